This is an optimization exercise on Yosys and OpenROAD, whose aim is small area, not a production implementation.
The RTL was checked by simulation tests, not by an equivalence proof against the original design.
Order is by start time. A run may have started before the one above it ended, and the first run may already hold edits.
The series may have gaps, and a smaller design here may also do less where the tests do not look.
The clock port is modelled as an ideal driver; clocking choices that lean on that would not hold on a real chip.

==> design/flow/design.v <==
module baud_tick_gen(
	input clk, reset, enable,
	output tick);
parameter clk_freq = 12000000;
parameter baud = 115200;
parameter oversampling = 1;
function integer log2(input integer v); begin log2=0; while(v >> log2) log2 = log2 + 1; end endfunction
localparam acc_width = log2(clk_freq / baud) + 8;  
reg [acc_width:0] acc;
localparam shiftlimiter = log2((baud * oversampling) >> (31 - acc_width));  
localparam inc = ((baud * oversampling << (acc_width - shiftlimiter)) + (clk_freq >> (shiftlimiter + 1))) / (clk_freq >> shiftlimiter);  
always @(posedge clk) if (reset) acc <= 0; else if (enable) acc <= acc[acc_width-1:0] + inc[acc_width:0]; else acc <= inc[acc_width:0];
assign tick = acc[acc_width];
endmodule
module uart_rx(
	input clk,
	input reset,
	input rx,
	output reg rx_ready,
	output reg [7:0] rx_data,  
	output rx_idle,  
	output reg rx_eop  
);
parameter clk_freq = 12000000;
parameter baud = 115200;
parameter oversampling = 8;  
localparam
	IDLE      = 4'b0000,
	BIT_START = 4'b0001,
	BIT0      = 4'b1000,
	BIT1      = 4'b1001,
	BIT2      = 4'b1010,
	BIT3      = 4'b1011,
	BIT4      = 4'b1100,
	BIT5      = 4'b1101,
	BIT6      = 4'b1110,
	BIT7      = 4'b1111,
	BIT_STOP  = 4'b0010;
reg [3:0] rx_state;
wire os_tick;
baud_tick_gen #(clk_freq, baud, oversampling) tickgen(.clk(clk), .reset(reset), .enable(1'b1), .tick(os_tick));
reg [1:0] rx_sync;
always @(posedge clk) if (reset) rx_sync <= 2'b11; else if(os_tick) rx_sync <= {rx_sync[0], rx};
reg [1:0] filter_cnt;
reg rx_bit;
always @(posedge clk)
	if (reset) begin
		filter_cnt <= 2'b11;
		rx_bit <= 1'b1;
	end else if(os_tick) begin
		if((rx_sync[1] == 1'b1) && (filter_cnt != 2'b11)) filter_cnt <= filter_cnt + 1'd1;
		if((rx_sync[1] == 1'b0) && (filter_cnt != 2'b00)) filter_cnt <= filter_cnt - 1'd1;
		if(filter_cnt == 2'b11) rx_bit <= 1'b1;
		else 
		if(filter_cnt == 2'b00) rx_bit <= 1'b0;
	end
function integer log2(input integer v); begin log2 = 0; while(v >> log2) log2 = log2 + 1; end endfunction
localparam l2o = log2(oversampling);
reg [l2o-2:0] os_cnt;
always @(posedge clk) if (reset) os_cnt <= 0; else if(os_tick) os_cnt <= (rx_state == IDLE) ? 1'd0 : os_cnt + 1'd1;
wire sample_now = os_tick && (os_cnt == ((oversampling / 2) - 1));
always @(posedge clk)
	if (reset) rx_state <= IDLE; else
	case(rx_state)
		IDLE:      if(~rx_bit) rx_state <= BIT_START;
		BIT_START: if(sample_now) rx_state <= BIT0;
		BIT0:      if(sample_now) rx_state <= BIT1;
		BIT1:      if(sample_now) rx_state <= BIT2;
		BIT2:      if(sample_now) rx_state <= BIT3;
		BIT3:      if(sample_now) rx_state <= BIT4;
		BIT4:      if(sample_now) rx_state <= BIT5;
		BIT5:      if(sample_now) rx_state <= BIT6;
		BIT6:      if(sample_now) rx_state <= BIT7;
		BIT7:      if(sample_now) rx_state <= BIT_STOP;
		BIT_STOP:  if(sample_now) rx_state <= IDLE;
		default:   rx_state <= IDLE;
	endcase
always @(posedge clk) begin
	if(sample_now && rx_state[3]) begin
		rx_data <= {rx_bit, rx_data[7:1]};
	end
end
always @(posedge clk)
begin
	if (reset) rx_ready <= 1'b0; else
	rx_ready <= (sample_now && (rx_state == BIT_STOP) && rx_bit);  
end
reg [l2o+1:0] gap_cnt;
always @(posedge clk)
	if (reset || rx_state != IDLE) 
		gap_cnt <= 0;
	else
		if(os_tick & ~gap_cnt[l2o+1]) gap_cnt <= gap_cnt + 1'd1;
assign rx_idle = gap_cnt[l2o+1];
always @(posedge clk) if (reset) rx_eop <= 1'b0; else rx_eop <= os_tick & ~gap_cnt[l2o+1] & &gap_cnt[l2o:0];
endmodule
module uart_tx(
	input clk,
	input reset,
	input tx_start,
	input [7:0] tx_data,
	output tx,
	output tx_busy);
parameter clk_freq = 12000000;
parameter baud = 115200;
wire bit_tick;
baud_tick_gen #(clk_freq, baud) tickgen(.clk(clk), .reset(reset), .enable(tx_busy), .tick(bit_tick));
localparam
	IDLE      = 4'b0000,  
	BIT_START = 4'b0100,  
	BIT0      = 4'b1000,  
	BIT1      = 4'b1001,  
	BIT2      = 4'b1010,  
	BIT3      = 4'b1011,  
	BIT4      = 4'b1100,  
	BIT5      = 4'b1101,  
	BIT6      = 4'b1110,  
	BIT7      = 4'b1111,  
	BIT_STOP1 = 4'b0010,  
	BIT_STOP2 = 4'b0011;  
reg [3:0] tx_state;
wire tx_ready = (tx_state == 0);
assign tx_busy = ~tx_ready;
reg [7:0] tx_shift;
always @(posedge clk)
if (reset) begin
	tx_shift <= 0;
	tx_state <= IDLE;
end else begin
	if (tx_ready & tx_start)
		tx_shift <= tx_data;
	else
	if (tx_state[3] & bit_tick)
		tx_shift <= (tx_shift >> 1);
	case (tx_state)
		IDLE:      if(tx_start) tx_state <= BIT_START;
		BIT_START: if(bit_tick) tx_state <= BIT0;
		BIT0:      if(bit_tick) tx_state <= BIT1;
		BIT1:      if(bit_tick) tx_state <= BIT2;
		BIT2:      if(bit_tick) tx_state <= BIT3;
		BIT3:      if(bit_tick) tx_state <= BIT4;
		BIT4:      if(bit_tick) tx_state <= BIT5;
		BIT5:      if(bit_tick) tx_state <= BIT6;
		BIT6:      if(bit_tick) tx_state <= BIT7;
		BIT7:      if(bit_tick) tx_state <= BIT_STOP1;
		BIT_STOP1: if(bit_tick) tx_state <= BIT_STOP2;
		BIT_STOP2: if(bit_tick) tx_state <= IDLE;
		default:   if(bit_tick) tx_state <= IDLE;
	endcase
end
assign tx = (tx_state < 4) | (tx_state[3] & tx_shift[0]);
endmodule
`default_nettype none
module control #(
	parameter FREQ = 28125000,
	parameter BAUD = 115200,
	parameter DOUT_WIDTH = 64,
	parameter DIN_WIDTH = 64
) (
	input clk, reset,
	input uart_rx,
	output uart_tx,
	output reg strobe,
	output reg [DOUT_WIDTH-1:0] dout,
	input [DIN_WIDTH-1:0] din
);
	localparam DOUT_NIBBLES = (DOUT_WIDTH + 3) / 4;
	localparam DIN_NIBBLES = (DIN_WIDTH + 3) / 4;
	reg [DOUT_NIBBLES*4 - 1 : 0] dout_sr;
	wire [DIN_NIBBLES*4 - 1 : 0] din_pad = {{(DIN_NIBBLES*4 - DIN_WIDTH){1'b0}}, din};
	wire uart_rx_ready;
	wire [7:0] uart_rx_data;
	reg [1:0] shift_out_state;
	reg [15:0] shift_out_ctr;
	reg [7:0] uart_tx_data;
	reg uart_tx_valid;
	wire uart_tx_busy;
	always @(posedge clk) begin
		strobe <= 1'b0;
		if (uart_rx_ready) begin
			if (uart_rx_data[7:4] == 4'h4)  
				dout_sr <= {dout_sr[DOUT_NIBBLES*4 - 5 : 0], uart_rx_data[3:0]};
			else if (uart_rx_data == 8'h6F) begin  
				shift_out_ctr <= 16'hFFFF;
				shift_out_state <= 1;
				strobe <= 1'b1;
			end
		end
		if (shift_out_state == 1) begin
			uart_tx_valid <= 1'b1;
			shift_out_state <= 2;
		end else if (shift_out_state == 2) begin
			uart_tx_valid <= 1'b0;
			shift_out_state <= 3;
		end else if (shift_out_state == 3) begin
			if (!uart_tx_busy) begin
				shift_out_ctr <= shift_out_ctr + 1'b1;
				if (shift_out_ctr < DIN_NIBBLES || &shift_out_ctr)
					shift_out_state <= 1;
				else
					shift_out_state <= 0;
			end
		end
		dout <= dout_sr;
		uart_tx_data <= &shift_out_ctr ? 8'h07 : {4'h4, (shift_out_ctr < DIN_NIBBLES) ? din_pad[shift_out_ctr * 4 +: 4] : 4'h0};
		if (reset) begin
			dout <= 0;
			dout_sr <= 0;
			shift_out_ctr <= 0;
			shift_out_state <= 1'b0;
			uart_tx_data <= 0;
			uart_tx_valid <= 0;
			strobe <= 1'b0;
		end
	end
    uart_rx #(
        .clk_freq(FREQ),
        .baud(BAUD)
    ) uart_rx_i (
        .clk(clk),
        .reset(reset),
        .rx(uart_rx),
        .rx_ready(uart_rx_ready),
        .rx_data(uart_rx_data)
    );
    uart_tx #(
        .clk_freq(FREQ),
        .baud(BAUD)
    ) uart_tx_i (
        .clk(clk),
        .reset(reset),
        .tx_start(uart_tx_valid),
        .tx_data(uart_tx_data),
        .tx_busy(uart_tx_busy),
        .tx(uart_tx)
    );
endmodule
module dut(
	input a_signed, b_signed,
	input [34:0] a,
	input [29:0] b,
	output [64:0] z
);
	assign z = a * b;
endmodule
module top(input clk, input gsrn, uart_rx, output uart_tx, output [3:0] led);
	wire strobe;
	reg reset;
	always @(posedge clk)
		reset <= !gsrn;
	localparam DOUT_WIDTH = 67;
	localparam DIN_WIDTH = 65;
	wire [66:0] dut_din;
	wire [64:0] dut_dout;
	dut dut_i (.a(dut_din[0 +: 35]),
	    .a_signed(dut_din[35 +: 1]),
	    .b(dut_din[36 +: 30]),
	    .b_signed(dut_din[66 +: 1]),
	    .z(dut_dout[0 +: 65]));
	control #(
		.FREQ(28125000),
		.BAUD(921600),
		.DOUT_WIDTH(DOUT_WIDTH),
		.DIN_WIDTH(DIN_WIDTH)
	) ctrl_i (
		.clk(clk),
		.reset(reset),
		.uart_rx(uart_rx),
		.uart_tx(uart_tx),
		.strobe(strobe),
		.dout(dut_din),
		.din(dut_dout)
	);
	reg [15:0] led_ctr;
	always @(posedge clk)
		if (reset) led_ctr <= 0;
		else led_ctr <= led_ctr + 1'b1;
	assign led = ~{reset, ~uart_tx, ~uart_rx, led_ctr[15]};
endmodule
==> design/flow/run.sh <==
#!/bin/bash
# synth_recipe.tcl (not shown) runs the flow's synth.tcl, then flattens the netlist and writes it again
# the make line also repeats each setting of config.mk as NAME=value (left out here)
make -C /OpenROAD-flow-scripts/flow DESIGN_CONFIG=/design/flow/config.mk WORK_HOME=/design/flow/orfs CLKGATE_MAP_FILE= SYNTH_SCRIPT=/design/flow/synth_recipe.tcl finish
==> design/flow/config.mk <==
export PLATFORM = sky130hd
export DESIGN_NAME = top
export DESIGN_NICKNAME = top
export VERILOG_FILES = /design/flow/design.v
export SDC_FILE = /design/flow/constraint.sdc
export NUM_CORES = 4
export LEC_CHECK = 0
export CAP_MARGIN = 20
export CORE_MARGIN = 2
export CORE_UTILIZATION = 40
export PLACE_DENSITY = 0.6
export SLEW_MARGIN = 20
==> design/flow/constraint.sdc <==
create_clock -name core_clock -period 12.0 [get_ports {clk}]
set_input_delay 2.4000 -clock core_clock [delete_from_list [all_inputs] [get_ports {clk}]]
set_output_delay 2.4000 -clock core_clock [all_outputs]
set_load 0.01 [all_outputs]
==> flow_summary.yaml, run 1 <==
clocking:
  path_clk_slew_ps: 70
  cts_setup_buffers: 0
  cts_root_buffer: "clkbuf_16"
  cts_resized: 0
  cts_buffer_depth: 3
  cts_buffers: 24
  worstSkewPairLatency_ps: 530
  cts-hold-fix-buffers: 0
  clkSinkCount: 230
  cts_tree: "built"
  htreeDepth: 1
layout:
  drive_gt1_share_pct: 3.16
  multi_input_area_mm2: 0.0335
  fin_nets: 5945
  area_growth_pct: 5.07
  ff_latch_area_mm2: 0.00469
  fillers: 10600
detailed_routing:
  drt_iter0_drc: 1827
  ant_nets: 0
  via_per_inst: 5.09
  firstDrtPassIters: 5
  routedWlPerCell_um: 17.9
  drc: 0
  routed_wl_mm: 111
  vias: 31500
grt:
  grt_max_degree: 76
  grt.total_usage_pct: 20.9
  grt_pass1_wl_mm: 186
  grt_pass1_vias: 34200
  antenna_found_initial: 2
  use_met2_pct: 35.7
  grt_busiest_layer: "met2"
  gr-total-overflow: 0
  met3_usage_pct: 2.19
  grt_use_met1_pct: 28.0
logic_synthesis:
  synth.net_count: 6123
  yosysTopAreaCellShare_pct: 42.7
  synth_edf_count: 8
  synth_common_cells: "inv_1, fa_1, nand2_1"
  synth_top_area_cell: "fa_1"
  syn_inst: 4935
  yosysMostFrequentCell: "inv_1"
  netlist_area_mm2: 0.0431
  seq_area_frac_synth_pct: 10.9
  synthArstFlopShare_pct: 0
  ys_top_cells_by_area: "fa_1, dfxtp_1, inv_1"
  yosysUniqueCellTypes: 90
  syn_area_per_cell_um2: 8.74
  ys_warn_count: 6
  synthFlopType: "dfxtp_1"
  ys_ff_latch: 230
sta:
  finalClockSkew_ps: 20.6
  worst_slew_pin_slew_ps: 1140
  setup_viol: 0
  post-route-period-util_pct: 71.3
  rsz0062_at_grt: "false"
  hold_violations: 0
  maxSlewViolCount: 0
  min_period_ps: 8550
  slew_headroom_pct: 24.1
  tns_ps: 0
  max_freq_mhz: 117
floorplanning:
  die_h_um: 332
  core_area_mm2: 0.107
  start_util_pct: 40.3
  io-pin-count: 8
  fp.dieArea_mm2: 0.110
  die_w_um: 332
  row_count: 120
hold_path:
  hold_path.class: "reg2reg"
setup_path:
  crit_required_ps: 12380
  end_kind: "flip-flop"
  critPathLaunchType: "flip-flop"
  crit_type: "reg2reg"
  slowest_stage: "dfxtp_1"
  crit_chain: "buf_4 > nand2_1 > fa_1 > fa_1 > fa_1 > fa_1 > fa_1 > fa_1 > fa_1 > fa_1 > inv_1 > ha_1 > a211oi_1 > o21ai_1 > a41oi_2 > nor2_1 > nor3_2 > o211ai_1 > a221oi_2 > o31ai_1 > xor2_1 > a221oi_2 > o32ai_2"
  critPathMaxFanout: 29
  crit_arrival_ps: 8930
  cp_common_cell: "fa_1"
  worst_path_largest_cell_delay_ps: 730
  cp.buffers_inverters: 2
  crit_family: "adder cells"
placed_design:
  hpwl_mm: 85.8
  place_congestion: 0.946
  portBuffers: 7
flow_run:
  cap_violations: 0
run_status:
  status: "timing/DRC/antenna clean"
-- metrics by stage --
step                      setup WS, ps  cells  cell area, µm²  util (%)  hold WS (ps)
after global placement            3620   6134           44400      41.5           431
final                             3450   6179           45300      42.3           450
after global routing              2960   6177           45300      42.3           463
after detailed placement          3510   6134           44400      41.5           430
after floorplan                   4540   4935           43100         -           417
after CTS                         3480   6177           45300      42.3           453
-- registers in the layout (all words and copies together) (netlist names), 2 cells and up --
signal / count
ctrl_i.dout_sr: 66
ctrl_i.dout: 65
ctrl_i.shift_out_ctr: 16
led_ctr: 16
ctrl_i.uart_rx_i.tickgen.acc: 14
ctrl_i.uart_tx_i.tickgen.acc: 12
ctrl_i.uart_rx_i.rx_data: 8
ctrl_i.uart_tx_i.tx_shift: 7
ctrl_i.uart_tx_data: 5
ctrl_i.uart_rx_i.rx_state: 4
ctrl_i.uart_tx_i.tx_state: 4
ctrl_i.uart_rx_i.os_cnt: 3
ctrl_i.shift_out_state: 2
ctrl_i.uart_rx_i.filter_cnt: 2
ctrl_i.uart_rx_i.rx_sync: 2
-- cell usage in the layout (no fill, tap or decap), types with 6 or more instances in the layout --
cell,instances
a211oi_1,10
and2_1,478
o31ai_1,8
o21bai_1,7
edfxtp_1,8
a41oi_1,6
clkdlybuf4s50_1,7
ha_1,265
fa_1,920
and3_1,24
clkbuf_16,25
a311oi_1,11
mux2i_1,12
nor2_1,150
nor2b_1,69
a211o_1,7
o211ai_1,9
nand2b_1,9
or3_1,7
nand2_1,809
nor3b_1,6
o21ai_1,7
xor2_1,31
o2111ai_1,7
a21oi_1,186
a21o_1,30
o21ai_0,67
nor4_1,10
o21a_1,8
buf_4,75
dfxtp_1,219
xnor2_1,49
nand3_1,50
inv_1,1019
nand4_1,27
nor3_1,27
-- area by class of cell --
type	count	area share [%]
antenna	2	0.0110
clock buffer	31	1.50
clock inverter	12	0.445
inverter	1020	8.45
multi-input combinational	3399	74.0
sequential	230	10.4
tap	1403	3.87
timing repair buffer	82	1.40
-- cell families after synthesis --
group | Yosys count | share of synthesized area, %
XOR/XNOR | 80 | 1.62
multiplexers | 15 | 0.357
flip-flops | 230 | 10.9
AO/OA/AOI/OAI | 426 | 6.33
AND/OR/NAND/NOR | 1693 | 19.0
buffers and inverters | 1306 | 11.4
adder cells (fa/ha/maj) | 1185 | 50.4
-- worst paths after layout --
path | slack (ps) | cells after the start | endpoint | startpoint
setup reg to reg | 3450 | 23 | ctrl_i.uart_tx_data[2]$_SDFF_PP0_ | ctrl_i.dout[54]$_SDFF_PP0_
hold / removal | 450 | 1 | led_ctr[0]$_SDFF_PP0_ | led_ctr[0]$_SDFF_PP0_
hold reg to reg | 450 | 1 | led_ctr[0]$_SDFF_PP0_ | led_ctr[0]$_SDFF_PP0_
setup / recovery | 3450 | 23 | ctrl_i.uart_tx_data[2]$_SDFF_PP0_ | ctrl_i.dout[54]$_SDFF_PP0_
-- metal layers --
metal / share of wire, % / routed length (µm)
met5: 0 / 0
met4: 3.1 / 3450
met3: 5.2 / 5770
met2: 48 / 53100
met1: 44 / 48300
Power of run 1 is not shown: the default activity estimate is doubtful for this run.
==> inputs of run 2 (changes only) <==
==> design/flow/design.v (replaced) <==
module baud_tick_gen(
	input clk, reset,
	output reg tick,
	output wrap);
reg [12:0] acc;
always @(posedge clk)
	if (reset) {tick, acc} <= 14'd0;
	else {tick, acc} <= {1'b0, acc} + 14'd2147;
assign wrap = (acc == 13'd6045);
endmodule
module uart_rx(
	input clk,
	input reset,
	input rx,
	input tick,               
	input shift,              
	output reg rx_ready,
	output reg [7:0] rx_data
);
localparam
	IDLE      = 4'b0000,
	BIT_START = 4'b0001,
	BIT7      = 4'b1111,
	BIT_STOP  = 4'b0010;
reg [3:0] rx_state;
reg [1:0] rx_sync;
always @(posedge clk) if (reset) rx_sync <= 2'b11; else if (tick) rx_sync <= {rx_sync[0], rx};
reg [1:0] filter_cnt;
reg rx_bit;
always @(posedge clk)
	if (reset) begin
		filter_cnt <= 2'b11;
		rx_bit <= 1'b1;
	end else if (tick) begin
		if ((rx_sync[1] == 1'b1) && (filter_cnt != 2'b11)) filter_cnt <= filter_cnt + 1'd1;
		if ((rx_sync[1] == 1'b0) && (filter_cnt != 2'b00)) filter_cnt <= filter_cnt - 1'd1;
		if (filter_cnt == 2'b11) rx_bit <= 1'b1;
		else if (filter_cnt == 2'b00) rx_bit <= 1'b0;
	end
reg [2:0] os_cnt;
always @(posedge clk) if (reset) os_cnt <= 0; else if (tick) os_cnt <= (rx_state == IDLE) ? 3'd0 : os_cnt + 1'd1;
wire sample_now = tick && (os_cnt == 3'd3);
always @(posedge clk)
	if (reset) rx_state <= IDLE; else
	case (rx_state)
		IDLE:      if (~rx_bit) rx_state <= BIT_START;
		BIT_START: if (sample_now) rx_state <= 4'b1000;
		BIT_STOP:  if (sample_now) rx_state <= IDLE;
		4'b1000, 4'b1001, 4'b1010, 4'b1011,
		4'b1100, 4'b1101, 4'b1110:
		           if (sample_now) rx_state <= rx_state + 1'b1;
		BIT7:      if (sample_now) rx_state <= BIT_STOP;
		default:   rx_state <= IDLE;
	endcase
always @(posedge clk)
	if ((sample_now && rx_state[3]) || shift)
		rx_data <= {rx_bit, rx_data[7:1]};
always @(posedge clk)
	if (reset) rx_ready <= 1'b0;
	else rx_ready <= sample_now && (rx_state == BIT_STOP) && rx_bit;
endmodule
module uart_tx(
	input clk,
	input reset,
	input start,              
	input cont,               
	input [3:0] nib,          
	input full,               
	output load,              
	output active,
	output tx);
localparam
	IDLE  = 4'd0,
	STOP1 = 4'd2,
	STOP2 = 4'd3,
	G1    = 4'd4,
	G2    = 4'd5,
	G3    = 4'd6,
	START = 4'd7;    
reg [3:0] s;
reg [4:0] cnt;
reg [3:0] nb;
reg d6;
wire bitstate = s[3] | (s == START) | (s == STOP1) | (s == STOP2);
wire short = (s == 4'd9) | (s == 4'd11) | (s == 4'd13) | (s == STOP1);
wire tick = (cnt == (short ? 5'd29 : 5'd30));
assign load = (s == G3);
assign active = (s != IDLE);
always @(posedge clk) begin
	if (reset) begin
		s <= IDLE;
		cnt <= 0;
	end else begin
		cnt <= (bitstate && !tick) ? cnt + 1'b1 : 5'd0;
		case (s)
			IDLE:    if (start) s <= G2;
			G1:      s <= cont ? G2 : IDLE;
			G2:      s <= G3;
			G3:      s <= START;
			4'd15:   if (tick) s <= STOP1;
			STOP2:   if (tick) s <= G1;
			4'd1:    s <= IDLE;
			default: if (tick) s <= s + 1'b1;
		endcase
	end
	if (load) begin
		nb <= full ? nib : 4'b0111;
		d6 <= full;
	end
end
wire dbit = s[2] ? (s[1:0] == 2'd2 ? d6 : 1'b0) : nb[s[1:0]];
assign tx = s[3] ? dbit : (s != START);
endmodule
module control(
	input wire clk, reset,
	input wire uart_rx,
	output wire uart_tx,
	output wire wrap        
);
	wire rx_tick, rx_ready;
	wire [7:0] rx_data;
	wire ins_now;
	baud_tick_gen tickgen(.clk(clk), .reset(reset), .tick(rx_tick), .wrap(wrap));
	uart_rx uart_rx_i(
		.clk(clk), .reset(reset), .rx(uart_rx), .tick(rx_tick),
		.shift(ins_now), .rx_ready(rx_ready), .rx_data(rx_data));
	reg [65:0] ring;
	reg [6:0] ph;
	reg clr, insp, insa;
	wire nib_rx = rx_ready && rx_data[7:4] == 4'h4;
	wire ins_start = (insp || nib_rx) && (ph == 7'd62 || ph == 7'd29);
	assign ins_now = insa || ins_start;
	wire ins_hi = ins_now && ph > 7'd40;     
	wire ins_lo = ins_now && ph < 7'd40;     
	wire ins_end = insa && (ph == 7'd65 || ph == 7'd32);
	always @(posedge clk)
		ring <= {ins_hi ? rx_data[0] : (ring[0] && !clr), ring[65:34],
		         ins_lo ? rx_data[0] : ring[33], ring[32:1]};
	always @(posedge clk)
		if (reset) begin
			ph <= 0;
			clr <= 1;
			insp <= 0;
			insa <= 0;
		end else begin
			if (ph == 7'd65) begin
				ph <= ins_end ? 7'd4 : 7'd0;
				clr <= 0;
			end else if (ins_end)
				ph <= 7'd37;
			else
				ph <= ph + 1'b1;
			insa <= ins_now && !ins_end;
			insp <= (insp || nib_rx) && !ins_start;
		end
	wire start = rx_ready && rx_data == 8'h6F;
	wire load, active, full;
	wire [3:0] nib;
	wire [6:0] col;
	dut mul(
		.clk(clk), .start(start), .run(active), .consume(load),
		.ph(ph), .ring(ring), .nib(nib), .full(full), .i(col));
	uart_tx uart_tx_i(
		.clk(clk), .reset(reset), .start(start),
		.cont(col != 7'd76), .nib(nib), .full(full),
		.load(load), .active(active), .tx(uart_tx));
endmodule
module dut(
	input clk,
	input start,               
	input run,                 
	input consume,             
	input [6:0] ph,
	input [65:0] ring,
	output reg [3:0] nib,      
	output reg full,           
	output reg [6:0] i         
);
	reg [5:0] acc;
	reg act;
	wire [7:0] k = {1'b0, i} - {1'b0, ph};
	wire valid = act && (ph <= 7'd34) && !k[7] && (k[6:0] <= 7'd29);
	wire [6:0] p = 7'd36 + i - {ph[5:0], 1'b0};
	wire pp = valid && ring[0] && ring[p];
	wire col_end = act && (ph == 7'd35);
	always @(posedge clk) begin
		if (start) begin
			i <= 0;
			acc <= 0;
			full <= 0;
			act <= 0;
		end else begin
			if (col_end) begin
				acc <= {1'b0, acc[5:1]};
				nib <= {acc[0], nib[3:1]};
				i <= i + 1'b1;
				full <= (i[1:0] == 2'd3);
				act <= 0;
			end else begin
				if (pp) acc <= acc + 1'b1;
				if (ph == 7'd65 && run && !full) act <= 1;
				if (consume) full <= 0;
			end
		end
	end
endmodule
module top(input clk, input gsrn, uart_rx, output uart_tx, output [3:0] led);
	wire wrap;
	reg reset;
	always @(posedge clk)
		reset <= !gsrn;
	control ctrl_i (
		.clk(clk),
		.reset(reset),
		.uart_rx(uart_rx),
		.uart_tx(uart_tx),
		.wrap(wrap)
	);
	reg [2:0] led_hi;
	always @(posedge clk)
		if (reset) led_hi <= 0;
		else if (wrap) led_hi <= led_hi + 1'b1;
	assign led = ~{reset, ~uart_tx, ~uart_rx, led_hi[2]};
endmodule
==> run 2 against run 1 <==
Effect of this change:
- clock-buffer cell count is 7 lower
- cell count is 86% lower
- worst hold slack worse by 110 ps
==> flow_summary.yaml, run 2 <==
clocking:
  cts_root_buffer: "clkbuf_16"
  worstSkewPairLatency_ps: 420
  path_clk_slew_ps: 50
  cts_buffer_depth: 2
  cts_buffers: 17
  cts_resized: 0
  htreeDepth: 4
  cts_setup_buffers: 0
  cts_tree: "built"
  clkSinkCount: 148
  cts-hold-fix-buffers: 0
setup_path:
  slowest_stage: "clkdlybuf4s50_1"
  critPathLaunchType: "primary input"
  r2r_end: "ctrl_i.mul.acc[4]$_SDFFE_PP0P_"
  crit_type: "in2out"
  cp.buffers_inverters: 2
  ff2ff_setup_slack_ps: 7230
  crit_chain: "clkdlybuf4s50_1 > clkdlybuf4s50_1"
  rr_worst_depth: 12
  end_kind: "output port"
  worst_path_largest_cell_delay_ps: 530
  crit_arrival_ps: 3400
  crit_family: "buffers and inverters"
  cp_common_cell: "clkdlybuf4s50_1"
  r2r_start: "ctrl_i.ph[0]$_SDFF_PP0_"
  crit_required_ps: 9600
  critPathMaxFanout: 2
detailed_routing:
  drc: 0
  via_per_inst: 5.11
  ant_nets: 0
  routed_wl_mm: 11.9
  drt_iter0_drc: 183
  vias: 4328
  routedWlPerCell_um: 14.0
  firstDrtPassIters: 4
flow_run:
  cap_violations: 0
logic_synthesis:
  netlist_area_mm2: 0.00648
  synthArstFlopShare_pct: 0
  yosysTopAreaCellShare_pct: 40.5
  ys_warn_count: 6
  ys_top_cells_by_area: "dfxtp_1, edfxtp_1, ha_1"
  syn_inst: 606
  yosysMostFrequentCell: "dfxtp_1"
  synth_top_area_cell: "dfxtp_1"
  synth_edf_count: 17
  yosysUniqueCellTypes: 62
  synth_common_cells: "dfxtp_1, nor2_1, ha_1"
  syn_area_per_cell_um2: 10.7
  seq_area_frac_synth_pct: 48.4
  synthFlopType: "dfxtp_1"
  ys_ff_latch: 148
  synth.net_count: 650
sta:
  post-route-period-util_pct: 48.3
  tns_ps: 0
  maxSlewViolCount: 0
  rsz0062_at_grt: "false"
  worst_slew_pin_slew_ps: 983
  min_period_ps: 5800
  setup_viol: 0
  finalClockSkew_ps: 13.1
  max_freq_mhz: 172
  hold_violations: 0
  slew_headroom_pct: 34.5
floorplanning:
  die_w_um: 131
  die_h_um: 131
  row_count: 46
  io-pin-count: 8
  start_util_pct: 40.8
  core_area_mm2: 0.0159
  fp.dieArea_mm2: 0.0172
layout:
  multi_input_area_mm2: 0.00308
  drive_gt1_share_pct: 10.1
  final_common_cell: "dfxtp_1"
  fin_nets: 662
  postLayoutCellArea_mm2: 0.00724
  area_growth_pct: 11.7
  top_register: "ctrl_i.ring"
  top_regs: "ctrl_i.ring (66), ctrl_i.tickgen.acc (13), ctrl_i.uart_rx_i.rx_data (8)"
  ff_latch_area_mm2: 0.00313
  fillers: 1497
  largest_register_ffs: 66
  layout_common_cells: "dfxtp_1, nor2_1, ha_1"
  antennaDiodeCount: 0
grt:
  grt.total_usage_pct: 14.8
  grt_pass1_wl_mm: 20.6
  grt_max_degree: 33
  antenna_found_initial: 0
  gr-total-overflow: 0
  grt_pass1_vias: 4322
placed_design:
  portBuffers: 7
  placed_area_mm2: 0.00671
  hpwl_mm: 8.37
  place_congestion: 0.864
hold_path:
  hold_path.startpoint: "ctrl_i.ring[56]$_DFF_P_"
  hold_end: "ctrl_i.ring[55]$_DFF_P_"
  hold_path.class: "reg2reg"
  hold_depth: 0
run_status:
  status: "timing/DRC/antenna clean"
[run 2: through the flow]
step                hold slack [ps]  cells  setup WS (ps)  util, %
global placement                331    815           6190     42.3
detailed placement              333    815           6190     42.3
CTS                             345    847           6190     45.6
floorplan                       326    606           7080        -
global route                    351    847           6180     45.6
finish                          344    847           6200     45.6
[run 2: how the worst max path moves through the flow]
stage	depth (start not counted)	endpoint	from
floorplan	1	led[1]	uart_rx
global placement	2	led[1]	uart_rx
detailed placement	2	led[1]	uart_rx
CTS	2	led[1]	uart_rx
global route	2	led[1]	uart_rx
finish	2	led[1]	uart_rx
[run 2: area by class of cell]
type | instances | area share [%]
clock inverter | 8 | 0.743
multi-input combinational | 403 | 42.5
inverter | 38 | 1.97
timing repair buffer | 10 | 1.28
tap | 216 | 3.73
sequential | 148 | 43.3
clock buffer | 24 | 6.52
[run 2: cell families after synthesis]
logic type | synth area share (%)
AND/OR/NAND/NOR | 15.5
buffers and inverters | 4.17
AO/OA/AOI/OAI | 9.35
XOR/XNOR | 5.29
adder cells (fa/ha/maj) | 8.15
flip-flops | 48.4
multiplexers | 9.21
[run 2: per-layer routing]
| metal | up-vias | track usage [%] | part of all wire [%] |
|---|---|---|---|
| li1 | 2166 | - | - |
| met4 | 0 | 6.28 | 2.0 |
| met3 | 21 | 4.36 | 3.6 |
| met2 | 74 | 24.4 | 48 |
| met5 | - | 0 | 0 |
| met1 | 2067 | 18.0 | 46 |
Power of run 2 is not shown: the default activity estimate is doubtful for this run.
==> inputs of run 3 (changes only) <==
--- a/design/flow/config.mk
+++ b/design/flow/config.mk
@@ -8,5 +8,8 @@
 export CAP_MARGIN = 20
 export CORE_MARGIN = 2
 export CORE_UTILIZATION = 40
+export CTS_BUF_LIST = sky130_fd_sc_hd__clkbuf_8
+export CTS_CLUSTER_DIAMETER = 150
+export CTS_CLUSTER_SIZE = 50
 export PLACE_DENSITY = 0.6
 export SLEW_MARGIN = 20
==> run 3 against run 2 <==
Effect of this change:
- setup slack did not move
- fmax did not move
- critical path type unchanged
- critical path depth did not move
==> flow_summary.yaml, run 3 <==
run_status:
  status: "timing/DRC/antenna clean"
sta:
  post-route-period-util_pct: 48.3
  maxSlewViolCount: 0
  worst_slew_pin_slew_ps: 971
  setup_viol: 0
  tns_ps: 0
  max_freq_mhz: 172
  rsz0062_at_grt: "false"
  slew_headroom_pct: 35.3
  min_period_ps: 5800
  hold_violations: 0
  finalClockSkew_ps: 13.3
detailed_routing:
  drt_iter0_drc: 211
  ant_nets: 0
  routed_wl_mm: 11.8
  routedWlPerCell_um: 13.9
  vias: 4309
  via_per_inst: 5.09
  drc: 0
  firstDrtPassIters: 4
setup_path:
  critPathLaunchType: "primary input"
  cp.buffers_inverters: 2
  crit_family: "buffers and inverters"
  cp_common_cell: "clkdlybuf4s50_1"
  crit_required_ps: 9600
  crit_type: "in2out"
  critPathMaxFanout: 2
  crit_chain: "clkdlybuf4s50_1 > clkdlybuf4s50_1"
  crit_arrival_ps: 3400
  end_kind: "output port"
  slowest_stage: "clkdlybuf4s50_1"
  worst_path_largest_cell_delay_ps: 530
clocking:
  path_clk_slew_ps: 70
  cts_resized: 0
  worstSkewPairLatency_ps: 450
  cts_setup_buffers: 0
  cts_root_buffer: "clkbuf_8"
  cts_tree: "built"
  cts-hold-fix-buffers: 0
  htreeDepth: 4
  clkSinkCount: 148
  cts_buffer_depth: 2
  cts_buffers: 17
layout:
  final_core_util_pct: 44.4
  largest_register_ffs: 66
  top_register: "ctrl_i.ring"
  top_regs: "ctrl_i.ring (66), ctrl_i.tickgen.acc (13), ctrl_i.uart_rx_i.rx_data (8)"
  final_common_cell: "dfxtp_1"
  antennaDiodeCount: 0
  fin_nets: 662
  layout_common_cells: "dfxtp_1, nor2_1, inv_1"
  drive_gt1_share_pct: 10.1
  area_growth_pct: 8.79
logic_synthesis:
  synth_top_area_cell: "dfxtp_1"
  yosysMostFrequentCell: "dfxtp_1"
  syn_inst: 606
  ys_warn_count: 6
  yosysTopAreaCellShare_pct: 40.5
  ys_ff_latch: 148
  seq_area_frac_synth_pct: 48.4
  synth.net_count: 650
  syn_area_per_cell_um2: 10.7
  ys_top_cells_by_area: "dfxtp_1, edfxtp_1, ha_1"
  yosysUniqueCellTypes: 62
  synthArstFlopShare_pct: 0
  synth_common_cells: "dfxtp_1, nor2_1, ha_1"
  netlist_area_mm2: 0.00648
  synthFlopType: "dfxtp_1"
  synth_edf_count: 17
grt:
  grt_pass1_wl_mm: 20.5
  grt_pass1_vias: 4313
  gr-total-overflow: 0
  antenna_found_initial: 0
  grt.total_usage_pct: 14.6
  grt_max_degree: 33
placed_design:
  place_congestion: 0.864
  hpwl_mm: 8.37
  portBuffers: 7
floorplanning:
  die_h_um: 131
  fp.dieArea_mm2: 0.0172
  start_util_pct: 40.8
  core_area_mm2: 0.0159
  die_w_um: 131
  io-pin-count: 8
  row_count: 46
flow_run:
  cap_violations: 0
hold_path:
  hold_path.class: "reg2reg"
[run 3: changes by cell type in the layout (fill, tap and decap cells not counted)]
cell       delta
clkbuf_1      -5
clkbuf_16    -17
inv_1         +5
clkbuf_8     +17
[run 3: metrics by stage]
step	hold WS (ps)	instances	worst slack [ps]	cell area, µm²
6_report	346	847	6200	7050
5_1_grt	349	847	6180	7050
4_1_cts	345	847	6190	7050
3_5_place_dp	333	815	6190	6710
3_3_place_gp	331	815	6190	6710
2_1_floorplan	326	606	7080	6480
[run 3: worst paths after layout]
| check | startpoint | to | slack [ps] | cells after the start |
|---|---|---|---|---|
| setup / recovery | uart_rx | led[1] | 6200 | 2 |
| hold / removal | ctrl_i.ring[48]$_DFF_P_ | ctrl_i.ring[47]$_DFF_P_ | 350 | 0 |
| setup reg to reg | ctrl_i.ph[0]$_SDFF_PP0_ | ctrl_i.mul.acc[4]$_SDFFE_PP0P_ | 7250 | 12 |
| hold reg to reg | ctrl_i.ring[48]$_DFF_P_ | ctrl_i.ring[47]$_DFF_P_ | 350 | 0 |
[run 3: layout make-up]
type                            count  area [µm²]
Inverter                           38         143
Fill cell                        1527        8840
Multi-Input combinational cell    403        3080
Clock inverter                     13        72.6
Clock buffer                       19         262
Timing Repair Buffer               10        92.6
Tap cell                          216         270
Sequential cell                   148        3130
[run 3: layer usage]
metal  up-vias  GRT usage (%)  wire, µm  share of wire [%]
met5         -              0         0                  0
met4         0           6.34       212                1.8
met3        20           4.32       373                3.2
met2        66           24.0      5710                 48
met1      2057           17.8      5500                 47
li1       2166              -         -                  -
[run 3: cell families after synthesis]
| logic type | Yosys count | share of synthesized area [%] |
|---|---|---|
| and+or+nand+nor | 196 | 15.5 |
| DFF | 148 | 48.4 |
| AOI/OAI and AO/OA | 94 | 9.35 |
| buffers and inverters | 55 | 4.17 |
| adders and majority gates | 41 | 8.15 |
| xor gates and xnor gates | 37 | 5.29 |
| muxes | 35 | 9.21 |
Power of run 3 is not shown: the default activity estimate is doubtful for this run.
==> inputs of run 4 (changes only) <==
--- a/design/flow/design.v
+++ b/design/flow/design.v
@@ -65,7 +65,6 @@
 	input start,              
 	input cont,               
 	input [3:0] nib,          
-	input full,               
 	output load,              
 	output active,
 	output tx);
@@ -79,8 +78,7 @@
 	START = 4'd7;    
 reg [3:0] s;
 reg [4:0] cnt;
-reg [3:0] nb;
-reg d6;
+reg first;                
 wire bitstate = s[3] | (s == START) | (s == STOP1) | (s == STOP2);
 wire short = (s == 4'd9) | (s == 4'd11) | (s == 4'd13) | (s == STOP1);
 wire tick = (cnt == (short ? 5'd29 : 5'd30));
@@ -103,12 +101,10 @@
 			default: if (tick) s <= s + 1'b1;
 		endcase
 	end
-	if (load) begin
-		nb <= full ? nib : 4'b0111;
-		d6 <= full;
-	end
+	if (start) first <= 1;
+	else if (s == G1) first <= 0;
 end
-wire dbit = s[2] ? (s[1:0] == 2'd2 ? d6 : 1'b0) : nb[s[1:0]];
+wire dbit = s[2] ? (s[1:0] == 2'd2 && !first) : (first ? s[1:0] != 2'd3 : nib[s[1:0]]);
 assign tx = s[3] ? dbit : (s != START);
 endmodule
 module control(
@@ -124,18 +120,18 @@
 	uart_rx uart_rx_i(
 		.clk(clk), .reset(reset), .rx(uart_rx), .tick(rx_tick),
 		.shift(ins_now), .rx_ready(rx_ready), .rx_data(rx_data));
-	reg [65:0] ring;
+	reg [67:0] ring;
 	reg [6:0] ph;
 	reg clr, insp, insa;
 	wire nib_rx = rx_ready && rx_data[7:4] == 4'h4;
-	wire ins_start = (insp || nib_rx) && (ph == 7'd62 || ph == 7'd29);
+	wire ins_start = (insp || nib_rx) && (ph == 7'd64 || ph == 7'd30);
 	assign ins_now = insa || ins_start;
 	wire ins_hi = ins_now && ph > 7'd40;     
 	wire ins_lo = ins_now && ph < 7'd40;     
-	wire ins_end = insa && (ph == 7'd65 || ph == 7'd32);
-	always @(posedge clk)
-		ring <= {ins_hi ? rx_data[0] : (ring[0] && !clr), ring[65:34],
-		         ins_lo ? rx_data[0] : ring[33], ring[32:1]};
+	wire ins_end = insa && (ph == 7'd67 || ph == 7'd33);
+	always @(posedge clk)
+		ring <= {ins_hi ? rx_data[0] : (ring[0] && !clr), ring[67:35],
+		         ins_lo ? rx_data[0] : ring[34], ring[33:1]};
 	always @(posedge clk)
 		if (reset) begin
 			ph <= 0;
@@ -143,65 +139,62 @@
 			insp <= 0;
 			insa <= 0;
 		end else begin
-			if (ph == 7'd65) begin
+			if (ph == 7'd67) begin
 				ph <= ins_end ? 7'd4 : 7'd0;
 				clr <= 0;
 			end else if (ins_end)
-				ph <= 7'd37;
+				ph <= 7'd38;
 			else
 				ph <= ph + 1'b1;
 			insa <= ins_now && !ins_end;
 			insp <= (insp || nib_rx) && !ins_start;
 		end
 	wire start = rx_ready && rx_data == 8'h6F;
-	wire load, active, full;
+	wire load, active;
 	wire [3:0] nib;
 	wire [6:0] col;
 	dut mul(
-		.clk(clk), .start(start), .run(active), .consume(load),
-		.ph(ph), .ring(ring), .nib(nib), .full(full), .i(col));
+		.clk(clk), .start(start), .run(active), .load(load),
+		.ph(ph), .ring(ring), .nib(nib), .i(col));
 	uart_tx uart_tx_i(
 		.clk(clk), .reset(reset), .start(start),
-		.cont(col != 7'd76), .nib(nib), .full(full),
+		.cont(col < 7'd75), .nib(nib),
 		.load(load), .active(active), .tx(uart_tx));
 endmodule
 module dut(
 	input clk,
 	input start,               
 	input run,                 
-	input consume,             
+	input load,                
 	input [6:0] ph,
-	input [65:0] ring,
-	output reg [3:0] nib,      
-	output reg full,           
+	input [67:0] ring,
+	output reg [3:0] nib,
 	output reg [6:0] i         
 );
 	reg [5:0] acc;
-	reg act;
+	reg act, skip;
 	wire [7:0] k = {1'b0, i} - {1'b0, ph};
 	wire valid = act && (ph <= 7'd34) && !k[7] && (k[6:0] <= 7'd29);
 	wire [6:0] p = 7'd36 + i - {ph[5:0], 1'b0};
 	wire pp = valid && ring[0] && ring[p];
 	wire col_end = act && (ph == 7'd35);
+	wire sweep = ph == 7'd67;
 	always @(posedge clk) begin
 		if (start) begin
 			i <= 0;
 			acc <= 0;
-			full <= 0;
+			act <= 0;
+		end else if (col_end) begin
+			acc <= {1'b0, acc[5:1]};
+			nib[i[1:0]] <= acc[0];
+			i <= i + 1'b1;
 			act <= 0;
 		end else begin
-			if (col_end) begin
-				acc <= {1'b0, acc[5:1]};
-				nib <= {acc[0], nib[3:1]};
-				i <= i + 1'b1;
-				full <= (i[1:0] == 2'd3);
-				act <= 0;
-			end else begin
-				if (pp) acc <= acc + 1'b1;
-				if (ph == 7'd65 && run && !full) act <= 1;
-				if (consume) full <= 0;
-			end
+			if (pp) acc <= acc + 1'b1;
+			if (sweep) act <= run && !skip && !load;
 		end
+		if (sweep) skip <= 0;
+		else if (load || start) skip <= 1;
 	end
 endmodule
 module top(input clk, input gsrn, uart_rx, output uart_tx, output [3:0] led);
==> run 4 against run 3 <==
Effect of this change:
- setup slack got worse by 16 ps
- synthesized area rose by 0.12%
- worst hold slack got worse by 1.0 ps
- global-route usage rose by 0.096 points
- first-iteration DRC count rose by 44%
- register-to-register slack improved by 410 ps
- non-clock buffer count did not move
- synthesized cell count rose by 6.1%
==> flow_summary.yaml, run 4 <==
floorplanning:
  row_count: 46
  core_area_mm2: 0.0159
  fp.dieArea_mm2: 0.0173
  die_h_um: 131
  io-pin-count: 8
  die_w_um: 131
  start_util_pct: 40.8
logic_synthesis:
  synthFlopType: "dfxtp_1"
  yosysTopAreaCellShare_pct: 41.4
  syn_inst: 643
  ys_ff_latch: 146
  ys_warn_count: 6
  seq_area_frac_synth_pct: 46.9
  synthArstFlopShare_pct: 0
  ys_top_cells_by_area: "dfxtp_1, ha_1, edfxtp_1"
  syn_area_per_cell_um2: 10.1
  yosysMostFrequentCell: "dfxtp_1"
  netlist_area_mm2: 0.00649
  synth_top_area_cell: "dfxtp_1"
  yosysUniqueCellTypes: 67
  synth.net_count: 689
  synth_edf_count: 12
  synth_common_cells: "dfxtp_1, nor2_1, ha_1"
clocking:
  cts_buffer_depth: 2
  cts_buffers: 17
  cts_tree: "built"
  worstSkewPairLatency_ps: 450
  cts_root_buffer: "clkbuf_8"
  cts_resized: 0
  cts-hold-fix-buffers: 0
  htreeDepth: 4
  path_clk_slew_ps: 90
  clkSinkCount: 146
  cts_setup_buffers: 0
setup_path:
  cp.buffers_inverters: 2
  end_kind: "output port"
  crit_chain: "clkdlybuf4s50_1 > clkdlybuf4s50_1"
  critPathMaxFanout: 2
  rr_worst_depth: 12
  slowest_stage: "clkdlybuf4s50_1"
  critPathLaunchType: "primary input"
  worst_path_largest_cell_delay_ps: 540
  crit_arrival_ps: 3420
  crit_required_ps: 9600
  crit_type: "in2out"
  worst-path-stages: 2
  cp_common_cell: "clkdlybuf4s50_1"
  crit_family: "buffers and inverters"
grt:
  antenna_found_initial: 0
  grt_max_degree: 33
  grt.total_usage_pct: 14.7
  grt_pass1_vias: 4397
  grt_pass1_wl_mm: 20.7
  gr-total-overflow: 0
detailed_routing:
  routed_wl_mm: 12.2
  firstDrtPassIters: 5
  via_per_inst: 5.20
  drt_iter0_drc: 303
  drc: 0
  routedWlPerCell_um: 13.9
  ant_nets: 0
  vias: 4563
layout:
  antennaDiodeCount: 0
  final_common_cell: "dfxtp_1"
  fin_nets: 694
  area_growth_pct: 9.78
  largest_register_ffs: 68
  drive_gt1_share_pct: 9.98
  top_regs: "ctrl_i.ring (68), ctrl_i.tickgen.acc (13), ctrl_i.uart_rx_i.rx_data (8)"
  layout_common_cells: "dfxtp_1, nor2_1, ha_1"
  top_register: "ctrl_i.ring"
sta:
  finalClockSkew_ps: 11.6
  setup_viol: 0
  maxSlewViolCount: 0
  hold_violations: 0
  tns_ps: 0
  worst_slew_pin_slew_ps: 827
  rsz0062_at_grt: "false"
  slew_headroom_pct: 44.7
  post-route-period-util_pct: 48.5
  min_period_ps: 5820
  max_freq_mhz: 172
placed_design:
  hpwl_mm: 8.53
  portBuffers: 7
  place_congestion: 0.843
flow_run:
  cap_violations: 0
hold_path:
  hold_depth: 0
  hold_path.class: "reg2reg"
run_status:
  status: "timing/DRC/antenna clean"
-- run 4: changes by cell type after synthesis, moves of 7 or more --
| cell | change |
|---|---|
| clkbuf_1 | +9 |
| inv_2 | +7 |
| mux2i_1 | +9 |
| nand2_1 | +7 |
| nand2b_1 | -8 |
| nand3_1 | +9 |
| o21ai_1 | +11 |
-- run 4: area by class of cell --
type	count	area, µm²
timing repair buffer	10	92.6
sequential	146	3040
inverter	41	154
fill	1540	8760
clock buffer	18	248
multi-input combinational	432	3190
clock inverter	14	123
tap	216	270
-- run 4: final timing paths --
path	startpoint	to	slack [ps]
setup / recovery	uart_rx	led[1]	6180
setup reg to reg	ctrl_i.ph[0]$_SDFF_PP0_	ctrl_i.mul.acc[2]$_SDFFE_PP0P_	7660
hold / removal	ctrl_i.ring[3]$_DFF_P_	ctrl_i.ring[2]$_DFF_P_	350
hold reg to reg	ctrl_i.ring[3]$_DFF_P_	ctrl_i.ring[2]$_DFF_P_	350
-- run 4: cell families after synthesis --
group | share of synthesized area, %
AND/OR/NAND/NOR | 15.7
adder cells (fa/ha/maj) | 8.53
XOR/XNOR | 4.57
AO/OA/AOI/OAI | 11.6
flip-flops | 46.9
multiplexers | 8.80
buffers and inverters | 3.93
-- run 4: per-stage QoR --
step                area [µm²]  hold slack [ps]  worst slack (ps)  utilization (%)  instances
floorplan                 6490              324              7080                -        643
global placement          6750              329              6180             42.5        845
detailed placement        6750              329              6180             42.5        845
CTS                       7120              344              6170             44.8        877
global route              7120              356              6140             44.8        877
finish                    7120              345              6180             44.8        877
-- run 4: per-layer routing --
layer,part of all wire [%],track usage (%)
met3,3.0,3.74
met1,49,18.9
met4,1.6,6.22
met2,47,23.6
met5,0,0
Power of run 4 is not shown: the default activity estimate is doubtful for this run.
==> inputs of run 5 (changes only) <==
==> design/flow/config.mk (replaced) <==
export PLATFORM = sky130hd
export DESIGN_NAME = top
export DESIGN_NICKNAME = top
export VERILOG_FILES = /design/flow/design.v
export SDC_FILE = /design/flow/constraint.sdc
export NUM_CORES = 4
export LEC_CHECK = 0
export CAP_MARGIN = 20
export CORE_MARGIN = 2
export CORE_UTILIZATION = 60
export CTS_BUF_LIST = sky130_fd_sc_hd__clkbuf_8
export CTS_CLUSTER_DIAMETER = 300
export CTS_CLUSTER_SIZE = 100
export PLACE_DENSITY = 0.75
export SLEW_MARGIN = 20
==> run 5 against run 4 <==
Effect of this change:
- sequential share of layout area increased by 0.62 points
- global-route usage is 7.7 points higher
- highest routed layer unchanged
- flip-flop and latch count unchanged
- die area down 32%
==> flow_summary.yaml, run 5 <==
setup_path:
  crit_chain: "clkdlybuf4s50_1 > clkdlybuf4s50_1"
  critPathMaxFanout: 2
  crit_required_ps: 9600
  end_kind: "output port"
  slowest_stage: "clkdlybuf4s50_1"
  cp-endpoint: "led[1]"
  cp.buffers_inverters: 2
  crit_family: "buffers and inverters"
  critPathLaunchType: "primary input"
  ff2ff_setup_slack_ps: 7710
  crit_arrival_ps: 3410
  r2r_start: "ctrl_i.ph[0]$_SDFF_PP0_"
  worst_path_largest_cell_delay_ps: 530
  crit_start: "uart_rx"
  r2r_end: "ctrl_i.mul.acc[2]$_SDFFE_PP0P_"
  worst-path-stages: 2
  cp_common_cell: "clkdlybuf4s50_1"
  rr_worst_depth: 12
  crit_type: "in2out"
clocking:
  cts_resized: 0
  clkSinkCount: 146
  cts_root_buffer: "clkbuf_8"
  cts-hold-fix-buffers: 0
  worstSkewPairLatency_ps: 460
  cts_buffers: 17
  cts_tree: "built"
  htreeDepth: 4
  path_clk_slew_ps: 90
  cts_buffer_depth: 2
  cts_setup_buffers: 0
layout:
  fin_nets: 694
  drive_gt1_share_pct: 9.98
  layout_common_cells: "dfxtp_1, nor2_1, ha_1"
  top_register: "ctrl_i.ring"
  area_growth_pct: 8.22
  top_regs: "ctrl_i.ring (68), ctrl_i.tickgen.acc (13), ctrl_i.uart_rx_i.rx_data (8)"
  fillers: 811
  final_common_cell: "dfxtp_1"
  antennaDiodeCount: 0
  stdcell_count: 797
  largest_register_ffs: 68
detailed_routing:
  via_per_inst: 5.73
  vias: 4563
  routed_wl_mm: 11.9
  firstDrtPassIters: 5
  drc: 0
  drt_iter0_drc: 251
  routedWlPerCell_um: 14.9
  ant_nets: 0
logic_synthesis:
  synthArstFlopShare_pct: 0
  synthFlopType: "dfxtp_1"
  synth.net_count: 689
  ys_ff_latch: 146
  synth_common_cells: "dfxtp_1, nor2_1, ha_1"
  yosysTopAreaCellShare_pct: 41.4
  synth_top_area_cell: "dfxtp_1"
  ys_top_cells_by_area: "dfxtp_1, ha_1, edfxtp_1"
  seq_area_frac_synth_pct: 46.9
  synth_edf_count: 12
  yosysUniqueCellTypes: 67
  ys_warn_count: 6
  syn_area_per_cell_um2: 10.1
  syn_inst: 643
  yosysMostFrequentCell: "dfxtp_1"
  netlist_area_mm2: 0.00649
sta:
  max_freq_mhz: 172
  post-route-period-util_pct: 48.4
  setup_viol: 0
  worst_slew_pin_slew_ps: 842
  tns_ps: 0
  rsz0062_at_grt: "false"
  finalClockSkew_ps: 12.7
  maxSlewViolCount: 0
  min_period_ps: 5810
  hold_violations: 0
  slew_headroom_pct: 43.7
  setup_slack_ps: 6190
placed_design:
  placed_cells: 765
  portBuffers: 7
  hpwl_mm: 8.34
  place_congestion: 0.906
  dp_slack_ps: 6190
floorplanning:
  core_area_mm2: 0.0104
  fp.dieArea_mm2: 0.0117
  row_count: 37
  die_w_um: 108
  io-pin-count: 8
  die_h_um: 108
  start_util_pct: 62.3
grt:
  grt_pass1_vias: 4435
  gr-total-overflow: 0
  grt_max_degree: 33
  grt.total_usage_pct: 22.4
  antenna_found_initial: 0
  grt_pass1_wl_mm: 20.4
hold_path:
  hold_path.class: "reg2reg"
  hold_depth: 0
run_status:
  status: "timing/DRC/antenna clean"
flow_run:
  cap_violations: 0
run 5: how the worst min path moves through the flow:
stage	from	to	slack [ps]
6_report	ctrl_i.ring[29]$_DFF_P_	ctrl_i.ring[28]$_DFF_P_	350
2_1_floorplan	ctrl_i.ring[29]$_DFF_P_	ctrl_i.ring[28]$_DFF_P_	320
4_1_cts	ctrl_i.ring[49]$_DFF_P_	ctrl_i.ring[48]$_DFF_P_	350
3_3_place_gp	ctrl_i.ring[29]$_DFF_P_	ctrl_i.ring[28]$_DFF_P_	330
3_5_place_dp	ctrl_i.ring[49]$_DFF_P_	ctrl_i.ring[48]$_DFF_P_	330
5_1_grt	ctrl_i.ring[51]$_DFF_P_	ctrl_i.ring[50]$_DFF_P_	360
run 5: logic make-up (layout without fill, tap and decap cells):
kind of cell	count (synthesis)	count (layout)	synth area share [%]
and+or+nand+nor	202	202	15.7
muxes	39	39	8.80
AOI/OAI and AO/OA	115	115	11.6
xor gates and xnor gates	33	33	4.57
buffers and inverters	65	83	3.93
adders and majority gates	43	43	8.53
DFF	146	146	46.9
run 5: layout make-up:
type                       count  area, µm²  area share [%]
clock buffer                  18        248            3.53
clock inverter                14        121            1.73
inverter                      41        154            2.19
multi-input combinational    432       3190            45.5
sequential                   146       3040            43.4
tap                          136        170            2.42
timing repair buffer          10       92.6            1.32
run 5: per-layer routing:
layer  part of all wire (%)  vias to the layer above  wire, µm  GRT usage (%)
li1                       -                     2294         -              -
met1                     47                     2202      5550           28.4
met2                     50                       58      5910           36.5
met3                    2.8                        9       334           6.45
met4                   0.97                        0       115           8.52
met5                      0                        -         0              0
run 5: per-stage QoR:
step                      util (%)  area, µm²  hold slack [ps]
after floorplan                  -       6490              324
after global placement        63.8       6650              328
after detailed placement      63.8       6650              334
after CTS                     67.4       7020              354
after global routing          67.4       7020              360
final                         67.4       7020              352
Power of run 5 is not shown: the default activity estimate is doubtful for this run.
==> inputs of run 6 (changes only) <==
==> design/flow/config.mk (replaced) <==
export PLATFORM = sky130hd
export DESIGN_NAME = top
export DESIGN_NICKNAME = top
export VERILOG_FILES = /design/flow/design.v
export SDC_FILE = /design/flow/constraint.sdc
export NUM_CORES = 4
export LEC_CHECK = 0
export ABC_AREA = 1
export CAP_MARGIN = 20
export CORE_MARGIN = 2
export CORE_UTILIZATION = 40
export CTS_BUF_LIST = sky130_fd_sc_hd__clkbuf_8
export CTS_CLUSTER_DIAMETER = 150
export CTS_CLUSTER_SIZE = 50
export PLACE_DENSITY = 0.6
export SLEW_MARGIN = 20
==> run 6 against run 5 <==
Effect of this change:
- clock skew is 1.6 ps lower
- highest routed layer unchanged
- synthesized cell count is 30% higher
- clock-buffer cell count is 1 higher
- fmax hardly changed
- wire length is 6.9% higher
- cell count is 35% higher
- largest cell class unchanged
- setup slack worse by 2.5 ps
- still clean
==> flow_summary.yaml, run 6 <==
logic_synthesis:
  synth.net_count: 885
  synthFlopType: "dfxtp_1"
  synthArstFlopShare_pct: 0
  seq_area_frac_synth_pct: 46.0
  synth_common_cells: "nand2_1, dfxtp_1, nand3_1"
  syn_area_per_cell_um2: 7.89
  yosysTopAreaCellShare_pct: 40.5
  netlist_area_mm2: 0.00662
  synth_edf_count: 12
  yosysUniqueCellTypes: 42
  yosysMostFrequentCell: "nand2_1"
  ys_ff_latch: 146
  syn_inst: 839
  synth_top_area_cell: "dfxtp_1"
  ys_warn_count: 6
  ys_top_cells_by_area: "dfxtp_1, nand2_1, ha_1"
grt:
  grt_pass1_vias: 4710
  grt.total_usage_pct: 15.2
  grt_pass1_wl_mm: 21.9
  gr-total-overflow: 0
  antenna_found_initial: 0
  grt_max_degree: 42
setup_path:
  slowest_stage: "clkdlybuf4s50_1"
  crit_chain: "clkdlybuf4s50_1 > clkdlybuf4s50_1"
  critPathMaxFanout: 2
  crit_required_ps: 9600
  crit_family: "buffers and inverters"
  cp.buffers_inverters: 2
  end_kind: "output port"
  crit_type: "in2out"
  crit_arrival_ps: 3410
  worst_path_largest_cell_delay_ps: 530
  critPathLaunchType: "primary input"
  cp_common_cell: "clkdlybuf4s50_1"
clocking:
  cts_buffers: 17
  cts-hold-fix-buffers: 0
  cts_buffer_depth: 2
  cts_setup_buffers: 0
  clkSinkCount: 146
  htreeDepth: 4
  path_clk_slew_ps: 90
  cts_resized: 0
  worstSkewPairLatency_ps: 440
  cts_root_buffer: "clkbuf_8"
  cts_tree: "built"
detailed_routing:
  ant_nets: 0
  drt_iter0_drc: 345
  firstDrtPassIters: 5
  vias: 5201
  via_per_inst: 4.82
  routed_wl_mm: 12.7
  routedWlPerCell_um: 11.8
  drc: 0
layout:
  area_growth_pct: 9.26
  top_regs: "ctrl_i.ring (68), ctrl_i.tickgen.acc (13), ctrl_i.uart_rx_i.rx_data (8)"
  fillers: 1686
  multi_input_area_mm2: 0.00307
  drive_gt1_share_pct: 5.59
  top_register: "ctrl_i.ring"
  largest_register_ffs: 68
  layout_common_cells: "nand2_1, dfxtp_1, nand3_1"
  ff_latch_area_mm2: 0.00304
  antennaDiodeCount: 0
  fin_nets: 891
  final_common_cell: "nand2_1"
placed_design:
  portBuffers: 7
  hpwl_mm: 8.84
  place_congestion: 0.889
sta:
  rsz0062_at_grt: "false"
  max_freq_mhz: 172
  min_period_ps: 5810
  worst_slew_pin_slew_ps: 801
  slew_headroom_pct: 46.5
  setup_viol: 0
  finalClockSkew_ps: 11.1
  post-route-period-util_pct: 48.4
  hold_violations: 0
  maxSlewViolCount: 0
  tns_ps: 0
floorplanning:
  fp.dieArea_mm2: 0.0176
  die_w_um: 133
  io-pin-count: 8
  core_area_mm2: 0.0163
  start_util_pct: 40.5
  die_h_um: 133
  row_count: 47
hold_path:
  hold_path.class: "reg2reg"
flow_run:
  cap_violations: 0
run_status:
  status: "timing/DRC/antenna clean"
run 6: layer usage:
layer	global-route usage [%]	share of wire, %	up-vias
met1	20.4	51	2349
met2	24.2	45	59
met5	0	0	-
met3	3.68	2.9	6
li1	-	-	2787
met4	4.96	0.72	0
run 6: per-stage QoR:
step | utilization (%) | hold slack, ps | instance area, µm² | worst slack [ps] | std cells
after floorplan | - | 326 | 6620 | 7080 | 839
after global placement | 41.9 | 330 | 6850 | 6190 | 1046
after detailed placement | 41.9 | 335 | 6850 | 6190 | 1046
after CTS | 44.2 | 351 | 7230 | 6190 | 1078
after global routing | 44.2 | 353 | 7230 | 6170 | 1078
final | 44.2 | 346 | 7230 | 6190 | 1078
run 6: cell families (layout without fill, tap and decap cells):
group                      Yosys count  in the layout  share of synthesized area [%]
adders and majority gates           43             43                           8.36
buffers and inverters              121            140                           7.56
xor gates and xnor gates            14             14                           1.97
AOI/OAI and AO/OA                  121            121                           9.98
DFF                                146            146                           46.0
and+or+nand+nor                    394            394                           26.1
run 6: path summary, 6_finish.rpt:
kind         depth (start not counted)  slack, ps                     from                              to
min                                  0        350  ctrl_i.ring[18]$_DFF_P_         ctrl_i.ring[17]$_DFF_P_
min reg2reg                          0        350  ctrl_i.ring[18]$_DFF_P_         ctrl_i.ring[17]$_DFF_P_
max reg2reg                         17       7900  ctrl_i.ph[0]$_SDFF_PP0_  ctrl_i.mul.acc[3]$_SDFFE_PP0P_
max                                  2       6190                  uart_rx                          led[1]
run 6: layout make-up:
type | instances | share of cell area, %
multi-input combinational | 572 | 42.5
timing repair buffer | 8 | 1.07
inverter | 100 | 5.19
clock buffer | 19 | 3.62
sequential | 146 | 42.1
tap | 220 | 3.81
clock inverter | 13 | 1.71
Power of run 6 is not shown: the default activity estimate is doubtful for this run.
==> inputs of run 7 (changes only) <==
==> design/flow/flow/run.sh (new file) <==
#!/bin/bash
# Layout flow: the standard ORFS flow, except that the combinational logic
# of the standard synthesis is re-mapped by ABC for area (the registers, their
# names and cell types are kept), which is then proven equivalent to the
# standard netlist before it is used.
set -euo pipefail
W=$PWD
F=$W/flow
R=$W/orfs/results/$FLOW_PLATFORM/top/base
PD=$FLOW_HOME/platforms/$FLOW_PLATFORM
LIB=$(ls $PD/lib/sky130_fd_sc_hd__tt_025C_1v80.lib)

# 1. standard synthesis
bash standard.sh $R/1_2_yosys.v > synth_standard.log 2>&1
cp $R/1_2_yosys.v netlist_standard.v

# 2. re-map the combinational logic (sequential cells are black boxes)
DU=$(sed -n '/DONT_USE_CELLS/,/^$/p' $PD/config.mk | grep -o 'sky130_fd_sc_hd__[a-z0-9_]*' | sed 's/^/-dont_use /' | tr '\n' ' ')
BB=$(sed 's/^/setattr -mod -set blackbox 1 /' $F/seq_cells.txt)
cat > resyn.ys <<EOF
read_liberty -ignore_miss_func $LIB
$BB
read_verilog netlist_standard.v
hierarchy -top $FLOW_TOP
flatten
opt -full
abc -liberty $LIB $DU
opt_clean -purge
stat -liberty $LIB
write_verilog -noattr -noexpr -nohex -nodec netlist_resyn.v
EOF
yosys -s resyn.ys > resyn.log 2>&1

# 3. prove the new netlist equivalent to the standard one
cat > equiv.ys <<EOF
read_liberty -ignore_miss_func $LIB
read_verilog netlist_standard.v
hierarchy -top $FLOW_TOP
rename $FLOW_TOP gold
flatten gold
design -stash goldd
read_liberty -ignore_miss_func $LIB
read_verilog netlist_resyn.v
hierarchy -top $FLOW_TOP
rename $FLOW_TOP gate
flatten gate
design -stash gated
design -copy-from goldd -as gold gold
design -copy-from gated -as gate gate
equiv_make gold gate equiv
hierarchy -top equiv
opt_clean
equiv_simple -seq 2
equiv_induct
equiv_status -assert
EOF
if yosys -s equiv.ys > equiv.log 2>&1; then
  cp netlist_resyn.v $R/1_2_yosys.v
  echo "re-mapped netlist proven equivalent; using it" > resyn_status.txt
else
  echo "equivalence not proven; keeping the standard netlist" > resyn_status.txt
fi

# 4. the rest of the standard flow
bash standard.sh finish > flow_standard.log 2>&1
==> design/flow/flow/seq_cells.txt (new file) <==
sky130_fd_sc_hd__dfbbn_1
sky130_fd_sc_hd__dfbbn_2
sky130_fd_sc_hd__dfbbp_1
sky130_fd_sc_hd__dfrbp_1
sky130_fd_sc_hd__dfrbp_2
sky130_fd_sc_hd__dfrtn_1
sky130_fd_sc_hd__dfrtp_1
sky130_fd_sc_hd__dfrtp_2
sky130_fd_sc_hd__dfrtp_4
sky130_fd_sc_hd__dfsbp_1
sky130_fd_sc_hd__dfsbp_2
sky130_fd_sc_hd__dfstp_1
sky130_fd_sc_hd__dfstp_2
sky130_fd_sc_hd__dfstp_4
sky130_fd_sc_hd__dfxbp_1
sky130_fd_sc_hd__dfxbp_2
sky130_fd_sc_hd__dfxtp_1
sky130_fd_sc_hd__dfxtp_2
sky130_fd_sc_hd__dfxtp_4
sky130_fd_sc_hd__dlclkp_1
sky130_fd_sc_hd__dlclkp_2
sky130_fd_sc_hd__dlclkp_4
sky130_fd_sc_hd__dlrbn_1
sky130_fd_sc_hd__dlrbn_2
sky130_fd_sc_hd__dlrbp_1
sky130_fd_sc_hd__dlrbp_2
sky130_fd_sc_hd__dlrtn_1
sky130_fd_sc_hd__dlrtn_2
sky130_fd_sc_hd__dlrtn_4
sky130_fd_sc_hd__dlrtp_1
sky130_fd_sc_hd__dlrtp_2
sky130_fd_sc_hd__dlrtp_4
sky130_fd_sc_hd__dlxbn_1
sky130_fd_sc_hd__dlxbn_2
sky130_fd_sc_hd__dlxbp_1
sky130_fd_sc_hd__dlxtn_1
sky130_fd_sc_hd__dlxtn_2
sky130_fd_sc_hd__dlxtn_4
sky130_fd_sc_hd__dlxtp_1
sky130_fd_sc_hd__edfxbp_1
sky130_fd_sc_hd__edfxtp_1
sky130_fd_sc_hd__lpflow_inputisolatch_1
sky130_fd_sc_hd__sdfbbn_1
sky130_fd_sc_hd__sdfbbn_2
sky130_fd_sc_hd__sdfbbp_1
sky130_fd_sc_hd__sdfrbp_1
sky130_fd_sc_hd__sdfrbp_2
sky130_fd_sc_hd__sdfrtn_1
sky130_fd_sc_hd__sdfrtp_1
sky130_fd_sc_hd__sdfrtp_2
sky130_fd_sc_hd__sdfrtp_4
sky130_fd_sc_hd__sdfsbp_1
sky130_fd_sc_hd__sdfsbp_2
sky130_fd_sc_hd__sdfstp_1
sky130_fd_sc_hd__sdfstp_2
sky130_fd_sc_hd__sdfstp_4
sky130_fd_sc_hd__sdfxbp_1
sky130_fd_sc_hd__sdfxbp_2
sky130_fd_sc_hd__sdfxtp_1
sky130_fd_sc_hd__sdfxtp_2
sky130_fd_sc_hd__sdfxtp_4
sky130_fd_sc_hd__sdlclkp_1
sky130_fd_sc_hd__sdlclkp_2
sky130_fd_sc_hd__sdlclkp_4
sky130_fd_sc_hd__sedfxbp_1
sky130_fd_sc_hd__sedfxbp_2
sky130_fd_sc_hd__sedfxtp_1
sky130_fd_sc_hd__sedfxtp_2
sky130_fd_sc_hd__sedfxtp_4
==> design/flow/standard.sh (new file) <==
#!/bin/bash
# synth_recipe.tcl (not shown) runs the flow's synth.tcl, then flattens the netlist and writes it again
# the make line also repeats each setting of config.mk as NAME=value (left out here)
make -C /OpenROAD-flow-scripts/flow DESIGN_CONFIG=/design/flow/config.mk WORK_HOME=/design/flow/orfs CLKGATE_MAP_FILE= SYNTH_SCRIPT=/design/flow/synth_recipe.tcl "${@:-finish}"
--- a/design/flow/config.mk
+++ b/design/flow/config.mk
@@ -5,7 +5,6 @@
 export SDC_FILE = /design/flow/constraint.sdc
 export NUM_CORES = 4
 export LEC_CHECK = 0
-export ABC_AREA = 1
 export CAP_MARGIN = 20
 export CORE_MARGIN = 2
 export CORE_UTILIZATION = 40
removed: design/flow/run.sh
==> run 7 against run 6 <==
Effect of this change:
- register-to-register slack improved by 110 ps
- still clean on timing, DRC and antenna
- global-route usage rose by 0.41 points
- flip-flop and latch count did not move
- clock-buffer cell count fell by 2
- core utilization rose by 1.5 points
- non-clock buffer count rose by 4
- fmax barely moved
- setup slack got worse by 5.3 ps
- first-iteration DRC count fell by 23%
- critical endpoint unchanged
- sequential share of layout area rose by 6.2 points
- wire length fell by 15%
==> flow_summary.yaml, run 7 <==
clocking:
  path_clk_slew_ps: 80
  cts_setup_buffers: 0
  cts_buffers: 17
  worstSkewPairLatency_ps: 450
  htreeDepth: 4
  cts_tree: "built"
  cts-hold-fix-buffers: 0
  cts_resized: 0
  cts_root_buffer: "clkbuf_8"
  cts_buffer_depth: 2
  clkSinkCount: 146
floorplanning:
  die_h_um: 123
  io-pin-count: 8
  core_area_mm2: 0.0138
  row_count: 43
  die_w_um: 123
  start_util_pct: 40.8
  fp.dieArea_mm2: 0.0150
detailed_routing:
  routedWlPerCell_um: 13.7
  vias: 4223
  ant_nets: 0
  drc: 0
  via_per_inst: 5.33
  firstDrtPassIters: 4
  routed_wl_mm: 10.9
  drt_iter0_drc: 266
sta:
  slew_headroom_pct: 35.9
  rsz0062_at_grt: "false"
  fin_hold_ws_ps: 346
  min_period_ps: 5820
  finalClockSkew_ps: 12.5
  worst_slew_pin_slew_ps: 958
  hold_violations: 0
  tns_ps: 0
  maxSlewViolCount: 0
  max_freq_mhz: 172
  setup_viol: 0
  post-route-period-util_pct: 48.5
layout:
  top_regs: "ctrl_i.ring (68), ctrl_i.tickgen.acc (13), ctrl_i.uart_rx_i.rx_data (8)"
  final_common_cell: "dfxtp_1"
  area_growth_pct: 12.2
  antennaDiodeCount: 0
  fin_nets: 603
  stdcell_count: 792
  largest_register_ffs: 68
  layout_common_cells: "dfxtp_1, nor2_1, nand2_1"
  drive_gt1_share_pct: 7.19
  postLayoutCellArea_mm2: 0.00630
  top_register: "ctrl_i.ring"
setup_path:
  critPathMaxFanout: 2
  crit_family: "buffers and inverters"
  cp_common_cell: "clkdlybuf4s50_1"
  critPathLaunchType: "primary input"
  crit_arrival_ps: 3420
  end_kind: "output port"
  crit_chain: "clkdlybuf4s50_1 > clkdlybuf4s50_1"
  slowest_stage: "clkdlybuf4s50_1"
  worst_path_largest_cell_delay_ps: 540
  crit_type: "in2out"
  cp.buffers_inverters: 2
  crit_required_ps: 9600
grt:
  gr-total-overflow: 0
  grt_max_degree: 30
  antenna_found_initial: 0
  grt.total_usage_pct: 15.6
  grt_pass1_vias: 4089
  grt_pass1_wl_mm: 18.4
logic_synthesis:
  netlist_area_mm2: 0.00562
  synth.net_count: 572
  syn_inst: 569
  syn_area_per_cell_um2: 9.87
  ys_warn_count: 6
run_status:
  status: "timing/DRC/antenna clean"
placed_design:
  hpwl_mm: 7.39
  placed_cells: 761
  portBuffers: 7
  placed_area_mm2: 0.00595
  place_congestion: 0.808
hold_path:
  hold_path.class: "reg2reg"
flow_run:
  cap_violations: 0
run 7: cell types whose count changed in the layout (fill, tap and decap cells not counted), sizes merged, moves of 12 or more:
cell,previous run,this run
clkinv,5,24
ha,41,0
inv,104,5
nand2,185,54
nand2b,1,16
nand3,102,17
nand4,15,3
nor2b,0,13
nor3,14,30
o21ai,46,28
run 7: final cells by class:
class                           count  area, µm²
Fill cell                        1353       7470
Sequential cell                   146       3040
Multi-Input combinational cell    405       2510
Clock buffer                       17        234
Tap cell                          180        225
Clock inverter                     14        118
Timing Repair Buffer               12        108
Inverter                           18       67.6
run 7: metal layers:
layer / global-route usage [%] / vias to the layer above / routed length (µm)
li1: - / 2136 / -
met2: 25.4 / 79 / 5170
met5: 0 / - / 0
met4: 6.68 / 0 / 266
met3: 5.76 / 29 / 394
met1: 18.5 / 1979 / 5030
run 7: path summary, 6_finish.rpt:
check | from | endpoint | slack (ps) | cells after the start
hold / removal | ctrl_i.ring[38]$_DFF_P_ | ctrl_i.ring[37]$_DFF_P_ | 350 | 0
hold reg to reg | ctrl_i.ring[38]$_DFF_P_ | ctrl_i.ring[37]$_DFF_P_ | 350 | 0
setup reg to reg | ctrl_i.ph[1]$_SDFF_PP0_ | ctrl_i.mul.acc[3]$_SDFFE_PP0P_ | 8010 | 11
setup / recovery | uart_rx | led[1] | 6180 | 2
run 7: through the flow:
stage / utilization, % / setup WS (ps)
after global placement: 43.2 / 6180
after CTS: 45.8 / 6170
after detailed placement: 43.2 / 6180
final: 45.8 / 6180
after floorplan: - / 7200
after global routing: 45.8 / 6150
Power of run 7 is not shown: the default activity estimate is doubtful for this run.
==> inputs of run 8 (changes only) <==
--- a/design/flow/flow/run.sh
+++ b/design/flow/flow/run.sh
@@ -62,4 +62,4 @@
 fi
 
 # 4. the rest of the standard flow
-bash standard.sh finish > flow_standard.log 2>&1
+bash standard.sh "CTS_ARGS=-sink_clustering_enable -repair_clock_nets -sink_clustering_size 50 -sink_clustering_max_diameter 150 -buf_list sky130_fd_sc_hd__clkbuf_8 -dont_use_dummy_load" finish > flow_standard.log 2>&1
==> run 8 against run 7 <==
Effect of this change:
- still clean
- die area is the same
- global-route usage shrank 0.25 points
- sequential share of layout area grew 0.92 points
- flip-flop and latch count is the same
- clock skew grew 13 ps
- highest routed layer unchanged
==> flow_summary.yaml, run 8 <==
run_status:
  status: "timing/DRC/antenna clean"
setup_path:
  worst_path_largest_cell_delay_ps: 540
  crit_start: "uart_rx"
  crit_type: "in2out"
  worst-path-stages: 2
  crit_chain: "clkdlybuf4s50_1 > clkdlybuf4s50_1"
  r2r_start: "ctrl_i.ph[1]$_SDFF_PP0_"
  cp.buffers_inverters: 2
  critPathLaunchType: "primary input"
  cp_common_cell: "clkdlybuf4s50_1"
  r2r_end: "ctrl_i.mul.acc[2]$_SDFFE_PP0P_"
  crit_family: "buffers and inverters"
  end_kind: "output port"
  slowest_stage: "clkdlybuf4s50_1"
  critPathMaxFanout: 2
  cp-endpoint: "led[1]"
  crit_arrival_ps: 3420
  rr_worst_depth: 11
  ff2ff_setup_slack_ps: 8020
  crit_required_ps: 9600
floorplanning:
  fp.dieArea_mm2: 0.0150
  start_util_pct: 40.8
  core_area_mm2: 0.0138
  row_count: 43
  io-pin-count: 8
  die_w_um: 123
  die_h_um: 123
placed_design:
  place_congestion: 0.808
  portBuffers: 7
  placed_area_mm2: 0.00595
  hpwl_mm: 7.39
grt:
  grt_max_degree: 30
  grt_pass1_wl_mm: 18.1
  antenna_found_initial: 0
  grt.total_usage_pct: 15.4
  grt_pass1_vias: 4028
  gr-total-overflow: 0
sta:
  finalClockSkew_ps: 25.1
  setup_viol: 0
  slew_headroom_pct: 37.6
  rsz0062_at_grt: "false"
  post-route-period-util_pct: 48.5
  hold_violations: 0
  worst_slew_pin_slew_ps: 932
  tns_ps: 0
  max_freq_mhz: 172
  maxSlewViolCount: 0
  min_period_ps: 5820
detailed_routing:
  drc: 0
  via_per_inst: 5.38
  routedWlPerCell_um: 13.8
  ant_nets: 0
  firstDrtPassIters: 4
  drt_iter0_drc: 268
  vias: 4185
  routed_wl_mm: 10.7
clocking:
  worstSkewPairLatency_ps: 440
  path_clk_slew_ps: 80
  cts_setup_buffers: 0
  cts_root_buffer: "clkbuf_8"
  htreeDepth: 4
  cts_resized: 0
  clkSinkCount: 146
  cts_tree: "built"
  cts_buffer_depth: 2
  cts_buffers: 17
  cts-hold-fix-buffers: 0
logic_synthesis:
  ys_warn_count: 6
  synth.net_count: 572
  netlist_area_mm2: 0.00562
  syn_inst: 569
  syn_area_per_cell_um2: 9.87
flow_run:
  cap_violations: 0
layout:
  largest_register_ffs: 68
  antennaDiodeCount: 0
  drive_gt1_share_pct: 5.35
  top_register: "ctrl_i.ring"
  top_regs: "ctrl_i.ring (68), ctrl_i.tickgen.acc (13), ctrl_i.uart_rx_i.rx_data (8)"
  area_growth_pct: 10.1
  final_common_cell: "dfxtp_1"
  postLayoutCellArea_mm2: 0.00618
  fin_nets: 603
  layout_common_cells: "dfxtp_1, nor2_1, nand2_1"
hold_path:
  hold_path.class: "reg2reg"
-- run 8: cell types whose count changed in the layout (fill, tap and decap cells not counted) --
cell | before | now
inv_1 | 2 | 0
inv_4 | 1 | 0
clkinv_4 | 3 | 0
bufinv_16 | 1 | 0
inv_6 | 2 | 0
clkinvlp_4 | 2 | 0
clkinv_2 | 3 | 0
-- run 8: worst min path at each step --
| stage | startpoint | endpoint | cells past startpoint |
|---|---|---|---|
| after floorplan | ctrl_i.ring[18]$_DFF_P_ | ctrl_i.ring[17]$_DFF_P_ | 0 |
| after global placement | ctrl_i.ring[61]$_DFF_P_ | ctrl_i.ring[60]$_DFF_P_ | 0 |
| after detailed placement | ctrl_i.ring[38]$_DFF_P_ | ctrl_i.ring[37]$_DFF_P_ | 0 |
| after CTS | ctrl_i.ring[38]$_DFF_P_ | ctrl_i.ring[37]$_DFF_P_ | 0 |
| after global routing | ctrl_i.ring[29]$_DFF_P_ | ctrl_i.ring[28]$_DFF_P_ | 0 |
| final | ctrl_i.ring[29]$_DFF_P_ | ctrl_i.ring[28]$_DFF_P_ | 0 |
-- run 8: metrics by stage --
| stage | utilization, % | setup slack, ps | std cells | hold slack, ps |
|---|---|---|---|---|
| global placement | 43.2 | 6180 | 761 | 328 |
| floorplan | - | 7200 | 569 | 324 |
| CTS | 44.9 | 6170 | 778 | 342 |
| global route | 44.9 | 6150 | 778 | 335 |
| detailed placement | 43.2 | 6180 | 761 | 331 |
| finish | 44.9 | 6180 | 778 | 336 |
-- run 8: routing by layer --
metal	vias up	global-route usage [%]	part of all wire, %
li1	2119	-	-
met1	1973	18.4	47
met2	73	24.5	47
met3	20	5.76	3.6
met4	0	6.90	2.3
met5	-	0	0
-- run 8: layout make-up --
cell class / count / area [µm²]
tap: 180 / 225
clock buffer: 17 / 234
inverter: 18 / 67.6
sequential: 146 / 3040
timing repair buffer: 12 / 108
multi-input combinational: 405 / 2510
fill: 1363 / 7590
Power of run 8 is not shown: the default activity estimate is doubtful for this run.
==> inputs of run 9 (changes only) <==
--- a/design/flow/flow/run.sh
+++ b/design/flow/flow/run.sh
@@ -62,4 +62,4 @@
 fi
 
 # 4. the rest of the standard flow
-bash standard.sh "CTS_ARGS=-sink_clustering_enable -repair_clock_nets -sink_clustering_size 50 -sink_clustering_max_diameter 150 -buf_list sky130_fd_sc_hd__clkbuf_8 -dont_use_dummy_load" finish > flow_standard.log 2>&1
+bash standard.sh "CTS_ARGS=-sink_clustering_enable -repair_clock_nets -sink_clustering_size 80 -sink_clustering_max_diameter 300 -buf_list sky130_fd_sc_hd__clkbuf_8 -dont_use_dummy_load -sink_buffer_max_cap_derate 1.0 -sink_clustering_levels 1" finish > flow_standard.log 2>&1
==> run 9 against run 8 <==
Effect of this change:
- wire length unchanged
- clock-buffer cell count unchanged
- via count is the same
- first-iteration DRC count stayed put
- flip-flop and latch count is the same
- sequential share of layout area unchanged
- setup slack is the same
- non-clock buffer count unchanged
- global-route usage unchanged
- highest routed layer unchanged
- core utilization is the same
- fmax unchanged
==> flow_summary.yaml, run 9 <==
setup_path:
  end_kind: "output port"
  worst_path_largest_cell_delay_ps: 540
  ff2ff_setup_slack_ps: 8020
  crit_type: "in2out"
  crit_required_ps: 9600
  critPathLaunchType: "primary input"
  cp.buffers_inverters: 2
  slowest_stage: "clkdlybuf4s50_1"
  crit_chain: "clkdlybuf4s50_1 > clkdlybuf4s50_1"
  crit_family: "buffers and inverters"
  crit_arrival_ps: 3420
  cp_common_cell: "clkdlybuf4s50_1"
  critPathMaxFanout: 2
layout:
  top_regs: "ctrl_i.ring (68), ctrl_i.tickgen.acc (13), ctrl_i.uart_rx_i.rx_data (8)"
  ff_latch_area_mm2: 0.00304
  multi_input_area_mm2: 0.00251
  top_register: "ctrl_i.ring"
  antennaDiodeCount: 0
  drive_gt1_share_pct: 5.35
  final_common_cell: "dfxtp_1"
  fin_nets: 603
  area_growth_pct: 10.1
  postLayoutCellArea_mm2: 0.00618
  largest_register_ffs: 68
  fillers: 1363
  layout_common_cells: "dfxtp_1, nor2_1, nand2_1"
grt:
  grt_pass1_wl_mm: 18.1
  grt_pass1_vias: 4028
  grt.total_usage_pct: 15.4
  grt_max_degree: 30
  gr-total-overflow: 0
  antenna_found_initial: 0
clocking:
  cts_buffer_depth: 2
  cts-hold-fix-buffers: 0
  clkSinkCount: 146
  htreeDepth: 4
  cts_buffers: 17
  cts_resized: 0
  cts_root_buffer: "clkbuf_8"
  cts_tree: "built"
  cts_setup_buffers: 0
  path_clk_slew_ps: 80
  worstSkewPairLatency_ps: 440
detailed_routing:
  routed_wl_mm: 10.7
  drt_iter0_drc: 268
  ant_nets: 0
  drc: 0
  routedWlPerCell_um: 13.8
  firstDrtPassIters: 4
  vias: 4185
  via_per_inst: 5.38
logic_synthesis:
  ys_warn_count: 6
  syn_area_per_cell_um2: 9.87
  synth.net_count: 572
  syn_inst: 569
  netlist_area_mm2: 0.00562
sta:
  max_freq_mhz: 172
  slew_headroom_pct: 37.6
  setup_viol: 0
  rsz0062_at_grt: "false"
  worst_slew_pin_slew_ps: 932
  finalClockSkew_ps: 25.1
  tns_ps: 0
  hold_violations: 0
  min_period_ps: 5820
  post-route-period-util_pct: 48.5
  maxSlewViolCount: 0
flow_run:
  cap_violations: 0
floorplanning:
  core_area_mm2: 0.0138
  fp.dieArea_mm2: 0.0150
  io-pin-count: 8
  die_w_um: 123
  start_util_pct: 40.8
  die_h_um: 123
  row_count: 43
hold_path:
  hold_path.class: "reg2reg"
placed_design:
  hpwl_mm: 7.39
  place_congestion: 0.808
  portBuffers: 7
  placed_area_mm2: 0.00595
run_status:
  status: "timing/DRC/antenna clean"
run 9: layer usage:
| layer | up-vias | track usage (%) | wire (µm) |
|---|---|---|---|
| met4 | 0 | 6.90 | 243 |
| met2 | 73 | 24.5 | 5070 |
| met3 | 20 | 5.76 | 383 |
| li1 | 2119 | - | - |
| met5 | - | 0 | 0 |
| met1 | 1973 | 18.4 | 5000 |
run 9: worst paths after layout:
check | depth (start not counted) | from | to
worst max-delay path | 2 | uart_rx | led[1]
worst min-delay path | 0 | ctrl_i.ring[29]$_DFF_P_ | ctrl_i.ring[28]$_DFF_P_
worst max register to register | 11 | ctrl_i.ph[1]$_SDFF_PP0_ | ctrl_i.mul.acc[2]$_SDFFE_PP0P_
worst min register to register | 0 | ctrl_i.ring[29]$_DFF_P_ | ctrl_i.ring[28]$_DFF_P_
run 9: layout make-up:
cell class	instances	share of cell area, %
multi-input combinational	405	40.5
clock buffer	17	3.78
sequential	146	49.2
tap	180	3.64
inverter	18	1.09
timing repair buffer	12	1.74
run 9: metrics by stage:
step	worst slack [ps]	utilization, %	hold WS (ps)	instances
3_5_place_dp	6180	43.2	331	761
4_1_cts	6170	44.9	342	778
5_1_grt	6150	44.9	335	778
3_3_place_gp	6180	43.2	328	761
6_report	6180	44.9	336	778
2_1_floorplan	7200	-	324	569
Power of run 9 is not shown: the default activity estimate is doubtful for this run.
==> inputs of run 10 (changes only) <==
--- a/design/flow/flow/run.sh
+++ b/design/flow/flow/run.sh
@@ -62,4 +62,4 @@
 fi
 
 # 4. the rest of the standard flow
-bash standard.sh "CTS_ARGS=-sink_clustering_enable -repair_clock_nets -sink_clustering_size 80 -sink_clustering_max_diameter 300 -buf_list sky130_fd_sc_hd__clkbuf_8 -dont_use_dummy_load -sink_buffer_max_cap_derate 1.0 -sink_clustering_levels 1" finish > flow_standard.log 2>&1
+bash standard.sh "CTS_ARGS=-sink_clustering_enable -repair_clock_nets -sink_clustering_size 80 -sink_clustering_max_diameter 300 -buf_list sky130_fd_sc_hd__clkbuf_16 -dont_use_dummy_load -sink_buffer_max_cap_derate 1.0" finish > flow_standard.log 2>&1
==> run 10 against run 9 <==
Effect of this change:
- still clean
- wire length increased by 0.79%
- via count decreased by 0.67%
- global-route usage increased by 0.18 points
- register-to-register slack about the same
- flip-flop and latch count unchanged
- core utilization increased by 1.4 points
- synthesized cell count unchanged
- fmax unchanged
- highest routed layer unchanged
==> flow_summary.yaml, run 10 <==
run_status:
  status: "timing/DRC/antenna clean"
setup_path:
  crit_arrival_ps: 3420
  end_kind: "output port"
  critPathMaxFanout: 2
  cp_common_cell: "clkdlybuf4s50_1"
  ff2ff_setup_slack_ps: 8020
  cp.buffers_inverters: 2
  critPathLaunchType: "primary input"
  crit_family: "buffers and inverters"
  crit_type: "in2out"
  rr_worst_depth: 11
  slowest_stage: "clkdlybuf4s50_1"
  crit_chain: "clkdlybuf4s50_1 > clkdlybuf4s50_1"
  r2r_start: "ctrl_i.ph[1]$_SDFF_PP0_"
  crit_required_ps: 9600
  r2r_end: "ctrl_i.mul.acc[2]$_SDFFE_PP0P_"
  worst_path_largest_cell_delay_ps: 540
hold_path:
  hold_path.class: "reg2reg"
  hold_depth: 0
  hold_path.startpoint: "ctrl_i.ring[38]$_DFF_P_"
  hold_end: "ctrl_i.ring[37]$_DFF_P_"
detailed_routing:
  dr_wl_met2_mm: 5.22
  m1WireLength_mm: 5.03
  drt_iter0_drc: 220
  routed_wl_mm: 10.8
  drc: 0
  dr.max_layer_used: "met4"
  ant_nets: 0
  firstDrtPassIters: 4
  wl_met3_um: 378
  vias: 4157
  routedWlPerCell_um: 13.9
  via_per_inst: 5.34
sta:
  hold_violations: 0
  min_period_ps: 5820
  maxSlewViolCount: 0
  worst_slew_pin_slew_ps: 951
  max_freq_mhz: 172
  setup_slack_ps: 6180
  slew_headroom_pct: 36.4
  setup_viol: 0
  fin_hold_ws_ps: 342
  rsz0062_at_grt: "false"
  post-route-period-util_pct: 48.5
  finalClockSkew_ps: 7.48
  tns_ps: 0
layout:
  area_growth_pct: 13.5
  antennaDiodeCount: 0
  fin_nets: 603
  final_common_cell: "dfxtp_1"
  top_regs: "ctrl_i.ring (68), ctrl_i.tickgen.acc (13), ctrl_i.uart_rx_i.rx_data (8)"
  top_register: "ctrl_i.ring"
  stdcell_count: 778
  drive_gt1_share_pct: 5.35
  layout_common_cells: "dfxtp_1, nor2_1, nand2_1"
  fillers: 1338
  largest_register_ffs: 68
placed_design:
  placed_cells: 761
  hpwl_mm: 7.39
  place_congestion: 0.808
  portBuffers: 7
  dp_slack_ps: 6180
clocking:
  cts_root_buffer: "clkbuf_16"
  cts_tree: "built"
  path_clk_slew_ps: 60
  clkSinkCount: 146
  cts_buffers: 17
  cts_buffer_depth: 2
  worstSkewPairLatency_ps: 410
  cts_setup_buffers: 0
  htreeDepth: 4
  cts-hold-fix-buffers: 0
  cts_resized: 0
grt:
  grt_max_degree: 30
  grt_pass1_vias: 4074
  grt_pass1_wl_mm: 18.3
  grt.total_usage_pct: 15.5
  gr-total-overflow: 0
  antenna_found_initial: 0
floorplanning:
  row_count: 43
  start_util_pct: 40.8
  core_area_mm2: 0.0138
  io-pin-count: 8
  fp.dieArea_mm2: 0.0150
  die_h_um: 123
  die_w_um: 123
logic_synthesis:
  syn_inst: 569
  syn_area_per_cell_um2: 9.87
  synth.net_count: 572
  netlist_area_mm2: 0.00562
  ys_warn_count: 6
flow_run:
  cap_violations: 0
[run 10: final cells by class]
cell class                 instances  area, µm²  area share (%)
sequential                       146       3040            47.7
tap                              180        225            3.53
timing repair buffer              12        108            1.69
multi-input combinational        405       2510            39.3
clock buffer                      17        425            6.67
inverter                          18       67.6            1.06
[run 10: layer usage]
| metal | GRT usage, % | vias up |
|---|---|---|
| met2 | 25.1 | 61 |
| met3 | 5.07 | 11 |
| met5 | 0 | - |
| met1 | 18.4 | 1956 |
| met4 | 8.26 | 0 |
| li1 | - | 2129 |
[run 10: how the worst max path moves through the flow]
stage | startpoint | slack [ps] | endpoint | cells past startpoint
floorplan | uart_rx | 7200 | led[1] | 0
finish | uart_rx | 6180 | led[1] | 2
detailed placement | uart_rx | 6180 | led[1] | 2
global route | uart_rx | 6150 | led[1] | 2
global placement | uart_rx | 6180 | led[1] | 2
CTS | uart_rx | 6170 | led[1] | 2
[run 10: metrics by stage]
stage,instance area [µm²],utilization [%]
5_1_grt,6380,46.3
6_report,6380,46.3
4_1_cts,6380,46.3
3_5_place_dp,5950,43.2
2_1_floorplan,5620,-
3_3_place_gp,5950,43.2
[run 10: worst reg2reg max path, cell delays in order (launching register included)]
cell,delay (ps)
dfxtp_1,550
xor2_1,320
nand2_1,180
xor2_1,770
mux4_2,380
nor2b_1,150
a211oi_1,60
or3b_1,380
a31oi_1,310
nor2_1,220
o31a_1,360
a22o_1,190
Power of run 10 is not shown: the default activity estimate is doubtful for this run.
==> inputs of run 11 (changes only) <==
--- a/design/flow/design.v
+++ b/design/flow/design.v
@@ -15,7 +15,9 @@
 	input tick,               
 	input shift,              
 	output reg rx_ready,
-	output reg [7:0] rx_data
+	output reg [3:0] nib,     
+	output is_nib,            
+	output is_read            
 );
 localparam
 	IDLE      = 4'b0000,
@@ -38,7 +40,7 @@
 		else if (filter_cnt == 2'b00) rx_bit <= 1'b0;
 	end
 reg [2:0] os_cnt;
-always @(posedge clk) if (reset) os_cnt <= 0; else if (tick) os_cnt <= (rx_state == IDLE) ? 3'd0 : os_cnt + 1'd1;
+always @(posedge clk) if (tick) os_cnt <= (rx_state == IDLE) ? 3'd0 : os_cnt + 1'd1;
 wire sample_now = tick && (os_cnt == 3'd3);
 always @(posedge clk)
 	if (reset) rx_state <= IDLE; else
@@ -52,9 +54,20 @@
 		BIT7:      if (sample_now) rx_state <= BIT_STOP;
 		default:   rx_state <= IDLE;
 	endcase
-always @(posedge clk)
-	if ((sample_now && rx_state[3]) || shift)
-		rx_data <= {rx_bit, rx_data[7:1]};
+reg hi_ok, d5;
+always @(posedge clk) begin
+	if ((sample_now && rx_state[3] && !rx_state[2]) || shift)
+		nib <= {rx_bit, nib[3:1]};
+	if (sample_now && rx_state[3] && rx_state[2])
+		case (rx_state[1:0])
+			2'd0: hi_ok <= !rx_bit;
+			2'd1: d5 <= rx_bit;
+			2'd2: hi_ok <= hi_ok && rx_bit;
+			2'd3: hi_ok <= hi_ok && !rx_bit;
+		endcase
+end
+assign is_nib = hi_ok && !d5;
+assign is_read = hi_ok && d5 && nib == 4'hF;
 always @(posedge clk)
 	if (reset) rx_ready <= 1'b0;
 	else rx_ready <= sample_now && (rx_state == BIT_STOP) && rx_bit;
@@ -85,11 +98,10 @@
 assign load = (s == G3);
 assign active = (s != IDLE);
 always @(posedge clk) begin
+	cnt <= (bitstate && !tick) ? cnt + 1'b1 : 5'd0;    
 	if (reset) begin
 		s <= IDLE;
-		cnt <= 0;
 	end else begin
-		cnt <= (bitstate && !tick) ? cnt + 1'b1 : 5'd0;
 		case (s)
 			IDLE:    if (start) s <= G2;
 			G1:      s <= cont ? G2 : IDLE;
@@ -114,24 +126,26 @@
 	output wire wrap        
 );
 	wire rx_tick, rx_ready;
-	wire [7:0] rx_data;
+	wire [3:0] rx_nib;
+	wire is_nib, is_read;
 	wire ins_now;
 	baud_tick_gen tickgen(.clk(clk), .reset(reset), .tick(rx_tick), .wrap(wrap));
 	uart_rx uart_rx_i(
 		.clk(clk), .reset(reset), .rx(uart_rx), .tick(rx_tick),
-		.shift(ins_now), .rx_ready(rx_ready), .rx_data(rx_data));
+		.shift(ins_now), .rx_ready(rx_ready), .nib(rx_nib),
+		.is_nib(is_nib), .is_read(is_read));
 	reg [67:0] ring;
 	reg [6:0] ph;
 	reg clr, insp, insa;
-	wire nib_rx = rx_ready && rx_data[7:4] == 4'h4;
+	wire nib_rx = rx_ready && is_nib;
 	wire ins_start = (insp || nib_rx) && (ph == 7'd64 || ph == 7'd30);
 	assign ins_now = insa || ins_start;
 	wire ins_hi = ins_now && ph > 7'd40;     
 	wire ins_lo = ins_now && ph < 7'd40;     
 	wire ins_end = insa && (ph == 7'd67 || ph == 7'd33);
 	always @(posedge clk)
-		ring <= {ins_hi ? rx_data[0] : (ring[0] && !clr), ring[67:35],
-		         ins_lo ? rx_data[0] : ring[34], ring[33:1]};
+		ring <= {ins_hi ? rx_nib[0] : (ring[0] && !clr), ring[67:35],
+		         ins_lo ? rx_nib[0] : ring[34], ring[33:1]};
 	always @(posedge clk)
 		if (reset) begin
 			ph <= 0;
@@ -149,7 +163,7 @@
 			insa <= ins_now && !ins_end;
 			insp <= (insp || nib_rx) && !ins_start;
 		end
-	wire start = rx_ready && rx_data == 8'h6F;
+	wire start = rx_ready && is_read;
 	wire load, active;
 	wire [3:0] nib;
 	wire [6:0] col;
@@ -173,10 +187,11 @@
 );
 	reg [5:0] acc;
 	reg act, skip;
-	wire [7:0] k = {1'b0, i} - {1'b0, ph};
-	wire valid = act && (ph <= 7'd34) && !k[7] && (k[6:0] <= 7'd29);
-	wire [6:0] p = 7'd36 + i - {ph[5:0], 1'b0};
-	wire pp = valid && ring[0] && ring[p];
+	wire [6:0] k = {1'b0, i[5:0]} - {1'b0, ph[5:0]};    
+	wire valid = act && !i[6] && !k[6] && (k[5:0] <= 6'd29);
+	wire [4:0] q = 5'd17 + i[5:1] - ph[4:0];         
+	wire [63:0] rb = ring[65:2];
+	wire pp = valid && ring[0] && rb[{q, i[0]}];
 	wire col_end = act && (ph == 7'd35);
 	wire sweep = ph == 7'd67;
 	always @(posedge clk) begin
--- a/design/flow/flow/run.sh
+++ b/design/flow/flow/run.sh
@@ -1,8 +1,10 @@
 #!/bin/bash
-# Layout flow: the standard ORFS flow, except that the combinational logic
-# of the standard synthesis is re-mapped by ABC for area (the registers, their
-# names and cell types are kept), which is then proven equivalent to the
-# standard netlist before it is used.
+# Layout flow: the standard ORFS flow, except that
+# - the combinational logic of the standard synthesis is re-mapped by ABC for
+#   area (the registers, their names and cell types are kept), and proven
+#   equivalent to the standard netlist before it is used;
+# - the clock tree is four buffers, one per quarter of the registers
+#   (manual_cts.tcl), fed from the clock port through clock_tree_synthesis.
 set -euo pipefail
 W=$PWD
 F=$W/flow
@@ -24,7 +26,7 @@
 hierarchy -top $FLOW_TOP
 flatten
 opt -full
-abc -liberty $LIB $DU
+abc -liberty $LIB $DU -script +strash;dch,-f;amap,-F,20,-A,40;strash;dch,-f;amap,-F,20,-A,40;strash;dch,-f;amap,-F,20,-A,40;topo
 opt_clean -purge
 stat -liberty $LIB
 write_verilog -noattr -noexpr -nohex -nodec netlist_resyn.v
@@ -62,4 +64,4 @@
 fi
 
 # 4. the rest of the standard flow
-bash standard.sh "CTS_ARGS=-sink_clustering_enable -repair_clock_nets -sink_clustering_size 80 -sink_clustering_max_diameter 300 -buf_list sky130_fd_sc_hd__clkbuf_16 -dont_use_dummy_load -sink_buffer_max_cap_derate 1.0" finish > flow_standard.log 2>&1
+bash standard.sh "PRE_CTS_TCL=$F/manual_cts.tcl" "MANUAL_CTS_NET=clk" "MANUAL_CTS_LEAVES=4" "MANUAL_CTS_BUF=sky130_fd_sc_hd__clkbuf_16" "MANUAL_CTS_ROOT=sky130_fd_sc_hd__clkbuf_4" "CTS_ARGS=-clk_nets clk -buf_list sky130_fd_sc_hd__clkbuf_8 -dont_use_dummy_load" finish > flow_standard.log 2>&1
==> design/flow/flow/manual_cts.tcl (new file) <==
# Sourced by ORFS's CTS step (PRE_CTS_TCL) before clock_tree_synthesis.
# Builds the clock tree by hand: the register clock pins are split into
# MANUAL_CTS_LEAVES groups by position (recursive halving, alternately by x
# and by y), each group is driven by one MANUAL_CTS_BUF buffer at the group's
# centre, and those buffers by one MANUAL_CTS_ROOT buffer at their centre,
# which is the clock port's only load. clock_tree_synthesis then finds the
# port's net already buffered and leaves it alone.
set block [ord::get_db_block]
set db [ord::get_db]
set clk_net [$block findNet $::env(MANUAL_CTS_NET)]
set leaf_master [$db findMaster $::env(MANUAL_CTS_BUF)]
set root_master [$db findMaster $::env(MANUAL_CTS_ROOT)]
set nleaves $::env(MANUAL_CTS_LEAVES)

set sinks {}
foreach it [$clk_net getITerms] {
  set loc [[$it getInst] getLocation]
  lappend sinks [list $it [lindex $loc 0] [lindex $loc 1]]
}
puts "manual_cts: [llength $sinks] sinks on [$clk_net getName]"

proc split_groups {groups idx} {
  set out {}
  foreach g $groups {
    set s [lsort -integer -index $idx $g]
    set h [expr {[llength $s] / 2}]
    lappend out [lrange $s 0 [expr {$h - 1}]] [lrange $s $h end]
  }
  return $out
}

set groups [list $sinks]
set idx 1
while {[llength $groups] < $nleaves} {
  set groups [split_groups $groups $idx]
  set idx [expr {3 - $idx}]
}

proc centre {items} {
  set sx 0
  set sy 0
  foreach s $items {
    set sx [expr {$sx + [lindex $s 1]}]
    set sy [expr {$sy + [lindex $s 2]}]
  }
  set n [llength $items]
  return [list [expr {$sx / $n}] [expr {$sy / $n}]]
}

set root_net [odb::dbNet_create $block "clknet_manual_root"]
$root_net setSigType CLOCK
set leaves {}
set k 0
foreach g $groups {
  lassign [centre $g] cx cy
  set buf [odb::dbInst_create $block $leaf_master "clkbuf_manual_$k"]
  set net [odb::dbNet_create $block "clknet_manual_$k"]
  $net setSigType CLOCK
  foreach s $g {
    set it [lindex $s 0]
    $it disconnect
    $it connect $net
  }
  [$buf findITerm A] connect $root_net
  [$buf findITerm X] connect $net
  $buf setLocation $cx $cy
  $buf setPlacementStatus PLACED
  lappend leaves [list $buf $cx $cy]
  puts "manual_cts: clkbuf_manual_$k drives [llength $g] sinks at ($cx, $cy)"
  incr k
}

lassign [centre $leaves] rx ry
set root [odb::dbInst_create $block $root_master "clkbuf_manual_root"]
[$root findITerm A] connect $clk_net
[$root findITerm X] connect $root_net
$root setLocation $rx $ry
$root setPlacementStatus PLACED
puts "manual_cts: clkbuf_manual_root drives $k buffers at ($rx, $ry)"
==> run 11 against run 10 <==
Effect of this change:
- critical endpoint unchanged
- setup slack better by 2.2 ps
- synthesized area decreased by 5.9%
- core utilization is 2.6 points lower
- highest routed layer unchanged
- flip-flop and latch count is 2 lower
- still clean
==> flow_summary.yaml, run 11 <==
run_status:
  status: "timing/DRC/antenna clean"
detailed_routing:
  routedWlPerCell_um: 12.9
  ant_nets: 0
  via_per_inst: 5.29
  drc: 0
  vias: 4118
  drt_iter0_drc: 325
  firstDrtPassIters: 4
  routed_wl_mm: 10.1
setup_path:
  rr_worst_depth: 23
  r2r_end: "ctrl_i.mul.acc[5]$_SDFFE_PP0P_"
  critPathLaunchType: "primary input"
  slowest_stage: "clkdlybuf4s50_1"
  cp.buffers_inverters: 2
  crit_type: "in2out"
  crit_chain: "clkdlybuf4s50_1 > clkdlybuf4s50_1"
  cp_common_cell: "clkdlybuf4s50_1"
  crit_family: "buffers and inverters"
  ff2ff_setup_slack_ps: 7970
  end_kind: "output port"
  crit_arrival_ps: 3410
  worst_path_largest_cell_delay_ps: 540
  critPathMaxFanout: 2
  crit_required_ps: 9600
  r2r_start: "ctrl_i.ph[1]$_SDFF_PP0_"
sta:
  max_freq_mhz: 172
  worst_slew_pin_slew_ps: 1020
  fin_hold_ws_ps: 343
  tns_ps: 0
  slew_headroom_pct: 31.7
  rsz0062_at_grt: "false"
  min_period_ps: 5810
  finalClockSkew_ps: 8.26
  post-route-period-util_pct: 48.4
  hold_violations: 0
  maxSlewViolCount: 0
  setup_viol: 0
layout:
  final_core_util_pct: 43.7
  top_regs: "ctrl_i.ring (68), ctrl_i.tickgen.acc (13)"
  area_growth_pct: 8.14
  postLayoutCellArea_mm2: 0.00572
  largest_register_ffs: 68
  fillers: 1285
  fin_nets: 607
  top_register: "ctrl_i.ring"
  drive_gt1_share_pct: 1.50
  layout_common_cells: "dfxtp_1, nor2_1, clkinv_1"
  final_common_cell: "dfxtp_1"
floorplanning:
  die_h_um: 119
  io-pin-count: 8
  fp.dieArea_mm2: 0.0142
  start_util_pct: 40.4
  core_area_mm2: 0.0131
  die_w_um: 119
  row_count: 42
placed_design:
  placed_area_mm2: 0.00561
  hpwl_mm: 7.08
  place_congestion: 0.857
  portBuffers: 7
hold_path:
  hold_path.class: "reg2reg"
  hold_end: "ctrl_i.ring[66]$_DFF_P_"
  hold_path.startpoint: "ctrl_i.ring[67]$_DFF_P_"
  hold_depth: 0
logic_synthesis:
  netlist_area_mm2: 0.00529
  synth.net_count: 589
  syn_area_per_cell_um2: 9.02
  syn_inst: 586
  ys_warn_count: 6
clocking:
  cts_setup_buffers: 0
  worstSkewPairLatency_ps: 460
  path_clk_slew_ps: 120
  cts-hold-fix-buffers: 0
  cts_resized: 0
grt:
  grt_pass1_vias: 3903
  grt_max_degree: 40
  antenna_found_initial: 1
  grt_pass1_wl_mm: 17.7
  gr-total-overflow: 0
  grt.total_usage_pct: 14.3
flow_run:
  cap_violations: 0
run 11: cell count changes in the layout (fill, tap and decap cells not counted), sizes merged, moves of 12 or more:
| cell | before | now |
|---|---|---|
| o21ai | 28 | 48 |
| o22a | 1 | 14 |
| nand2b | 16 | 0 |
| nor2b | 13 | 1 |
| o22ai | 4 | 39 |
| nand2 | 54 | 35 |
| nor2 | 54 | 82 |
| clkbuf | 17 | 5 |
| clkinv | 18 | 81 |
| xnor2 | 13 | 1 |
run 11: worst max-delay path by stage:
stage                        from  slack (ps)  endpoint  cells after the start
after detailed placement  uart_rx        6180    led[1]                      2
after CTS                 uart_rx        6180    led[1]                      2
final                     uart_rx        6190    led[1]                      2
after global placement    uart_rx        6180    led[1]                      2
after global routing      uart_rx        6140    led[1]                      2
after floorplan           uart_rx        7200    led[1]                      0
run 11: final cells by class:
class                      instances  area, µm²  area share [%]
antenna                            1       2.50          0.0438
buffer                             5        108            1.88
inverter                          81        304            5.32
multi-input combinational        361       1970            34.4
sequential                       144       3010            52.7
tap                              176        220            3.85
timing repair buffer              11        100            1.75
run 11: per-stage QoR:
step           worst slack [ps]  cells
2_1_floorplan              7200    586
3_3_place_gp               6180    773
3_5_place_dp               6180    773
4_1_cts                    6180    778
5_1_grt                    6140    778
6_report                   6190    779
run 11: routing by layer:
layer,track usage (%),vias to the layer above,share of wire (%),wire [µm]
met5,0,-,0,0
met4,1.86,0,1.4,141
met3,1.20,8,2.5,251
met2,25.1,38,46,4670
met1,19.7,1918,50,5020
li1,-,2154,-,-
Power of run 11 is not shown: the default activity estimate is doubtful for this run.
==> inputs of run 12 (changes only) <==
--- a/design/flow/flow/run.sh
+++ b/design/flow/flow/run.sh
@@ -64,4 +64,4 @@
 fi
 
 # 4. the rest of the standard flow
-bash standard.sh "PRE_CTS_TCL=$F/manual_cts.tcl" "MANUAL_CTS_NET=clk" "MANUAL_CTS_LEAVES=4" "MANUAL_CTS_BUF=sky130_fd_sc_hd__clkbuf_16" "MANUAL_CTS_ROOT=sky130_fd_sc_hd__clkbuf_4" "CTS_ARGS=-clk_nets clk -buf_list sky130_fd_sc_hd__clkbuf_8 -dont_use_dummy_load" finish > flow_standard.log 2>&1
+bash standard.sh "PRE_CTS_TCL=$F/manual_cts.tcl" "MANUAL_CTS_NET=clk" "MANUAL_CTS_LEAVES=8" "MANUAL_CTS_BUF=sky130_fd_sc_hd__clkbuf_8" "MANUAL_CTS_ROOT=sky130_fd_sc_hd__clkbuf_4" "CTS_ARGS=-clk_nets clk -buf_list sky130_fd_sc_hd__clkbuf_8 -dont_use_dummy_load" finish > flow_standard.log 2>&1
==> run 12 against run 11 <==
Effect of this change:
- still clean on timing, DRC and antenna
- core utilization increased by 0.077 points
- design area increased by 0.18%
- synthesized area unchanged
- cell count increased by 0.51%
- critical path type unchanged
- register-to-register slack about the same
- critical path depth unchanged
- highest routed layer unchanged
==> flow_summary.yaml, run 12 <==
setup_path:
  ff2ff_setup_slack_ps: 7970
  slowest_stage: "clkdlybuf4s50_1"
  worst-path-stages: 2
  r2r_start: "ctrl_i.ph[1]$_SDFF_PP0_"
  crit_chain: "clkdlybuf4s50_1 > clkdlybuf4s50_1"
  crit_required_ps: 9600
  crit_arrival_ps: 3410
  crit_type: "in2out"
  crit_family: "buffers and inverters"
  r2r_end: "ctrl_i.mul.acc[5]$_SDFFE_PP0P_"
  worst_path_largest_cell_delay_ps: 540
  critPathMaxFanout: 2
  rr_worst_depth: 23
  cp.buffers_inverters: 2
  critPathLaunchType: "primary input"
  cp-endpoint: "led[1]"
  cp_common_cell: "clkdlybuf4s50_1"
  crit_start: "uart_rx"
  end_kind: "output port"
placed_design:
  place_congestion: 0.857
  placed_area_mm2: 0.00561
  portBuffers: 7
  dp_slack_ps: 6180
  hpwl_mm: 7.08
clocking:
  cts_resized: 0
  path_clk_slew_ps: 110
  cts-hold-fix-buffers: 0
  cts_setup_buffers: 0
  worstSkewPairLatency_ps: 500
floorplanning:
  die_h_um: 119
  die_w_um: 119
  row_count: 42
  start_util_pct: 40.4
  core_area_mm2: 0.0131
  fp.dieArea_mm2: 0.0142
  io-pin-count: 8
detailed_routing:
  firstDrtPassIters: 7
  drc: 0
  drt_iter0_drc: 365
  routed_wl_mm: 10.2
  routedWlPerCell_um: 13.0
  ant_nets: 0
  via_per_inst: 5.27
  vias: 4129
sta:
  worst_slew_pin_slew_ps: 1020
  post-route-period-util_pct: 48.4
  finalClockSkew_ps: 8.29
  setup_viol: 0
  max_freq_mhz: 172
  min_period_ps: 5810
  hold_violations: 0
  maxSlewViolCount: 0
  slew_headroom_pct: 31.4
  tns_ps: 0
  setup_slack_ps: 6190
  rsz0062_at_grt: "false"
layout:
  largest_register_ffs: 68
  final_common_cell: "dfxtp_1"
  final_core_util_pct: 43.8
  layout_common_cells: "dfxtp_1, nor2_1, clkinv_1"
  top_register: "ctrl_i.ring"
  fillers: 1284
  drive_gt1_share_pct: 2.15
  area_growth_pct: 8.33
  postLayoutCellArea_mm2: 0.00573
  top_regs: "ctrl_i.ring (68), ctrl_i.tickgen.acc (13)"
  fin_nets: 611
grt:
  grt_pass1_vias: 3930
  grt_pass1_wl_mm: 18.0
  antenna_found_initial: 1
  grt.total_usage_pct: 14.6
  gr-total-overflow: 0
  grt_max_degree: 40
flow_run:
  cap_violations: 0
logic_synthesis:
  syn_inst: 586
  netlist_area_mm2: 0.00529
  ys_warn_count: 6
  synth.net_count: 589
  syn_area_per_cell_um2: 9.02
hold_path:
  hold_path.class: "reg2reg"
run_status:
  status: "timing/DRC/antenna clean"
==> run 12: worst min-delay path by stage <==
stage / slack [ps] / cells after the start / start / to
finish: 340 / 0 / ctrl_i.ring[67]$_DFF_P_ / ctrl_i.ring[66]$_DFF_P_
global route: 350 / 0 / ctrl_i.ring[66]$_DFF_P_ / ctrl_i.ring[65]$_DFF_P_
CTS: 320 / 0 / ctrl_i.ring[67]$_DFF_P_ / ctrl_i.ring[66]$_DFF_P_
detailed placement: 320 / 0 / ctrl_i.ring[67]$_DFF_P_ / ctrl_i.ring[66]$_DFF_P_
global placement: 320 / 0 / ctrl_i.ring[66]$_DFF_P_ / ctrl_i.ring[65]$_DFF_P_
floorplan: 310 / 0 / ctrl_i.ring[1]$_DFF_P_ / ctrl_i.ring[0]$_DFF_P_
==> run 12: area by class of cell <==
| type | instances | area [µm²] | area share [%] |
|---|---|---|---|
| Sequential cell | 144 | 3010 | 52.6 |
| Buffer | 9 | 118 | 2.05 |
| Inverter | 81 | 304 | 5.31 |
| Timing Repair Buffer | 11 | 100 | 1.75 |
| Tap cell | 176 | 220 | 3.85 |
| Multi-Input combinational cell | 361 | 1970 | 34.4 |
| Antenna cell | 1 | 2.50 | 0.0437 |
==> run 12: through the flow <==
step / cells / hold slack [ps]
finish: 783 / 340
global route: 782 / 350
CTS: 782 / 319
detailed placement: 773 / 319
global placement: 773 / 317
floorplan: 586 / 310
==> run 12: metal layers <==
layer / up-vias / global-route usage (%) / routed length, µm
li1: 2156 / - / -
met1: 1920 / 20.0 / 5050
met2: 40 / 25.3 / 4660
met3: 13 / 1.48 / 295
met4: 0 / 2.23 / 183
met5: - / 0 / 0
Power of run 12 is not shown: the default activity estimate is doubtful for this run.
==> inputs of run 13 (changes only) <==
--- a/design/flow/flow/run.sh
+++ b/design/flow/flow/run.sh
@@ -64,4 +64,4 @@
 fi
 
 # 4. the rest of the standard flow
-bash standard.sh "PRE_CTS_TCL=$F/manual_cts.tcl" "MANUAL_CTS_NET=clk" "MANUAL_CTS_LEAVES=8" "MANUAL_CTS_BUF=sky130_fd_sc_hd__clkbuf_8" "MANUAL_CTS_ROOT=sky130_fd_sc_hd__clkbuf_4" "CTS_ARGS=-clk_nets clk -buf_list sky130_fd_sc_hd__clkbuf_8 -dont_use_dummy_load" finish > flow_standard.log 2>&1
+bash standard.sh "PRE_CTS_TCL=$F/manual_cts.tcl" "MANUAL_CTS_NET=clk" "BUFFER_PORTS_ARGS=-buffer_cell sky130_fd_sc_hd__buf_1" "MANUAL_CTS_LEAVES=8" "MANUAL_CTS_BUF=sky130_fd_sc_hd__clkbuf_8" "MANUAL_CTS_ROOT=sky130_fd_sc_hd__clkbuf_4" "CTS_ARGS=-clk_nets clk -buf_list sky130_fd_sc_hd__clkbuf_8 -dont_use_dummy_load" finish > flow_standard.log 2>&1
==> design/flow/config.mk (replaced) <==
export PLATFORM = sky130hd
export DESIGN_NAME = top
export DESIGN_NICKNAME = top
export VERILOG_FILES = /design/flow/design.v
export SDC_FILE = /design/flow/constraint.sdc
export NUM_CORES = 4
export LEC_CHECK = 0
export CAP_MARGIN = 0
export CORE_MARGIN = 2
export CORE_UTILIZATION = 40
export GPL_TIMING_DRIVEN = 0
export PLACE_DENSITY = 0.6
export SLEW_MARGIN = 0
==> run 13 against run 12 <==
Effect of this change:
- wire length decreased by 0.93%
- first-iteration DRC count decreased by 29%
- synthesized area unchanged
- global-route usage decreased by 0.13 points
- worst hold slack got worse by 12 ps
- sequential share of layout area increased by 0.62 points
- fmax increased by 6.7%
- synthesized cell count unchanged
- flip-flop and latch count unchanged
- critical path type is now reg2reg
- largest cell class unchanged
==> flow_summary.yaml, run 13 <==
clocking:
  path_clk_slew_ps: 110
  cts_resized: 0
  cts_setup_buffers: 0
  cts-hold-fix-buffers: 0
  worstSkewPairLatency_ps: 500
layout:
  layout_common_cells: "dfxtp_1, nor2_1, clkinv_1"
  fin_nets: 608
  ff_latch_area_mm2: 0.00301
  final_common_cell: "dfxtp_1"
  multi_input_area_mm2: 0.00197
  drive_gt1_share_pct: 1.66
  largest_register_ffs: 68
  fillers: 1284
  top_register: "ctrl_i.ring"
  top_regs: "ctrl_i.ring (68), ctrl_i.tickgen.acc (13)"
  area_growth_pct: 7.08
setup_path:
  crit_type: "reg2reg"
  cp.buffers_inverters: 3
  crit_chain: "clkinv_1 > a21oi_1 > o21bai_1 > nand2_1 > o21ai_0 > o22ai_1 > o22ai_1 > nand2_1 > nand2_1 > o21ai_0 > nor4_1 > nand2_1 > nor2_1 > clkinv_1 > nor2_1 > nand2_1 > clkinv_1 > nand2_1 > a21oi_1 > nor2_1"
  critPathMaxFanout: 40
  cp_common_cell: "nand2_1"
  end_kind: "flip-flop"
  ff2ff_setup_slack_ps: 6550
  critPathLaunchType: "flip-flop"
  crit_arrival_ps: 5830
  crit_required_ps: 12380
  worst_path_largest_cell_delay_ps: 1340
  crit_family: "buffers and inverters"
  slowest_stage: "clkinv_1"
detailed_routing:
  ant_nets: 0
  firstDrtPassIters: 7
  routedWlPerCell_um: 12.9
  vias: 4155
  routed_wl_mm: 10.1
  via_per_inst: 5.33
  drt_iter0_drc: 258
  drc: 0
grt:
  gr-total-overflow: 0
  antenna_found_initial: 1
  grt_pass1_wl_mm: 17.8
  grt_max_degree: 41
  grt_pass1_vias: 3944
  grt.total_usage_pct: 14.4
sta:
  rsz0062_at_grt: "false"
  hold_violations: 0
  setup_viol: 0
  max_freq_mhz: 184
  maxSlewViolCount: 0
  finalClockSkew_ps: 9.42
  tns_ps: 0
  min_period_ps: 5450
  post-route-period-util_pct: 45.4
  worst_slew_pin_slew_ps: 1250
  slew_headroom_pct: 16.7
floorplanning:
  core_area_mm2: 0.0131
  io-pin-count: 8
  die_w_um: 119
  start_util_pct: 40.4
  die_h_um: 119
  fp.dieArea_mm2: 0.0142
  row_count: 42
logic_synthesis:
  ys_warn_count: 6
  syn_inst: 586
  synth.net_count: 589
  netlist_area_mm2: 0.00529
  syn_area_per_cell_um2: 9.02
placed_design:
  place_congestion: 0.876
  portBuffers: 7
  hpwl_mm: 6.96
hold_path:
  hold_path.class: "reg2reg"
run_status:
  status: "timing/DRC/antenna clean"
flow_run:
  cap_violations: 0
[run 13: cell count changes in the layout (fill, tap and decap cells not counted)]
| cell | before | now |
|---|---|---|
| clkdlybuf4s50_1 | 7 | 0 |
| o21ai_1 | 0 | 1 |
| buf_4 | 4 | 1 |
| buf_1 | 0 | 7 |
| o21ai_0 | 48 | 47 |
[run 13: final cells by class]
class / instances / area share [%]
repair buffers: 8 / 0.597
well taps: 176 / 3.89
diodes: 1 / 0.0442
flip-flops and latches: 144 / 53.2
inverters: 81 / 5.37
multi-input cells: 361 / 34.8
plain buffers: 9 / 2.08
[run 13: path summary, 6_finish.rpt]
path                           startpoint                              to  depth (start not counted)
min reg2reg       ctrl_i.ring[66]$_DFF_P_         ctrl_i.ring[65]$_DFF_P_                          0
max reg2reg  ctrl_i.mul.i[0]$_SDFFE_PP0P_  ctrl_i.mul.acc[5]$_SDFFE_PP0P_                         20
max          ctrl_i.mul.i[0]$_SDFFE_PP0P_  ctrl_i.mul.acc[5]$_SDFFE_PP0P_                         20
min               ctrl_i.ring[66]$_DFF_P_         ctrl_i.ring[65]$_DFF_P_                          0
[run 13: per-layer routing]
metal	track usage [%]	up-vias	share of wire [%]
li1	-	2156	-
met1	19.7	1914	49
met2	24.7	64	45
met3	1.58	21	3.6
met4	2.98	0	2.4
met5	0	-	0
[run 13: through the flow]
stage | hold WS [ps] | std cells | setup WS (ps) | utilization [%] | instance area [µm²]
6_report | 328 | 780 | 6550 | 43.3 | 5660
5_1_grt | 337 | 779 | 5650 | 43.2 | 5660
4_1_cts | 315 | 779 | 6490 | 43.2 | 5660
3_5_place_dp | 312 | 770 | 6490 | 42.3 | 5540
3_3_place_gp | 316 | 769 | 6610 | 42.3 | 5530
2_1_floorplan | 310 | 586 | 7200 | - | 5290
Power of run 13 is not shown: the default activity estimate is doubtful for this run.
==> inputs of run 14 (changes only) <==
==> design/flow/config.mk (replaced) <==
export PLATFORM = sky130hd
export DESIGN_NAME = top
export DESIGN_NICKNAME = top
export VERILOG_FILES = /design/flow/design.v
export SDC_FILE = /design/flow/constraint.sdc
export NUM_CORES = 4
export LEC_CHECK = 0
export CAP_MARGIN = 20
export CORE_MARGIN = 2
export CORE_UTILIZATION = 60
export PLACE_DENSITY = 0.75
export SLEW_MARGIN = 20
==> run 14 against run 13 <==
Effect of this change:
- cell count fell by 8.5%
- fmax rose by 8.2%
- wire length fell by 2.6%
- first-iteration DRC count fell by 25%
- synthesized area did not move
- clock skew fell by 0.60 ps
- flip-flop and latch count did not move
- core utilization rose by 22 points
- design area fell by 1.1%
- sequential share of layout area rose by 0.62 points
- critical endpoint is now led[1]
- largest cell class unchanged
==> flow_summary.yaml, run 14 <==
clocking:
  worstSkewPairLatency_ps: 490
  cts-hold-fix-buffers: 0
  path_clk_slew_ps: 100
  cts_resized: 0
  cts_setup_buffers: 0
floorplanning:
  core_area_mm2: 0.00864
  die_h_um: 97.9
  row_count: 34
  start_util_pct: 61.2
  fp.dieArea_mm2: 0.00958
  die_w_um: 97.9
  io-pin-count: 8
grt:
  antenna_found_initial: 0
  grt_pass1_vias: 3883
  grt.total_usage_pct: 20.4
  gr-total-overflow: 0
  grt_max_degree: 40
  grt_pass1_wl_mm: 17.3
layout:
  largest_register_ffs: 68
  top_register: "ctrl_i.ring"
  antennaDiodeCount: 0
  drive_gt1_share_pct: 2.15
  final_common_cell: "dfxtp_1"
  stdcell_count: 714
  layout_common_cells: "dfxtp_1, nor2_1, clkinv_1"
  area_growth_pct: 5.85
  fin_nets: 611
  top_regs: "ctrl_i.ring (68), ctrl_i.tickgen.acc (13)"
  final_core_util_pct: 64.8
sta:
  slew_headroom_pct: 42.3
  min_period_ps: 5040
  setup_viol: 0
  tns_ps: 0
  maxSlewViolCount: 0
  max_freq_mhz: 199
  rsz0062_at_grt: "false"
  finalClockSkew_ps: 8.82
  post-route-period-util_pct: 42.0
  fin_hold_ws_ps: 339
  worst_slew_pin_slew_ps: 865
  hold_violations: 0
detailed_routing:
  via_per_inst: 5.92
  routed_wl_mm: 9.84
  routedWlPerCell_um: 13.8
  ant_nets: 0
  firstDrtPassIters: 5
  drc: 0
  vias: 4228
  drt_iter0_drc: 194
setup_path:
  critPathLaunchType: "primary input"
  crit_family: "buffers and inverters"
  slowest_stage: "buf_1"
  cp.buffers_inverters: 2
  worst_path_largest_cell_delay_ps: 150
  crit_required_ps: 9600
  end_kind: "output port"
  crit_type: "in2out"
  cp_common_cell: "buf_1"
  crit_chain: "buf_1 > buf_1"
  crit_arrival_ps: 2640
  critPathMaxFanout: 2
placed_design:
  portBuffers: 7
  placed_cells: 705
  place_congestion: 0.878
  hpwl_mm: 6.92
flow_run:
  cap_violations: 0
logic_synthesis:
  netlist_area_mm2: 0.00529
  syn_area_per_cell_um2: 9.02
  synth.net_count: 589
  ys_warn_count: 6
  syn_inst: 586
run_status:
  status: "timing/DRC/antenna clean"
hold_path:
  hold_path.class: "reg2reg"
## run 14: area by class of cell
type                       instances  area, µm²
buffer                             9        118
fill                             749       3040
tap                              108        135
multi-input combinational        361       1970
sequential                       144       3010
inverter                          81        304
timing repair buffer              11       56.3
## run 14: final timing paths
path / startpoint / end / slack [ps] / cells after the start
min: ctrl_i.ring[67]$_DFF_P_ / ctrl_i.ring[66]$_DFF_P_ / 340 / 0
min reg2reg: ctrl_i.ring[67]$_DFF_P_ / ctrl_i.ring[66]$_DFF_P_ / 340 / 0
max: uart_rx / led[1] / 6960 / 2
max reg2reg: ctrl_i.ph[1]$_SDFF_PP0_ / ctrl_i.mul.acc[5]$_SDFFE_PP0P_ / 8020 / 23
## run 14: per-stage QoR
stage	instance area (µm²)	setup WS [ps]
4_1_cts	5600	6960
3_5_place_dp	5480	6960
2_1_floorplan	5290	7200
3_3_place_gp	5480	6960
6_report	5600	6960
5_1_grt	5600	6960
## run 14: layer usage
layer / part of all wire, % / vias up / track usage [%]
met5: 0 / - / 0
met4: 2.4 / 0 / 4.59
met3: 4.6 / 22 / 2.36
met2: 48 / 95 / 36.4
met1: 45 / 1954 / 26.9
li1: - / 2157 / -
Power of run 14 is not shown: the default activity estimate is doubtful for this run.
==> inputs of run 15 (changes only) <==
==> design/flow/flow/run.sh (replaced) <==
#!/bin/bash
# Layout flow: the standard ORFS flow, except that
# - the combinational logic of the standard synthesis is re-mapped by ABC for
#   area (the registers, their names and cell types are kept): several ABC
#   scripts are tried, the smallest result that is proven equivalent to the
#   standard netlist is used (else the standard netlist);
# - the clock tree is built by manual_cts.tcl: eight buffers, one per eighth
#   of the registers, fed by one root buffer on the clock port;
# - the port buffers are buf_1 cells.
# Each tool's output goes to a log file of its own in this folder.
set -euo pipefail
W=$PWD
F=$W/flow
R=$W/orfs/results/$FLOW_PLATFORM/top/base
PD=$FLOW_HOME/platforms/$FLOW_PLATFORM
LIB=$(ls $PD/lib/sky130_fd_sc_hd__tt_025C_1v80.lib)

# 1. standard synthesis
bash standard.sh $R/1_2_yosys.v > synth_standard.log 2>&1
cp $R/1_2_yosys.v netlist_standard.v

# 2. re-map the combinational logic (sequential cells are black boxes)
DU=$(sed -n '/DONT_USE_CELLS/,/^$/p' $PD/config.mk | grep -o 'sky130_fd_sc_hd__[a-z0-9_]*' | sed 's/^/-dont_use /' | tr '\n' ' ')
BB=$(sed 's/^/setattr -mod -set blackbox 1 /' $F/seq_cells.txt)
AMAP="dch,-f;amap,-F,30,-A,60;strash;dch,-f;amap,-F,30,-A,60;strash;dch,-f;amap,-F,30,-A,60;topo"
SCRIPTS=(
  "+strash;$AMAP"
  "+strash;&get,-n;&deepsyn,-T,30,-S,1;&put;$AMAP"
  "+strash;&get,-n;&deepsyn,-T,30,-S,7;&put;$AMAP"
  "+strash;&get,-n;&deepsyn,-T,30,-S,13;&put;$AMAP"
)
for n in "${!SCRIPTS[@]}"; do
  cat > resyn_$n.ys <<EOF
read_liberty -ignore_miss_func $LIB
$BB
read_verilog netlist_standard.v
hierarchy -top $FLOW_TOP
flatten
opt -full
abc -liberty $LIB $DU -script ${SCRIPTS[$n]}
opt_clean -purge
tee -o resyn_$n.stat stat -liberty $LIB
write_verilog -noattr -noexpr -nohex -nodec netlist_resyn_$n.v
EOF
  (timeout 600 yosys -s resyn_$n.ys > resyn_$n.log 2>&1 || true) &
done
wait

# candidates, smallest first
: > resyn_areas.txt
for n in "${!SCRIPTS[@]}"; do
  if [[ -s netlist_resyn_$n.v && -s resyn_$n.stat ]]; then
    echo "$(grep 'Chip area' resyn_$n.stat | awk '{print $NF}') $n" >> resyn_areas.txt
  fi
done
sort -n resyn_areas.txt -o resyn_areas.txt

# 3. use the smallest candidate proven equivalent to the standard netlist
echo "standard netlist kept" > resyn_status.txt
while read -r area n; do
  cat > equiv_$n.ys <<EOF
read_liberty -ignore_miss_func $LIB
read_verilog netlist_standard.v
hierarchy -top $FLOW_TOP
rename $FLOW_TOP gold
flatten gold
design -stash goldd
read_liberty -ignore_miss_func $LIB
read_verilog netlist_resyn_$n.v
hierarchy -top $FLOW_TOP
rename $FLOW_TOP gate
flatten gate
design -stash gated
design -copy-from goldd -as gold gold
design -copy-from gated -as gate gate
equiv_make gold gate equiv
hierarchy -top equiv
opt_clean
equiv_simple -seq 2
equiv_induct
equiv_status -assert
EOF
  if timeout 900 yosys -s equiv_$n.ys > equiv_$n.log 2>&1; then
    cp netlist_resyn_$n.v $R/1_2_yosys.v
    echo "candidate $n (area $area) proven equivalent; using it" > resyn_status.txt
    break
  fi
done < resyn_areas.txt

# 4. the rest of the standard flow, with the manual clock tree and buf_1 port buffers
bash standard.sh "PRE_CTS_TCL=$F/manual_cts.tcl" "MANUAL_CTS_NET=clk" \
  "BUFFER_PORTS_ARGS=-buffer_cell sky130_fd_sc_hd__buf_1" \
  "MANUAL_CTS_LEAVES=8" "MANUAL_CTS_BUF=sky130_fd_sc_hd__clkbuf_8" "MANUAL_CTS_ROOT=sky130_fd_sc_hd__clkbuf_4" \
  "CTS_ARGS=-clk_nets clk -buf_list sky130_fd_sc_hd__clkbuf_8 -dont_use_dummy_load" \
  finish > flow_standard.log 2>&1
==> design/flow/config.mk (replaced) <==
export PLATFORM = sky130hd
export DESIGN_NAME = top
export DESIGN_NICKNAME = top
export VERILOG_FILES = /design/flow/design.v
export SDC_FILE = /design/flow/constraint.sdc
export NUM_CORES = 4
export LEC_CHECK = 0
export CAP_MARGIN = 5
export CORE_MARGIN = 2
export CORE_UTILIZATION = 60
export GPL_TIMING_DRIVEN = 0
export PLACE_DENSITY = 0.75
export SLEW_MARGIN = 5
==> run 15 against run 14 <==
Effect of this change:
- worst hold slack worse by 2.1 ps
- global-route usage rose by 0.86 points
- first-iteration DRC count rose by 6.2%
- critical path type is now reg2reg
- cell count is 6.9% lower
- setup slack got worse by 1400 ps
- via count decreased by 7.9%
- clock skew is 3.1 ps lower
==> flow_summary.yaml, run 15 <==
logic_synthesis:
  syn_inst: 543
  netlist_area_mm2: 0.00508
  syn_area_per_cell_um2: 9.36
  ys_warn_count: 6
  synth.net_count: 546
grt:
  grt.total_usage_pct: 21.3
  antenna_found_initial: 0
  grt_pass1_wl_mm: 16.1
  grt_max_degree: 29
  grt_pass1_vias: 3558
  gr-total-overflow: 0
layout:
  fillers: 691
  antennaDiodeCount: 0
  layout_common_cells: "dfxtp_1, nor2_1, clkinv_1"
  top_regs: "ctrl_i.ring (68), ctrl_i.tickgen.acc (13)"
  fin_nets: 565
  largest_register_ffs: 68
  top_register: "ctrl_i.ring"
  final_common_cell: "dfxtp_1"
  area_growth_pct: 5.69
  drive_gt1_share_pct: 1.96
detailed_routing:
  via_per_inst: 5.86
  vias: 3894
  routedWlPerCell_um: 14.4
  drc: 0
  routed_wl_mm: 9.54
  ant_nets: 0
  drt_iter0_drc: 206
  firstDrtPassIters: 4
placed_design:
  place_congestion: 0.868
  portBuffers: 7
  hpwl_mm: 6.96
hold_path:
  hold_path.class: "reg2reg"
clocking:
  cts-hold-fix-buffers: 0
  cts_resized: 0
  worstSkewPairLatency_ps: 480
  cts_setup_buffers: 0
  path_clk_slew_ps: 100
setup_path:
  crit_start: "ctrl_i.ph[2]$_SDFF_PP0_"
  r2r_end: "ctrl_i.mul.acc[5]$_SDFFE_PP0P_"
  end_kind: "flip-flop"
  crit_required_ps: 12390
  crit_arrival_ps: 6850
  critPathMaxFanout: 13
  critPathLaunchType: "flip-flop"
  crit_type: "reg2reg"
  ff2ff_setup_slack_ps: 5530
  rr_worst_depth: 21
  r2r_start: "ctrl_i.ph[2]$_SDFF_PP0_"
  cp-endpoint: "ctrl_i.mul.acc[5]$_SDFFE_PP0P_"
floorplanning:
  core_area_mm2: 0.00822
  io-pin-count: 8
  die_w_um: 96.0
  start_util_pct: 61.9
  row_count: 33
  fp.dieArea_mm2: 0.00922
  die_h_um: 96.0
sta:
  slew_headroom_pct: 19.7
  setup_viol: 0
  worst_slew_pin_slew_ps: 1190
  max_freq_mhz: 155
  tns_ps: 0
  min_period_ps: 6470
  hold_violations: 0
  finalClockSkew_ps: 5.75
  rsz0062_at_grt: "false"
  maxSlewViolCount: 0
  post-route-period-util_pct: 53.9
run_status:
  status: "timing/DRC/antenna clean"
flow_run:
  cap_violations: 0
run 15: critical path, cell delays in order (launching register included):
cell,delay (ps)
dfxtp_1,530
clkinv_1,260
o22ai_1,300
clkinv_1,170
o32ai_1,350
clkinv_1,270
a21oi_1,920
nor4_2,240
nor3_1,970
clkinv_1,320
o21ai_0,250
o22ai_1,120
o22a_1,230
o221ai_1,180
o2111ai_1,130
nor2b_1,220
nand2_1,110
nor2_1,170
nand2_1,100
nor2_1,150
nand2_1,90
a221oi_1,290
run 15: worst min-delay path by stage:
stage	from	end	slack, ps	cells past startpoint
after global routing	ctrl_i.ring[1]$_DFF_P_	ctrl_i.ring[0]$_DFF_P_	340	0
after global placement	ctrl_i.ring[67]$_DFF_P_	ctrl_i.ring[66]$_DFF_P_	310	0
final	ctrl_i.ring[1]$_DFF_P_	ctrl_i.ring[0]$_DFF_P_	340	0
after floorplan	ctrl_i.ring[1]$_DFF_P_	ctrl_i.ring[0]$_DFF_P_	310	0
after detailed placement	ctrl_i.ring[66]$_DFF_P_	ctrl_i.ring[65]$_DFF_P_	310	0
after CTS	ctrl_i.ring[66]$_DFF_P_	ctrl_i.ring[65]$_DFF_P_	310	0
run 15: final cells by class:
type	instances	area, µm²	share of cell area, %
plain buffers	9	118	2.19
inverters	58	218	4.05
multi-input cells	341	1860	34.6
flip-flops and latches	144	3010	56.1
well taps	105	131	2.45
repair buffers	8	33.8	0.629
run 15: layer usage:
metal | up-vias | wire length, µm | track usage, %
met5 | - | 0 | 0
met4 | 0 | 129 | 2.98
met3 | 9 | 381 | 2.11
met2 | 70 | 4440 | 36.4
met1 | 1808 | 4590 | 30.1
li1 | 2007 | - | -
run 15: per-stage QoR:
stage	worst slack (ps)	area, µm²	utilization (%)	std cells	hold slack (ps)
detailed placement	5620	5260	64.0	656	315
global route	4800	5370	65.4	665	345
finish	5530	5370	65.4	665	337
CTS	5670	5370	65.4	665	315
global placement	4840	5240	63.8	655	313
floorplan	6640	5080	-	543	310
Power of run 15 is not shown: the default activity estimate is doubtful for this run.
==> inputs of run 16 (changes only) <==
--- a/design/flow/design.v
+++ b/design/flow/design.v
@@ -13,7 +13,11 @@
 	input reset,
 	input rx,
 	input tick,               
+	input [2:0] os_cnt,       
+	output [2:0] os_next,
 	input shift,              
+	input [3:0] wr,           
+	input wr_bit,
 	output reg rx_ready,
 	output reg [3:0] nib,     
 	output is_nib,            
@@ -39,8 +43,7 @@
 		if (filter_cnt == 2'b11) rx_bit <= 1'b1;
 		else if (filter_cnt == 2'b00) rx_bit <= 1'b0;
 	end
-reg [2:0] os_cnt;
-always @(posedge clk) if (tick) os_cnt <= (rx_state == IDLE) ? 3'd0 : os_cnt + 1'd1;
+assign os_next = tick ? ((rx_state == IDLE) ? 3'd0 : os_cnt + 1'd1) : os_cnt;
 wire sample_now = tick && (os_cnt == 3'd3);
 always @(posedge clk)
 	if (reset) rx_state <= IDLE; else
@@ -55,9 +58,13 @@
 		default:   rx_state <= IDLE;
 	endcase
 reg hi_ok, d5;
+integer b;
 always @(posedge clk) begin
 	if ((sample_now && rx_state[3] && !rx_state[2]) || shift)
 		nib <= {rx_bit, nib[3:1]};
+	else
+		for (b = 0; b < 4; b = b + 1)
+			if (wr[b]) nib[b] <= wr_bit;
 	if (sample_now && rx_state[3] && rx_state[2])
 		case (rx_state[1:0])
 			2'd0: hi_ok <= !rx_bit;
@@ -80,6 +87,8 @@
 	input [3:0] nib,          
 	output load,              
 	output active,
+	input [4:0] cnt,          
+	output [4:0] cnt_next,
 	output tx);
 localparam
 	IDLE  = 4'd0,
@@ -90,15 +99,14 @@
 	G3    = 4'd6,
 	START = 4'd7;    
 reg [3:0] s;
-reg [4:0] cnt;
 reg first;                
 wire bitstate = s[3] | (s == START) | (s == STOP1) | (s == STOP2);
 wire short = (s == 4'd9) | (s == 4'd11) | (s == 4'd13) | (s == STOP1);
 wire tick = (cnt == (short ? 5'd29 : 5'd30));
 assign load = (s == G3);
+assign cnt_next = (bitstate && !tick) ? cnt + 1'b1 : 5'd0;    
 assign active = (s != IDLE);
 always @(posedge clk) begin
-	cnt <= (bitstate && !tick) ? cnt + 1'b1 : 5'd0;    
 	if (reset) begin
 		s <= IDLE;
 	end else begin
@@ -129,10 +137,19 @@
 	wire [3:0] rx_nib;
 	wire is_nib, is_read;
 	wire ins_now;
+	wire [3:0] nib_wr;
+	wire nib_bit;
 	baud_tick_gen tickgen(.clk(clk), .reset(reset), .tick(rx_tick), .wrap(wrap));
+	reg [4:0] cnt;
+	wire [2:0] os_next;
+	wire [4:0] cnt_next;
+	wire active;
+	always @(posedge clk) cnt <= active ? cnt_next : {cnt_next[4:3], os_next};
 	uart_rx uart_rx_i(
 		.clk(clk), .reset(reset), .rx(uart_rx), .tick(rx_tick),
-		.shift(ins_now), .rx_ready(rx_ready), .nib(rx_nib),
+		.os_cnt(cnt[2:0]), .os_next(os_next),
+		.shift(ins_now), .wr(nib_wr), .wr_bit(nib_bit),
+		.rx_ready(rx_ready), .nib(rx_nib),
 		.is_nib(is_nib), .is_read(is_read));
 	reg [67:0] ring;
 	reg [6:0] ph;
@@ -164,16 +181,16 @@
 			insp <= (insp || nib_rx) && !ins_start;
 		end
 	wire start = rx_ready && is_read;
-	wire load, active;
-	wire [3:0] nib;
+	wire load;
 	wire [6:0] col;
 	dut mul(
 		.clk(clk), .start(start), .run(active), .load(load),
-		.ph(ph), .ring(ring), .nib(nib), .i(col));
+		.ph(ph), .ring(ring), .nib_wr(nib_wr), .nib_bit(nib_bit), .i(col));
 	uart_tx uart_tx_i(
 		.clk(clk), .reset(reset), .start(start),
-		.cont(col < 7'd75), .nib(nib),
-		.load(load), .active(active), .tx(uart_tx));
+		.cont(col < 7'd75), .nib(rx_nib),
+		.load(load), .active(active),
+		.cnt(cnt), .cnt_next(cnt_next), .tx(uart_tx));
 endmodule
 module dut(
 	input clk,
@@ -182,7 +199,8 @@
 	input load,                
 	input [6:0] ph,
 	input [67:0] ring,
-	output reg [3:0] nib,
+	output [3:0] nib_wr,       
+	output nib_bit,
 	output reg [6:0] i         
 );
 	reg [5:0] acc;
@@ -194,6 +212,8 @@
 	wire pp = valid && ring[0] && rb[{q, i[0]}];
 	wire col_end = act && (ph == 7'd35);
 	wire sweep = ph == 7'd67;
+	assign nib_wr = {4{col_end}} & (4'b0001 << i[1:0]);
+	assign nib_bit = acc[0];
 	always @(posedge clk) begin
 		if (start) begin
 			i <= 0;
@@ -201,7 +221,6 @@
 			act <= 0;
 		end else if (col_end) begin
 			acc <= {1'b0, acc[5:1]};
-			nib[i[1:0]] <= acc[0];
 			i <= i + 1'b1;
 			act <= 0;
 		end else begin
==> run 16 against run 15 <==
Effect of this change:
- largest cell class unchanged
- setup slack improved by 1400 ps
- die area shrank 3.1%
- still clean
- via count up 1.3%
- critical path depth down 19
- synthesized area shrank 3.2%
- core utilization down 1.2 points
- global-route usage rose by 1.0 points
- clock skew grew 12 ps
- first-iteration DRC count is the same
- wire length increased by 3.2%
==> flow_summary.yaml, run 16 <==
sta:
  rsz0062_at_grt: "false"
  hold_violations: 0
  min_period_ps: 5040
  setup_viol: 0
  tns_ps: 0
  post-route-period-util_pct: 42.0
  worst_slew_pin_slew_ps: 1230
  max_freq_mhz: 199
  finalClockSkew_ps: 18.0
  setup_slack_ps: 6960
  slew_headroom_pct: 17.9
  maxSlewViolCount: 0
setup_path:
  crit_arrival_ps: 2640
  crit_required_ps: 9600
  cp.buffers_inverters: 2
  slowest_stage: "buf_1"
  end_kind: "output port"
  crit_chain: "buf_1 > buf_1"
  critPathMaxFanout: 2
  cp_common_cell: "buf_1"
  critPathLaunchType: "primary input"
  crit_type: "in2out"
  worst_path_largest_cell_delay_ps: 150
  crit_family: "buffers and inverters"
layout:
  drive_gt1_share_pct: 1.60
  fillers: 700
  layout_common_cells: "dfxtp_1, clkinv_1, nor2_1"
  antennaDiodeCount: 0
  multi_input_area_mm2: 0.00179
  largest_register_ffs: 68
  area_growth_pct: 5.60
  top_regs: "ctrl_i.ring (68), ctrl_i.tickgen.acc (13)"
  ff_latch_area_mm2: 0.00283
  fin_nets: 568
  final_common_cell: "dfxtp_1"
  top_register: "ctrl_i.ring"
floorplanning:
  start_util_pct: 60.8
  core_area_mm2: 0.00809
  die_h_um: 94.6
  die_w_um: 94.6
  io-pin-count: 8
  row_count: 33
  fp.dieArea_mm2: 0.00894
run_status:
  status: "timing/DRC/antenna clean"
grt:
  gr-total-overflow: 0
  antenna_found_initial: 0
  grt_pass1_vias: 3709
  grt_pass1_wl_mm: 16.6
  grt.total_usage_pct: 22.3
  grt_max_degree: 35
clocking:
  cts-hold-fix-buffers: 0
  path_clk_slew_ps: 110
  cts_setup_buffers: 0
  cts_resized: 0
  worstSkewPairLatency_ps: 470
detailed_routing:
  ant_nets: 0
  routed_wl_mm: 9.85
  via_per_inst: 5.91
  drc: 0
  vias: 3945
  drt_iter0_drc: 206
  firstDrtPassIters: 4
  routedWlPerCell_um: 14.7
logic_synthesis:
  synth.net_count: 550
  netlist_area_mm2: 0.00492
  ys_warn_count: 6
  syn_area_per_cell_um2: 8.99
  syn_inst: 547
placed_design:
  hpwl_mm: 7.06
  dp_slack_ps: 6960
  portBuffers: 7
  place_congestion: 0.870
hold_path:
  hold_path.class: "reg2reg"
flow_run:
  cap_violations: 0
run 16: metrics by stage:
step	area (µm²)	cells	hold slack (ps)	util [%]
finish	5190	668	337	64.2
global route	5190	668	344	64.2
CTS	5190	668	315	64.2
detailed placement	5080	659	317	62.7
global placement	5080	659	313	62.7
floorplan	4920	547	310	-
run 16: layer usage:
metal | GRT usage (%) | wire length [µm]
met1 | 29.1 | 4360
met2 | 41.0 | 4850
met3 | 2.31 | 489
met4 | 3.26 | 148
met5 | 0 | 0
run 16: path summary, 6_finish.rpt:
| path | start | endpoint | slack (ps) | depth (start not counted) |
|---|---|---|---|---|
| max reg2reg | ctrl_i.ph[1]$_SDFF_PP0_ | ctrl_i.mul.acc[5]$_SDFFE_PP0P_ | 7490 | 16 |
| min reg2reg | ctrl_i.ring[66]$_DFF_P_ | ctrl_i.ring[65]$_DFF_P_ | 340 | 0 |
| max | uart_rx | led[1] | 6960 | 2 |
| min | ctrl_i.ring[66]$_DFF_P_ | ctrl_i.ring[65]$_DFF_P_ | 340 | 0 |
run 16: cell type report:
cell class	count	area share (%)
Tap cell	105	2.53
Timing Repair Buffer	7	0.506
Inverter	79	5.71
Buffer	9	2.26
Sequential cell	137	54.5
Multi-Input combinational cell	331	34.5
Power of run 16 is not shown: the default activity estimate is doubtful for this run.
==> inputs of run 17 (changes only) <==
--- a/design/flow/flow/run.sh
+++ b/design/flow/flow/run.sh
@@ -28,8 +28,13 @@
   "+strash;&get,-n;&deepsyn,-T,30,-S,1;&put;$AMAP"
   "+strash;&get,-n;&deepsyn,-T,30,-S,7;&put;$AMAP"
   "+strash;&get,-n;&deepsyn,-T,30,-S,13;&put;$AMAP"
+  "+strash;&get,-n;&deepsyn,-T,30,-S,1;&put;dc2;$AMAP"
+  "+strash;&get,-n;&deepsyn,-T,30,-S,3;&put;dc2;$AMAP"
+  "+strash;&get,-n;&deepsyn,-T,30,-S,5;&put;$AMAP"
+  "+strash;&get,-n;&deepsyn,-T,30,-S,9;&put;dc2;$AMAP"
 )
 for n in "${!SCRIPTS[@]}"; do
+  if (( n > 0 && n % NUM_CORES == 0 )); then wait; fi
   cat > resyn_$n.ys <<EOF
 read_liberty -ignore_miss_func $LIB
 $BB
==> run 17 against run 16 <==
Effect of this change:
- sequential share of layout area rose by 0.13 points
- die area fell by 0.30%
- core utilization increased by 2.2 points
- highest routed layer unchanged
==> flow_summary.yaml, run 17 <==
floorplanning:
  die_h_um: 94.4
  core_area_mm2: 0.00781
  row_count: 32
  fp.dieArea_mm2: 0.00891
  die_w_um: 94.4
  start_util_pct: 62.8
  io-pin-count: 8
sta:
  min_period_ps: 5040
  hold_violations: 0
  worst_slew_pin_slew_ps: 1200
  finalClockSkew_ps: 13.4
  max_freq_mhz: 198
  rsz0062_at_grt: "false"
  slew_headroom_pct: 19.8
  setup_viol: 0
  maxSlewViolCount: 0
  post-route-period-util_pct: 42.0
  tns_ps: 0
layout:
  final_common_cell: "dfxtp_1"
  largest_register_ffs: 68
  fin_nets: 568
  antennaDiodeCount: 0
  area_growth_pct: 5.66
  drive_gt1_share_pct: 1.78
  top_register: "ctrl_i.ring"
  top_regs: "ctrl_i.ring (68), ctrl_i.tickgen.acc (13)"
  layout_common_cells: "dfxtp_1, nor2_1, clkinv_1"
  final_core_util_pct: 66.4
grt:
  gr-total-overflow: 0
  grt_pass1_vias: 3470
  grt_max_degree: 35
  grt_pass1_wl_mm: 16.0
  grt.total_usage_pct: 21.5
  antenna_found_initial: 0
setup_path:
  cp.buffers_inverters: 2
  end_kind: "output port"
  critPathLaunchType: "primary input"
  worst_path_largest_cell_delay_ps: 150
  crit_family: "buffers and inverters"
  ff2ff_setup_slack_ps: 7740
  crit_type: "in2out"
  crit_required_ps: 9600
  crit_arrival_ps: 2640
  cp_common_cell: "buf_1"
  critPathMaxFanout: 2
  slowest_stage: "buf_1"
  crit_chain: "buf_1 > buf_1"
logic_synthesis:
  netlist_area_mm2: 0.00490
  synth.net_count: 550
  ys_warn_count: 6
  syn_inst: 547
  syn_area_per_cell_um2: 8.97
clocking:
  worstSkewPairLatency_ps: 460
  path_clk_slew_ps: 90
  cts_setup_buffers: 0
  cts-hold-fix-buffers: 0
  cts_resized: 0
detailed_routing:
  vias: 3880
  via_per_inst: 5.83
  routedWlPerCell_um: 14.1
  ant_nets: 0
  drt_iter0_drc: 166
  routed_wl_mm: 9.36
  firstDrtPassIters: 5
  drc: 0
run_status:
  status: "timing/DRC/antenna clean"
placed_design:
  hpwl_mm: 6.79
  place_congestion: 0.901
  portBuffers: 7
flow_run:
  cap_violations: 0
hold_path:
  hold_path.class: "reg2reg"
==> run 17: final cells by class <==
| type | instances | area (µm²) |
|---|---|---|
| Buffer | 9 | 118 |
| Fill cell | 660 | 2630 |
| Inverter | 76 | 285 |
| Multi-Input combinational cell | 334 | 1790 |
| Sequential cell | 137 | 2830 |
| Tap cell | 102 | 128 |
| Timing Repair Buffer | 7 | 26.3 |
==> run 17: per-layer routing <==
layer	track usage [%]	part of all wire (%)	routed length, µm	vias to the layer above
met4	3.99	1.6	148	0
met2	35.0	45	4230	71
met3	2.23	3.4	321	11
met1	31.8	50	4660	1802
met5	0	0	0	-
li1	-	-	-	1996
==> run 17: final timing paths <==
check                           from  depth (start not counted)                             end
max                          uart_rx                          2                          led[1]
min          ctrl_i.ring[66]$_DFF_P_                          0         ctrl_i.ring[65]$_DFF_P_
max reg2reg  ctrl_i.ph[1]$_SDFF_PP0_                         17  ctrl_i.mul.acc[5]$_SDFFE_PP0P_
min reg2reg  ctrl_i.ring[66]$_DFF_P_                          0         ctrl_i.ring[65]$_DFF_P_
==> run 17: per-stage QoR <==
step	hold slack (ps)	instances	instance area, µm²	setup WS (ps)
after floorplan	310	547	4900	7200
after detailed placement	317	656	5060	6960
final	334	665	5180	6960
after global placement	314	656	5060	6960
after global routing	348	665	5180	6900
after CTS	318	665	5180	6960
Power of run 17 is not shown: the default activity estimate is doubtful for this run.
==> inputs of run 18 (changes only) <==
--- a/design/flow/flow/run.sh
+++ b/design/flow/flow/run.sh
@@ -23,16 +23,14 @@
 DU=$(sed -n '/DONT_USE_CELLS/,/^$/p' $PD/config.mk | grep -o 'sky130_fd_sc_hd__[a-z0-9_]*' | sed 's/^/-dont_use /' | tr '\n' ' ')
 BB=$(sed 's/^/setattr -mod -set blackbox 1 /' $F/seq_cells.txt)
 AMAP="dch,-f;amap,-F,30,-A,60;strash;dch,-f;amap,-F,30,-A,60;strash;dch,-f;amap,-F,30,-A,60;topo"
-SCRIPTS=(
-  "+strash;$AMAP"
-  "+strash;&get,-n;&deepsyn,-T,30,-S,1;&put;$AMAP"
-  "+strash;&get,-n;&deepsyn,-T,30,-S,7;&put;$AMAP"
-  "+strash;&get,-n;&deepsyn,-T,30,-S,13;&put;$AMAP"
-  "+strash;&get,-n;&deepsyn,-T,30,-S,1;&put;dc2;$AMAP"
-  "+strash;&get,-n;&deepsyn,-T,30,-S,3;&put;dc2;$AMAP"
-  "+strash;&get,-n;&deepsyn,-T,30,-S,5;&put;$AMAP"
-  "+strash;&get,-n;&deepsyn,-T,30,-S,9;&put;dc2;$AMAP"
-)
+SCRIPTS=("+strash;$AMAP")
+for seed in 1 3 5 7 9 11 13 15 17 19 21; do
+  if (( seed % 4 == 1 )); then
+    SCRIPTS+=("+strash;&get,-n;&deepsyn,-T,30,-S,$seed;&put;dc2;$AMAP")
+  else
+    SCRIPTS+=("+strash;&get,-n;&deepsyn,-T,30,-S,$seed;&put;$AMAP")
+  fi
+done
 for n in "${!SCRIPTS[@]}"; do
   if (( n > 0 && n % NUM_CORES == 0 )); then wait; fi
   cat > resyn_$n.ys <<EOF
==> run 18 against run 17 <==
Effect of this change:
- wire length stayed put
- setup slack stayed put
- synthesized cell count stayed put
- fmax stayed put
- first-iteration DRC count stayed put
- clock skew stayed put
- cell count stayed put
- via count stayed put
- critical path depth stayed put
- register-to-register slack hardly changed
- largest cell class unchanged
==> flow_summary.yaml, run 18 <==
detailed_routing:
  ant_nets: 0
  vias: 3880
  drc: 0
  routedWlPerCell_um: 14.1
  routed_wl_mm: 9.36
  drt_iter0_drc: 166
  via_per_inst: 5.83
  firstDrtPassIters: 5
floorplanning:
  die_h_um: 94.4
  die_w_um: 94.4
  row_count: 32
  core_area_mm2: 0.00781
  start_util_pct: 62.8
  fp.dieArea_mm2: 0.00891
  io-pin-count: 8
clocking:
  cts-hold-fix-buffers: 0
  cts_resized: 0
  cts_setup_buffers: 0
  worstSkewPairLatency_ps: 460
  path_clk_slew_ps: 90
sta:
  tns_ps: 0
  setup_viol: 0
  min_period_ps: 5040
  worst_slew_pin_slew_ps: 1200
  max_freq_mhz: 198
  finalClockSkew_ps: 13.4
  maxSlewViolCount: 0
  slew_headroom_pct: 19.8
  post-route-period-util_pct: 42.0
  hold_violations: 0
  rsz0062_at_grt: "false"
placed_design:
  hpwl_mm: 6.79
  placed_cells: 656
  place_congestion: 0.901
  portBuffers: 7
  placed_area_mm2: 0.00506
setup_path:
  rr_worst_depth: 17
  crit_arrival_ps: 2640
  crit_required_ps: 9600
  crit_family: "buffers and inverters"
  end_kind: "output port"
  worst_path_largest_cell_delay_ps: 150
  slowest_stage: "buf_1"
  critPathLaunchType: "primary input"
  cp.buffers_inverters: 2
  r2r_start: "ctrl_i.ph[1]$_SDFF_PP0_"
  cp_common_cell: "buf_1"
  crit_chain: "buf_1 > buf_1"
  ff2ff_setup_slack_ps: 7740
  critPathMaxFanout: 2
  r2r_end: "ctrl_i.mul.acc[5]$_SDFFE_PP0P_"
  crit_type: "in2out"
grt:
  grt_pass1_wl_mm: 16.0
  grt_use_met1_pct: 31.8
  grt_pass1_vias: 3470
  grt.total_usage_pct: 21.5
  grt_busiest_layer: "met2"
  gr-total-overflow: 0
  use_met2_pct: 35.0
  grt_max_degree: 35
  met3_usage_pct: 2.23
  antenna_found_initial: 0
layout:
  top_regs: "ctrl_i.ring (68), ctrl_i.tickgen.acc (13)"
  postLayoutCellArea_mm2: 0.00518
  drive_gt1_share_pct: 1.78
  top_register: "ctrl_i.ring"
  final_common_cell: "dfxtp_1"
  stdcell_count: 665
  largest_register_ffs: 68
  fin_nets: 568
  antennaDiodeCount: 0
  layout_common_cells: "dfxtp_1, nor2_1, clkinv_1"
  area_growth_pct: 5.66
logic_synthesis:
  ys_warn_count: 6
  synth.net_count: 550
  netlist_area_mm2: 0.00490
  syn_inst: 547
  syn_area_per_cell_um2: 8.97
flow_run:
  cap_violations: 0
hold_path:
  hold_path.startpoint: "ctrl_i.ring[66]$_DFF_P_"
  hold_depth: 0
  hold_path.class: "reg2reg"
  hold_end: "ctrl_i.ring[65]$_DFF_P_"
run_status:
  status: "timing/DRC/antenna clean"
-- run 18: worst max path at each step --
stage	cells past startpoint	end	from
after floorplan	0	led[1]	uart_rx
after global routing	2	led[1]	uart_rx
after CTS	2	led[1]	uart_rx
after global placement	2	led[1]	uart_rx
after detailed placement	2	led[1]	uart_rx
final	2	led[1]	uart_rx
-- run 18: layout make-up --
| class | instances | area, µm² |
|---|---|---|
| inverters | 76 | 285 |
| multi-input cells | 334 | 1790 |
| plain buffers | 9 | 118 |
| fillers | 660 | 2630 |
| repair buffers | 7 | 26.3 |
| well taps | 102 | 128 |
| flip-flops and latches | 137 | 2830 |
-- run 18: stage by stage --
step                      hold WS (ps)  worst slack, ps  utilization (%)
after detailed placement           317             6960             64.9
after floorplan                    310             7200                -
final                              334             6960             66.4
after global placement             314             6960             64.8
after CTS                          318             6960             66.4
after global routing               348             6900             66.4
-- run 18: metal layers --
| layer | vias up | part of all wire (%) | routed length, µm |
|---|---|---|---|
| li1 | 1996 | - | - |
| met1 | 1802 | 50 | 4660 |
| met2 | 71 | 45 | 4230 |
| met3 | 11 | 3.4 | 321 |
| met4 | 0 | 1.6 | 148 |
| met5 | - | 0 | 0 |
Power of run 18 is not shown: the default activity estimate is doubtful for this run.

==> port drivers added, routing unchanged <==
Ports are ideal in the flow. The routed layouts listed here were re-timed in OpenROAD. Step 1: set_driving_cell puts a clkbuf_16 on clk and a buf_2 on each other input, an assumption about the parent block. Step 2 also shifts input and output timing later by t, the mid clock arrival at the registers, as if the neighbouring blocks saw the same clock. Three values: ideal, step 1, step 2; two values: the first two.
run | shift t [ns] | setup slack, ns | hold slack, ns | worst setup path after step 2 | worst register clock-pin slew, ns
run 1 | 0.571 | 3.450 / 3.450 / 3.450 | 0.450 / 0.450 / 0.450 | register to register | 0.07 / 0.07
run 2 | 0.458 | 6.198 / 6.170 / 6.170 | 0.344 / 0.344 / 0.344 | input to output | 0.06 / 0.06
run 3 | 0.481 | 6.198 / 6.170 / 6.170 | 0.346 / 0.346 / 0.346 | input to output | 0.08 / 0.08
run 4 | 0.482 | 6.182 / 6.161 / 6.161 | 0.345 / 0.345 / 0.345 | input to output | 0.09 / 0.09
run 5 | 0.487 | 6.193 / 6.170 / 6.170 | 0.352 / 0.352 / 0.352 | input to output | 0.09 / 0.09
run 6 | 0.476 | 6.190 / 6.168 / 6.168 | 0.346 / 0.346 / 0.346 | input to output | 0.09 / 0.09
run 7 | 0.475 | 6.185 / 6.162 / 6.162 | 0.346 / 0.346 / 0.346 | input to output | 0.09 / 0.09
run 8 | 0.465 | 6.185 / 6.162 / 6.162 | 0.336 / 0.336 / 0.336 | input to output | 0.08 / 0.08
run 9 | 0.465 | 6.185 / 6.162 / 6.162 | 0.336 / 0.336 / 0.336 | input to output | 0.08 / 0.08
run 10 | 0.448 | 6.185 / 6.162 / 6.162 | 0.342 / 0.342 / 0.342 | input to output | 0.06 / 0.06
run 11 | 0.493 | 6.187 / 6.164 / 6.164 | 0.343 / 0.343 / 0.343 | input to output | 0.12 / 0.12
run 12 | 0.524 | 6.186 / 6.164 / 6.164 | 0.340 / 0.340 / 0.340 | input to output | 0.11 / 0.11
run 13 | 0.524 | 6.553 / 6.553 / 6.553 | 0.328 / 0.328 / 0.328 | register to register | 0.11 / 0.11
run 14 | 0.516 | 6.963 / 6.941 / 6.941 | 0.339 / 0.339 / 0.339 | input to output | 0.11 / 0.11
run 15 | 0.506 | 5.533 / 5.533 / 5.533 | 0.337 / 0.337 / 0.337 | register to register | 0.10 / 0.10
run 16 | 0.488 | 6.965 / 6.943 / 6.943 | 0.337 / 0.337 / 0.337 | input to output | 0.11 / 0.11
run 17 | 0.476 | 6.961 / 6.935 / 6.935 | 0.334 / 0.334 / 0.334 | input to output | 0.11 / 0.11
run 18 | 0.476 | 6.961 / 6.935 / 6.935 | 0.334 / 0.334 / 0.334 | input to output | 0.11 / 0.11
After both steps setup and hold are still met in every run listed.
